Context: an optimization exercise on an open-source flow, tuned for small area and a short achievable clock period. The choices shown serve that exercise and are no tape-out recipe.
Only simulation tests tie the RTL to the original design; equivalence was not proved.
The runs stand in the order in which they began. Some may have run side by side, so a run need not build on the results above it, and the first need not be the original design.
Not every run is shown, and edits may drop behaviour that the tests do not exercise.
Power and IR drop assume default switching activity.

### flow/config.mk
export PLATFORM = sky130hd
export DESIGN_NAME = alu_top
export DESIGN_NICKNAME = alu_top
export VERILOG_FILES = /design/flow/design.v
export SDC_FILE = /design/flow/constraint.sdc
export NUM_CORES = 4
export LEC_CHECK = 0
export CAP_MARGIN = 20
export CORE_MARGIN = 2
export CORE_UTILIZATION = 40
export SLEW_MARGIN = 20
### flow/constraint.sdc
create_clock -name core_clock -period 24.0 [get_ports {clk}]
set_input_delay 4.8000 -clock core_clock [delete_from_list [all_inputs] [get_ports {clk}]]
set_output_delay 4.8000 -clock core_clock [all_outputs]
set_load 0.01 [all_outputs]
### flow/design.v
module alu_top (
    input             clk,
    input      [7:0]  a_in,
    input      [7:0]  b_in,
    input      [3:0]  command_in,
    input             oe,
    output reg [15:0] d_out
);
    reg [7:0] a_q, b_q;
    reg [3:0] cmd_q;
    reg       oe_q;
    wire [15:0] alu_out;
    always @(posedge clk) begin
        a_q   <= a_in;
        b_q   <= b_in;
        cmd_q <= command_in;
        oe_q  <= oe;
        d_out <= alu_out;
    end
    alu u_alu (.a_in(a_q), .b_in(b_q), .command_in(cmd_q), .oe(oe_q), .d_out(alu_out));
endmodule

module alu ( input [7:0]a_in,b_in,input [3:0]command_in,input oe,output [15:0]d_out);
	parameter 	ADD = 4'b0000,
				INC = 4'b0001,
				SUB =  4'b0010,
				DEC = 4'b0011,
				MUL = 4'b0100,
				DIV = 4'b0101,
				SHL = 4'b0110,
				SHR = 4'b0111,
				AND = 4'b1000,
				OR = 4'b1001,
				INV = 4'b1010,
				NAND = 4'b1011,
				NOR = 4'b1100,
				XOR = 4'b1101,
				XNOR = 4'b1110,
				BUF = 4'b1111;
	reg [15:0] out;
	always@(command_in,a_in,b_in)
		begin
			case(command_in)
				ADD : out = a_in+b_in;
				INC : out = a_in+1'b1;
				SUB : out = a_in-b_in;
				DEC : out = a_in-1'b1;
				MUL : out = a_in*b_in;
				DIV : out = (b_in == 8'd0) ? 16'hFFFF : a_in/b_in;
				SHL : out = a_in<<1;
				SHR : out = a_in>>1;
				AND : out = a_in&&b_in;
				OR : out = a_in||b_in;
				INV : out = !(a_in);
				NAND : out = ~(a_in&b_in);
				NOR : out = ~(a_in|b_in);
				XOR : out = a_in^b_in;
				XNOR : out = a_in~^b_in;
				BUF : out = a_in;
			endcase
		end
	assign d_out = (oe) ? out : 16'h0000;
endmodule  
### flow/run.sh
#!/bin/bash
# synth_recipe.tcl (not shown) runs the flow's synth.tcl, then flattens the netlist and writes it again
# the make line also repeats each setting of config.mk as NAME=value (left out here)
make -C /OpenROAD-flow-scripts/flow DESIGN_CONFIG=/design/flow/config.mk WORK_HOME=/design/flow/orfs CLKGATE_MAP_FILE= SYNTH_SCRIPT=/design/flow/synth_recipe.tcl finish
==> results of run 1 <==
flip-flops by register name, summed over array words and instances (netlist names):
| name | cells |
|---|---|
| a_q | 8 |
| d_out | 16 |
| oe_q | 1 |
| b_q | 8 |
| cmd_q | 4 |
final timing paths:
kind | end | slack, ns | cells past startpoint
setup / recovery | d_out[0]$_SDFF_PN0_ | 0.88 | 121
hold / removal | d_out[6]$_SDFF_PN0_ | 0.67 | 1
setup reg to reg | d_out[0]$_SDFF_PN0_ | 0.88 | 121
hold reg to reg | d_out[6]$_SDFF_PN0_ | 0.67 | 1
what timing repair did:
item,4_1_cts,5_1_grt
resized for setup,19,91
gates cloned,1,0
setup endpoints to repair,1,2
pin swaps,7,72
buffers inserted,15,46
cell usage in the layout (no fill, tap or decap), types with 14 or more instances in the layout:
master	count
buf_4	93
o21ai_0	54
clkdlybuf4s50_1	37
xor2_1	24
o21a_1	39
o31ai_1	21
a21oi_2	16
nand3_1	20
a21o_1	20
dfxtp_1	34
inv_1	92
a21oi_1	61
nand2_1	118
mux2_2	18
xnor2_1	45
fa_1	38
ha_1	151
nand2b_1	15
nor2_1	133
nor3_1	57
or3_1	14
ha_4	21
nor2b_1	17
logic make-up (layout without fill, tap and decap cells):
logic type                 Yosys count  after routing  share of synthesized area, %
muxes                               45             45                         5.123
DFF                                 37             37                         7.433
xor gates and xnor gates            70             70                         6.153
AOI/OAI and AO/OA                  349            350                         24.10
adders and majority gates          212            212                         29.46
and+or+nand+nor                    455            455                         22.10
buffers and inverters              144            243                         5.600
other                                1              8                       0.03763
worst register-to-register path, delay by kind of cell, from the launching register on:
family | cells | cell delay [ns]
AOI/OAI and AO/OA | 64 | 12.15
and+or+nand+nor | 31 | 3.96
adders and majority gates | 13 | 3.70
muxes | 8 | 2.14
buffers and inverters | 5 | 0.72
DFF | 1 | 0.37
per-layer routing:
layer | vias to the layer above | global-route usage (%) | part of all wire (%)
met3 | 53 | 1.966 | 6.2
li1 | 4936 | - | -
met4 | 0 | 4.787 | 2.0
met1 | 4774 | 33.89 | 46
met5 | - | 0 | 0
met2 | 365 | 38.53 | 46
cells in the mapped netlist (5+ instances only):
master	n	area (um2)
o21bai_1	12	90.09
xor2_1	25	219.0
a21o_1	20	150.1
and3_1	6	37.54
a31oi_1	12	75.07
o31ai_1	21	157.7
nor4_1	8	50.05
nor3b_1	6	45.04
a221oi_1	7	61.31
nor3_1	59	295.3
a211oi_1	9	67.56
dfxtp_1	37	740.7
nand4_1	11	68.82
ha_1	173	2165
inv_1	96	360.4
o21ai_0	67	335.3
nor2b_1	19	118.9
a21oi_1	80	400.4
clkbuf_1	36	135.1
mux2i_1	14	140.1
or2_2	10	62.56
fa_1	38	760.7
a22oi_1	6	45.04
a21boi_0	5	37.54
o21a_1	39	292.8
nor2_1	139	521.8
nand2b_1	15	93.84
or3_1	14	87.58
mux2_2	23	259.0
nand3_1	21	105.1
and2_1	8	50.05
xnor2_1	45	394.1
nand2_1	118	442.9
o211ai_1	12	90.09
through the flow:
step / setup TNS (ns) / hold slack (ns) / utilization [%] / instances / worst slack [ns]
global route: -0.4122 / 0.6944 / 50.23 / 1744 / -0.4122
CTS: 0 / 0.6666 / 46.75 / 1698 / 0.06955
floorplan: 0 / 0.6022 / - / 1320 / 0.007525
detailed placement: -0.6625 / 0.6354 / 45.22 / 1674 / -0.6625
finish: 0 / 0.6705 / 50.23 / 1744 / 0.8824
global placement: -0.1501 / 0.6543 / 45.22 / 1674 / -0.1501
layout make-up:
class	instances	share of cell area, %
Clock inverter	3	0.1736
Clock buffer	5	1.021
Timing Repair Buffer	135	9.253
Tap cell	324	3.309
Sequential cell	37	6.097
Inverter	100	3.187
Multi-Input combinational cell	1140	76.96
power by group through the flow:
| stage | logic, mW | clock network, mW | registers (mW) |
|---|---|---|---|
| final | 1.81 | 0.0697 | 0.0717 |
| after global routing | 2.01 | 0.0732 | 0.0723 |
| after CTS | 1.57 | 0.0706 | 0.0719 |
| after detailed placement | 1.55 | 0 | 0.0732 |
| after global placement | 1.53 | 0 | 0.0734 |
| after floorplan | 1.26 | 0 | 0.0735 |
==> impl_metrics.py, run 1 <==
metrics = {
    "status": {
        "status": "complete, no violations",
    },
    "detailed_routing": {
        "antenna_left": 0,
        "via_per_inst": 5.807,
        "drcViolationCount": 0,
        "drt_iter0_markers": 886,
        "vias": 10130,
        "drtPass1Iterations": 6,
        "post_drt_wl_per_cell_um": 18.31,
        "totalWireLength_um": 31930,
    },
    "sta": {
        "final_hold_viol_count": 0,
        "finalMaxSlewViolations": 0,
        "period_minus_slack_ns": 23.12,
        "final-setup-viol-count": 0,
        "clock_skew_ns": 0.01252,
        "slew_headroom_pct": 24.32,
        "rsz0062_at_grt": "yes",
        "fmax_ghz": 0.04326,
        "min_period_over_period_pct": 96.32,
        "tightestPinTransition_ns": 1.126,
    },
    "final_layout": {
        "fillers": 2434,
        "multiInputGateArea_um2": 9428,
        "final_net_count": 1652,
        "fin_area_um2": 12250,
        "diodes": 0,
        "final-seq-area_um2": 747.0,
        "drive_above_1_share_pct": 18.17,
        "area_growth_pct": 22.94,
    },
    "critical_path": {
        "cp-startpoint": "b_q[2]$_DFF_P_",
        "cp_slowest_cell": "ha_1",
        "endpoint_kind": "register",
        "crit-reg2reg-launch": "b_q[2]$_DFF_P_",
        "cp_top_family": "compound AO/OA/AOI/OAI gates",
        "critPathKind": "reg2reg",
        "crit_fanout": 8,
        "max_stage_delay_ns": 0.41,
        "startpoint_type": "register",
        "crit_top_cell": "o21a_1",
        "critPathBufInv": 5,
        "cp.arrival_ns": 23.29,
        "required_ns": 24.18,
    },
    "pwr": {
        "p_int_mw": 0.9641,
        "power_mw": 1.952,
        "power.density_nw_per_um2": 159.4,
        "swShare_pct": 50.62,
        "power.switching_mw": 0.9883,
        "p_leak_nw": 5.419,
        "p_seq_share_pct": 3.7,
        "p_comb_share_pct": 92.8,
        "clockPowerShare_pct": 3.6,
        "peakVddDrop_uv": 299.9,
    },
    "synthesis": {
        "syn_area_um2": 9965,
        "synthArstFlopShare_pct": 0,
        "yosysSeqAreaShare_pct": 7.433,
        "synthFlopType": "dfxtp_1",
        "yosys_warnings": 2,
        "syn_area_per_cell_um2": 7.589,
        "netlist_instances": 1313,
        "yosysUniqueCellTypes": 96,
        "ys_seq_elements": 37,
        "synth_edf_count": 0,
    },
    "grt": {
        "grt_pass1_wl_um": 50080,
        "grt_util_all_layers_pct": 23.54,
        "overflow": 0,
        "grt_max_degree": 37,
        "antenna_found_initial": 1,
        "grt_pass1_vias": 9537,
    },
    "die": {
        "die_x_um": 161.8,
        "die_y_um": 161.8,
        "rows": 57,
        "ios": 38,
        "die_area_um2": 26190,
        "start_util_pct": 40.85,
        "coreArea_um2": 24390,
    },
    "clock_network": {
        "cts_root_buffer": "clkbuf_16",
        "clk_latency_ns": 0.30,
        "cts.clk_slew.worst_paths_ns": 0.07,
        "h-tree-depth": 2,
        "cts_tree": "yes",
        "numCtsBuffers": 5,
        "clkSinkCount": 37,
        "cts_hold_buffers": 0,
        "clockBufferDepth": 2,
    },
    "run": {
        "drv_cap": 0,
    },
    "placed_design": {
        "port_buffers": 37,
        "gp_congestion": 0.9438,
        "dpl-instance-area_um2": 11030,
        "dp_hpwl_um": 23460,
    },
    "worst_hold_path": {
        "holdCritPathClass": "reg2reg",
        "min_from": "oe_q$_DFF_P_",
    },
}
==> run 2: changes to the inputs <==
==> flow/design.v (replaced) <==
module alu_top (
    input             clk,
    input      [7:0]  a_in,
    input      [7:0]  b_in,
    input      [3:0]  command_in,
    input             oe,
    output reg [15:0] d_out
);
    reg [7:0] a_q, b_q;
    reg [3:0] cmd_q;
    reg       oe_q;
    wire [15:0] alu_out;
    always @(posedge clk) begin
        a_q   <= a_in;
        b_q   <= b_in;
        cmd_q <= command_in;
        oe_q  <= oe;
        d_out <= alu_out;
    end
    alu u_alu (.a_in(a_q), .b_in(b_q), .command_in(cmd_q), .oe(oe_q), .d_out(alu_out));
endmodule

module alu ( input [7:0]a_in,b_in,input [3:0]command_in,input oe,output [15:0]d_out);
	wire [7:0] a = a_in;
	wire [7:0] b = b_in;
	wire [3:0] c = command_in;
	wire [7:0] y   = c[0] ? {8{c[1]}} : (b ^ {8{c[1]}});
	wire       cin = c[1] ^ c[0];
	wire [8:0] sum = {1'b0, a} + {1'b0, y} + {8'd0, cin};
	wire [15:0] prod = a * b;
	wire [7:0] q;
	wire [7:0] rem [0:8];
	assign rem[8] = 8'd0;
	genvar i;
	generate
		for (i = 7; i >= 0; i = i - 1) begin : g_div
			localparam W = 8 - i;
			wire [W-1:0] t;
			wire [W:0]   d;
			if (W == 1) begin : g_t1
				assign t = a[i];
			end else begin : g_tn
				assign t = {rem[i+1][W-2:0], a[i]};
			end
			assign d = {1'b0, t} - {1'b0, b[W-1:0]};
			if (W == 8) begin : g_q8
				assign q[i] = ~d[W];
			end else begin : g_qn
				assign q[i] = ~d[W] & ~(|b[7:W]);
			end
			if (W == 8) begin : g_r8
				assign rem[i] = q[i] ? d[W-1:0] : t;
			end else begin : g_rn
				assign rem[i] = {{(8-W){1'b0}}, (q[i] ? d[W-1:0] : t)};
			end
		end
	endgenerate
	wire bz = (b == 8'd0);
	reg [15:0] out;
	always @(*) begin
		case (c)
			4'd0, 4'd1: out = {7'd0, sum[8], sum[7:0]};
			4'd2, 4'd3: out = {{8{~sum[8]}}, sum[7:0]};
			4'd4: out = prod;
			4'd5: out = {{8{bz}}, q};
			4'd6: out = {7'd0, a, 1'b0};
			4'd7: out = {9'd0, a[7:1]};
			4'd8: out = {15'd0, (|a) & (|b)};
			4'd9: out = {15'd0, (|a) | (|b)};
			4'd10: out = {15'd0, ~(|a)};
			4'd11: out = {8'hFF, ~(a & b)};
			4'd12: out = {8'hFF, ~(a | b)};
			4'd13: out = {8'h00, a ^ b};
			4'd14: out = {8'hFF, ~(a ^ b)};
			default: out = {8'h00, a};
		endcase
	end
	assign d_out = oe ? out : 16'h0000;
endmodule
--- a/flow/config.mk
+++ b/flow/config.mk
@@ -6,4 +6,5 @@
 export NUM_CORES = 4
 export LEC_CHECK = 0
+export ABC_AREA = 1
 export CAP_MARGIN = 20
 export CORE_MARGIN = 2
==> run 2 against run 1 <==
  * Routed wire length shrank 51%
  * First-iteration DRC count shrank 57%
  * Via count shrank 48%
  * Sequential power grew 3.2%
  * Critical endpoint unchanged
  * Sequential share of layout area grew 5.1 points
==> impl_metrics.py, run 2 <==
metrics = {
    "placed_design": {
        "port_buffers": 37,
        "gp_congestion": 0.9254,
        "dpl-instance-area_um2": 6420,
        "pre_cts_ws_ns": 14.24,
        "dp_hpwl_um": 12210,
    },
    "clock_network": {
        "post_cts_buffers": 0,
        "cts_root_buffer": "clkbuf_16",
        "h-tree-depth": 2,
        "numCtsBuffers": 5,
        "cts_hold_buffers": 0,
        "cts_tree": "yes",
        "cts_resized": 0,
        "clkSinkCount": 37,
        "clk_latency_ns": 0.30,
        "clockBufferDepth": 2,
        "cts.clk_slew.worst_paths_ns": 0.06,
    },
    "synthesis": {
        "synth_top_area_share_pct": 22.18,
        "netlist_instances": 806,
        "syn_area_um2": 5922,
        "yosys_warnings": 2,
        "yosysSeqAreaShare_pct": 12.51,
        "netlist_top_cells_count": "nand2_1 (158), inv_1 (151), ha_1 (105)",
        "synth_top_cell_by_area": "ha_1",
        "yosysUniqueCellTypes": 46,
        "synthArstFlopShare_pct": 0,
        "yosysMostFrequentCell": "nand2_1",
        "synthFlopType": "dfxtp_1",
        "synth_edf_count": 0,
        "synthTopCellsByArea": "ha_1 (22%), fa_1 (15%), dfxtp_1 (13%)",
        "syn_area_per_cell_um2": 7.347,
        "ys_seq_elements": 37,
    },
    "detailed_routing": {
        "via_per_inst": 5.132,
        "totalWireLength_um": 15780,
        "drtPass1Iterations": 5,
        "post_drt_wl_per_cell_um": 15.52,
        "antenna_left": 0,
        "drt_iter0_markers": 383,
        "drcViolationCount": 0,
        "vias": 5219,
    },
    "worst_hold_path": {
        "holdPathStages": 1,
        "min_from": "oe_q$_DFF_P_",
        "holdCritPathClass": "reg2reg",
    },
    "pwr": {
        "peakVddDrop_uv": 30.42,
        "p_leak_nw": 3.549,
        "power.density_nw_per_um2": 53.38,
    },
    "critical_path": {
        "critPathKind": "reg2reg",
        "r2r_cells": 57,
        "max_stage_delay_ns": 0.58,
        "crit_top_cell": "nand2_1",
        "crit-reg2reg-launch": "a_q[7]$_DFF_P_",
        "startpoint_type": "register",
        "cp.arrival_ns": 10.06,
        "cp-startpoint": "a_q[7]$_DFF_P_",
        "required_ns": 24.19,
        "cp_slowest_cell": "dfxtp_1",
        "endpoint_kind": "register",
        "crit_fanout": 13,
    },
    "sta": {
        "rsz0062_at_grt": "no",
        "min_period_over_period_pct": 41.11,
        "clock_skew_ns": 0.005156,
        "period_minus_slack_ns": 9.867,
        "slew_headroom_pct": 50.87,
        "holdWs_ns": 0.6300,
        "final_hold_viol_count": 0,
        "tightestPinTransition_ns": 0.7345,
        "setup_ws_ns": 14.13,
        "finalMaxSlewViolations": 0,
        "final-setup-viol-count": 0,
        "setup-tns-final_ns": 0,
        "fmax_ghz": 0.1013,
    },
    "die": {
        "die_area_um2": 15790,
        "start_util_pct": 40.90,
        "die_x_um": 125.7,
        "rows": 44,
        "die_y_um": 125.7,
        "coreArea_um2": 14480,
        "ios": 38,
    },
    "final_layout": {
        "top_register": "d_out",
        "final_common_cell": "nand2_1",
        "fin_util_pct": 45.50,
        "final_cell_mix": "nand2_1 (158), inv_1 (151), ha_1 (105)",
        "largest_register_ffs": 16,
        "area_growth_pct": 11.24,
        "largestRegisters": "d_out x16, a_q x8, b_q x8",
        "fin_area_um2": 6588,
        "final_net_count": 1003,
        "diodes": 0,
        "drive_above_1_share_pct": 5.402,
    },
    "grt": {
        "grt_util_all_layers_pct": 20.92,
        "overflow": 0,
        "grt_pass1_vias": 5081,
        "antenna_found_initial": 0,
        "grt_pass1_wl_um": 26430,
        "grt_max_degree": 21,
    },
    "status": {
        "status": "complete, no violations",
    },
    "run": {
        "drv_cap": 0,
    },
}
-- run 2: final timing paths --
check	to	slack, ns
min	d_out[11]$_SDFF_PN0_	0.63
max reg2reg	d_out[0]$_SDFF_PN0_	14.13
min reg2reg	d_out[11]$_SDFF_PN0_	0.63
max	d_out[0]$_SDFF_PN0_	14.13
-- run 2: per-stage QoR --
stage	instances	power, mW
final	1017	0.3516
after global routing	1017	0.3896
after CTS	1017	0.3551
after detailed placement	1009	0.2744
after global placement	1009	0.2739
after floorplan	806	0.2228
-- run 2: power by group --
group	switching (mW)	internal, mW	leakage (nW)
sequential	0.00739	0.0666	0.310
combinational	0.118	0.0811	3.16
clock	0.0290	0.0493	0.0810
total	0.155	0.197	3.55
-- run 2: critical path, delay by kind of cell (launching register included) --
| kind | cells | cell delay (ns) |
|---|---|---|
| and+or+nand+nor | 22 | 2.65 |
| AOI/OAI and AO/OA | 21 | 3.05 |
| DFF | 1 | 0.58 |
| buffers and inverters | 6 | 0.72 |
| adders and majority gates | 8 | 2.75 |
-- run 2: cells by family (layout without fill, tap and decap cells) --
logic type      count (synthesis)  after routing  share of synthesized area (%)
simple gates                  273            273                          20.58
xor+xnor                       16             16                          2.366
compound gates                154            154                          15.36
buf+inv                       177            204                          12.13
fa+ha+maj                     149            149                          37.06
flops                          37             37                          12.51
-- run 2: cell type report --
class,instances,area [um2]
repair buffers,40,392.9
clock inverters,2,38.79
inverters,156,593.1
multi-input cells,592,4463
clock buffers,6,128.9
flip-flops and latches,37,740.7
well taps,184,230.2
fillers,1490,7891
-- run 2: per-layer routing --
metal	up-vias	GRT usage [%]	routed length (um)
met3	26	2.846	891
met1	2363	28.91	7465
met4	0	5.948	357
met2	168	34.37	7066
met5	-	0	0
li1	2662	-	-
==> run 3: changes to the inputs <==
==> flow/design.v (replaced) <==
module alu_top (
    input             clk,
    input      [7:0]  a_in,
    input      [7:0]  b_in,
    input      [3:0]  command_in,
    input             oe,
    output reg [15:0] d_out
);
    reg [7:0] a_q, b_q;
    reg [3:0] cmd_q;
    reg       oe_q;
    wire [15:0] alu_out;
    always @(posedge clk) begin
        a_q   <= a_in;
        b_q   <= b_in;
        cmd_q <= command_in;
        oe_q  <= oe;
        d_out <= alu_out;
    end
    alu u_alu (.a_in(a_q), .b_in(b_q), .command_in(cmd_q), .oe(oe_q), .d_out(alu_out));
endmodule

module alu ( input [7:0]a_in,b_in,input [3:0]command_in,input oe,output [15:0]d_out);
	wire [15:0] prod;
	wire [7:0] q;
	mul u_mul (.a(a_in), .b(b_in), .p(prod));
	div u_div (.a(a_in), .b(b_in), .q(q));
	wire [7:0] a = a_in;
	wire [7:0] b = b_in;
	wire [3:0] c = command_in;
	wire s_ar  = oe & (c[3:2] == 2'b00);
	wire s_add = oe & (c[3:1] == 3'b000);
	wire s_sub = oe & (c[3:1] == 3'b001);
	wire s_mul = oe & (c == 4'd4);
	wire s_div = oe & (c == 4'd5);
	wire s_shl = oe & (c == 4'd6);
	wire s_shr = oe & (c == 4'd7);
	wire s_and = oe & (c == 4'd8);
	wire s_or  = oe & (c == 4'd9);
	wire s_inv = oe & (c == 4'd10);
	wire s_ff  = oe & ((c == 4'd11) | (c == 4'd12) | (c == 4'd14));
	wire t00 = oe & ((c == 4'd11) | (c == 4'd12) | (c == 4'd14));
	wire t01 = oe & ((c == 4'd11) | (c == 4'd13));
	wire t10 = oe & ((c == 4'd11) | (c == 4'd13) | (c == 4'd15));
	wire t11 = oe & ((c == 4'd14) | (c == 4'd15));
	wire [7:0] y   = c[0] ? {8{c[1]}} : (b ^ {8{c[1]}});
	wire       cin = c[1] ^ c[0];
	wire [8:0] sum = {1'b0, a} + {1'b0, y} + {8'd0, cin};
	wire bz = ~(|b);
	wire az = ~(|a);
	wire hi = s_ff | (s_sub & ~sum[8]) | (s_div & bz);
	wire [7:0] lg = ({8{t00}} & ~a & ~b) | ({8{t01}} & ~a & b) | ({8{t10}} & a & ~b) | ({8{t11}} & a & b);
	wire [7:0] lo = ({8{s_ar}} & sum[7:0]) | ({8{s_mul}} & prod[7:0]) | ({8{s_div}} & q)
	              | ({8{s_shl}} & {a[6:0], 1'b0}) | ({8{s_shr}} & {1'b0, a[7:1]}) | lg
	              | {7'd0, (s_and & ~az & ~bz) | (s_or & ~(az & bz)) | (s_inv & az)};
	assign d_out[7:0] = lo;
	assign d_out[8] = hi | (s_mul & prod[8]) | (s_add & sum[8]) | (s_shl & a[7]);
	assign d_out[15:9] = {7{hi}} | ({7{s_mul}} & prod[15:9]);
endmodule
module fa (input x, y, z, output s, c);
	assign s = x ^ y ^ z;
	assign c = (x & y) | (z & (x ^ y));
endmodule
module ha (input x, y, output s, c);
	assign s = x ^ y;
	assign c = x & y;
endmodule
module mul (input [7:0] a, b, output [15:0] p);
	wire [7:0] pp [0:7];
	genvar i, j;
	generate
		for (i = 0; i < 8; i = i + 1) begin : g_pp
			assign pp[i] = a & {8{b[i]}};
		end
	endgenerate
	wire [6:0] s [1:7];
	wire [6:0] c [1:7];
	generate
		for (j = 0; j < 7; j = j + 1) begin : g_r1
			ha h (.x(pp[0][j+1]), .y(pp[1][j]), .s(s[1][j]), .c(c[1][j]));
		end
		for (i = 2; i < 8; i = i + 1) begin : g_row
			for (j = 0; j < 7; j = j + 1) begin : g_col
				wire top = (j == 6) ? pp[i-1][7] : s[i-1][j+1];
				fa f (.x(top), .y(pp[i][j]), .z(c[i-1][j]), .s(s[i][j]), .c(c[i][j]));
			end
		end
	endgenerate
	assign p[0] = pp[0][0];
	generate
		for (i = 1; i < 8; i = i + 1) begin : g_lo
			assign p[i] = s[i][0];
		end
	endgenerate
	wire [7:0] rc;
	ha hf (.x(s[7][1]), .y(c[7][0]), .s(p[8]), .c(rc[0]));
	generate
		for (j = 1; j < 7; j = j + 1) begin : g_fin
			wire top = (j == 6) ? pp[7][7] : s[7][j+1];
			fa f (.x(top), .y(c[7][j]), .z(rc[j-1]), .s(p[8+j]), .c(rc[j]));
		end
	endgenerate
	assign p[15] = rc[6];
endmodule
module div (input [7:0] a, b, output [7:0] q);
	wire [9:0] b1 = {2'b00, b};
	wire [9:0] b2 = {1'b0, b, 1'b0};
	wire [9:0] b3 = b1 + b2;
	wire [7:0] rem [0:4];
	assign rem[4] = 8'd0;
	genvar k;
	generate
		for (k = 3; k >= 0; k = k - 1) begin : g_st
			localparam I = 2*k;
			localparam W = 8 - I;
			wire [W-1:0] t;
			if (W == 2) begin : g_t2
				assign t = a[I+1:I];
			end else begin : g_tn
				assign t = {rem[k+1][W-3:0], a[I+1:I]};
			end
			wire [10:0] d1 = {11'd0, t} - {1'b0, b1};
			wire [10:0] d2 = {11'd0, t} - {1'b0, b2};
			wire [10:0] d3 = {11'd0, t} - {1'b0, b3};
			wire ge1 = ~d1[10], ge2 = ~d2[10], ge3 = ~d3[10];
			assign q[I+1] = ge2;
			assign q[I] = ge3 | (ge1 & ~ge2);
			wire [W-1:0] r = ge3 ? d3[W-1:0] : ge2 ? d2[W-1:0] : ge1 ? d1[W-1:0] : t;
			if (W == 8) begin : g_r8
				assign rem[k] = r;
			end else begin : g_rn
				assign rem[k] = {{(8-W){1'b0}}, r};
			end
		end
	endgenerate
endmodule
==> run 3 against run 2 <==
  * Power is 2.2% lower
  * Worst hold slack lost 0.020 ns
  * Non-clock buffer count increased by 1
  * Final cell count rose by 1.2%
  * Die area hardly changed
  * Sequential power barely moved
  * Sequential share of layout area decreased by 0.12 points
  * Global-route usage fell by 0.18 points
  * Routed wire length decreased by 0.54%
  * Synthesized area barely moved
==> impl_metrics.py, run 3 <==
metrics = {
    "synthesis": {
        "synthTopCellsByArea": "fa_1 (20%), ha_1 (19%), dfxtp_1 (13%)",
        "yosys_warnings": 3,
        "syn_area_per_cell_um2": 7.286,
        "ys_seq_elements": 37,
        "synthArstFlopShare_pct": 0,
        "synth_edf_count": 0,
        "yosysMostFrequentCell": "nand2_1",
        "synth_top_cell_by_area": "fa_1",
        "syn_area_um2": 5923,
        "yosysUniqueCellTypes": 46,
        "yosysSeqAreaShare_pct": 12.51,
        "netlist_top_cells_count": "nand2_1 (186), inv_1 (159), ha_1 (88)",
        "synthFlopType": "dfxtp_1",
        "synth_top_area_share_pct": 19.94,
        "netlist_instances": 813,
    },
    "detailed_routing": {
        "post_drt_wl_per_cell_um": 15.25,
        "highest_layer": "met4",
        "drcViolationCount": 0,
        "totalWireLength_um": 15690,
        "drtPass1Iterations": 7,
        "wl_met2_um": 6910,
        "wl_met1_um": 7621,
        "vias": 5191,
        "route.met3.wl_um": 949,
        "drt_iter0_markers": 397,
        "antenna_left": 0,
        "via_per_inst": 5.045,
    },
    "final_layout": {
        "final_net_count": 1013,
        "diodes": 0,
        "area_growth_pct": 12.42,
        "largestRegisters": "d_out x16, a_q x8, b_q x8",
        "final_cell_mix": "nand2_1 (186), inv_1 (159), ha_1 (88)",
        "fin_cells": 1029,
        "largest_register_ffs": 16,
        "final_common_cell": "nand2_1",
        "drive_above_1_share_pct": 5.444,
        "top_register": "d_out",
    },
    "placed_design": {
        "gp_congestion": 0.9262,
        "dp_cells": 1021,
        "dp_hpwl_um": 12470,
        "port_buffers": 37,
    },
    "clock_network": {
        "cts_hold_buffers": 0,
        "clk_latency_ns": 0.30,
        "clkSinkCount": 37,
        "cts.clk_slew.worst_paths_ns": 0.06,
        "cts_root_buffer": "clkbuf_16",
        "h-tree-depth": 2,
        "post_cts_buffers": 0,
        "clockBufferDepth": 2,
        "cts_resized": 0,
        "numCtsBuffers": 5,
        "cts_tree": "yes",
    },
    "critical_path": {
        "cp-startpoint": "a_q[7]$_DFF_P_",
        "startpoint_type": "register",
        "reg2reg_to": "d_out[14]$_DFF_P_",
        "max_stage_delay_ns": 0.78,
        "cp_slowest_cell": "dfxtp_1",
        "cp_top_family": "adder cells",
        "crit-reg2reg-launch": "a_q[7]$_DFF_P_",
        "crit_top_cell": "fa_1",
        "reg2reg_slack_ns": 16.53,
        "critPathKind": "reg2reg",
        "r2r_cells": 22,
        "crit_fanout": 13,
        "required_ns": 24.23,
        "crit_chain": "ha_1 -> ha_1 -> inv_1 -> fa_1 -> inv_1 -> fa_1 -> fa_1 -> fa_1 -> inv_1 -> fa_1 -> fa_1 -> inv_1 -> ha_1 -> fa_1 -> fa_1 -> fa_1 -> fa_1 -> fa_1 -> inv_1 -> fa_1 -> or2_2 -> nand2_1",
        "cp.depth": 22,
        "cp.arrival_ns": 7.70,
        "critPathBufInv": 5,
        "critPathCapture": "d_out[14]$_DFF_P_",
        "endpoint_kind": "register",
    },
    "die": {
        "die_x_um": 125.7,
        "rows": 44,
        "ios": 38,
        "die_area_um2": 15800,
        "start_util_pct": 40.91,
        "die_y_um": 125.7,
        "coreArea_um2": 14480,
    },
    "pwr": {
        "swShare_pct": 41.93,
        "power.switching_mw": 0.1442,
        "p_seq_share_pct": 21.5,
        "p_comb_share_pct": 55.4,
        "clockPowerShare_pct": 23.1,
        "p_leak_nw": 3.499,
        "p_int_mw": 0.1997,
        "peakVddDrop_uv": 27.39,
        "power.density_nw_per_um2": 51.64,
    },
    "sta": {
        "clock_skew_ns": 0.01248,
        "fmax_ghz": 0.1339,
        "period_minus_slack_ns": 7.470,
        "setup-tns-final_ns": 0,
        "final_hold_viol_count": 0,
        "min_period_over_period_pct": 31.12,
        "rsz0062_at_grt": "no",
        "slew_headroom_pct": 37.95,
        "tightestPinTransition_ns": 0.9273,
        "finalMaxSlewViolations": 0,
        "holdWs_ns": 0.6101,
        "final-setup-viol-count": 0,
    },
    "grt": {
        "overflow": 0,
        "antenna_found_initial": 0,
        "grt_util_all_layers_pct": 20.75,
        "grt_pass1_wl_um": 26270,
        "grt_pass1_vias": 5113,
        "grt_max_degree": 21,
    },
    "status": {
        "status": "complete, no violations",
    },
    "run": {
        "drv_cap": 0,
    },
    "worst_hold_path": {
        "holdCritPathClass": "reg2reg",
    },
}
-- run 3: worst reg2reg max path: cells and delay by family (launching register included) --
kind,cells,cell delay [ns]
fa+ha+maj,15,6.00
buf+inv,5,0.29
flops,1,0.78
simple gates,2,0.35
-- run 3: worst min-delay path by stage --
stage,startpoint,to,slack (ns),depth (start not counted)
finish,oe_q$_DFF_P_,d_out[0]$_DFF_P_,0.61,2
global route,oe_q$_DFF_P_,d_out[0]$_DFF_P_,0.68,2
CTS,oe_q$_DFF_P_,d_out[0]$_DFF_P_,0.61,2
detailed placement,oe_q$_DFF_P_,d_out[0]$_DFF_P_,0.59,2
global placement,oe_q$_DFF_P_,d_out[0]$_DFF_P_,0.60,2
floorplan,oe_q$_DFF_P_,d_out[0]$_DFF_P_,0.55,2
-- run 3: routing by layer --
layer | vias to the layer above | global-route usage (%)
li1 | 2634 | -
met1 | 2365 | 29.63
met2 | 171 | 33.20
met3 | 21 | 3.483
met4 | 0 | 4.379
met5 | - | 0
-- run 3: layout make-up --
class | instances | area (um2)
inverters | 165 | 619.3
multi-input cells | 594 | 4496
flip-flops and latches | 37 | 740.7
fillers | 1485 | 7820
clock inverters | 1 | 30.03
repair buffers | 41 | 400.4
well taps | 184 | 230.2
clock buffers | 7 | 142.6
-- run 3: metrics by stage --
step / power [mW] / util, % / instance area, um2 / setup WS, ns
floorplan: 0.2148 / - / 5923 / 16.81
global placement: 0.2649 / 44.80 / 6486 / 16.53
detailed placement: 0.2660 / 44.80 / 6486 / 16.51
CTS: 0.3475 / 45.99 / 6659 / 16.51
global route: 0.3831 / 45.99 / 6659 / 15.93
finish: 0.3439 / 45.99 / 6659 / 16.53
-- run 3: power groups by stage --
stage	combinational (mW)	clock [mW]	sequential, mW
floorplan	0.141	0	0.0735
global placement	0.189	0	0.0754
detailed placement	0.191	0	0.0754
CTS	0.191	0.0818	0.0741
global route	0.223	0.0848	0.0752
finish	0.190	0.0794	0.0741
-- run 3: cell families (layout without fill, tap and decap cells) --
family | Yosys count | in the layout | synth area share (%)
fa+ha+maj | 147 | 147 | 38.53
simple gates | 306 | 306 | 22.60
flops | 37 | 37 | 12.51
compound gates | 130 | 130 | 13.14
buf+inv | 182 | 214 | 11.60
xor+xnor | 11 | 11 | 1.626
==> run 4: changes to the inputs <==
--- a/flow/design.v
+++ b/flow/design.v
@@ -29,31 +29,39 @@
 	wire [7:0] b = b_in;
 	wire [3:0] c = command_in;
-	wire s_ar  = oe & (c[3:2] == 2'b00);
-	wire s_add = oe & (c[3:1] == 3'b000);
-	wire s_sub = oe & (c[3:1] == 3'b001);
-	wire s_mul = oe & (c == 4'd4);
-	wire s_div = oe & (c == 4'd5);
-	wire s_shl = oe & (c == 4'd6);
-	wire s_shr = oe & (c == 4'd7);
-	wire s_and = oe & (c == 4'd8);
-	wire s_or  = oe & (c == 4'd9);
-	wire s_inv = oe & (c == 4'd10);
-	wire s_ff  = oe & ((c == 4'd11) | (c == 4'd12) | (c == 4'd14));
-	wire t00 = oe & ((c == 4'd11) | (c == 4'd12) | (c == 4'd14));
-	wire t01 = oe & ((c == 4'd11) | (c == 4'd13));
-	wire t10 = oe & ((c == 4'd11) | (c == 4'd13) | (c == 4'd15));
-	wire t11 = oe & ((c == 4'd14) | (c == 4'd15));
-	wire [7:0] y   = c[0] ? {8{c[1]}} : (b ^ {8{c[1]}});
-	wire       cin = c[1] ^ c[0];
-	wire [8:0] sum = {1'b0, a} + {1'b0, y} + {8'd0, cin};
+	wire [15:0] dc = 16'd1 << c;
+	wire t00 = dc[2] | dc[3] | dc[11] | dc[12] | dc[14];
+	wire t01 = dc[0] | dc[3] | dc[11] | dc[13];
+	wire t10 = dc[2] | dc[3] | dc[6] | dc[12] | dc[14];
+	wire t11 = dc[0] | dc[3] | dc[6] | dc[11] | dc[12] | dc[13];
+	wire cen = dc[0] | dc[1] | dc[2] | dc[3] | dc[6];
+	wire cin = dc[1] | dc[2];
+	wire [7:0] y;
+	wire [8:0] cy;
+	wire [7:0] sum;
+	assign cy[0] = cin;
+	genvar k;
+	generate
+		for (k = 0; k < 8; k = k + 1) begin : g_add
+			assign y[k] = a[k] ? (b[k] ? t11 : t10) : (b[k] ? t01 : t00);
+			wire ck = (k == 0) ? cy[0] : (cy[k] & cen);
+			assign sum[k] = a[k] ^ y[k] ^ ck;
+			assign cy[k+1] = (a[k] & y[k]) | (ck & (a[k] ^ y[k]));
+		end
+	endgenerate
 	wire bz = ~(|b);
 	wire az = ~(|a);
-	wire hi = s_ff | (s_sub & ~sum[8]) | (s_div & bz);
-	wire [7:0] lg = ({8{t00}} & ~a & ~b) | ({8{t01}} & ~a & b) | ({8{t10}} & a & ~b) | ({8{t11}} & a & b);
-	wire [7:0] lo = ({8{s_ar}} & sum[7:0]) | ({8{s_mul}} & prod[7:0]) | ({8{s_div}} & q)
-	              | ({8{s_shl}} & {a[6:0], 1'b0}) | ({8{s_shr}} & {1'b0, a[7:1]}) | lg
-	              | {7'd0, (s_and & ~az & ~bz) | (s_or & ~(az & bz)) | (s_inv & az)};
+	wire s_sum = oe & (dc[0] | dc[1] | dc[2] | dc[3] | dc[6] | dc[11] | dc[12] | dc[13] | dc[14] | dc[15]);
+	wire s_co  = oe & (dc[0] | dc[1] | dc[6]);
+	wire s_sub = oe & (dc[2] | dc[3]);
+	wire s_mul = oe & dc[4];
+	wire s_div = oe & dc[5];
+	wire s_shr = oe & dc[7];
+	wire s_ff  = oe & (dc[11] | dc[12] | dc[14]);
+	wire hi = s_ff | (s_sub & ~cy[8]) | (s_div & bz);
+	wire b0 = oe & ((dc[8] & ~az & ~bz) | (dc[9] & ~(az & bz)) | (dc[10] & az));
+	wire [7:0] lo = ({8{s_sum}} & sum) | ({8{s_mul}} & prod[7:0]) | ({8{s_div}} & q)
+	              | ({8{s_shr}} & {1'b0, a[7:1]}) | {7'd0, b0};
 	assign d_out[7:0] = lo;
-	assign d_out[8] = hi | (s_mul & prod[8]) | (s_add & sum[8]) | (s_shl & a[7]);
+	assign d_out[8] = hi | (s_mul & prod[8]) | (s_co & cy[8]);
 	assign d_out[15:9] = {7{hi}} | ({7{s_mul}} & prod[15:9]);
 endmodule
==> run 4 against run 3 <==
  * Still clean
  * Synthesized area decreased by 5.2%
  * Worst hold slack better by 0.0064 ns
  * Power fell by 4.9%
  * Sequential share of layout area is 0.60 points higher
  * Critical endpoint unchanged
==> impl_metrics.py, run 4 <==
metrics = {
    "placed_design": {
        "dp_hpwl_um": 11800,
        "gp_congestion": 0.9556,
        "dpl-instance-area_um2": 6155,
        "port_buffers": 37,
        "dp_cells": 950,
    },
    "grt": {
        "overflow": 0,
        "grtUsageMet3_pct": 3.160,
        "grt_pass1_vias": 5052,
        "grt_pass1_wl_um": 24580,
        "grt_use_met1_pct": 27.15,
        "grt_max_degree": 20,
        "grt_util_all_layers_pct": 21.19,
        "busiest_layer": "met2",
        "grtUsageMet2_pct": 34.86,
        "antenna_found_initial": 0,
    },
    "critical_path": {
        "endpoint_kind": "register",
        "crit_fanout": 19,
        "startpoint_type": "register",
        "cp.arrival_ns": 7.61,
        "required_ns": 24.22,
        "critPathKind": "reg2reg",
    },
    "pwr": {
        "p_leak_nw": 3.247,
        "peakVddDrop_uv": 50.80,
        "power_mw": 0.3270,
        "power.density_nw_per_um2": 51.77,
    },
    "synthesis": {
        "synth_top_cell_by_area": "fa_1",
        "synthTopCellsByArea": "fa_1 (23%), ha_1 (17%), dfxtp_1 (13%)",
        "synth_top_area_share_pct": 23.17,
        "netlist_top_cells_count": "nand2_1 (192), inv_1 (125), ha_1 (77)",
        "yosys_warnings": 3,
        "yosysUniqueCellTypes": 44,
        "synth_edf_count": 0,
        "syn_area_um2": 5617,
        "ys_seq_elements": 37,
        "synthArstFlopShare_pct": 0,
        "syn_area_per_cell_um2": 7.499,
        "yosysMostFrequentCell": "nand2_1",
        "netlist_instances": 749,
        "synthFlopType": "dfxtp_1",
        "yosysSeqAreaShare_pct": 13.19,
    },
    "detailed_routing": {
        "drtPass1Iterations": 6,
        "post_drt_wl_per_cell_um": 15.42,
        "drcViolationCount": 0,
        "vias": 5013,
        "via_per_inst": 5.233,
        "antenna_left": 0,
        "totalWireLength_um": 14770,
        "drt_iter0_markers": 348,
    },
    "final_layout": {
        "fillers": 1390,
        "fin_cells": 958,
        "top_register": "d_out",
        "largest_register_ffs": 16,
        "fin_area_um2": 6316,
        "diodes": 0,
        "final_common_cell": "nand2_1",
        "final_cell_mix": "nand2_1 (192), inv_1 (125), ha_1 (77)",
        "fin_util_pct": 45.86,
        "final_net_count": 941,
        "largestRegisters": "d_out x16, a_q x8, b_q x8",
        "area_growth_pct": 12.45,
        "drive_above_1_share_pct": 5.656,
    },
    "run": {
        "drv_cap": 0,
    },
    "die": {
        "die_y_um": 122.5,
        "coreArea_um2": 13770,
        "die_area_um2": 15010,
        "die_x_um": 122.5,
        "ios": 38,
        "start_util_pct": 40.78,
        "rows": 43,
    },
    "sta": {
        "finalMaxSlewViolations": 0,
        "clock_skew_ns": 0.01269,
        "setup-tns-final_ns": 0,
        "final_hold_viol_count": 0,
        "final-setup-viol-count": 0,
        "period_minus_slack_ns": 7.398,
        "fmax_ghz": 0.1352,
        "tightestPinTransition_ns": 0.8730,
        "rsz0062_at_grt": "no",
        "min_period_over_period_pct": 30.82,
        "slew_headroom_pct": 41.72,
    },
    "clock_network": {
        "clkSinkCount": 37,
        "cts_resized": 0,
        "cts.clk_slew.worst_paths_ns": 0.06,
        "numCtsBuffers": 5,
        "h-tree-depth": 2,
        "cts_hold_buffers": 0,
        "clk_latency_ns": 0.30,
        "clockBufferDepth": 2,
        "post_cts_buffers": 0,
        "cts_tree": "yes",
        "cts_root_buffer": "clkbuf_16",
    },
    "worst_hold_path": {
        "holdCritPathClass": "reg2reg",
    },
    "status": {
        "status": "complete, no violations",
    },
}
run 4: path summary, 6_finish.rpt:
path                   from  cells after the start                 to  slack, ns
max          b_q[0]$_DFF_P_                     21  d_out[14]$_DFF_P_      16.60
min            oe_q$_DFF_P_                      2   d_out[8]$_DFF_P_       0.62
max reg2reg  b_q[0]$_DFF_P_                     21  d_out[14]$_DFF_P_      16.60
min reg2reg    oe_q$_DFF_P_                      2   d_out[8]$_DFF_P_       0.62
run 4: layout make-up:
cell class              instances  area [um2]  share of cell area (%)
clock buffers                   7       152.6                   2.417
repair buffers                 38       377.9                   5.983
multi-input cells             561        4308                   68.21
inverters                     134       503.0                   7.964
well taps                     180       225.2                   3.566
clock inverters                 1       8.758                  0.1387
flip-flops and latches         37       740.7                   11.73
run 4: cells by family after synthesis:
group,synth area share [%]
compound gates,11.52
buf+inv,10.11
flops,13.19
simple gates,23.15
xor+xnor,1.715
fa+ha+maj,40.32
run 4: worst max-delay path: stages, from the launching register on:
cell	delay (ns)
dfxtp_1	0.89
ha_1	0.28
ha_1	0.14
inv_1	0.05
fa_1	0.47
inv_1	0.06
fa_1	0.51
fa_1	0.52
fa_1	0.54
inv_1	0.05
fa_1	0.50
fa_1	0.54
inv_1	0.04
ha_1	0.20
fa_1	0.38
fa_1	0.38
fa_1	0.38
fa_1	0.39
fa_1	0.37
inv_1	0.07
fa_1	0.39
o21ai_0	0.15
run 4: through the flow:
step | worst slack, ns | hold slack [ns]
after floorplan | 17.09 | 0.5229
after global placement | 16.59 | 0.6163
after detailed placement | 16.57 | 0.6004
after CTS | 16.55 | 0.6150
after global routing | 15.99 | 0.6520
final | 16.60 | 0.6164
run 4: where the power goes:
group,switching [mW],internal (mW),leakage (nW)
combinational,0.101,0.0770,2.86
sequential,0.00898,0.0665,0.309
clock,0.0289,0.0446,0.0805
run 4: routing by layer:
layer | share of wire, % | wire length, um
met5 | 0 | 0
met4 | 3.9 | 577
met3 | 5.1 | 749
met2 | 47 | 6923
met1 | 44 | 6519
==> run 5: changes to the inputs <==
==> flow/design.v: back to that of run 3 <==
--- a/flow/config.mk
+++ b/flow/config.mk
@@ -10,3 +10,4 @@
 export CORE_MARGIN = 2
 export CORE_UTILIZATION = 40
+export CTS_BUF_LIST = sky130_fd_sc_hd__clkbuf_8
 export SLEW_MARGIN = 20
==> run 5 against run 4 <==
  * Critical path depth is 1 higher
  * Clock-buffer cell count is 1 lower
  * Sequential power is 2% lower
  * Routed wire length is 6.5% higher
  * Register-to-register slack worse by 0.07 ns
  * Via count is 3.7% higher
  * Power is 1.1% lower
  * Largest power group unchanged
  * Design area is 4.5% higher
  * Flip-flop and latch count stayed put
  * Maximum frequency is 0.94% lower
  * Still clean on timing, DRC and antenna
  * Synthesized cell count is 8.5% higher
  * Largest cell class unchanged
  * Critical path type unchanged
==> impl_metrics.py, run 5 <==
metrics = {
    "status": {
        "status": "complete, no violations",
    },
    "run": {
        "drv_cap": 0,
    },
    "clock_network": {
        "clkSinkCount": 37,
        "clockBufferDepth": 2,
        "cts_tree": "yes",
        "h-tree-depth": 2,
        "cts_hold_buffers": 0,
        "post_cts_buffers": 0,
        "cts.clk_slew.worst_paths_ns": 0.08,
        "numCtsBuffers": 5,
        "cts_root_buffer": "clkbuf_8",
        "cts_resized": 0,
        "clk_latency_ns": 0.31,
    },
    "critical_path": {
        "crit_top_cell": "fa_1",
        "cp_top_family": "adder cells",
        "endpoint_kind": "register",
        "crit-reg2reg-launch": "a_q[7]$_DFF_P_",
        "required_ns": 24.25,
        "startpoint_type": "register",
        "max_stage_delay_ns": 0.78,
        "cp_slowest_cell": "dfxtp_1",
        "cp.arrival_ns": 7.71,
        "critPathKind": "reg2reg",
        "cp-startpoint": "a_q[7]$_DFF_P_",
        "critPathBufInv": 5,
        "crit_chain": "ha_1 -> ha_1 -> inv_1 -> fa_1 -> inv_1 -> fa_1 -> fa_1 -> fa_1 -> inv_1 -> fa_1 -> fa_1 -> inv_1 -> ha_1 -> fa_1 -> fa_1 -> fa_1 -> fa_1 -> fa_1 -> inv_1 -> fa_1 -> or2_2 -> nand2_1",
        "crit_fanout": 13,
    },
    "grt": {
        "grt_pass1_wl_um": 26230,
        "grt_max_degree": 21,
        "antenna_found_initial": 0,
        "overflow": 0,
        "grt_pass1_vias": 5122,
        "grt_util_all_layers_pct": 20.65,
    },
    "synthesis": {
        "netlist_instances": 813,
        "syn_area_um2": 5923,
        "ys_seq_elements": 37,
        "synth_edf_count": 0,
        "yosys_warnings": 3,
        "netlist_top_cells_count": "nand2_1 (186), inv_1 (159), ha_1 (88)",
        "syn_area_per_cell_um2": 7.286,
        "synth_top_area_share_pct": 19.94,
        "yosysUniqueCellTypes": 46,
        "synth_top_cell_by_area": "fa_1",
        "synthFlopType": "dfxtp_1",
        "yosysSeqAreaShare_pct": 12.51,
        "synthArstFlopShare_pct": 0,
        "yosysMostFrequentCell": "nand2_1",
        "synthTopCellsByArea": "fa_1 (20%), ha_1 (19%), dfxtp_1 (13%)",
    },
    "sta": {
        "clock_skew_ns": 0.01709,
        "setup-tns-final_ns": 0,
        "finalMaxSlewViolations": 0,
        "tightestPinTransition_ns": 0.9620,
        "slew_headroom_pct": 35.63,
        "rsz0062_at_grt": "no",
        "fmax_ghz": 0.1339,
        "final_hold_viol_count": 0,
        "final-setup-viol-count": 0,
        "setup_ws_ns": 16.53,
        "min_period_over_period_pct": 31.12,
        "period_minus_slack_ns": 7.468,
    },
    "detailed_routing": {
        "totalWireLength_um": 15730,
        "drt_iter0_markers": 418,
        "via_per_inst": 5.052,
        "drtPass1Iterations": 5,
        "post_drt_wl_per_cell_um": 15.28,
        "antenna_left": 0,
        "drcViolationCount": 0,
        "vias": 5199,
    },
    "placed_design": {
        "pre_cts_ws_ns": 16.51,
        "port_buffers": 37,
        "dp_hpwl_um": 12470,
        "gp_congestion": 0.9262,
        "dpl-instance-area_um2": 6486,
    },
    "final_layout": {
        "diodes": 0,
        "fin_area_um2": 6603,
        "fillers": 1496,
        "final_cell_mix": "nand2_1 (186), inv_1 (160), ha_1 (88)",
        "final_net_count": 1013,
        "largestRegisters": "d_out x16, a_q x8, b_q x8",
        "top_register": "d_out",
        "area_growth_pct": 11.47,
        "final_common_cell": "nand2_1",
        "fin_util_pct": 45.60,
        "drive_above_1_share_pct": 5.444,
        "largest_register_ffs": 16,
    },
    "pwr": {
        "power_mw": 0.3234,
        "power.density_nw_per_um2": 48.97,
        "p_leak_nw": 3.477,
        "peakVddDrop_uv": 21.92,
    },
    "die": {
        "die_area_um2": 15800,
        "die_y_um": 125.7,
        "rows": 44,
        "die_x_um": 125.7,
        "coreArea_um2": 14480,
        "start_util_pct": 40.91,
        "ios": 38,
    },
    "worst_hold_path": {
        "holdCritPathClass": "reg2reg",
        "min_from": "oe_q$_DFF_P_",
    },
}
[run 5: final cells by class]
| type | count | area, um2 | area share (%) |
|---|---|---|---|
| flip-flops and latches | 37 | 740.7 | 11.22 |
| multi-input cells | 594 | 4496 | 68.09 |
| clock inverters | 2 | 33.78 | 0.5117 |
| well taps | 184 | 230.2 | 3.487 |
| repair buffers | 41 | 400.4 | 6.064 |
| clock buffers | 6 | 82.58 | 1.251 |
| inverters | 165 | 619.3 | 9.380 |
[run 5: cells by family (layout without fill, tap and decap cells)]
kind of cell	count (synthesis)	in the layout	synth area share (%)
AO/OA/AOI/OAI	130	130	13.14
XOR/XNOR	11	11	1.626
buffers and inverters	182	214	11.60
flip-flops	37	37	12.51
AND/OR/NAND/NOR	306	306	22.60
adder cells (fa/ha/maj)	147	147	38.53
[run 5: per-layer routing]
metal,share of wire [%],track usage (%),up-vias,routed length [um]
li1,-,-,2636,-
met1,48,29.74,2344,7500
met2,44,32.91,189,6903
met3,6.8,3.483,30,1063
met4,1.6,3.987,0,258
met5,0,0,-,0
[run 5: final timing paths]
check | to | slack, ns | depth (start not counted)
setup / recovery | d_out[14]$_DFF_P_ | 16.53 | 22
setup reg to reg | d_out[14]$_DFF_P_ | 16.53 | 22
hold reg to reg | d_out[0]$_DFF_P_ | 0.61 | 2
hold / removal | d_out[0]$_DFF_P_ | 0.61 | 2
[run 5: power by group]
part | internal (mW) | switching, mW | total (mW)
combinational | 0.0810 | 0.110 | 0.191
clock | 0.0335 | 0.0252 | 0.0587
sequential | 0.0667 | 0.00729 | 0.0740
[run 5: worst min-delay path, cell delays in order (launching register included)]
cell       delay (ns)
dfxtp_1          0.36
nand3_1          0.11
o2111ai_1        0.09
[run 5: through the flow]
stage,std cells,hold WS (ns)
CTS,1029,0.6103
detailed placement,1021,0.5925
global placement,1021,0.6001
floorplan,813,0.5541
global route,1029,0.6838
finish,1029,0.6123
==> run 6: changes to the inputs <==
--- a/flow/config.mk
+++ b/flow/config.mk
@@ -11,3 +11,5 @@
 export CORE_UTILIZATION = 40
 export CTS_BUF_LIST = sky130_fd_sc_hd__clkbuf_8
+export CTS_CLUSTER_DIAMETER = 500
+export CTS_CLUSTER_SIZE = 40
 export SLEW_MARGIN = 20
==> run 6 against run 5 <==
  * Setup slack unchanged
  * Sequential power about the same
  * Die area unchanged
  * Highest routed layer unchanged
==> impl_metrics.py, run 6 <==
metrics = {
    "detailed_routing": {
        "via_per_inst": 5.052,
        "drtPass1Iterations": 5,
        "drcViolationCount": 0,
        "drt_iter0_markers": 418,
        "antenna_left": 0,
        "totalWireLength_um": 15730,
        "vias": 5199,
        "post_drt_wl_per_cell_um": 15.28,
    },
    "synthesis": {
        "synthArstFlopShare_pct": 0,
        "yosysMostFrequentCell": "nand2_1",
        "yosysUniqueCellTypes": 46,
        "netlist_instances": 813,
        "synth_top_cell_by_area": "fa_1",
        "ys_seq_elements": 37,
        "yosys_warnings": 3,
        "netlist_top_cells_count": "nand2_1 (186), inv_1 (159), ha_1 (88)",
        "synth_top_area_share_pct": 19.94,
        "synthFlopType": "dfxtp_1",
        "synth_edf_count": 0,
        "syn_area_um2": 5923,
        "yosysSeqAreaShare_pct": 12.51,
        "synthTopCellsByArea": "fa_1 (20%), ha_1 (19%), dfxtp_1 (13%)",
        "syn_area_per_cell_um2": 7.286,
    },
    "sta": {
        "rsz0062_at_grt": "no",
        "final_hold_viol_count": 0,
        "finalMaxSlewViolations": 0,
        "tightestPinTransition_ns": 0.9620,
        "period_minus_slack_ns": 7.468,
        "fmax_ghz": 0.1339,
        "min_period_over_period_pct": 31.12,
        "slew_headroom_pct": 35.63,
        "final-setup-viol-count": 0,
        "setup-tns-final_ns": 0,
        "clock_skew_ns": 0.01709,
    },
    "pwr": {
        "p_int_mw": 0.1812,
        "p_seq_share_pct": 22.9,
        "power.density_nw_per_um2": 48.97,
        "swShare_pct": 43.96,
        "p_leak_nw": 3.477,
        "p_comb_share_pct": 59.0,
        "peakVddDrop_uv": 21.92,
        "clockPowerShare_pct": 18.1,
        "power_mw": 0.3234,
        "power.switching_mw": 0.1421,
    },
    "worst_hold_path": {
        "min_from": "oe_q$_DFF_P_",
        "holdPathStages": 2,
        "holdCritPathClass": "reg2reg",
        "min_to": "d_out[0]$_DFF_P_",
    },
    "placed_design": {
        "gp_congestion": 0.9262,
        "dp_hpwl_um": 12470,
        "port_buffers": 37,
    },
    "final_layout": {
        "largest_register_ffs": 16,
        "largestRegisters": "d_out x16, a_q x8, b_q x8",
        "top_register": "d_out",
        "final_common_cell": "nand2_1",
        "drive_above_1_share_pct": 5.444,
        "diodes": 0,
        "final_net_count": 1013,
        "final_cell_mix": "nand2_1 (186), inv_1 (160), ha_1 (88)",
        "area_growth_pct": 11.47,
    },
    "grt": {
        "grt_max_degree": 21,
        "grt_pass1_wl_um": 26230,
        "overflow": 0,
        "antenna_found_initial": 0,
        "grt_pass1_vias": 5122,
        "grt_util_all_layers_pct": 20.65,
    },
    "critical_path": {
        "endpoint_kind": "register",
        "critPathKind": "reg2reg",
        "startpoint_type": "register",
        "reg2reg_to": "d_out[14]$_DFF_P_",
        "crit_chain": "ha_1 -> ha_1 -> inv_1 -> fa_1 -> inv_1 -> fa_1 -> fa_1 -> fa_1 -> inv_1 -> fa_1 -> fa_1 -> inv_1 -> ha_1 -> fa_1 -> fa_1 -> fa_1 -> fa_1 -> fa_1 -> inv_1 -> fa_1 -> or2_2 -> nand2_1",
        "r2r_cells": 22,
        "reg2reg_slack_ns": 16.53,
        "cp_top_family": "adder cells",
        "critPathBufInv": 5,
        "crit_fanout": 13,
        "cp.depth": 22,
        "cp.arrival_ns": 7.71,
        "crit_top_cell": "fa_1",
        "max_stage_delay_ns": 0.78,
        "required_ns": 24.25,
        "cp_slowest_cell": "dfxtp_1",
        "crit-reg2reg-launch": "a_q[7]$_DFF_P_",
    },
    "clock_network": {
        "clk_latency_ns": 0.31,
        "cts_root_buffer": "clkbuf_8",
        "clkSinkCount": 37,
        "post_cts_buffers": 0,
        "cts.clk_slew.worst_paths_ns": 0.08,
        "h-tree-depth": 2,
        "numCtsBuffers": 5,
        "cts_hold_buffers": 0,
        "clockBufferDepth": 2,
        "cts_resized": 0,
        "cts_tree": "yes",
    },
    "die": {
        "die_area_um2": 15800,
        "start_util_pct": 40.91,
        "die_y_um": 125.7,
        "coreArea_um2": 14480,
        "rows": 44,
        "die_x_um": 125.7,
        "ios": 38,
    },
    "run": {
        "drv_cap": 0,
    },
    "status": {
        "status": "complete, no violations",
    },
}
[run 6: cell counts after synthesis]
No cell type changed its count.
[run 6: how the worst max path moves through the flow]
stage | startpoint | to
final | a_q[7]$_DFF_P_ | d_out[14]$_DFF_P_
after global routing | b_q[7]$_DFF_P_ | d_out[0]$_DFF_P_
after global placement | a_q[7]$_DFF_P_ | d_out[14]$_DFF_P_
after CTS | a_q[7]$_DFF_P_ | d_out[14]$_DFF_P_
after floorplan | b_q[1]$_DFF_P_ | d_out[14]$_DFF_P_
after detailed placement | a_q[7]$_DFF_P_ | d_out[14]$_DFF_P_
[run 6: per-stage QoR]
stage | cells | area [um2] | setup slack [ns] | util [%] | hold slack [ns]
2_1_floorplan | 813 | 5923 | 16.81 | - | 0.5541
3_3_place_gp | 1021 | 6486 | 16.53 | 44.80 | 0.6001
3_5_place_dp | 1021 | 6486 | 16.51 | 44.80 | 0.5925
4_1_cts | 1029 | 6603 | 16.50 | 45.60 | 0.6103
5_1_grt | 1029 | 6603 | 15.93 | 45.60 | 0.6838
6_report | 1029 | 6603 | 16.53 | 45.60 | 0.6123
[run 6: area by class of cell]
class / instances / area (um2)
Clock inverter: 2 / 33.78
Fill cell: 1496 / 7876
Inverter: 165 / 619.3
Multi-Input combinational cell: 594 / 4496
Clock buffer: 6 / 82.58
Sequential cell: 37 / 740.7
Tap cell: 184 / 230.2
Timing Repair Buffer: 41 / 400.4
[run 6: worst reg2reg max path, cell delays in order, from the launching register on]
cell and delay (ns):
dfxtp_1 0.78, ha_1 0.26, ha_1 0.14, inv_1 0.05, fa_1 0.47, inv_1 0.06, fa_1 0.50, fa_1 0.51
fa_1 0.54, inv_1 0.05, fa_1 0.50, fa_1 0.55, inv_1 0.04, ha_1 0.20, fa_1 0.38, fa_1 0.39
fa_1 0.39, fa_1 0.40, fa_1 0.37, inv_1 0.09, fa_1 0.40, or2_2 0.29, nand2_1 0.06
[run 6: logic make-up (layout without fill, tap and decap cells)]
| kind of cell | Yosys count | in the layout | share of synthesized area, % |
|---|---|---|---|
| AO/OA/AOI/OAI | 130 | 130 | 13.14 |
| AND/OR/NAND/NOR | 306 | 306 | 22.60 |
| adder cells (fa/ha/maj) | 147 | 147 | 38.53 |
| XOR/XNOR | 11 | 11 | 1.626 |
| buffers and inverters | 182 | 214 | 11.60 |
| flip-flops | 37 | 37 | 12.51 |
[run 6: metal layers]
metal  up-vias  GRT usage, %  part of all wire [%]
met2       189         32.91                    44
met1      2344         29.74                    48
met5         -             0                     0
li1       2636             -                     -
met3        30         3.483                   6.8
met4         0         3.987                   1.6
[run 6: power groups by stage]
stage               sequential (mW)  combinational, mW  clock (mW)
floorplan                    0.0735              0.141           0
global placement             0.0754              0.189           0
detailed placement           0.0754              0.191           0
CTS                          0.0741              0.191      0.0606
global route                 0.0751              0.223      0.0635
finish                       0.0740              0.191      0.0587
==> run 7: changes to the inputs <==
==> flow/design.v: back to that of run 4 <==
--- a/flow/config.mk
+++ b/flow/config.mk
@@ -11,5 +11,3 @@
 export CORE_UTILIZATION = 40
 export CTS_BUF_LIST = sky130_fd_sc_hd__clkbuf_8
-export CTS_CLUSTER_DIAMETER = 500
-export CTS_CLUSTER_SIZE = 40
-export SLEW_MARGIN = 20
+export SLEW_MARGIN = 60
==> run 7 against run 6 <==
  * Still clean
  * Clock power decreased by 21%
  * Sequential power increased by 3%
  * Register-to-register slack improved by 0.32 ns
  * Die area decreased by 5.0%
  * Via count decreased by 4.3%
  * Flip-flop and latch count unchanged
  * Largest power group unchanged
  * Highest routed layer unchanged
==> impl_metrics.py, run 7 <==
metrics = {
    "critical_path": {
        "r2r_cells": 25,
        "critPathKind": "reg2reg",
        "reg2reg_to": "d_out[15]$_DFF_P_",
        "cp.arrival_ns": 7.33,
        "crit_fanout": 8,
        "endpoint_kind": "register",
        "required_ns": 24.18,
        "reg2reg_slack_ns": 16.85,
        "crit-reg2reg-launch": "cmd_q[2]$_DFF_P_",
        "startpoint_type": "register",
    },
    "run": {
        "drv_cap": 0,
    },
    "synthesis": {
        "netlist_instances": 749,
        "synthArstFlopShare_pct": 0,
        "synth_top_area_share_pct": 23.17,
        "yosysUniqueCellTypes": 44,
        "synthTopCellsByArea": "fa_1 (23%), ha_1 (17%), dfxtp_1 (13%)",
        "synthFlopType": "dfxtp_1",
        "netlist_top_cells_count": "nand2_1 (192), inv_1 (125), ha_1 (77)",
        "yosysSeqAreaShare_pct": 13.19,
        "yosysMostFrequentCell": "nand2_1",
        "synth_edf_count": 0,
        "yosys_warnings": 3,
        "syn_area_per_cell_um2": 7.499,
        "synth_top_cell_by_area": "fa_1",
        "syn_area_um2": 5617,
        "ys_seq_elements": 37,
    },
    "die": {
        "rows": 43,
        "coreArea_um2": 13770,
        "die_area_um2": 15010,
        "die_y_um": 122.5,
        "ios": 38,
        "start_util_pct": 40.78,
        "die_x_um": 122.5,
    },
    "pwr": {
        "power.density_nw_per_um2": 47.92,
        "p_seq_share_pct": 25.2,
        "swShare_pct": 45.53,
        "power_mw": 0.3013,
        "peakVddDrop_uv": 31.18,
        "clockPowerShare_pct": 15.3,
        "power.switching_mw": 0.1372,
        "p_comb_share_pct": 59.5,
        "p_int_mw": 0.1641,
        "p_leak_nw": 3.223,
    },
    "final_layout": {
        "final_cell_mix": "nand2_1 (192), inv_1 (126), ha_1 (77)",
        "top_register": "d_out",
        "final_common_cell": "nand2_1",
        "final_net_count": 941,
        "diodes": 0,
        "largestRegisters": "d_out x16, a_q x8, b_q x8",
        "area_growth_pct": 11.94,
        "largest_register_ffs": 16,
        "drive_above_1_share_pct": 7.979,
        "fillers": 1408,
    },
    "clock_network": {
        "numCtsBuffers": 5,
        "cts_resized": 0,
        "h-tree-depth": 2,
        "cts_hold_buffers": 0,
        "cts_root_buffer": "clkbuf_8",
        "clkSinkCount": 37,
        "cts.clk_slew.worst_paths_ns": 0.07,
        "post_cts_buffers": 0,
        "clockBufferDepth": 2,
        "cts_tree": "yes",
        "clk_latency_ns": 0.33,
    },
    "detailed_routing": {
        "wl_met2_um": 7038,
        "via_per_inst": 5.200,
        "drtPass1Iterations": 5,
        "vias": 4976,
        "wl_met1_um": 6679,
        "highest_layer": "met4",
        "totalWireLength_um": 14950,
        "post_drt_wl_per_cell_um": 15.63,
        "route.met3.wl_um": 775,
        "antenna_left": 0,
        "drcViolationCount": 0,
        "drt_iter0_markers": 295,
    },
    "grt": {
        "overflow": 0,
        "grt_pass1_wl_um": 24630,
        "antenna_found_initial": 0,
        "grt_pass1_vias": 5019,
        "grt_max_degree": 20,
        "grt_util_all_layers_pct": 21.17,
    },
    "sta": {
        "holdWs_ns": 0.6212,
        "final-setup-viol-count": 0,
        "clock_skew_ns": 0.02028,
        "period_minus_slack_ns": 7.151,
        "final_hold_viol_count": 0,
        "tightestPinTransition_ns": 0.5839,
        "finalMaxSlewViolations": 0,
        "slew_headroom_pct": 61.02,
        "setup-tns-final_ns": 0,
        "setup_ws_ns": 16.85,
        "min_period_over_period_pct": 29.80,
        "fmax_ghz": 0.1398,
        "rsz0062_at_grt": "no",
    },
    "status": {
        "status": "complete, no violations",
    },
    "placed_design": {
        "gp_congestion": 0.9556,
        "pre_cts_ws_ns": 16.80,
        "dp_hpwl_um": 11910,
        "port_buffers": 37,
    },
    "worst_hold_path": {
        "holdCritPathClass": "reg2reg",
        "holdPathStages": 2,
        "min_to": "d_out[8]$_DFF_P_",
        "min_from": "oe_q$_DFF_P_",
    },
}
## run 7: layout make-up
cell class	instances	area (um2)	area share (%)
flip-flops and latches	37	758.2	12.06
inverters	134	503.0	8.000
multi-input cells	561	4342	69.05
well taps	180	225.2	3.582
repair buffers	38	377.9	6.010
clock inverters	2	12.51	0.1990
clock buffers	5	68.82	1.095
## run 7: through the flow
step / instances / instance area, um2 / util [%]
2_1_floorplan: 749 / 5617 / -
5_1_grt: 957 / 6287 / 45.65
3_5_place_dp: 950 / 6192 / 44.96
6_report: 957 / 6287 / 45.65
4_1_cts: 957 / 6274 / 45.55
3_3_place_gp: 950 / 6155 / 44.69
## run 7: metal layers
layer | track usage (%) | vias to the layer above
met5 | 0 | -
met2 | 35.49 | 163
met3 | 2.649 | 23
li1 | - | 2431
met1 | 27.91 | 2359
met4 | 7.902 | 0
## run 7: power groups by stage
stage                     Combinational (mW)  Clock (mW)  Sequential (mW)
after floorplan                        0.136           0           0.0729
after global placement                 0.176           0           0.0768
after detailed placement               0.180           0           0.0772
after CTS                              0.182      0.0482           0.0757
after global routing                   0.209      0.0497           0.0769
final                                  0.179      0.0461           0.0759
## run 7: kinds of logic (layout without fill, tap and decap cells)
kind of cell               Yosys count  in the layout  synth area share (%)
AOI/OAI and AO/OA                  107            107                 11.52
xor gates and xnor gates            11             11                 1.715
adders and majority gates          142            142                 40.32
buffers and inverters              151            179                 10.11
DFF                                 37             37                 13.19
and+or+nand+nor                    301            301                 23.15
## run 7: critical path, stage by stage, from the launching register on
cell and delay [ns]:
dfxtp_1 0.50, inv_2 0.15, nor3_2 0.38, nor2_1 0.07
nand2_1 0.26, a21oi_1 0.10, o21ai_0 0.09, o211ai_1 0.13
fa_1 0.39, or2_2 0.31, fa_1 0.35, or2_2 0.31
fa_1 0.36, or2_2 0.31, fa_1 0.35, or2_2 0.31
fa_1 0.34, or2_2 0.31, fa_1 0.34, or2_2 0.31
fa_1 0.36, nor2_1 0.16, fa_1 0.22, o21ai_0 0.11
a21oi_2 0.34, o21ai_0 0.15
## run 7: worst max path at each step
stage	from	endpoint	slack, ns	cells after the start
finish	cmd_q[2]$_DFF_P_	d_out[15]$_DFF_P_	16.85	25
detailed placement	cmd_q[2]$_DFF_P_	d_out[15]$_DFF_P_	16.80	25
floorplan	b_q[0]$_DFF_P_	d_out[14]$_DFF_P_	17.09	21
global route	cmd_q[2]$_DFF_P_	d_out[15]$_DFF_P_	16.41	25
CTS	cmd_q[2]$_DFF_P_	d_out[15]$_DFF_P_	16.77	25
global placement	b_q[0]$_DFF_P_	d_out[14]$_DFF_P_	16.59	21
==> run 8: changes to the inputs <==
--- a/flow/config.mk
+++ b/flow/config.mk
@@ -11,3 +11,3 @@
 export CORE_UTILIZATION = 40
 export CTS_BUF_LIST = sky130_fd_sc_hd__clkbuf_8
-export SLEW_MARGIN = 60
+export SLEW_MARGIN = 80
==> run 8 against run 7 <==
  * Still clean
  * Global-route usage rose by 0.65 points
  * Sequential power barely moved
  * Clock skew fell by 0.0017 ns
  * Final cell count rose by 1.1%
  * Maximum frequency barely moved
  * Synthesized area did not move
  * Largest power group unchanged
==> impl_metrics.py, run 8 <==
metrics = {
    "detailed_routing": {
        "drtPass1Iterations": 5,
        "vias": 5019,
        "antenna_left": 0,
        "drt_iter0_markers": 284,
        "drcViolationCount": 0,
        "via_per_inst": 5.185,
        "post_drt_wl_per_cell_um": 15.54,
        "totalWireLength_um": 15050,
    },
    "critical_path": {
        "max_stage_delay_ns": 0.54,
        "critPathKind": "reg2reg",
        "reg2reg_slack_ns": 16.85,
        "endpoint_kind": "register",
        "reg2reg_to": "d_out[8]$_DFF_P_",
        "cp.depth": 25,
        "startpoint_type": "register",
        "crit-reg2reg-launch": "cmd_q[3]$_DFF_P_",
        "cp.arrival_ns": 7.32,
        "crit_top_cell": "fa_1",
        "critPathCapture": "d_out[8]$_DFF_P_",
        "cp_top_family": "adder cells",
        "required_ns": 24.17,
        "cp_slowest_cell": "clkdlybuf4s50_1",
        "crit_fanout": 8,
        "critPathBufInv": 2,
        "r2r_cells": 25,
        "cp-startpoint": "cmd_q[3]$_DFF_P_",
    },
    "synthesis": {
        "synthFlopType": "dfxtp_1",
        "post_synth_xor_area_fraction_pct": 1.715,
        "synth_top_cell_by_area": "fa_1",
        "syn_area_um2": 5617,
        "synth_edf_count": 0,
        "synth_top_family_by_area": "adder cells",
        "netlist_top_cells_count": "nand2_1 (192), inv_1 (125), ha_1 (77)",
        "synthTopCellsByArea": "fa_1 (23%), ha_1 (17%), dfxtp_1 (13%)",
        "yosysUniqueCellTypes": 44,
        "netlist_instances": 749,
        "synth_fa_ha_area_share_pct": 40.32,
        "synth_top_area_share_pct": 23.17,
        "yosysSeqAreaShare_pct": 13.19,
        "yosysMostFrequentCell": "nand2_1",
        "muxShareOfSynthArea_pct": 0,
        "ys_seq_elements": 37,
        "synthArstFlopShare_pct": 0,
        "yosys_warnings": 3,
        "yosys.area_share.simple_pct": 23.15,
        "syn_area_per_cell_um2": 7.499,
        "synth_compound_area_share_pct": 11.52,
    },
    "worst_hold_path": {
        "holdCritPathClass": "reg2reg",
    },
    "final_layout": {
        "final_cell_mix": "nand2_1 (190), inv_1 (120), ha_1 (77)",
        "drive_above_1_share_pct": 12.31,
        "fillers": 1396,
        "top_register": "d_out",
        "largestRegisters": "d_out x16, a_q x8, b_q x8",
        "diodes": 0,
        "final_net_count": 951,
        "area_growth_pct": 16.97,
        "final_common_cell": "nand2_1",
        "largest_register_ffs": 16,
    },
    "clock_network": {
        "h-tree-depth": 2,
        "cts_resized": 0,
        "numCtsBuffers": 5,
        "cts.clk_slew.worst_paths_ns": 0.07,
        "clockBufferDepth": 2,
        "cts_hold_buffers": 0,
        "cts_root_buffer": "clkbuf_8",
        "post_cts_buffers": 0,
        "clkSinkCount": 37,
        "clk_latency_ns": 0.32,
        "cts_tree": "yes",
    },
    "die": {
        "coreArea_um2": 13770,
        "die_area_um2": 15010,
        "die_y_um": 122.5,
        "ios": 38,
        "start_util_pct": 40.78,
        "die_x_um": 122.5,
        "rows": 43,
    },
    "sta": {
        "min_period_over_period_pct": 29.79,
        "setup_ws_ns": 16.85,
        "setup-tns-final_ns": 0,
        "fmax_ghz": 0.1399,
        "final_hold_viol_count": 0,
        "final-setup-viol-count": 0,
        "slew_headroom_pct": 80.87,
        "tightestPinTransition_ns": 0.2847,
        "finalMaxSlewViolations": 0,
        "clock_skew_ns": 0.01857,
        "period_minus_slack_ns": 7.150,
        "rsz0062_at_grt": "no",
    },
    "placed_design": {
        "port_buffers": 37,
        "dp_hpwl_um": 12100,
        "pre_cts_ws_ns": 16.83,
        "gp_congestion": 0.9556,
    },
    "status": {
        "status": "complete, no violations",
    },
    "pwr": {
        "p_seq_share_pct": 24.8,
        "peakVddDrop_uv": 24.51,
        "p_comb_share_pct": 60.9,
        "power.density_nw_per_um2": 46.41,
        "power.switching_mw": 0.1385,
        "power_mw": 0.3049,
        "swShare_pct": 45.42,
        "clockPowerShare_pct": 14.3,
        "p_leak_nw": 3.299,
        "p_int_mw": 0.1664,
    },
    "run": {
        "drv_cap": 0,
    },
    "grt": {
        "antenna_found_initial": 0,
        "overflow": 0,
        "grt_pass1_wl_um": 25360,
        "grt_max_degree": 20,
        "grt_util_all_layers_pct": 21.82,
        "grt_pass1_vias": 5185,
    },
}
## run 8: power groups by stage
| stage | registers, mW | logic [mW] | clock network, mW |
|---|---|---|---|
| floorplan | 0.0729 | 0.136 | 0 |
| global placement | 0.0768 | 0.176 | 0 |
| detailed placement | 0.0769 | 0.186 | 0 |
| CTS | 0.0755 | 0.187 | 0.0452 |
| global route | 0.0767 | 0.218 | 0.0484 |
| finish | 0.0757 | 0.186 | 0.0436 |
## run 8: cells by family (layout without fill, tap and decap cells)
logic type	after synthesis	after routing
compound gates	107	107
buf+inv	151	190
xor+xnor	11	11
fa+ha+maj	142	142
simple gates	301	301
flops	37	37
## run 8: stage by stage
step	hold slack, ns	std cells	area [um2]	utilization, %
floorplan	0.5229	749	5617	-
global placement	0.6163	950	6155	44.69
detailed placement	0.5976	958	6430	46.68
CTS	0.6063	966	6511	47.27
global route	0.6317	968	6570	47.70
finish	0.6083	968	6570	47.70
## run 8: how the worst min path moves through the flow
stage,start,endpoint,cells after the start
2_1_floorplan,oe_q$_DFF_P_,d_out[8]$_DFF_P_,2
3_3_place_gp,oe_q$_DFF_P_,d_out[8]$_DFF_P_,2
3_5_place_dp,oe_q$_DFF_P_,d_out[8]$_DFF_P_,2
4_1_cts,oe_q$_DFF_P_,d_out[8]$_DFF_P_,2
5_1_grt,oe_q$_DFF_P_,d_out[8]$_DFF_P_,2
6_report,oe_q$_DFF_P_,d_out[8]$_DFF_P_,2
## run 8: cell type report
| class | instances | area [um2] | area share, % |
|---|---|---|---|
| Timing Repair Buffer | 48 | 426.7 | 6.494 |
| Tap cell | 180 | 225.2 | 3.428 |
| Multi-Input combinational cell | 561 | 4531 | 68.96 |
| Inverter | 134 | 505.5 | 7.694 |
| Clock inverter | 3 | 12.51 | 0.1904 |
| Sequential cell | 37 | 800.8 | 12.19 |
| Clock buffer | 5 | 68.82 | 1.047 |
## run 8: tightest hold or removal path, stage by stage, from the launching register on
cell	delay [ns]
dfxtp_2	0.38
nand2_1	0.07
o211ai_1	0.09
## run 8: routing by layer
| layer | vias up | share of wire (%) | track usage (%) | wire, um |
|---|---|---|---|---|
| met5 | - | 0 | 0 | 0 |
| met4 | 0 | 3.8 | 8.549 | 572 |
| met3 | 29 | 5.9 | 3.671 | 884 |
| met2 | 160 | 46 | 35.31 | 6978 |
| met1 | 2368 | 44 | 29.07 | 6610 |
| li1 | 2462 | - | - | - |
==> run 9: changes to the inputs <==
==> flow/flow/run.sh (new file) <==
#!/bin/bash
# The standard layout, with the port buffers that global placement inserts
# made of the smallest plain buffer instead of the default choice.
set -euo pipefail
export BUFFER_PORTS_ARGS="-buffer_cell sky130_fd_sc_hd__buf_1"
bash standard.sh finish > standard_flow.log 2>&1
==> flow/standard.sh (new file) <==
#!/bin/bash
# synth_recipe.tcl (not shown) runs the flow's synth.tcl, then flattens the netlist and writes it again
# the make line also repeats each setting of config.mk as NAME=value (left out here)
make -C /OpenROAD-flow-scripts/flow DESIGN_CONFIG=/design/flow/config.mk WORK_HOME=/design/flow/orfs CLKGATE_MAP_FILE= SYNTH_SCRIPT=/design/flow/synth_recipe.tcl "${@:-finish}"
--- a/flow/config.mk
+++ b/flow/config.mk
@@ -11,3 +11,3 @@
 export CORE_UTILIZATION = 40
 export CTS_BUF_LIST = sky130_fd_sc_hd__clkbuf_8
-export SLEW_MARGIN = 80
+export SLEW_MARGIN = 60
removed: flow/run.sh
==> run 9 against run 8 <==
  * Still clean
  * Largest cell class unchanged
  * Power shrank 0.14%
  * Die area is the same
  * Sequential power is essentially flat
  * Via count shrank 3.8%
  * Critical path type unchanged
  * Critical path depth is 4 lower
  * Synthesized area is the same
  * Clock skew is essentially flat
==> impl_metrics.py, run 9 <==
metrics = {
    "clock_network": {
        "h-tree-depth": 2,
        "clockBufferDepth": 2,
        "cts.clk_slew.worst_paths_ns": 0.08,
        "post_cts_buffers": 0,
        "clk_latency_ns": 0.32,
        "numCtsBuffers": 5,
        "cts_hold_buffers": 0,
        "cts_resized": 0,
        "cts_tree": "yes",
        "cts_root_buffer": "clkbuf_8",
        "clkSinkCount": 37,
    },
    "grt": {
        "antenna_found_initial": 0,
        "grt_pass1_vias": 4788,
        "grt_max_degree": 20,
        "grt_pass1_wl_um": 24200,
        "overflow": 0,
        "grt_util_all_layers_pct": 20.94,
    },
    "die": {
        "die_x_um": 122.5,
        "rows": 43,
        "die_y_um": 122.5,
        "die_area_um2": 15010,
        "start_util_pct": 40.78,
        "coreArea_um2": 13770,
        "ios": 38,
    },
    "worst_hold_path": {
        "holdCritPathClass": "reg2reg",
        "min_from": "oe_q$_DFF_P_",
        "min_to": "d_out[8]$_DFF_P_",
        "holdPathStages": 2,
    },
    "critical_path": {
        "cp_slowest_cell": "dfxtp_2",
        "max_stage_delay_ns": 0.63,
        "cp.arrival_ns": 7.39,
        "required_ns": 24.24,
        "r2r_cells": 21,
        "critPathKind": "reg2reg",
        "startpoint_type": "register",
        "reg2reg_slack_ns": 16.85,
        "crit_chain": "ha_1 -> ha_1 -> inv_1 -> fa_1 -> inv_1 -> fa_1 -> fa_1 -> fa_1 -> inv_1 -> fa_1 -> fa_1 -> inv_1 -> ha_1 -> fa_1 -> fa_1 -> fa_1 -> fa_1 -> fa_1 -> inv_1 -> fa_1 -> o21ai_0",
        "crit-reg2reg-launch": "b_q[0]$_DFF_P_",
        "crit_top_cell": "fa_1",
        "reg2reg_to": "d_out[14]$_DFF_P_",
        "crit_fanout": 19,
        "endpoint_kind": "register",
    },
    "synthesis": {
        "syn_area_per_cell_um2": 7.499,
        "yosysUniqueCellTypes": 44,
        "synth_edf_count": 0,
        "netlist_instances": 749,
        "synthTopCellsByArea": "fa_1 (23%), ha_1 (17%), dfxtp_1 (13%)",
        "ys_seq_elements": 37,
        "synth_top_cell_by_area": "fa_1",
        "synthArstFlopShare_pct": 0,
        "netlist_top_cells_count": "nand2_1 (192), inv_1 (125), ha_1 (77)",
        "yosysMostFrequentCell": "nand2_1",
        "syn_area_um2": 5617,
        "yosysSeqAreaShare_pct": 13.19,
        "yosys_warnings": 3,
        "synthFlopType": "dfxtp_1",
        "synth_top_area_share_pct": 23.17,
    },
    "final_layout": {
        "largest_register_ffs": 16,
        "final_cell_mix": "nand2_1 (192), inv_1 (125), ha_1 (77)",
        "area_growth_pct": 8.242,
        "final_common_cell": "nand2_1",
        "drive_above_1_share_pct": 8.216,
        "fin_area_um2": 6080,
        "fin_util_pct": 44.14,
        "final_net_count": 942,
        "diodes": 0,
        "largestRegisters": "d_out x16, a_q x8, b_q x8",
        "top_register": "d_out",
    },
    "sta": {
        "final-setup-viol-count": 0,
        "period_minus_slack_ns": 7.153,
        "tightestPinTransition_ns": 0.5592,
        "finalMaxSlewViolations": 0,
        "fmax_ghz": 0.1398,
        "setup-tns-final_ns": 0,
        "min_period_over_period_pct": 29.80,
        "final_hold_viol_count": 0,
        "rsz0062_at_grt": "no",
        "slew_headroom_pct": 62.45,
        "clock_skew_ns": 0.01820,
    },
    "detailed_routing": {
        "post_drt_wl_per_cell_um": 15.38,
        "vias": 4829,
        "drt_iter0_markers": 306,
        "antenna_left": 0,
        "totalWireLength_um": 14750,
        "drtPass1Iterations": 5,
        "drcViolationCount": 0,
        "via_per_inst": 5.035,
    },
    "pwr": {
        "power.density_nw_per_um2": 50.08,
        "peakVddDrop_uv": 33.26,
        "p_leak_nw": 3.137,
    },
    "status": {
        "status": "complete, no violations",
    },
    "placed_design": {
        "port_buffers": 37,
        "gp_congestion": 0.9069,
        "dpl-instance-area_um2": 5957,
        "dp_hpwl_um": 11720,
    },
    "run": {
        "drv_cap": 0,
    },
}
## run 9: cell count changes in the layout (fill, tap and decap cells not counted), moves of 6 or more
cell / delta
buf_1: +32
dfxtp_2: +12
o311ai_0: +6
clkdlybuf4s50_1: -38
dfxtp_4: -15
## run 9: logic make-up after synthesis
kind of cell	share of synthesized area, %
compound gates	11.52
buf+inv	10.11
fa+ha+maj	40.32
xor+xnor	1.715
simple gates	23.15
flops	13.19
## run 9: final cells by class
class / instances / area [um2]
clock inverter: 1 / 8.758
multi-input combinational: 561 / 4333
timing repair buffer: 39 / 153.9
tap: 180 / 225.2
clock buffer: 7 / 96.34
fill: 1468 / 7694
sequential: 37 / 759.5
inverter: 134 / 503.0
## run 9: per-layer routing
metal	wire length, um	GRT usage [%]	vias to the layer above
met5	0	0	-
met4	203	4.598	0
met2	7148	35.97	104
met3	682	2.788	14
met1	6716	28.04	2276
li1	-	-	2435
## run 9: where the power goes
group	switching, mW	leakage, nW	internal (mW)	total [mW]
Sequential	0.00916	0.309	0.0667	0.0759
Clock	0.0277	0.0549	0.0266	0.0543
Combinational	0.102	2.77	0.0721	0.174
Total	0.139	3.14	0.165	0.304
## run 9: critical path, delay by kind of cell (launching register included)
family,cells,cell delay (ns)
AO/OA/AOI/OAI,1,0.15
adder cells (fa/ha/maj),15,5.99
flip-flops,1,0.63
buffers and inverters,5,0.26
## run 9: worst max-delay path by stage
| stage | slack, ns | end | start |
|---|---|---|---|
| after floorplan | 17.09 | d_out[14]$_DFF_P_ | b_q[0]$_DFF_P_ |
| after global routing | 16.33 | d_out[14]$_DFF_P_ | cmd_q[2]$_DFF_P_ |
| after detailed placement | 16.67 | d_out[15]$_DFF_P_ | cmd_q[3]$_DFF_P_ |
| after CTS | 16.64 | d_out[8]$_DFF_P_ | cmd_q[3]$_DFF_P_ |
| final | 16.85 | d_out[14]$_DFF_P_ | b_q[0]$_DFF_P_ |
| after global placement | 16.62 | d_out[14]$_DFF_P_ | b_q[0]$_DFF_P_ |
## run 9: stage by stage
stage / power [mW] / std cells / setup WS (ns) / hold slack, ns
4_1_cts: 0.3095 / 959 / 16.64 / 0.6274
2_1_floorplan: 0.2085 / 749 / 17.09 / 0.5229
5_1_grt: 0.3395 / 959 / 16.33 / 0.6684
6_report: 0.3045 / 959 / 16.85 / 0.6444
3_3_place_gp: 0.2484 / 951 / 16.62 / 0.6200
3_5_place_dp: 0.2531 / 951 / 16.67 / 0.6147
==> run 10: changes to the inputs <==
--- a/flow/design.v
+++ b/flow/design.v
@@ -37,16 +37,13 @@
 	wire cin = dc[1] | dc[2];
 	wire [7:0] y;
-	wire [8:0] cy;
-	wire [7:0] sum;
-	assign cy[0] = cin;
 	genvar k;
 	generate
-		for (k = 0; k < 8; k = k + 1) begin : g_add
+		for (k = 0; k < 8; k = k + 1) begin : g_y
 			assign y[k] = a[k] ? (b[k] ? t11 : t10) : (b[k] ? t01 : t00);
-			wire ck = (k == 0) ? cy[0] : (cy[k] & cen);
-			assign sum[k] = a[k] ^ y[k] ^ ck;
-			assign cy[k+1] = (a[k] & y[k]) | (ck & (a[k] ^ y[k]));
 		end
 	endgenerate
+	wire [8:0] full = {1'b0, a} + {1'b0, y} + {8'd0, cin};
+	wire [7:0] sum = cen ? full[7:0] : (a ^ y);
+	wire [8:0] cy = {full[8], 8'd0};
 	wire bz = ~(|b);
 	wire az = ~(|a);
@@ -101,18 +98,9 @@
 		end
 	endgenerate
-	wire [7:0] rc;
-	ha hf (.x(s[7][1]), .y(c[7][0]), .s(p[8]), .c(rc[0]));
-	generate
-		for (j = 1; j < 7; j = j + 1) begin : g_fin
-			wire top = (j == 6) ? pp[7][7] : s[7][j+1];
-			fa f (.x(top), .y(c[7][j]), .z(rc[j-1]), .s(p[8+j]), .c(rc[j]));
-		end
-	endgenerate
-	assign p[15] = rc[6];
+	assign p[15:8] = {1'b0, pp[7][7], s[7][6:1]} + {1'b0, c[7][6:0]};
 endmodule
 module div (input [7:0] a, b, output [7:0] q);
 	wire [9:0] b1 = {2'b00, b};
 	wire [9:0] b2 = {1'b0, b, 1'b0};
-	wire [9:0] b3 = b1 + b2;
 	wire [7:0] rem [0:4];
 	assign rem[4] = 8'd0;
@@ -128,8 +116,12 @@
 				assign t = {rem[k+1][W-3:0], a[I+1:I]};
 			end
-			wire [10:0] d1 = {11'd0, t} - {1'b0, b1};
-			wire [10:0] d2 = {11'd0, t} - {1'b0, b2};
-			wire [10:0] d3 = {11'd0, t} - {1'b0, b3};
-			wire ge1 = ~d1[10], ge2 = ~d2[10], ge3 = ~d3[10];
+			wire f1 = (b <= ((1 << W) - 1));
+			wire f2 = (b <= ((1 << W) - 1) / 2);
+			wire f3 = (b <= ((1 << W) - 1) / 3);
+			wire [W:0] d1 = {1'b0, t} - {1'b0, b1[W-1:0]};
+			wire [W:0] d2 = {1'b0, t} - {1'b0, b2[W-1:0]};
+			wire [W-1:0] m3 = {b[W-2:0], 1'b0} + b[W-2:0];
+			wire [W:0] d3 = {1'b0, t} - {1'b0, m3};
+			wire ge1 = ~d1[W] & f1, ge2 = ~d2[W] & f2, ge3 = ~d3[W] & f3;
 			assign q[I+1] = ge2;
 			assign q[I] = ge3 | (ge1 & ~ge2);
==> flow/run.sh (new file) <==
#!/bin/bash
# synth_recipe.tcl (not shown) runs the flow's synth.tcl, then flattens the netlist and writes it again
# the make line also repeats each setting of config.mk as NAME=value (left out here)
make -C /OpenROAD-flow-scripts/flow DESIGN_CONFIG=/design/flow/config.mk WORK_HOME=/design/flow/orfs CLKGATE_MAP_FILE= SYNTH_SCRIPT=/design/flow/synth_recipe.tcl finish
removed: flow/flow/run.sh
removed: flow/standard.sh
==> run 10 against run 9 <==
  * Still clean on timing, DRC and antenna
  * Routed wire length grew 9.1%
  * Power grew 14%
  * Combinational power grew 18%
  * Via count grew 10%
  * Register-to-register slack gained 1.0 ns
  * Setup slack gained 1.0 ns
==> impl_metrics.py, run 10 <==
metrics = {
    "critical_path": {
        "critPathKind": "reg2reg",
        "max_stage_delay_ns": 0.42,
        "cp_top_family": "compound AO/OA/AOI/OAI gates",
        "required_ns": 24.26,
        "critPathBufInv": 5,
        "cp.arrival_ns": 6.38,
        "startpoint_type": "register",
        "endpoint_kind": "register",
        "crit_top_cell": "nand2_1",
        "cp_slowest_cell": "inv_1",
        "crit_fanout": 15,
        "r2r_cells": 38,
        "crit-reg2reg-launch": "b_q[2]$_DFF_P_",
        "reg2reg_to": "d_out[0]$_DFF_P_",
        "reg2reg_slack_ns": 17.87,
    },
    "synthesis": {
        "synth_top_cell_by_area": "ha_1",
        "synthArstFlopShare_pct": 0,
        "syn_area_um2": 5868,
        "synth_top_area_share_pct": 20.04,
        "synth_compound_area_share_pct": 13.58,
        "netlist_top_cells_count": "nand2_1 (194), inv_1 (141), ha_1 (94)",
        "yosysSeqAreaShare_pct": 12.62,
        "synth_edf_count": 0,
        "syn_area_per_cell_um2": 7.191,
        "synthFlopType": "dfxtp_1",
        "synth_fa_ha_area_share_pct": 38.46,
        "yosysUniqueCellTypes": 39,
        "post_synth_xor_area_fraction_pct": 2.836,
        "ys_seq_elements": 37,
        "yosysMostFrequentCell": "nand2_1",
        "muxShareOfSynthArea_pct": 0,
        "synth_top_family_by_area": "adder cells",
        "synthTopCellsByArea": "ha_1 (20%), fa_1 (18%), dfxtp_1 (13%)",
        "yosys.area_share.simple_pct": 22.24,
        "netlist_instances": 816,
        "yosys_warnings": 3,
    },
    "final_layout": {
        "final_net_count": 1022,
        "area_growth_pct": 13.01,
        "diodes": 0,
        "fin_util_pct": 45.98,
        "top_register": "d_out",
        "drive_above_1_share_pct": 5.862,
        "largestRegisters": "d_out x16, a_q x8, b_q x8",
        "final_common_cell": "nand2_1",
        "fin_area_um2": 6631,
        "largest_register_ffs": 16,
        "final_cell_mix": "nand2_1 (194), inv_1 (140), ha_1 (94)",
    },
    "detailed_routing": {
        "vias": 5334,
        "antenna_left": 0,
        "totalWireLength_um": 16090,
        "drcViolationCount": 0,
        "via_per_inst": 5.144,
        "drtPass1Iterations": 5,
        "drt_iter0_markers": 464,
        "post_drt_wl_per_cell_um": 15.51,
    },
    "clock_network": {
        "clkSinkCount": 37,
        "clockBufferDepth": 2,
        "cts_hold_buffers": 0,
        "clk_latency_ns": 0.32,
        "cts_root_buffer": "clkbuf_8",
        "h-tree-depth": 2,
        "post_cts_buffers": 0,
        "cts.clk_slew.worst_paths_ns": 0.09,
        "cts_resized": 0,
        "numCtsBuffers": 5,
        "cts_tree": "yes",
    },
    "die": {
        "start_util_pct": 40.68,
        "die_area_um2": 15660,
        "die_y_um": 125.1,
        "coreArea_um2": 14420,
        "ios": 38,
        "die_x_um": 125.1,
        "rows": 44,
    },
    "sta": {
        "clock_skew_ns": 0.01003,
        "rsz0062_at_grt": "no",
        "fmax_ghz": 0.1633,
        "final-setup-viol-count": 0,
        "slew_headroom_pct": 63.43,
        "final_hold_viol_count": 0,
        "min_period_over_period_pct": 25.52,
        "tightestPinTransition_ns": 0.5469,
        "setup-tns-final_ns": 0,
        "period_minus_slack_ns": 6.125,
        "finalMaxSlewViolations": 0,
    },
    "grt": {
        "grt_pass1_wl_um": 26650,
        "overflow": 0,
        "antenna_found_initial": 0,
        "grt_pass1_vias": 5247,
        "grt_util_all_layers_pct": 21.22,
        "grt_max_degree": 19,
    },
    "pwr": {
        "swShare_pct": 43.91,
        "power_mw": 0.3465,
        "p_leak_nw": 3.547,
        "peakVddDrop_uv": 34.40,
        "clockPowerShare_pct": 19.7,
        "p_seq_share_pct": 21.1,
        "power.density_nw_per_um2": 52.25,
        "power.switching_mw": 0.1522,
        "p_int_mw": 0.1943,
        "p_comb_share_pct": 59.2,
    },
    "placed_design": {
        "dp_hpwl_um": 12870,
        "dpl-instance-area_um2": 6490,
        "port_buffers": 37,
        "gp_congestion": 0.9384,
    },
    "worst_hold_path": {
        "holdCritPathClass": "reg2reg",
        "min_from": "oe_q$_DFF_P_",
        "min_to": "d_out[0]$_DFF_P_",
        "holdPathStages": 2,
    },
    "run": {
        "drv_cap": 0,
    },
    "status": {
        "status": "complete, no violations",
    },
}
-- run 10: cell types whose count changed in the layout (fill, tap and decap cells not counted), moves of 7 or more --
| cell | previous run | this run |
|---|---|---|
| inv_1 | 125 | 140 |
| clkdlybuf4s50_1 | 0 | 37 |
| nand3_1 | 28 | 38 |
| a21oi_1 | 33 | 61 |
| o21ai_0 | 31 | 39 |
| nor2_1 | 37 | 46 |
| dfxtp_2 | 15 | 8 |
| buf_1 | 37 | 0 |
| dfxtp_1 | 22 | 29 |
| fa_1 | 65 | 54 |
| ha_1 | 77 | 94 |
-- run 10: routing by layer --
metal,routed length (um),GRT usage (%)
met5,0,0
met4,469,7.255
met3,810,2.653
met2,7489,34.91
met1,7316,28.92
-- run 10: cell families (layout without fill, tap and decap cells) --
group	Yosys count	in the layout
XOR/XNOR	19	19
AND/OR/NAND/NOR	311	311
flip-flops	37	37
AO/OA/AOI/OAI	142	142
adder cells (fa/ha/maj)	148	148
buffers and inverters	159	196
-- run 10: layout make-up --
cell class | instances | area, um2
Timing Repair Buffer | 46 | 435.4
Sequential cell | 37 | 750.7
Multi-Input combinational cell | 620 | 4548
Clock buffer | 5 | 68.82
Tap cell | 184 | 230.2
Fill cell | 1491 | 7792
Inverter | 142 | 533.0
Clock inverter | 3 | 65.06
-- run 10: worst max path at each step --
stage                               from                 to  slack, ns  cells after the start
after detailed placement  b_q[3]$_DFF_P_   d_out[0]$_DFF_P_      17.83                     36
final                     b_q[2]$_DFF_P_   d_out[0]$_DFF_P_      17.87                     38
after floorplan           b_q[0]$_DFF_P_  d_out[15]$_DFF_P_      18.51                     24
after global routing      b_q[2]$_DFF_P_   d_out[0]$_DFF_P_      17.21                     38
after CTS                 b_q[3]$_DFF_P_   d_out[0]$_DFF_P_      17.78                     36
after global placement    b_q[1]$_DFF_P_   d_out[0]$_DFF_P_      17.73                     36
-- run 10: power groups by stage --
stage	Clock [mW]	Combinational (mW)	Sequential (mW)
final	0.0684	0.205	0.0730
after global routing	0.0731	0.244	0.0739
after global placement	0	0.205	0.0742
after detailed placement	0	0.206	0.0745
after CTS	0.0718	0.208	0.0731
after floorplan	0	0.155	0.0733
-- run 10: through the flow --
step | hold WS [ns] | worst slack, ns | std cells
final | 0.6127 | 17.87 | 1037
after global routing | 0.6491 | 17.21 | 1037
after CTS | 0.6302 | 17.78 | 1037
after detailed placement | 0.6199 | 17.83 | 1029
after global placement | 0.6079 | 17.73 | 1028
after floorplan | 0.5168 | 18.51 | 816
-- run 10: worst register-to-register path, delay by kind of cell, from the launching register on --
kind / cells / cell delay (ns)
compound gates: 12 / 1.81
flops: 1 / 0.32
simple gates: 17 / 1.65
fa+ha+maj: 4 / 1.31
buf+inv: 5 / 1.00
==> run 11: changes to the inputs <==
==> flow/flow/run.sh (new file) <==
#!/bin/bash
# The standard layout, with the port buffers that global placement inserts
# made of the smallest plain buffer instead of the default choice.
set -euo pipefail
export BUFFER_PORTS_ARGS="-buffer_cell sky130_fd_sc_hd__buf_1"
bash standard.sh finish > standard_flow.log 2>&1
==> flow/standard.sh (new file) <==
#!/bin/bash
# synth_recipe.tcl (not shown) runs the flow's synth.tcl, then flattens the netlist and writes it again
# the make line also repeats each setting of config.mk as NAME=value (left out here)
make -C /OpenROAD-flow-scripts/flow DESIGN_CONFIG=/design/flow/config.mk WORK_HOME=/design/flow/orfs CLKGATE_MAP_FILE= SYNTH_SCRIPT=/design/flow/synth_recipe.tcl "${@:-finish}"
removed: flow/run.sh
==> run 11 against run 10 <==
  * Clock power decreased by 13%
  * Via count decreased by 0.54%
  * Sequential power grew 2%
  * Final cell count shrank 0.29%
  * Combinational power shrank 3%
  * Maximum frequency shrank 1.8%
  * Setup slack worse by 0.11 ns
==> impl_metrics.py, run 11 <==
metrics = {
    "critical_path": {
        "max_stage_delay_ns": 0.59,
        "reg2reg_slack_ns": 17.76,
        "endpoint_kind": "register",
        "crit_top_cell": "nand2_1",
        "cp_slowest_cell": "dfxtp_2",
        "critPathKind": "reg2reg",
        "required_ns": 24.19,
        "crit-reg2reg-launch": "b_q[2]$_DFF_P_",
        "cp.arrival_ns": 6.43,
        "crit_fanout": 15,
        "critPathCapture": "d_out[0]$_DFF_P_",
        "reg2reg_to": "d_out[0]$_DFF_P_",
        "startpoint_type": "register",
        "r2r_cells": 36,
        "cp-startpoint": "b_q[2]$_DFF_P_",
    },
    "final_layout": {
        "top_register": "d_out",
        "fin_cells": 1034,
        "fin_util_pct": 44.08,
        "largest_register_ffs": 16,
        "final_net_count": 1019,
        "final_cell_mix": "nand2_1 (194), inv_1 (141), ha_1 (94)",
        "final_common_cell": "nand2_1",
        "diodes": 0,
        "largestRegisters": "d_out x16, a_q x8, b_q x8",
        "area_growth_pct": 8.337,
        "drive_above_1_share_pct": 5.529,
    },
    "clock_network": {
        "clockBufferDepth": 2,
        "clkSinkCount": 37,
        "cts.clk_slew.worst_paths_ns": 0.09,
        "clk_latency_ns": 0.32,
        "cts_tree": "yes",
        "cts_hold_buffers": 0,
        "cts_resized": 0,
        "numCtsBuffers": 5,
        "post_cts_buffers": 0,
        "h-tree-depth": 2,
        "cts_root_buffer": "clkbuf_8",
    },
    "synthesis": {
        "yosysUniqueCellTypes": 39,
        "yosysMostFrequentCell": "nand2_1",
        "ys_seq_elements": 37,
        "synthArstFlopShare_pct": 0,
        "yosysSeqAreaShare_pct": 12.62,
        "yosys_warnings": 3,
        "syn_area_um2": 5868,
        "netlist_top_cells_count": "nand2_1 (194), inv_1 (141), ha_1 (94)",
        "synthTopCellsByArea": "ha_1 (20%), fa_1 (18%), dfxtp_1 (13%)",
        "synth_edf_count": 0,
        "synth_top_area_share_pct": 20.04,
        "syn_area_per_cell_um2": 7.191,
        "netlist_instances": 816,
        "synth_top_cell_by_area": "ha_1",
        "synthFlopType": "dfxtp_1",
    },
    "sta": {
        "final_hold_viol_count": 0,
        "final-setup-viol-count": 0,
        "clock_skew_ns": 0.01195,
        "finalMaxSlewViolations": 0,
        "period_minus_slack_ns": 6.238,
        "min_period_over_period_pct": 25.99,
        "setup-tns-final_ns": 0,
        "tightestPinTransition_ns": 0.6105,
        "fmax_ghz": 0.1603,
        "slew_headroom_pct": 59.15,
        "rsz0062_at_grt": "no",
    },
    "detailed_routing": {
        "via_per_inst": 5.131,
        "totalWireLength_um": 16080,
        "drt_iter0_markers": 399,
        "drtPass1Iterations": 6,
        "post_drt_wl_per_cell_um": 15.55,
        "antenna_left": 0,
        "drcViolationCount": 0,
        "vias": 5305,
    },
    "placed_design": {
        "dp_hpwl_um": 12680,
        "dp_cells": 1026,
        "gp_congestion": 0.9201,
        "port_buffers": 37,
    },
    "grt": {
        "antenna_found_initial": 0,
        "grt_pass1_vias": 5307,
        "grt_pass1_wl_um": 26880,
        "grt_util_all_layers_pct": 21.41,
        "overflow": 0,
        "grt_max_degree": 19,
    },
    "pwr": {
        "p_leak_nw": 3.431,
        "power_mw": 0.3321,
        "peakVddDrop_uv": 33.17,
        "power.density_nw_per_um2": 52.23,
    },
    "die": {
        "die_area_um2": 15660,
        "die_x_um": 125.1,
        "ios": 38,
        "coreArea_um2": 14420,
        "start_util_pct": 40.68,
        "rows": 44,
        "die_y_um": 125.1,
    },
    "worst_hold_path": {
        "holdPathStages": 2,
        "holdCritPathClass": "reg2reg",
    },
    "status": {
        "status": "complete, no violations",
    },
    "run": {
        "drv_cap": 0,
    },
}
-- run 11: cell counts after synthesis --
No cell type changed its count.
-- run 11: stage by stage --
stage / hold WS [ns] / worst slack (ns) / cell area, um2
6_report: 0.6251 / 17.76 / 6357
5_1_grt: 0.6519 / 17.06 / 6357
4_1_cts: 0.6244 / 17.68 / 6355
3_5_place_dp: 0.6100 / 17.74 / 6238
3_3_place_gp: 0.6110 / 17.42 / 6213
2_1_floorplan: 0.5168 / 18.51 / 5868
-- run 11: worst max-delay path: cells and delay by family (launching register included) --
family                     cells  cell delay (ns)
AOI/OAI and AO/OA             10             1.68
adders and majority gates      4             1.33
buffers and inverters          4             0.76
DFF                            1             0.59
and+or+nand+nor               18             1.77
-- run 11: cells by family (layout without fill, tap and decap cells) --
group	count (synthesis)	in the layout	synth area share, %
AND/OR/NAND/NOR	311	311	22.24
buffers and inverters	159	193	10.26
adder cells (fa/ha/maj)	148	148	38.46
AO/OA/AOI/OAI	142	142	13.58
flip-flops	37	37	12.62
XOR/XNOR	19	19	2.836
-- run 11: power breakdown --
group	total [mW]	switching [mW]	leakage, nW	internal [mW]
combinational	0.198	0.118	3.06	0.0800
clock	0.0598	0.0263	0.0626	0.0335
sequential	0.0746	0.00785	0.309	0.0668
total	0.332	0.152	3.43	0.180
-- run 11: area by class of cell --
class | count | area [um2]
Inverter | 142 | 533.0
Clock buffer | 6 | 82.58
Sequential cell | 37 | 755.7
Fill cell | 1541 | 8066
Timing Repair Buffer | 43 | 183.9
Multi-Input combinational cell | 620 | 4538
Tap cell | 184 | 230.2
Clock inverter | 2 | 33.78
-- run 11: worst min path at each step --
stage / to / from / slack [ns]
2_1_floorplan: d_out[0]$_DFF_P_ / oe_q$_DFF_P_ / 0.52
3_3_place_gp: d_out[0]$_DFF_P_ / oe_q$_DFF_P_ / 0.61
3_5_place_dp: d_out[0]$_DFF_P_ / oe_q$_DFF_P_ / 0.61
4_1_cts: d_out[0]$_DFF_P_ / oe_q$_DFF_P_ / 0.62
5_1_grt: d_out[0]$_DFF_P_ / oe_q$_DFF_P_ / 0.65
6_report: d_out[0]$_DFF_P_ / oe_q$_DFF_P_ / 0.63
-- run 11: routing by layer --
layer / share of wire, % / GRT usage (%)
met1: 45 / 28.55
met2: 47 / 36.22
met3: 5.2 / 2.482
met4: 2.7 / 7.124
met5: 0 / 0
==> run 12: changes to the inputs <==
==> flow/flow/run.sh (replaced) <==
#!/bin/bash
# The standard layout with two changes: synthesis leaves arithmetic to ABC
# instead of extracting full/half adder cells (ADDER_MAP_FILE empty), and
# the port buffers that global placement inserts use the smallest buffer.
set -euo pipefail
export BUFFER_PORTS_ARGS="-buffer_cell sky130_fd_sc_hd__buf_1"
bash standard.sh ADDER_MAP_FILE= finish > standard_flow.log 2>&1
==> run 12 against run 11 <==
  * Register-to-register slack better by 1.5 ns
  * First-iteration DRC count up 42%
  * Non-clock buffer count unchanged
  * Critical path type is now reg2out
==> impl_metrics.py, run 12 <==
metrics = {
    "status": {
        "status": "complete, no violations",
    },
    "worst_hold_path": {
        "min_to": "d_out[8]$_DFF_P_",
        "holdCritPathClass": "reg2reg",
        "holdPathStages": 2,
        "min_from": "oe_q$_DFF_P_",
    },
    "synthesis": {
        "syn_area_um2": 5704,
        "synth_top_family_by_area": "simple AND/OR/NAND/NOR gates",
        "yosysUniqueCellTypes": 54,
        "ys_seq_elements": 37,
        "synthTopCellsByArea": "nand2_1 (26%), dfxtp_1 (13%), nand3_1 (12%)",
        "yosysSeqAreaShare_pct": 12.99,
        "synth_edf_count": 0,
        "synthArstFlopShare_pct": 0,
        "syn_area_per_cell_um2": 5.296,
        "yosysMostFrequentCell": "nand2_1",
        "synthFlopType": "dfxtp_1",
        "synth_compound_area_share_pct": 15.09,
        "yosys_warnings": 3,
        "synth_top_area_share_pct": 25.80,
        "netlist_instances": 1077,
        "synth_fa_ha_area_share_pct": 0.3729,
        "synth_top_cell_by_area": "nand2_1",
        "post_synth_xor_area_fraction_pct": 3.378,
        "netlist_top_cells_count": "nand2_1 (392), nand3_1 (138), inv_1 (105)",
        "muxShareOfSynthArea_pct": 0,
        "yosys.area_share.simple_pct": 56.99,
    },
    "grt": {
        "grt_pass1_vias": 5953,
        "grt_pass1_wl_um": 28750,
        "overflow": 0,
        "grt_max_degree": 26,
        "grt_util_all_layers_pct": 23.91,
        "antenna_found_initial": 0,
    },
    "detailed_routing": {
        "drcViolationCount": 0,
        "drt_iter0_markers": 566,
        "post_drt_wl_per_cell_um": 14.23,
        "antenna_left": 0,
        "totalWireLength_um": 18140,
        "drtPass1Iterations": 6,
        "via_per_inst": 5.447,
        "vias": 6945,
    },
    "final_layout": {
        "final_common_cell": "nand2_1",
        "top_register": "d_out",
        "diodes": 0,
        "area_growth_pct": 6.602,
        "largest_register_ffs": 16,
        "largestRegisters": "d_out x16, a_q x8, b_q x8",
        "final_cell_mix": "nand2_1 (392), nand3_1 (138), inv_1 (104)",
        "fillers": 1592,
        "drive_above_1_share_pct": 8.950,
        "final_net_count": 1116,
    },
    "die": {
        "rows": 43,
        "start_util_pct": 41.09,
        "die_x_um": 123.4,
        "ios": 38,
        "coreArea_um2": 13880,
        "die_y_um": 123.4,
        "die_area_um2": 15230,
    },
    "critical_path": {
        "cp_top_family": "flip-flops",
        "crit_chain": "buf_1",
        "cp.arrival_ns": 0.78,
        "critPathBufInv": 1,
        "critPathKind": "reg2out",
        "required_ns": 19.20,
        "r2r_cells": 32,
        "endpoint_kind": "primary output",
        "crit-reg2reg-launch": "b_q[2]$_DFF_P_",
        "crit_fanout": 1,
        "startpoint_type": "register",
        "reg2reg_to": "d_out[0]$_DFF_P_",
        "cp-startpoint": "d_out[14]$_DFF_P_",
        "max_stage_delay_ns": 0.33,
        "reg2reg_slack_ns": 19.26,
        "cp_slowest_cell": "dfxtp_1",
    },
    "sta": {
        "final_hold_viol_count": 0,
        "tightestPinTransition_ns": 0.6036,
        "rsz0062_at_grt": "no",
        "final-setup-viol-count": 0,
        "min_period_over_period_pct": 23.25,
        "fmax_ghz": 0.1792,
        "finalMaxSlewViolations": 0,
        "setup_ws_ns": 18.42,
        "period_minus_slack_ns": 5.581,
        "setup-tns-final_ns": 0,
        "slew_headroom_pct": 59.71,
        "clock_skew_ns": 0.007005,
    },
    "pwr": {
        "power.switching_mw": 0.1395,
        "p_seq_share_pct": 25.3,
        "p_int_mw": 0.1498,
        "clockPowerShare_pct": 19.1,
        "power.density_nw_per_um2": 47.57,
        "p_comb_share_pct": 55.5,
        "swShare_pct": 48.23,
        "p_leak_nw": 3.340,
        "peakVddDrop_uv": 28.51,
    },
    "clock_network": {
        "clk_latency_ns": 0.30,
        "cts_tree": "yes",
        "numCtsBuffers": 5,
        "clockBufferDepth": 2,
        "cts.clk_slew.worst_paths_ns": 0.08,
        "h-tree-depth": 2,
        "clkSinkCount": 37,
        "post_cts_buffers": 0,
        "cts_root_buffer": "clkbuf_8",
        "cts_hold_buffers": 0,
        "cts_resized": 0,
    },
    "placed_design": {
        "port_buffers": 37,
        "gp_congestion": 0.9369,
        "dp_hpwl_um": 13830,
        "pre_cts_ws_ns": 18.73,
    },
    "run": {
        "drv_cap": 0,
    },
}
==> run 12: cell types whose count changed in the layout (fill, tap and decap cells not counted), sizes merged, moves of 7 or more <==
cell and delta:
or2 +7, ha -94, nand4 +16, o21ai +12, fa -54, nor3 +11, a21oi -27, nand3b +16
inv -22, nand3 +110, nor2 +24, nand2 +220
==> run 12: area by class of cell <==
class / instances / area (um2) / area share, %
multi-input combinational: 883 / 4343 / 71.42
inverter: 124 / 465.4 / 7.654
sequential: 37 / 752.0 / 12.37
timing repair buffer: 43 / 183.9 / 3.025
clock inverter: 3 / 42.54 / 0.6996
clock buffer: 5 / 68.82 / 1.132
tap: 180 / 225.2 / 3.704
==> run 12: power groups by stage <==
stage	combinational (mW)	sequential [mW]	clock (mW)
final	0.161	0.0733	0.0553
after global routing	0.183	0.0740	0.0588
after CTS	0.159	0.0731	0.0566
after detailed placement	0.158	0.0746	0
after global placement	0.157	0.0742	0
after floorplan	0.129	0.0708	0
==> run 12: how the worst max path moves through the flow <==
stage                endpoint  slack [ns]  depth (start not counted)
floorplan            d_out[0]       18.87                          0
global placement     d_out[3]       18.76                          1
global route        d_out[14]       18.38                          1
CTS                 d_out[14]       18.40                          1
detailed placement  d_out[14]       18.73                          1
finish              d_out[14]       18.42                          1
==> run 12: stage by stage <==
step                hold slack (ns)  cell area (um2)  instances  utilization [%]  total power [mW]
detailed placement           0.6000             5963       1267            42.96            0.2329
global placement             0.6042             5941       1267            42.80            0.2308
floorplan                    0.4928             5704       1077                -            0.2003
finish                       0.6230             6081       1275            43.81            0.2893
CTS                          0.6189             6075       1275            43.76            0.2889
global route                 0.6451             6081       1275            43.81            0.3158
==> run 12: logic make-up after synthesis <==
logic type | after synthesis
DFF | 37
AOI/OAI and AO/OA | 143
buffers and inverters | 157
adders and majority gates | 2
xor gates and xnor gates | 22
and+or+nand+nor | 716
==> run 12: layer usage <==
metal	vias up	GRT usage, %	wire length, um	part of all wire (%)
met5	-	0	0	0
met4	0	6.676	474	2.6
met2	248	39.42	8024	44
met3	38	3.413	1301	7.2
met1	3092	32.40	8341	46
li1	3567	-	-	-
==> run 13: changes to the inputs <==
==> flow/flow/run.sh (replaced) <==
#!/bin/bash
# The standard layout with three changes:
#  - synthesis leaves arithmetic to ABC instead of extracting full/half adder
#    cells (ADDER_MAP_FILE empty);
#  - ABC maps with flow/abc_area.script, which sizes gates against a delay
#    target instead of upsizing every path as far as it goes;
#  - the port buffers that global placement inserts use the smallest buffer.
set -euo pipefail
rm -rf scripts_abc
cp -r "$FLOW_HOME/scripts" scripts_abc
cp flow/abc_area.script scripts_abc/abc_area.script
export SCRIPTS_DIR="$PWD/scripts_abc"
export BUFFER_PORTS_ARGS="-buffer_cell sky130_fd_sc_hd__buf_1"
bash standard.sh ADDER_MAP_FILE= finish > standard_flow.log 2>&1
==> flow/flow/abc_area.script (new file) <==
strash
dch
map -B 0.9
topo
stime -c
upsize -c -D 3500
dnsize -c -D 3500
==> run 13 against run 12 <==
  * Routed wire length fell by 2.1%
  * Power fell by 2.1%
  * Clock power fell by 4.2%
  * Setup slack improved by 0.018 ns
  * Worst hold slack got worse by 0.0071 ns
  * Register-to-register slack improved by 0.10 ns
  * Maximum frequency rose by 0.32%
  * Sequential power fell by 3.0%
  * Critical path type unchanged
  * Largest cell class unchanged
==> impl_metrics.py, run 13 <==
metrics = {
    "final_layout": {
        "area_growth_pct": 10.57,
        "largest_register_ffs": 16,
        "top_register": "d_out",
        "final_common_cell": "nand2_1",
        "final-seq-area_um2": 748.2,
        "fin_util_pct": 45.25,
        "multiInputGateArea_um2": 4207,
        "largestRegisters": "d_out x16, a_q x8, b_q x8",
        "final_cell_mix": "nand2_1 (406), nand3_1 (145), clkinv_1 (109)",
        "final_net_count": 1120,
        "drive_above_1_share_pct": 6.369,
        "fillers": 1523,
        "fin_area_um2": 5968,
        "fin_cells": 1275,
        "diodes": 0,
    },
    "die": {
        "start_util_pct": 40.92,
        "coreArea_um2": 13190,
        "ios": 38,
        "die_area_um2": 14440,
        "rows": 42,
        "die_x_um": 120.2,
        "die_y_um": 120.2,
    },
    "critical_path": {
        "cp-startpoint": "d_out[3]$_DFF_P_",
        "cp.depth": 1,
        "cp_top_family": "flip-flops",
        "crit_chain": "buf_1",
        "critPathKind": "reg2out",
        "crit_fanout": 1,
        "cp_slowest_cell": "dfxtp_1",
        "endpoint_kind": "primary output",
        "critPathBufInv": 1,
        "required_ns": 19.20,
        "cp.arrival_ns": 0.76,
        "critPathCapture": "d_out[3]",
        "crit-reg2reg-launch": "b_q[6]$_DFF_P_",
        "max_stage_delay_ns": 0.32,
        "reg2reg_slack_ns": 19.36,
        "startpoint_type": "register",
        "reg2reg_to": "d_out[0]$_DFF_P_",
        "r2r_cells": 33,
    },
    "detailed_routing": {
        "drt_iter0_markers": 567,
        "via_per_inst": 5.516,
        "drtPass1Iterations": 8,
        "totalWireLength_um": 17760,
        "vias": 7033,
        "post_drt_wl_per_cell_um": 13.93,
        "drcViolationCount": 0,
        "antenna_left": 0,
    },
    "clock_network": {
        "cts.clk_slew.worst_paths_ns": 0.08,
        "numCtsBuffers": 5,
        "clkSinkCount": 37,
        "post_cts_buffers": 0,
        "h-tree-depth": 2,
        "clockBufferDepth": 2,
        "cts_tree": "yes",
        "cts_root_buffer": "clkbuf_8",
        "clk_latency_ns": 0.29,
        "cts_hold_buffers": 0,
        "cts_resized": 0,
    },
    "sta": {
        "fmax_ghz": 0.1798,
        "tightestPinTransition_ns": 0.5787,
        "slew_headroom_pct": 61.28,
        "clock_skew_ns": 0.007413,
        "setup-tns-final_ns": 0,
        "final_hold_viol_count": 0,
        "rsz0062_at_grt": "no",
        "setup_ws_ns": 18.44,
        "period_minus_slack_ns": 5.563,
        "final-setup-viol-count": 0,
        "finalMaxSlewViolations": 0,
        "min_period_over_period_pct": 23.18,
    },
    "synthesis": {
        "syn_area_um2": 5398,
        "synthFlopType": "dfxtp_1",
        "syn_area_per_cell_um2": 5.170,
        "synth_edf_count": 0,
        "ys_seq_elements": 37,
        "yosysSeqAreaShare_pct": 13.72,
        "yosysUniqueCellTypes": 43,
        "synthArstFlopShare_pct": 0,
        "synth_top_area_share_pct": 28.23,
        "synthTopCellsByArea": "nand2_1 (28%), dfxtp_1 (14%), nand3_1 (13%)",
        "yosysMostFrequentCell": "nand2_1",
        "synth_top_cell_by_area": "nand2_1",
        "netlist_top_cells_count": "nand2_1 (406), nand3_1 (145), clkinv_1 (109)",
        "yosys_warnings": 3,
        "netlist_instances": 1044,
    },
    "grt": {
        "grtUsageMet3_pct": 3.802,
        "grt_use_met1_pct": 34.87,
        "grtUsageMet2_pct": 39.84,
        "busiest_layer": "met2",
        "antenna_found_initial": 0,
        "grt_pass1_wl_um": 29270,
        "grt_max_degree": 25,
        "grt_util_all_layers_pct": 24.91,
        "grt_pass1_vias": 6034,
        "overflow": 0,
    },
    "pwr": {
        "p_int_mw": 0.1485,
        "p_leak_nw": 2.923,
        "clockPowerShare_pct": 18.7,
        "power.density_nw_per_um2": 47.46,
        "p_comb_share_pct": 56.2,
        "p_seq_share_pct": 25.1,
        "peakVddDrop_uv": 42.51,
        "power.switching_mw": 0.1347,
        "swShare_pct": 47.55,
    },
    "run": {
        "drv_cap": 0,
    },
    "status": {
        "status": "complete, no violations",
    },
    "worst_hold_path": {
        "holdCritPathClass": "reg2reg",
    },
    "placed_design": {
        "dp_hpwl_um": 13650,
        "pre_cts_ws_ns": 18.76,
        "port_buffers": 37,
        "gp_congestion": 0.9317,
        "dpl-instance-area_um2": 5849,
        "dp_cells": 1267,
    },
}
[run 13: worst min path at each step]
stage / start / end / cells past startpoint
CTS: oe_q$_DFF_P_ / d_out[8]$_DFF_P_ / 2
detailed placement: oe_q$_DFF_P_ / d_out[8]$_DFF_P_ / 2
finish: oe_q$_DFF_P_ / d_out[8]$_DFF_P_ / 2
global route: oe_q$_DFF_P_ / d_out[8]$_DFF_P_ / 2
global placement: oe_q$_DFF_P_ / d_out[8]$_DFF_P_ / 2
floorplan: oe_q$_DFF_P_ / d_out[8]$_DFF_P_ / 2
[run 13: cells by family (layout without fill, tap and decap cells)]
kind of cell | count (synthesis) | after routing | share of synthesized area (%)
AO/OA/AOI/OAI | 143 | 143 | 15.81
XOR/XNOR | 22 | 22 | 3.570
adder cells (fa/ha/maj) | 2 | 2 | 0.3941
AND/OR/NAND/NOR | 716 | 716 | 57.84
flip-flops | 37 | 37 | 13.72
buffers and inverters | 124 | 179 | 8.669
[run 13: final cells by class]
cell class	count	area share [%]
clock buffer	5	1.153
clock inverter	3	0.7128
sequential	37	12.54
tap	176	3.690
inverter	124	7.841
multi-input combinational	883	70.48
timing repair buffer	47	3.585
[run 13: layer usage]
layer  vias up  routed length, um
met1      3128               8094
met5         -                  0
li1       3615                  -
met4         0                377
met3        29               1409
met2       261               7882
[run 13: power by group through the flow]
| stage | combinational [mW] | clock [mW] | sequential (mW) |
|---|---|---|---|
| 2_1_floorplan | 0.120 | 0 | 0.0748 |
| 3_3_place_gp | 0.155 | 0 | 0.0722 |
| 3_5_place_dp | 0.157 | 0 | 0.0724 |
| 4_1_cts | 0.158 | 0.0547 | 0.0710 |
| 5_1_grt | 0.183 | 0.0577 | 0.0717 |
| 6_report | 0.159 | 0.0530 | 0.0711 |
[run 13: through the flow]
| step | hold slack, ns | total power [mW] |
|---|---|---|
| after CTS | 0.5981 | 0.2835 |
| after detailed placement | 0.5821 | 0.2296 |
| after global placement | 0.5917 | 0.2276 |
| after global routing | 0.6222 | 0.3129 |
| final | 0.6160 | 0.2832 |
| after floorplan | 0.4968 | 0.1945 |
==> run 14: changes to the inputs <==
==> flow/flow/abc_area.script (replaced) <==
strash
dch
map -B 0.9
topo
stime -c
upsize -c -D 3750
dnsize -c -D 3750
==> run 14 against run 13 <==
  * Still clean
  * Sequential share of layout area rose by 0.18 points
  * Non-clock buffer count up 1
  * Clock power is 18% lower
  * Synthesized area fell by 1.4%
  * Worst hold slack gained 0.011 ns
  * Largest cell class unchanged
  * Highest routed layer unchanged
==> impl_metrics.py, run 14 <==
metrics = {
    "grt": {
        "antenna_found_initial": 0,
        "grt_max_degree": 25,
        "overflow": 0,
        "grt_pass1_wl_um": 29120,
        "grt_util_all_layers_pct": 24.78,
        "grt_pass1_vias": 6063,
    },
    "synthesis": {
        "yosysMostFrequentCell": "nand2_1",
        "yosys_warnings": 3,
        "syn_area_um2": 5323,
        "netlist_top_cells_count": "nand2_1 (418), nand3_1 (149), clkinv_1 (116)",
        "syn_area_per_cell_um2": 5.098,
        "synth_top_area_share_pct": 29.48,
        "yosysSeqAreaShare_pct": 13.92,
        "synth_top_cell_by_area": "nand2_1",
        "synthFlopType": "dfxtp_1",
        "synthArstFlopShare_pct": 0,
        "yosysUniqueCellTypes": 36,
        "synthTopCellsByArea": "nand2_1 (29%), nand3_1 (14%), dfxtp_1 (14%)",
        "netlist_instances": 1044,
        "ys_seq_elements": 37,
        "synth_edf_count": 0,
    },
    "final_layout": {
        "diodes": 0,
        "top_register": "d_out",
        "fillers": 1498,
        "final_cell_mix": "nand2_1 (418), nand3_1 (149), clkinv_1 (116)",
        "multiInputGateArea_um2": 4129,
        "area_growth_pct": 10.34,
        "drive_above_1_share_pct": 4.545,
        "final-seq-area_um2": 747.0,
        "largestRegisters": "d_out x16, a_q x8, b_q x8",
        "largest_register_ffs": 16,
        "final_common_cell": "nand2_1",
        "final_net_count": 1121,
        "fin_area_um2": 5873,
        "fin_cells": 1276,
    },
    "sta": {
        "period_minus_slack_ns": 5.558,
        "fmax_ghz": 0.1799,
        "tightestPinTransition_ns": 0.5835,
        "setup-tns-final_ns": 0,
        "finalMaxSlewViolations": 0,
        "clock_skew_ns": 0.005873,
        "final-setup-viol-count": 0,
        "holdWs_ns": 0.6266,
        "min_period_over_period_pct": 23.16,
        "rsz0062_at_grt": "no",
        "setup_ws_ns": 18.44,
        "final_hold_viol_count": 0,
        "slew_headroom_pct": 60.80,
    },
    "clock_network": {
        "cts_tree": "yes",
        "cts_resized": 0,
        "clkSinkCount": 37,
        "cts_root_buffer": "clkbuf_8",
        "numCtsBuffers": 5,
        "post_cts_buffers": 0,
        "cts_hold_buffers": 0,
        "clockBufferDepth": 2,
        "cts.clk_slew.worst_paths_ns": 0.08,
        "clk_latency_ns": 0.29,
        "h-tree-depth": 2,
    },
    "critical_path": {
        "endpoint_kind": "primary output",
        "required_ns": 19.20,
        "reg2reg_slack_ns": 19.02,
        "critPathKind": "reg2out",
        "startpoint_type": "register",
        "cp_slowest_cell": "dfxtp_1",
        "crit_chain": "buf_1",
        "cp_top_family": "flip-flops",
        "reg2reg_to": "d_out[0]$_DFF_P_",
        "crit-reg2reg-launch": "b_q[2]$_DFF_P_",
        "r2r_cells": 35,
        "critPathBufInv": 1,
        "cp.arrival_ns": 0.76,
        "max_stage_delay_ns": 0.32,
        "crit_fanout": 1,
    },
    "die": {
        "coreArea_um2": 13140,
        "die_area_um2": 14250,
        "ios": 38,
        "start_util_pct": 40.51,
        "die_y_um": 119.4,
        "rows": 42,
        "die_x_um": 119.4,
    },
    "detailed_routing": {
        "via_per_inst": 5.478,
        "route.met3.wl_um": 1351,
        "wl_met1_um": 7982,
        "totalWireLength_um": 17620,
        "post_drt_wl_per_cell_um": 13.81,
        "drt_iter0_markers": 584,
        "drcViolationCount": 0,
        "vias": 6990,
        "drtPass1Iterations": 7,
        "wl_met2_um": 7886,
        "highest_layer": "met4",
        "antenna_left": 0,
    },
    "placed_design": {
        "gp_congestion": 0.9484,
        "pre_cts_ws_ns": 18.76,
        "dp_hpwl_um": 13520,
        "dpl-instance-area_um2": 5782,
        "dp_cells": 1268,
        "port_buffers": 37,
    },
    "worst_hold_path": {
        "min_from": "oe_q$_DFF_P_",
        "holdCritPathClass": "reg2reg",
        "min_to": "d_out[8]$_DFF_P_",
        "holdPathStages": 2,
    },
    "status": {
        "status": "complete, no violations",
    },
    "pwr": {
        "peakVddDrop_uv": 32.35,
        "p_leak_nw": 2.880,
        "power.density_nw_per_um2": 46.18,
    },
    "run": {
        "drv_cap": 0,
    },
}
[run 14: worst min-delay path, stage by stage, from the launching register on]
cell and delay, ns:
dfxtp_1 0.35, nand4_1 0.14, nand3_1 0.08
[run 14: logic make-up (layout without fill, tap and decap cells)]
| kind of cell | count (synthesis) | in the layout | share of synthesized area (%) |
|---|---|---|---|
| AO/OA/AOI/OAI | 143 | 143 | 15.77 |
| adder cells (fa/ha/maj) | 2 | 2 | 0.3761 |
| flip-flops | 37 | 37 | 13.92 |
| AND/OR/NAND/NOR | 716 | 716 | 57.57 |
| XOR/XNOR | 22 | 22 | 3.620 |
| buffers and inverters | 124 | 180 | 8.745 |
[run 14: how the worst max path moves through the flow]
stage,from,to,slack [ns],cells after the start
3_3_place_gp,d_out[0]$_DFF_P_,d_out[0],18.77,1
4_1_cts,d_out[13]$_DFF_P_,d_out[13],18.43,1
2_1_floorplan,d_out[0]$_DFF_P_,d_out[0],18.87,0
3_5_place_dp,d_out[13]$_DFF_P_,d_out[13],18.76,1
6_report,d_out[13]$_DFF_P_,d_out[13],18.44,1
5_1_grt,d_out[1]$_DFF_P_,d_out[1],18.41,1
[run 14: power by group]
| part | leakage, nW | internal [mW] | switching, mW |
|---|---|---|---|
| logic | 2.53 | 0.0509 | 0.106 |
| registers | 0.309 | 0.0662 | 0.00458 |
| clock network | 0.0445 | 0.0206 | 0.0231 |
[run 14: final cells by class]
| cell class | count | area share [%] |
|---|---|---|
| multi-input combinational | 883 | 70.30 |
| sequential | 37 | 12.72 |
| inverter | 124 | 7.925 |
| timing repair buffer | 48 | 3.771 |
| tap | 176 | 3.749 |
| clock buffer | 5 | 1.172 |
| clock inverter | 3 | 0.3622 |
[run 14: through the flow]
step / power (mW) / utilization (%)
after CTS: 0.2711 / 44.70
after global routing: 0.3005 / 44.70
final: 0.2712 / 44.70
after global placement: 0.2248 / 43.88
after detailed placement: 0.2268 / 44.01
after floorplan: 0.1923 / -
[run 14: per-layer routing]
layer | up-vias | global-route usage (%)
met1 | 3062 | 34.17
li1 | 3606 | -
met3 | 30 | 3.257
met2 | 292 | 40.45
met4 | 0 | 6.985
met5 | - | 0
==> run 15: changes to the inputs <==
==> flow/flow/abc_area.script (replaced) <==
strash
dch -f
map -B 0.9
topo
stime -c
upsize -c -D 4000
dnsize -c -D 4000
==> run 15 against run 14 <==
  * Die area is 1.1% lower
  * Routed wire length grew 4.4%
  * Largest cell class unchanged
  * Critical path depth did not move
==> impl_metrics.py, run 15 <==
metrics = {
    "detailed_routing": {
        "post_drt_wl_per_cell_um": 14.60,
        "totalWireLength_um": 18410,
        "vias": 6995,
        "drtPass1Iterations": 7,
        "antenna_left": 0,
        "drt_iter0_markers": 566,
        "via_per_inst": 5.547,
        "drcViolationCount": 0,
    },
    "sta": {
        "finalMaxSlewViolations": 0,
        "slew_headroom_pct": 61.68,
        "min_period_over_period_pct": 23.16,
        "clock_skew_ns": 0.01361,
        "final-setup-viol-count": 0,
        "tightestPinTransition_ns": 0.5688,
        "rsz0062_at_grt": "no",
        "fmax_ghz": 0.1799,
        "period_minus_slack_ns": 5.559,
        "final_hold_viol_count": 0,
        "setup_ws_ns": 18.44,
        "setup-tns-final_ns": 0,
    },
    "final_layout": {
        "fin_area_um2": 5806,
        "largest_register_ffs": 16,
        "final_common_cell": "nand2_1",
        "drive_above_1_share_pct": 4.224,
        "diodes": 0,
        "largestRegisters": "d_out x16, a_q x8, b_q x8",
        "final_cell_mix": "nand2_1 (405), nand3_1 (136), clkinv_1 (106)",
        "fillers": 1508,
        "area_growth_pct": 10.29,
        "final_net_count": 1110,
        "top_register": "d_out",
    },
    "critical_path": {
        "startpoint_type": "register",
        "crit_fanout": 1,
        "critPathKind": "reg2out",
        "cp_top_family": "flip-flops",
        "cp_slowest_cell": "dfxtp_1",
        "cp.depth": 1,
        "crit-reg2reg-launch": "b_q[1]$_DFF_P_",
        "cp-startpoint": "d_out[15]$_DFF_P_",
        "crit_chain": "buf_1",
        "endpoint_kind": "primary output",
        "max_stage_delay_ns": 0.31,
        "cp.arrival_ns": 0.76,
        "critPathBufInv": 1,
        "required_ns": 19.20,
        "r2r_cells": 31,
    },
    "grt": {
        "busiest_layer": "met2",
        "grt_pass1_wl_um": 30220,
        "grt_util_all_layers_pct": 26.25,
        "grt_use_met1_pct": 34.61,
        "grtUsageMet3_pct": 5.502,
        "overflow": 0,
        "grtUsageMet2_pct": 41.56,
        "antenna_found_initial": 0,
        "grt_max_degree": 22,
        "grt_pass1_vias": 6259,
    },
    "synthesis": {
        "synth_top_cell_by_area": "nand2_1",
        "synthTopCellsByArea": "nand2_1 (29%), dfxtp_1 (14%), nand3_1 (13%)",
        "synthFlopType": "dfxtp_1",
        "ys_seq_elements": 37,
        "yosysSeqAreaShare_pct": 14.07,
        "syn_area_per_cell_um2": 5.091,
        "synth_top_area_share_pct": 28.88,
        "synth_edf_count": 0,
        "synthArstFlopShare_pct": 0,
        "yosys_warnings": 3,
        "netlist_top_cells_count": "nand2_1 (405), nand3_1 (136), clkinv_1 (106)",
        "netlist_instances": 1034,
        "syn_area_um2": 5264,
        "yosysMostFrequentCell": "nand2_1",
        "yosysUniqueCellTypes": 33,
    },
    "clock_network": {
        "h-tree-depth": 2,
        "cts.clk_slew.worst_paths_ns": 0.08,
        "cts_tree": "yes",
        "cts_resized": 0,
        "numCtsBuffers": 5,
        "clockBufferDepth": 2,
        "cts_hold_buffers": 0,
        "post_cts_buffers": 0,
        "clkSinkCount": 37,
        "cts_root_buffer": "clkbuf_8",
        "clk_latency_ns": 0.31,
    },
    "die": {
        "die_area_um2": 14090,
        "coreArea_um2": 12720,
        "rows": 41,
        "die_x_um": 118.7,
        "die_y_um": 118.7,
        "start_util_pct": 41.37,
        "ios": 38,
    },
    "pwr": {
        "clockPowerShare_pct": 16.2,
        "power.density_nw_per_um2": 46.77,
        "power.switching_mw": 0.1349,
        "p_seq_share_pct": 26.1,
        "swShare_pct": 49.67,
        "peakVddDrop_uv": 35.25,
        "p_int_mw": 0.1367,
        "power_mw": 0.2715,
        "p_leak_nw": 2.803,
        "p_comb_share_pct": 57.7,
    },
    "worst_hold_path": {
        "min_from": "oe_q$_DFF_P_",
        "holdPathStages": 4,
        "holdCritPathClass": "reg2reg",
    },
    "status": {
        "status": "complete, no violations",
    },
    "placed_design": {
        "dp_hpwl_um": 13980,
        "pre_cts_ws_ns": 18.75,
        "port_buffers": 37,
        "dpl-instance-area_um2": 5705,
        "gp_congestion": 0.9771,
    },
    "run": {
        "drv_cap": 0,
    },
}
[run 15: layout make-up]
class	count	area, um2	share of cell area, %
multi-input combinational	883	4115	70.88
sequential	37	747.0	12.87
inverter	114	427.9	7.371
tap	172	215.2	3.707
timing repair buffer	47	214.0	3.685
clock buffer	5	68.82	1.185
clock inverter	3	17.52	0.3017
[run 15: metal layers]
metal  routed length [um]  share of wire (%)
met3                 1635                8.9
met4                  602                3.3
met5                    0                  0
met1                 8161                 44
met2                 8006                 43
[run 15: per-stage QoR]
| step | cells | utilization (%) | hold slack [ns] |
|---|---|---|---|
| finish | 1261 | 45.63 | 0.6755 |
| global route | 1261 | 45.63 | 0.7378 |
| CTS | 1261 | 45.53 | 0.6690 |
| detailed placement | 1253 | 44.85 | 0.6517 |
| global placement | 1253 | 44.75 | 0.6369 |
| floorplan | 1034 | - | 0.5567 |
[run 15: logic make-up after synthesis]
family / count (synthesis) / synth area share [%]
simple gates: 693 / 55.62
compound gates: 158 / 16.83
fa+ha+maj: 1 / 0.1902
xor+xnor: 31 / 5.158
buf+inv: 114 / 8.129
flops: 37 / 14.07
[run 15: final timing paths]
kind                                         end  slack (ns)
worst max-delay path                   d_out[15]       18.44
worst min-delay path            d_out[8]$_DFF_P_        0.68
worst max register to register  d_out[1]$_DFF_P_       19.10
worst min register to register  d_out[8]$_DFF_P_        0.68
[run 15: power by group through the flow]
| stage | combinational [mW] | sequential (mW) | clock [mW] |
|---|---|---|---|
| final | 0.157 | 0.0709 | 0.0439 |
| after CTS | 0.155 | 0.0707 | 0.0450 |
| after global routing | 0.180 | 0.0716 | 0.0476 |
| after floorplan | 0.117 | 0.0745 | 0 |
| after global placement | 0.153 | 0.0720 | 0 |
| after detailed placement | 0.154 | 0.0721 | 0 |
==> run 16: changes to the inputs <==
==> flow/flow/abc_area.script (replaced) <==
strash
dc2
dch -f
map -B 0.9
topo
stime -c
upsize -c -D 4000
dnsize -c -D 4000
==> run 16 against run 15 <==
  * Clock-buffer cell count stayed put
  * Synthesized cell count shrank 7.4%
  * Clock skew fell by 0.00052 ns
  * Register-to-register slack got worse by 0.21 ns
  * Power down 2.5%
  * Sequential power rose by 2%
  * Worst hold slack worse by 0.11 ns
  * Flip-flop and latch count is the same
  * Non-clock buffer count decreased by 4
  * Final cell count fell by 6.7%
  * First-iteration DRC count decreased by 8.0%
  * Largest cell class unchanged
  * Highest routed layer unchanged
==> impl_metrics.py, run 16 <==
metrics = {
    "status": {
        "status": "complete, no violations",
    },
    "detailed_routing": {
        "via_per_inst": 5.440,
        "post_drt_wl_per_cell_um": 14.06,
        "drcViolationCount": 0,
        "antenna_left": 0,
        "drt_iter0_markers": 521,
        "drtPass1Iterations": 5,
        "totalWireLength_um": 16540,
        "vias": 6403,
    },
    "synthesis": {
        "yosys_warnings": 3,
        "synth_top_area_share_pct": 29.17,
        "synth_top_cell_by_area": "nand2_1",
        "synthTopCellsByArea": "nand2_1 (29%), dfxtp_1 (15%), nand3_1 (13%)",
        "syn_area_per_cell_um2": 5.198,
        "ys_seq_elements": 37,
        "synthFlopType": "dfxtp_1",
        "syn_area_um2": 4980,
        "synthArstFlopShare_pct": 0,
        "yosysMostFrequentCell": "nand2_1",
        "synth_edf_count": 0,
        "yosysSeqAreaShare_pct": 14.87,
        "netlist_instances": 958,
        "yosysUniqueCellTypes": 39,
        "netlist_top_cells_count": "nand2_1 (387), nand3_1 (128), clkinv_1 (112)",
    },
    "die": {
        "ios": 38,
        "die_area_um2": 13360,
        "coreArea_um2": 12060,
        "rows": 40,
        "start_util_pct": 41.29,
        "die_x_um": 115.6,
        "die_y_um": 115.6,
    },
    "grt": {
        "grt_pass1_vias": 5877,
        "grt_pass1_wl_um": 27480,
        "overflow": 0,
        "grt_max_degree": 21,
        "grt_util_all_layers_pct": 25.61,
        "antenna_found_initial": 0,
    },
    "critical_path": {
        "reg2reg_slack_ns": 18.89,
        "max_stage_delay_ns": 0.40,
        "endpoint_kind": "primary output",
        "required_ns": 19.20,
        "crit-reg2reg-launch": "b_q[3]$_DFF_P_",
        "startpoint_type": "register",
        "critPathKind": "reg2out",
        "cp.arrival_ns": 0.89,
        "cp_top_family": "flip-flops",
        "cp_slowest_cell": "dfxtp_1",
        "critPathBufInv": 1,
        "r2r_cells": 34,
        "crit_fanout": 1,
        "crit_chain": "buf_1",
        "reg2reg_to": "d_out[1]$_DFF_P_",
    },
    "placed_design": {
        "dp_hpwl_um": 12650,
        "dp_cells": 1169,
        "gp_congestion": 0.9431,
        "port_buffers": 37,
    },
    "sta": {
        "slew_headroom_pct": 63.12,
        "clock_skew_ns": 0.01309,
        "tightestPinTransition_ns": 0.5524,
        "fmax_ghz": 0.1757,
        "min_period_over_period_pct": 23.71,
        "final_hold_viol_count": 0,
        "final-setup-viol-count": 0,
        "finalMaxSlewViolations": 0,
        "period_minus_slack_ns": 5.691,
        "setup-tns-final_ns": 0,
        "rsz0062_at_grt": "no",
        "holdWs_ns": 0.5682,
    },
    "final_layout": {
        "diodes": 0,
        "fin_cells": 1177,
        "fillers": 1368,
        "largestRegisters": "d_out x16, a_q x8, b_q x8",
        "largest_register_ffs": 16,
        "area_growth_pct": 10.53,
        "final_net_count": 1030,
        "drive_above_1_share_pct": 3.568,
        "top_register": "d_out",
        "final_cell_mix": "nand2_1 (387), nand3_1 (128), clkinv_1 (112)",
        "final_common_cell": "nand2_1",
    },
    "clock_network": {
        "cts_hold_buffers": 0,
        "clkSinkCount": 37,
        "cts.clk_slew.worst_paths_ns": 0.09,
        "clk_latency_ns": 0.31,
        "cts_root_buffer": "clkbuf_8",
        "cts_tree": "yes",
        "numCtsBuffers": 5,
        "cts_resized": 0,
        "h-tree-depth": 2,
        "clockBufferDepth": 2,
        "post_cts_buffers": 0,
    },
    "worst_hold_path": {
        "min_from": "oe_q$_DFF_P_",
        "holdPathStages": 2,
        "holdCritPathClass": "reg2reg",
        "min_to": "d_out[8]$_DFF_P_",
    },
    "pwr": {
        "p_leak_nw": 2.637,
        "power.density_nw_per_um2": 48.10,
        "peakVddDrop_uv": 31.12,
    },
    "run": {
        "drv_cap": 0,
    },
}
==> run 16: metal layers <==
layer  vias to the layer above  GRT usage [%]  wire, um
li1                       3312              -         -
met4                         0          8.675       489
met3                        39          4.759      1160
met5                         -              0         0
met2                       219          42.69      7423
met1                      2833          33.26      7469
==> run 16: worst max path at each step <==
stage                                start       end  slack, ns  cells after the start
final                     d_out[0]$_DFF_P_  d_out[0]      18.31                      1
after global routing      d_out[0]$_DFF_P_  d_out[0]      18.28                      1
after CTS                 d_out[0]$_DFF_P_  d_out[0]      18.31                      1
after detailed placement  d_out[0]$_DFF_P_  d_out[0]      18.67                      1
after global placement    d_out[0]$_DFF_P_  d_out[0]      18.66                      1
after floorplan           d_out[0]$_DFF_P_  d_out[0]      18.87                      0
==> run 16: cell type report <==
class                   instances  area, um2  area share [%]
multi-input cells             804       3810           69.22
repair buffers                 43      183.9           3.342
clock buffers                   5      68.82           1.250
inverters                     117      439.2           7.979
clock inverters                 3      42.54          0.7729
flip-flops and latches         37      749.5           13.62
well taps                     168      210.2           3.819
==> run 16: logic make-up (layout without fill, tap and decap cells) <==
family | after synthesis | count (layout) | share of synthesized area, %
adder cells (fa/ha/maj) | 2 | 2 | 0.4020
AND/OR/NAND/NOR | 621 | 621 | 53.34
XOR/XNOR | 24 | 24 | 4.221
AO/OA/AOI/OAI | 157 | 157 | 18.34
buffers and inverters | 117 | 168 | 8.819
flip-flops | 37 | 37 | 14.87
==> run 16: tightest hold or removal path, delay by kind of cell, from the launching register on <==
| family | cells | cell delay, ns |
|---|---|---|
| flops | 1 | 0.36 |
| compound gates | 1 | 0.07 |
| simple gates | 1 | 0.08 |
==> run 16: power by group <==
part | total (mW) | internal (mW) | leakage, nW | switching (mW)
registers | 0.0721 | 0.0661 | 0.309 | 0.00592
clock network | 0.0555 | 0.0308 | 0.0595 | 0.0247
logic | 0.137 | 0.0457 | 2.27 | 0.0915
total | 0.265 | 0.143 | 2.64 | 0.122
==> run 16: metrics by stage <==
step	util [%]	total power [mW]	setup slack (ns)	area, um2
finish	45.63	0.2648	18.31	5504
global route	45.63	0.2921	18.28	5504
CTS	45.59	0.2651	18.31	5499
detailed placement	44.67	0.2089	18.67	5388
global placement	44.55	0.2078	18.66	5374
floorplan	-	0.1778	18.87	4980
==> run 17: changes to the inputs <==
--- a/flow/design.v
+++ b/flow/design.v
@@ -45,5 +45,4 @@
 	wire [8:0] full = {1'b0, a} + {1'b0, y} + {8'd0, cin};
 	wire [7:0] sum = cen ? full[7:0] : (a ^ y);
-	wire [8:0] cy = {full[8], 8'd0};
 	wire bz = ~(|b);
 	wire az = ~(|a);
@@ -55,10 +54,10 @@
 	wire s_shr = oe & dc[7];
 	wire s_ff  = oe & (dc[11] | dc[12] | dc[14]);
-	wire hi = s_ff | (s_sub & ~cy[8]) | (s_div & bz);
+	wire hi = s_ff | (s_sub & ~full[8]) | (s_div & bz);
 	wire b0 = oe & ((dc[8] & ~az & ~bz) | (dc[9] & ~(az & bz)) | (dc[10] & az));
 	wire [7:0] lo = ({8{s_sum}} & sum) | ({8{s_mul}} & prod[7:0]) | ({8{s_div}} & q)
 	              | ({8{s_shr}} & {1'b0, a[7:1]}) | {7'd0, b0};
 	assign d_out[7:0] = lo;
-	assign d_out[8] = hi | (s_mul & prod[8]) | (s_co & cy[8]);
+	assign d_out[8] = hi | (s_mul & prod[8]) | (s_co & full[8]);
 	assign d_out[15:9] = {7{hi}} | ({7{s_mul}} & prod[15:9]);
 endmodule
@@ -72,31 +71,141 @@
 endmodule
 module mul (input [7:0] a, b, output [15:0] p);
-	wire [7:0] pp [0:7];
-	genvar i, j;
-	generate
-		for (i = 0; i < 8; i = i + 1) begin : g_pp
-			assign pp[i] = a & {8{b[i]}};
-		end
-	endgenerate
-	wire [6:0] s [1:7];
-	wire [6:0] c [1:7];
-	generate
-		for (j = 0; j < 7; j = j + 1) begin : g_r1
-			ha h (.x(pp[0][j+1]), .y(pp[1][j]), .s(s[1][j]), .c(c[1][j]));
-		end
-		for (i = 2; i < 8; i = i + 1) begin : g_row
-			for (j = 0; j < 7; j = j + 1) begin : g_col
-				wire top = (j == 6) ? pp[i-1][7] : s[i-1][j+1];
-				fa f (.x(top), .y(pp[i][j]), .z(c[i-1][j]), .s(s[i][j]), .c(c[i][j]));
-			end
-		end
-	endgenerate
-	assign p[0] = pp[0][0];
-	generate
-		for (i = 1; i < 8; i = i + 1) begin : g_lo
-			assign p[i] = s[i][0];
-		end
-	endgenerate
-	assign p[15:8] = {1'b0, pp[7][7], s[7][6:1]} + {1'b0, c[7][6:0]};
+	wire [7:0] pp0 = a & {8{b[0]}};
+	wire [7:0] pp1 = a & {8{b[1]}};
+	wire [7:0] pp2 = a & {8{b[2]}};
+	wire [7:0] pp3 = a & {8{b[3]}};
+	wire [7:0] pp4 = a & {8{b[4]}};
+	wire [7:0] pp5 = a & {8{b[5]}};
+	wire [7:0] pp6 = a & {8{b[6]}};
+	wire [7:0] pp7 = a & {8{b[7]}};
+	wire s0h;
+	wire c0h;
+	wire s0f;
+	wire c0f;
+	wire s1h;
+	wire c1h;
+	wire s1f;
+	wire c1f;
+	wire s2h;
+	wire c2h;
+	wire s2f;
+	wire c2f;
+	wire s3h;
+	wire c3h;
+	wire s3f;
+	wire c3f;
+	wire s4h;
+	wire c4h;
+	wire s4f;
+	wire c4f;
+	wire s5f;
+	wire c5f;
+	wire s6f;
+	wire c6f;
+	wire s7f;
+	wire c7f;
+	wire s8f;
+	wire c8f;
+	wire s9f;
+	wire c9f;
+	wire s10f;
+	wire c10f;
+	wire s11f;
+	wire c11f;
+	wire s12f;
+	wire c12f;
+	wire s13f;
+	wire c13f;
+	wire s14f;
+	wire c14f;
+	wire s5h;
+	wire c5h;
+	wire s15f;
+	wire c15f;
+	wire s16f;
+	wire c16f;
+	wire s17f;
+	wire c17f;
+	wire s18f;
+	wire c18f;
+	wire s19f;
+	wire c19f;
+	wire s20f;
+	wire c20f;
+	wire s21f;
+	wire c21f;
+	wire s22f;
+	wire c22f;
+	wire s23f;
+	wire c23f;
+	wire s6h;
+	wire c6h;
+	wire s24f;
+	wire c24f;
+	wire s25f;
+	wire c25f;
+	wire s26f;
+	wire c26f;
+	wire s27f;
+	wire c27f;
+	wire s28f;
+	wire c28f;
+	wire s29f;
+	wire c29f;
+	wire s30f;
+	wire c30f;
+	wire s31f;
+	wire c31f;
+	wire s32f;
+	wire c32f;
+	wire s33f;
+	wire c33f;
+	wire s34f;
+	wire c34f;
+	ha h0 (.x(pp0[6]), .y(pp1[5]), .s(s0h), .c(c0h));
+	fa f0 (.x(pp0[7]), .y(pp1[6]), .z(pp2[5]), .s(s0f), .c(c0f));
+	ha h1 (.x(pp3[4]), .y(pp4[3]), .s(s1h), .c(c1h));
+	fa f1 (.x(pp1[7]), .y(pp2[6]), .z(pp3[5]), .s(s1f), .c(c1f));
+	ha h2 (.x(pp4[4]), .y(pp5[3]), .s(s2h), .c(c2h));
+	fa f2 (.x(pp2[7]), .y(pp3[6]), .z(pp4[5]), .s(s2f), .c(c2f));
+	ha h3 (.x(pp0[4]), .y(pp1[3]), .s(s3h), .c(c3h));
+	fa f3 (.x(pp0[5]), .y(pp1[4]), .z(pp2[3]), .s(s3f), .c(c3f));
+	ha h4 (.x(pp3[2]), .y(pp4[1]), .s(s4h), .c(c4h));
+	fa f4 (.x(s0h), .y(pp2[4]), .z(pp3[3]), .s(s4f), .c(c4f));
+	fa f5 (.x(pp4[2]), .y(pp5[1]), .z(pp6[0]), .s(s5f), .c(c5f));
+	fa f6 (.x(s0f), .y(s1h), .z(pp5[2]), .s(s6f), .c(c6f));
+	fa f7 (.x(pp6[1]), .y(pp7[0]), .z(c0h), .s(s7f), .c(c7f));
+	fa f8 (.x(s1f), .y(s2h), .z(pp6[2]), .s(s8f), .c(c8f));
+	fa f9 (.x(pp7[1]), .y(c0f), .z(c1h), .s(s9f), .c(c9f));
+	fa f10 (.x(s2f), .y(pp5[4]), .z(pp6[3]), .s(s10f), .c(c10f));
+	fa f11 (.x(pp7[2]), .y(c1f), .z(c2h), .s(s11f), .c(c11f));
+	fa f12 (.x(pp3[7]), .y(pp4[6]), .z(pp5[5]), .s(s12f), .c(c12f));
+	fa f13 (.x(pp6[4]), .y(pp7[3]), .z(c2f), .s(s13f), .c(c13f));
+	fa f14 (.x(pp4[7]), .y(pp5[6]), .z(pp6[5]), .s(s14f), .c(c14f));
+	ha h5 (.x(pp0[3]), .y(pp1[2]), .s(s5h), .c(c5h));
+	fa f15 (.x(s3h), .y(pp2[2]), .z(pp3[1]), .s(s15f), .c(c15f));
+	fa f16 (.x(s3f), .y(s4h), .z(pp5[0]), .s(s16f), .c(c16f));
+	fa f17 (.x(s4f), .y(s5f), .z(c3f), .s(s17f), .c(c17f));
+	fa f18 (.x(s6f), .y(s7f), .z(c4f), .s(s18f), .c(c18f));
+	fa f19 (.x(s8f), .y(s9f), .z(c6f), .s(s19f), .c(c19f));
+	fa f20 (.x(s10f), .y(s11f), .z(c8f), .s(s20f), .c(c20f));
+	fa f21 (.x(s12f), .y(s13f), .z(c10f), .s(s21f), .c(c21f));
+	fa f22 (.x(s14f), .y(pp7[4]), .z(c12f), .s(s22f), .c(c22f));
+	fa f23 (.x(pp5[7]), .y(pp6[6]), .z(pp7[5]), .s(s23f), .c(c23f));
+	ha h6 (.x(pp0[2]), .y(pp1[1]), .s(s6h), .c(c6h));
+	fa f24 (.x(s5h), .y(pp2[1]), .z(pp3[0]), .s(s24f), .c(c24f));
+	fa f25 (.x(s15f), .y(pp4[0]), .z(c5h), .s(s25f), .c(c25f));
+	fa f26 (.x(s16f), .y(c3h), .z(c15f), .s(s26f), .c(c26f));
+	fa f27 (.x(s17f), .y(c4h), .z(c16f), .s(s27f), .c(c27f));
+	fa f28 (.x(s18f), .y(c5f), .z(c17f), .s(s28f), .c(c28f));
+	fa f29 (.x(s19f), .y(c7f), .z(c18f), .s(s29f), .c(c29f));
+	fa f30 (.x(s20f), .y(c9f), .z(c19f), .s(s30f), .c(c30f));
+	fa f31 (.x(s21f), .y(c11f), .z(c20f), .s(s31f), .c(c31f));
+	fa f32 (.x(s22f), .y(c13f), .z(c21f), .s(s32f), .c(c32f));
+	fa f33 (.x(s23f), .y(c14f), .z(c22f), .s(s33f), .c(c33f));
+	fa f34 (.x(pp6[7]), .y(pp7[6]), .z(c23f), .s(s34f), .c(c34f));
+	wire [15:0] ra = {1'b0, pp7[7], s34f, s33f, s32f, s31f, s30f, s29f, s28f, s27f, s26f, s25f, s24f, s6h, pp0[1], pp0[0]};
+	wire [15:0] rb = {1'b0, c34f, c33f, c32f, c31f, c30f, c29f, c28f, c27f, c26f, c25f, c24f, c6h, pp2[0], pp1[0], 1'b0};
+	assign p = ra + rb;
 endmodule
 module div (input [7:0] a, b, output [7:0] q);
==> run 17 against run 16 <==
  * Clock power down about 20%
  * Combinational power about the same
  * Register-to-register slack better by 0.18 ns
  * Utilization down 1.0 points
  * Critical endpoint unchanged
  * Routed wire length down 4.8%
  * Still clean
  * Clock skew up 0.0027 ns
  * Largest cell class unchanged
  * Final cell count down 5.8%
  * Die area down 2.6%
==> impl_metrics.py, run 17 <==
metrics = {
    "critical_path": {
        "cp-startpoint": "d_out[0]$_DFF_P_",
        "reg2reg_to": "d_out[0]$_DFF_P_",
        "crit_chain": "buf_1",
        "r2r_cells": 38,
        "crit-reg2reg-launch": "b_q[3]$_DFF_P_",
        "cp_slowest_cell": "dfxtp_1",
        "reg2reg_slack_ns": 19.07,
        "critPathKind": "reg2out",
        "cp_top_family": "flip-flops",
        "endpoint_kind": "primary output",
        "required_ns": 19.20,
        "cp.arrival_ns": 0.84,
        "critPathBufInv": 1,
        "max_stage_delay_ns": 0.36,
        "crit_fanout": 1,
        "startpoint_type": "register",
    },
    "final_layout": {
        "largestRegisters": "d_out x16, a_q x8, b_q x8",
        "diodes": 0,
        "fin_cells": 1109,
        "top_register": "d_out",
        "final_net_count": 983,
        "drive_above_1_share_pct": 4.470,
        "area_growth_pct": 9.603,
        "final_cell_mix": "nand2_1 (357), clkinv_1 (102), nand3_1 (90)",
        "largest_register_ffs": 16,
        "final_common_cell": "nand2_1",
    },
    "detailed_routing": {
        "drt_iter0_markers": 576,
        "drtPass1Iterations": 5,
        "antenna_left": 0,
        "via_per_inst": 5.367,
        "totalWireLength_um": 15750,
        "post_drt_wl_per_cell_um": 14.20,
        "vias": 5952,
        "drcViolationCount": 0,
    },
    "synthesis": {
        "synth_top_area_share_pct": 27.65,
        "yosysUniqueCellTypes": 33,
        "syn_area_per_cell_um2": 5.315,
        "yosysMostFrequentCell": "nand2_1",
        "netlist_instances": 912,
        "synth_edf_count": 0,
        "yosys_warnings": 2,
        "netlist_top_cells_count": "nand2_1 (357), clkinv_1 (102), nand3_1 (90)",
        "synthArstFlopShare_pct": 0,
        "synth_top_cell_by_area": "nand2_1",
        "synthTopCellsByArea": "nand2_1 (28%), dfxtp_1 (15%), nand3_1 (9.3%)",
        "ys_seq_elements": 37,
        "yosysSeqAreaShare_pct": 15.28,
        "synthFlopType": "dfxtp_1",
        "syn_area_um2": 4847,
    },
    "die": {
        "die_x_um": 114.1,
        "ios": 38,
        "coreArea_um2": 11910,
        "start_util_pct": 40.69,
        "die_area_um2": 13010,
        "rows": 40,
        "die_y_um": 114.1,
    },
    "grt": {
        "grt_max_degree": 24,
        "overflow": 0,
        "grt_pass1_vias": 5194,
        "antenna_found_initial": 0,
        "grt_util_all_layers_pct": 24.46,
        "grt_pass1_wl_um": 25680,
    },
    "sta": {
        "finalMaxSlewViolations": 0,
        "slew_headroom_pct": 61.67,
        "clock_skew_ns": 0.01580,
        "fmax_ghz": 0.1774,
        "final_hold_viol_count": 0,
        "min_period_over_period_pct": 23.48,
        "setup-tns-final_ns": 0,
        "period_minus_slack_ns": 5.636,
        "final-setup-viol-count": 0,
        "tightestPinTransition_ns": 0.5741,
        "rsz0062_at_grt": "no",
    },
    "run": {
        "drv_cap": 0,
    },
    "status": {
        "status": "complete, no violations",
    },
    "clock_network": {
        "clockBufferDepth": 2,
        "cts_root_buffer": "clkbuf_8",
        "cts_tree": "yes",
        "h-tree-depth": 2,
        "clkSinkCount": 37,
        "clk_latency_ns": 0.30,
        "numCtsBuffers": 5,
        "cts_hold_buffers": 0,
        "cts_resized": 0,
        "cts.clk_slew.worst_paths_ns": 0.09,
        "post_cts_buffers": 0,
    },
    "placed_design": {
        "port_buffers": 37,
        "gp_congestion": 0.9914,
        "dp_hpwl_um": 12060,
        "dp_cells": 1101,
    },
    "pwr": {
        "p_leak_nw": 2.471,
        "peakVddDrop_uv": 32.66,
        "power.density_nw_per_um2": 48.21,
    },
    "worst_hold_path": {
        "min_to": "d_out[8]$_DFF_P_",
        "holdCritPathClass": "reg2reg",
        "holdPathStages": 4,
        "min_from": "oe_q$_DFF_P_",
    },
}
-- run 17: tightest hold or removal path, delay by kind of cell, from the launching register on --
kind	cells	cell delay, ns
AO/OA/AOI/OAI	1	0.04
buffers and inverters	1	0.07
flip-flops	1	0.35
AND/OR/NAND/NOR	2	0.22
-- run 17: worst max-delay path by stage --
stage	endpoint	cells after the start
6_report	d_out[0]	1
5_1_grt	d_out[0]	1
4_1_cts	d_out[0]	1
3_5_place_dp	d_out[0]	1
3_3_place_gp	d_out[0]	1
2_1_floorplan	d_out[0]	0
-- run 17: layout make-up --
cell class / instances / area, um2
Clock buffer: 5 / 68.82
Clock inverter: 3 / 18.77
Fill cell: 1339 / 6599
Inverter: 107 / 401.6
Multi-Input combinational cell: 768 / 3712
Sequential cell: 37 / 750.7
Tap cell: 147 / 183.9
Timing Repair Buffer: 42 / 176.4
-- run 17: kinds of logic after synthesis --
group           count (synthesis)  share of synthesized area, %
buf+inv                       107                         8.286
fa+ha+maj                       1                        0.2065
xor+xnor                       56                         10.12
simple gates                  547                         46.93
flops                          37                         15.28
compound gates                164                         19.18
-- run 17: per-stage QoR --
step                      setup WS, ns  cell area (um2)  util (%)  power (mW)  hold WS [ns]
final                            18.36             5313     44.60      0.2561        0.7279
after global routing             18.32             5313     44.60      0.2816        0.7663
after CTS                        18.34             5309     44.57      0.2561        0.7287
after detailed placement         18.68             5221     43.83      0.2115        0.7077
after global placement           18.68             5207     43.72      0.2111        0.7021
after floorplan                  18.87             4847         -      0.1815        0.5586
-- run 17: metal layers --
metal | vias up | wire length (um) | track usage (%)
met1 | 2585 | 7333 | 34.06
met3 | 31 | 1106 | 3.547
met5 | - | 0 | 0
li1 | 3114 | - | -
met2 | 222 | 6950 | 39.52
met4 | 0 | 358 | 6.667
-- run 17: power by group --
| part | internal, mW | total, mW | switching, mW | leakage [nW] |
|---|---|---|---|---|
| clock network | 0.0201 | 0.0443 | 0.0243 | 0.0416 |
| registers | 0.0664 | 0.0734 | 0.00698 | 0.309 |
| logic | 0.0488 | 0.138 | 0.0897 | 2.12 |
| total | 0.135 | 0.256 | 0.121 | 2.47 |
==> run 18: changes to the inputs <==
==> flow/design.v: back to that of run 10 <==
--- a/flow/config.mk
+++ b/flow/config.mk
@@ -9,5 +9,5 @@
 export CAP_MARGIN = 20
 export CORE_MARGIN = 2
-export CORE_UTILIZATION = 40
+export CORE_UTILIZATION = 60
 export CTS_BUF_LIST = sky130_fd_sc_hd__clkbuf_8
 export SLEW_MARGIN = 60
==> run 18 against run 17 <==
  * Largest power group unchanged
  * Maximum frequency up 1.2%
  * Critical endpoint is now d_out[14]
  * Flip-flop and latch count did not move
  * Synthesized cell count up 5.0%
  * Largest cell class unchanged
  * Final cell count is 0.36% higher
  * Die area down 31%
  * Critical path depth unchanged
==> impl_metrics.py, run 18 <==
metrics = {
    "grt": {
        "grt_pass1_vias": 6152,
        "grt_max_degree": 21,
        "grt_pass1_wl_um": 27460,
        "grt_util_all_layers_pct": 37.98,
        "antenna_found_initial": 0,
        "overflow": 0,
    },
    "die": {
        "start_util_pct": 61.22,
        "die_x_um": 95.10,
        "ios": 38,
        "coreArea_um2": 8134,
        "die_y_um": 95.10,
        "rows": 33,
        "die_area_um2": 9044,
    },
    "final_layout": {
        "final_cell_mix": "nand2_1 (387), nand3_1 (128), clkinv_1 (112)",
        "final_net_count": 1029,
        "drive_above_1_share_pct": 3.373,
        "final_common_cell": "nand2_1",
        "fillers": 818,
        "largest_register_ffs": 16,
        "largestRegisters": "d_out x16, a_q x8, b_q x8",
        "area_growth_pct": 8.241,
        "diodes": 0,
        "fin_area_um2": 5390,
        "top_register": "d_out",
    },
    "clock_network": {
        "clk_latency_ns": 0.29,
        "numCtsBuffers": 5,
        "cts_hold_buffers": 0,
        "clkSinkCount": 37,
        "cts_root_buffer": "clkbuf_8",
        "cts.clk_slew.worst_paths_ns": 0.08,
        "cts_tree": "yes",
        "cts_resized": 0,
        "h-tree-depth": 2,
        "clockBufferDepth": 2,
        "post_cts_buffers": 0,
    },
    "synthesis": {
        "ys_seq_elements": 37,
        "yosys_warnings": 3,
        "yosysUniqueCellTypes": 39,
        "netlist_instances": 958,
        "yosysMostFrequentCell": "nand2_1",
        "netlist_top_cells_count": "nand2_1 (387), nand3_1 (128), clkinv_1 (112)",
        "synth_edf_count": 0,
        "synth_top_area_share_pct": 29.17,
        "synth_top_cell_by_area": "nand2_1",
        "synthArstFlopShare_pct": 0,
        "synthFlopType": "dfxtp_1",
        "synthTopCellsByArea": "nand2_1 (29%), dfxtp_1 (15%), nand3_1 (13%)",
        "syn_area_per_cell_um2": 5.198,
        "syn_area_um2": 4980,
        "yosysSeqAreaShare_pct": 14.87,
    },
    "detailed_routing": {
        "drcViolationCount": 0,
        "totalWireLength_um": 17110,
        "drt_iter0_markers": 694,
        "post_drt_wl_per_cell_um": 15.37,
        "drtPass1Iterations": 7,
        "vias": 6770,
        "via_per_inst": 6.083,
        "antenna_left": 0,
    },
    "pwr": {
        "p_leak_nw": 2.616,
        "power_mw": 0.2601,
        "power.density_nw_per_um2": 48.26,
        "peakVddDrop_uv": 37.39,
    },
    "critical_path": {
        "startpoint_type": "register",
        "cp_slowest_cell": "dfxtp_1",
        "crit_fanout": 1,
        "cp.arrival_ns": 0.77,
        "max_stage_delay_ns": 0.33,
        "crit_chain": "buf_1",
        "cp_top_family": "flip-flops",
        "endpoint_kind": "primary output",
        "critPathBufInv": 1,
        "critPathKind": "reg2out",
        "required_ns": 19.20,
    },
    "status": {
        "status": "complete, no violations",
    },
    "sta": {
        "min_period_over_period_pct": 23.22,
        "period_minus_slack_ns": 5.572,
        "setup-tns-final_ns": 0,
        "final-setup-viol-count": 0,
        "final_hold_viol_count": 0,
        "clock_skew_ns": 0.006426,
        "tightestPinTransition_ns": 0.5727,
        "rsz0062_at_grt": "no",
        "slew_headroom_pct": 61.77,
        "finalMaxSlewViolations": 0,
        "fmax_ghz": 0.1795,
    },
    "run": {
        "drv_cap": 0,
    },
    "placed_design": {
        "gp_congestion": 1.033,
        "dpl-instance-area_um2": 5291,
        "dp_hpwl_um": 12860,
        "port_buffers": 37,
    },
    "worst_hold_path": {
        "holdCritPathClass": "reg2reg",
    },
}
run 18: power by group:
group | internal [mW] | switching, mW | leakage, nW
registers | 0.0662 | 0.00699 | 0.309
logic | 0.0455 | 0.0948 | 2.26
clock network | 0.0233 | 0.0234 | 0.0512
total | 0.135 | 0.125 | 2.62
run 18: kinds of logic after synthesis:
logic type	after synthesis	share of synthesized area, %
AO/OA/AOI/OAI	157	18.34
XOR/XNOR	24	4.221
adder cells (fa/ha/maj)	2	0.4020
buffers and inverters	117	8.819
flip-flops	37	14.87
AND/OR/NAND/NOR	621	53.34
run 18: cell type report:
cell class                      instances  area, um2  share of cell area [%]
Sequential cell                        37      750.7                   13.93
Timing Repair Buffer                   42      172.7                   3.203
Clock buffer                            6      82.58                   1.532
Tap cell                              105      131.4                   2.437
Clock inverter                          2      13.76                  0.2553
Multi-Input combinational cell        804       3800                   70.50
Inverter                              117      439.2                   8.148
run 18: worst paths after layout:
path | from | cells after the start | to | slack, ns
max | d_out[14]$_DFF_P_ | 1 | d_out[14] | 18.43
min | oe_q$_DFF_P_ | 2 | d_out[8]$_DFF_P_ | 0.56
max reg2reg | b_q[3]$_DFF_P_ | 36 | d_out[0]$_DFF_P_ | 18.84
min reg2reg | oe_q$_DFF_P_ | 2 | d_out[8]$_DFF_P_ | 0.56
run 18: per-layer routing:
| layer | global-route usage (%) | up-vias | wire length [um] |
|---|---|---|---|
| li1 | - | 3312 | - |
| met1 | 46.11 | 3009 | 6781 |
| met2 | 63.38 | 363 | 7785 |
| met3 | 8.696 | 86 | 1806 |
| met4 | 17.75 | 0 | 736 |
| met5 | 0 | - | 0 |
run 18: stage by stage:
stage | cells | hold slack [ns] | setup WS [ns] | utilization, %
finish | 1113 | 0.5588 | 18.43 | 66.27
global route | 1113 | 0.5905 | 18.30 | 66.27
CTS | 1113 | 0.5556 | 18.42 | 66.24
detailed placement | 1105 | 0.5435 | 18.75 | 65.05
global placement | 1104 | 0.5305 | 18.77 | 64.91
floorplan | 958 | 0.5005 | 18.87 | -
==> run 19: changes to the inputs <==
==> flow/design.v: back to that of run 17 <==
--- a/flow/config.mk
+++ b/flow/config.mk
@@ -9,5 +9,5 @@
 export CAP_MARGIN = 20
 export CORE_MARGIN = 2
-export CORE_UTILIZATION = 60
+export CORE_UTILIZATION = 40
 export CTS_BUF_LIST = sky130_fd_sc_hd__clkbuf_8
-export SLEW_MARGIN = 60
+export SLEW_MARGIN = 20
==> run 19 against run 18 <==
  * Still clean on timing, DRC and antenna
  * Register-to-register slack got worse by 0.11 ns
  * Sequential power barely moved
  * Setup slack worse by 0.067 ns
  * Critical path type unchanged
  * Largest cell class unchanged
  * Largest power group unchanged
==> impl_metrics.py, run 19 <==
metrics = {
    "final_layout": {
        "final_common_cell": "nand2_1",
        "area_growth_pct": 9.241,
        "diodes": 0,
        "largest_register_ffs": 16,
        "final_cell_mix": "nand2_1 (357), clkinv_1 (102), nand3_1 (90)",
        "fin_area_um2": 5295,
        "fillers": 1344,
        "drive_above_1_share_pct": 3.534,
        "final_net_count": 983,
        "top_register": "d_out",
        "largestRegisters": "d_out x16, a_q x8, b_q x8",
    },
    "detailed_routing": {
        "drcViolationCount": 0,
        "vias": 5961,
        "totalWireLength_um": 15670,
        "drtPass1Iterations": 6,
        "drt_iter0_markers": 538,
        "post_drt_wl_per_cell_um": 14.13,
        "via_per_inst": 5.375,
        "antenna_left": 0,
    },
    "synthesis": {
        "yosysMostFrequentCell": "nand2_1",
        "ys_seq_elements": 37,
        "yosys_warnings": 2,
        "synth_edf_count": 0,
        "synthTopCellsByArea": "nand2_1 (28%), dfxtp_1 (15%), nand3_1 (9.3%)",
        "netlist_instances": 912,
        "synthFlopType": "dfxtp_1",
        "yosysUniqueCellTypes": 33,
        "syn_area_per_cell_um2": 5.315,
        "synth_top_cell_by_area": "nand2_1",
        "netlist_top_cells_count": "nand2_1 (357), clkinv_1 (102), nand3_1 (90)",
        "synth_top_area_share_pct": 27.65,
        "syn_area_um2": 4847,
        "synthArstFlopShare_pct": 0,
        "yosysSeqAreaShare_pct": 15.28,
    },
    "worst_hold_path": {
        "min_from": "oe_q$_DFF_P_",
        "holdCritPathClass": "reg2reg",
    },
    "critical_path": {
        "cp_top_family": "flip-flops",
        "cp_slowest_cell": "dfxtp_1",
        "required_ns": 19.20,
        "crit-reg2reg-launch": "b_q[1]$_DFF_P_",
        "crit_fanout": 1,
        "cp.arrival_ns": 0.84,
        "critPathKind": "reg2out",
        "critPathBufInv": 1,
        "reg2reg_slack_ns": 18.73,
        "endpoint_kind": "primary output",
        "max_stage_delay_ns": 0.36,
        "startpoint_type": "register",
        "cp-startpoint": "d_out[0]$_DFF_P_",
        "crit_chain": "buf_1",
    },
    "grt": {
        "grt_util_all_layers_pct": 24.20,
        "grt_pass1_vias": 5106,
        "grt_pass1_wl_um": 25390,
        "overflow": 0,
        "grt_max_degree": 24,
        "antenna_found_initial": 0,
    },
    "sta": {
        "finalMaxSlewViolations": 0,
        "setup-tns-final_ns": 0,
        "min_period_over_period_pct": 23.50,
        "rsz0062_at_grt": "no",
        "final_hold_viol_count": 0,
        "setup_ws_ns": 18.36,
        "slew_headroom_pct": 43.11,
        "fmax_ghz": 0.1773,
        "period_minus_slack_ns": 5.639,
        "tightestPinTransition_ns": 0.8521,
        "clock_skew_ns": 0.01729,
        "final-setup-viol-count": 0,
    },
    "pwr": {
        "power.density_nw_per_um2": 48.22,
        "p_leak_nw": 2.466,
        "peakVddDrop_uv": 39.14,
    },
    "die": {
        "die_x_um": 114.1,
        "rows": 40,
        "start_util_pct": 40.69,
        "coreArea_um2": 11910,
        "die_y_um": 114.1,
        "die_area_um2": 13010,
        "ios": 38,
    },
    "clock_network": {
        "cts_tree": "yes",
        "cts_hold_buffers": 0,
        "post_cts_buffers": 0,
        "cts_resized": 0,
        "clk_latency_ns": 0.30,
        "cts_root_buffer": "clkbuf_8",
        "clockBufferDepth": 2,
        "cts.clk_slew.worst_paths_ns": 0.09,
        "h-tree-depth": 2,
        "numCtsBuffers": 5,
        "clkSinkCount": 37,
    },
    "placed_design": {
        "port_buffers": 37,
        "pre_cts_ws_ns": 18.69,
        "gp_congestion": 0.9914,
        "dpl-instance-area_um2": 5207,
        "dp_hpwl_um": 12000,
    },
    "status": {
        "status": "complete, no violations",
    },
    "run": {
        "drv_cap": 0,
    },
}
## run 19: cell count changes after synthesis, moves of 15 or more
cell     change
nand3_1     -38
nand2_1     -30
xnor2_1     +20
o21ai_0     +15
## run 19: worst reg2reg max path, delay by kind of cell (launching register included)
| kind | cells | cell delay (ns) |
|---|---|---|
| flops | 1 | 0.76 |
| fa+ha+maj | 1 | 0.36 |
| buf+inv | 2 | 0.70 |
| compound gates | 1 | 0.20 |
| simple gates | 32 | 3.14 |
## run 19: power breakdown
part | switching (mW) | internal (mW) | total (mW)
Clock | 0.0242 | 0.0201 | 0.0443
Combinational | 0.0891 | 0.0487 | 0.138
Sequential | 0.00702 | 0.0662 | 0.0733
## run 19: final cells by class
cell class	count	area, um2	share of cell area [%]
Timing Repair Buffer	42	176.4	3.332
Clock buffer	5	68.82	1.300
Inverter	107	401.6	7.585
Sequential cell	37	740.7	13.99
Tap cell	147	183.9	3.474
Multi-Input combinational cell	768	3705	69.97
Clock inverter	3	18.77	0.3544
## run 19: stage by stage
step | utilization [%] | hold WS [ns] | total power, mW | std cells
after detailed placement | 43.72 | 0.6885 | 0.2109 | 1101
after global placement | 43.72 | 0.7021 | 0.2111 | 1101
after CTS | 44.45 | 0.7233 | 0.2554 | 1109
after floorplan | - | 0.5586 | 0.1815 | 912
after global routing | 44.45 | 0.7749 | 0.2799 | 1109
final | 44.45 | 0.7185 | 0.2553 | 1109
## run 19: layer usage
layer / routed length, um / track usage, % / vias up
li1: - / - / 3122
met5: 0 / 0 / -
met3: 1128 / 4.447 / 38
met1: 7340 / 33.59 / 2572
met2: 6802 / 38.49 / 229
met4: 393 / 6.667 / 0
## run 19: cell families after synthesis
kind of cell / after synthesis / share of synthesized area (%)
AO/OA/AOI/OAI: 164 / 19.18
buffers and inverters: 107 / 8.286
flip-flops: 37 / 15.28
AND/OR/NAND/NOR: 547 / 46.93
XOR/XNOR: 56 / 10.12
adder cells (fa/ha/maj): 1 / 0.2065
## run 19: worst paths after layout
kind	endpoint	depth (start not counted)
worst max register to register	d_out[0]$_DFF_P_	36
worst min-delay path	d_out[8]$_DFF_P_	4
worst min register to register	d_out[8]$_DFF_P_	4
worst max-delay path	d_out[0]	1
==> run 20: changes to the inputs <==
--- a/flow/config.mk
+++ b/flow/config.mk
@@ -9,5 +9,5 @@
 export CAP_MARGIN = 20
 export CORE_MARGIN = 2
-export CORE_UTILIZATION = 40
+export CORE_UTILIZATION = 75
 export CTS_BUF_LIST = sky130_fd_sc_hd__clkbuf_8
 export SLEW_MARGIN = 20
==> run 20 against run 19 <==
  * Sequential power grew 3%
  * Utilization grew 38 points
  * First-iteration DRC count grew 100%
  * Critical path type unchanged
  * Routed wire length grew 3.5%
  * Clock-buffer cell count grew 1
  * Global-route usage grew 20 points
  * Power grew 7.2%
  * Synthesized area is the same
  * Maximum frequency grew 0.81%
  * Largest cell class unchanged
  * Critical path depth is the same
==> impl_metrics.py, run 20 <==
metrics = {
    "status": {
        "status": "complete, no violations",
    },
    "clock_network": {
        "numCtsBuffers": 5,
        "h-tree-depth": 2,
        "cts_tree": "yes",
        "clk_latency_ns": 0.30,
        "cts.clk_slew.worst_paths_ns": 0.08,
        "clkSinkCount": 37,
        "cts_root_buffer": "clkbuf_8",
        "cts_hold_buffers": 0,
        "post_cts_buffers": 0,
        "clockBufferDepth": 2,
        "cts_resized": 0,
    },
    "synthesis": {
        "synth_edf_count": 0,
        "ys_seq_elements": 37,
        "synthArstFlopShare_pct": 0,
        "syn_area_per_cell_um2": 5.315,
        "syn_area_um2": 4847,
        "yosysSeqAreaShare_pct": 15.28,
        "synthFlopType": "dfxtp_1",
        "netlist_instances": 912,
        "yosys_warnings": 2,
        "synth_top_cell_by_area": "nand2_1",
        "synthTopCellsByArea": "nand2_1 (28%), dfxtp_1 (15%), nand3_1 (9.3%)",
        "yosysMostFrequentCell": "nand2_1",
        "synth_top_area_share_pct": 27.65,
        "netlist_top_cells_count": "nand2_1 (357), clkinv_1 (102), nand3_1 (90)",
        "yosysUniqueCellTypes": 33,
    },
    "die": {
        "start_util_pct": 76.77,
        "die_y_um": 84.39,
        "die_area_um2": 7122,
        "rows": 29,
        "die_x_um": 84.39,
        "ios": 38,
        "coreArea_um2": 6314,
    },
    "sta": {
        "period_minus_slack_ns": 5.593,
        "min_period_over_period_pct": 23.31,
        "tightestPinTransition_ns": 0.9801,
        "finalMaxSlewViolations": 0,
        "setup-tns-final_ns": 0,
        "final-setup-viol-count": 0,
        "final_hold_viol_count": 0,
        "slew_headroom_pct": 34.57,
        "clock_skew_ns": 0.01199,
        "fmax_ghz": 0.1788,
        "rsz0062_at_grt": "no",
    },
    "grt": {
        "antenna_found_initial": 0,
        "grt_max_degree": 24,
        "grt_util_all_layers_pct": 44.56,
        "grt_pass1_wl_um": 26460,
        "overflow": 0,
        "grt_pass1_vias": 6129,
    },
    "placed_design": {
        "dp_hpwl_um": 11790,
        "port_buffers": 37,
        "gp_congestion": 1.031,
        "dp_cells": 1028,
    },
    "pwr": {
        "p_int_mw": 0.1484,
        "p_seq_share_pct": 27.5,
        "p_leak_nw": 2.467,
        "p_comb_share_pct": 51.6,
        "power.switching_mw": 0.1253,
        "peakVddDrop_uv": 60.80,
        "swShare_pct": 45.79,
        "power.density_nw_per_um2": 52.46,
        "clockPowerShare_pct": 20.9,
    },
    "critical_path": {
        "cp_top_family": "flip-flops",
        "crit_fanout": 1,
        "required_ns": 19.20,
        "max_stage_delay_ns": 0.32,
        "crit_chain": "buf_1",
        "cp_slowest_cell": "dfxtp_1",
        "critPathBufInv": 1,
        "endpoint_kind": "primary output",
        "startpoint_type": "register",
        "cp.arrival_ns": 0.79,
        "critPathKind": "reg2out",
    },
    "worst_hold_path": {
        "holdCritPathClass": "reg2reg",
    },
    "detailed_routing": {
        "via_per_inst": 6.413,
        "post_drt_wl_per_cell_um": 15.65,
        "totalWireLength_um": 16220,
        "antenna_left": 0,
        "drcViolationCount": 0,
        "drt_iter0_markers": 1077,
        "drtPass1Iterations": 21,
        "vias": 6644,
    },
    "final_layout": {
        "diodes": 0,
        "drive_above_1_share_pct": 3.337,
        "top_register": "d_out",
        "final_net_count": 980,
        "largest_register_ffs": 16,
        "area_growth_pct": 7.641,
        "final_cell_mix": "nand2_1 (357), clkinv_1 (102), nand3_1 (90)",
        "final_common_cell": "nand2_1",
        "fin_util_pct": 82.64,
        "fin_cells": 1036,
        "largestRegisters": "d_out x16, a_q x8, b_q x8",
    },
    "run": {
        "drv_cap": 0,
    },
}
==> run 20: cell counts after synthesis <==
No cell type changed its count.
==> run 20: worst min-delay path, cell delays in order, from the launching register on <==
cell	delay [ns]
dfxtp_1	0.36
clkinv_1	0.07
a21oi_1	0.04
nand2_1	0.10
nand3_1	0.08
==> run 20: area by class of cell <==
| cell class | count | area [um2] |
|---|---|---|
| Clock buffer | 6 | 82.58 |
| Clock inverter | 2 | 37.54 |
| Fill cell | 480 | 1096 |
| Inverter | 107 | 401.6 |
| Multi-Input combinational cell | 768 | 3705 |
| Sequential cell | 37 | 740.7 |
| Tap cell | 77 | 96.34 |
| Timing Repair Buffer | 39 | 153.9 |
==> run 20: stage by stage <==
step	total power, mW	hold WS, ns	setup slack (ns)	cell area (um2)
5_1_grt	0.2916	0.7518	18.08	5218
2_1_floorplan	0.1815	0.5586	18.87	4847
3_3_place_gp	0.2033	0.6515	18.77	5097
4_1_cts	0.2674	0.6772	18.44	5218
6_report	0.2737	0.6903	18.41	5218
3_5_place_dp	0.2116	0.6681	18.75	5097
==> run 20: path summary, 6_finish.rpt <==
check	startpoint	end	slack, ns	depth (start not counted)
max reg2reg	b_q[1]$_DFF_P_	d_out[0]$_DFF_P_	18.50	35
max	d_out[4]$_DFF_P_	d_out[4]	18.41	1
min	oe_q$_DFF_P_	d_out[8]$_DFF_P_	0.69	4
min reg2reg	oe_q$_DFF_P_	d_out[8]$_DFF_P_	0.69	4
==> run 20: power by group through the flow <==
| stage | logic, mW | registers, mW | clock network, mW |
|---|---|---|---|
| 3_3_place_gp | 0.128 | 0.0752 | 0 |
| 2_1_floorplan | 0.107 | 0.0745 | 0 |
| 6_report | 0.141 | 0.0753 | 0.0573 |
| 5_1_grt | 0.159 | 0.0751 | 0.0580 |
| 3_5_place_dp | 0.136 | 0.0756 | 0 |
| 4_1_cts | 0.137 | 0.0742 | 0.0558 |
==> run 20: logic make-up after synthesis <==
kind of cell | share of synthesized area (%)
AND/OR/NAND/NOR | 46.93
flip-flops | 15.28
adder cells (fa/ha/maj) | 0.2065
buffers and inverters | 8.286
AO/OA/AOI/OAI | 19.18
XOR/XNOR | 10.12
==> run 20: routing by layer <==
layer	wire [um]	GRT usage (%)	share of wire, %
met2	7208	75.61	44
met1	5631	51.87	35
met3	2164	9.243	13
met5	0	0	0
met4	1212	25.97	7.5
==> run 21: changes to the inputs <==
--- a/flow/config.mk
+++ b/flow/config.mk
@@ -9,5 +9,5 @@
 export CAP_MARGIN = 20
 export CORE_MARGIN = 2
-export CORE_UTILIZATION = 75
+export CORE_UTILIZATION = 65
 export CTS_BUF_LIST = sky130_fd_sc_hd__clkbuf_8
 export SLEW_MARGIN = 20
==> run 21 against run 20 <==
  * Still clean on timing, DRC and antenna
  * Via count is 2.0% lower
  * Utilization is 10 points lower
  * Clock power hardly changed
  * Flip-flop and latch count stayed put
  * Synthesized cell count stayed put
  * Combinational power hardly changed
  * Routed wire length is 1.3% lower
  * Synthesized area stayed put
  * Die area is 15% higher
  * Non-clock buffer count stayed put
  * Critical path depth stayed put
  * Highest routed layer unchanged
==> impl_metrics.py, run 21 <==
metrics = {
    "detailed_routing": {
        "totalWireLength_um": 16000,
        "wl_met1_um": 5917,
        "vias": 6511,
        "drcViolationCount": 0,
        "antenna_left": 0,
        "drtPass1Iterations": 9,
        "wl_met2_um": 7215,
        "route.met3.wl_um": 1917,
        "post_drt_wl_per_cell_um": 15.13,
        "drt_iter0_markers": 814,
        "via_per_inst": 6.154,
        "highest_layer": "met4",
    },
    "die": {
        "die_y_um": 90.36,
        "coreArea_um2": 7253,
        "die_x_um": 90.36,
        "start_util_pct": 66.83,
        "ios": 38,
        "die_area_um2": 8164,
        "rows": 31,
    },
    "final_layout": {
        "final_common_cell": "nand2_1",
        "final_cell_mix": "nand2_1 (357), clkinv_1 (102), nand3_1 (90)",
        "largestRegisters": "d_out x16, a_q x8, b_q x8",
        "final_net_count": 980,
        "largest_register_ffs": 16,
        "drive_above_1_share_pct": 3.337,
        "diodes": 0,
        "area_growth_pct": 8.209,
        "fin_area_um2": 5245,
        "top_register": "d_out",
    },
    "pwr": {
        "p_comb_share_pct": 51.1,
        "swShare_pct": 45.07,
        "peakVddDrop_uv": 47.27,
        "p_leak_nw": 2.467,
        "p_int_mw": 0.1484,
        "clockPowerShare_pct": 21.1,
        "power.density_nw_per_um2": 51.49,
        "power.switching_mw": 0.1217,
        "p_seq_share_pct": 27.7,
    },
    "synthesis": {
        "yosysSeqAreaShare_pct": 15.28,
        "synth_edf_count": 0,
        "yosysUniqueCellTypes": 33,
        "synthFlopType": "dfxtp_1",
        "ys_seq_elements": 37,
        "synthArstFlopShare_pct": 0,
        "netlist_top_cells_count": "nand2_1 (357), clkinv_1 (102), nand3_1 (90)",
        "syn_area_per_cell_um2": 5.315,
        "yosysMostFrequentCell": "nand2_1",
        "yosys_warnings": 2,
        "synth_top_cell_by_area": "nand2_1",
        "synthTopCellsByArea": "nand2_1 (28%), dfxtp_1 (15%), nand3_1 (9.3%)",
        "synth_top_area_share_pct": 27.65,
        "netlist_instances": 912,
        "syn_area_um2": 4847,
    },
    "clock_network": {
        "clockBufferDepth": 2,
        "clk_latency_ns": 0.29,
        "cts_tree": "yes",
        "cts_root_buffer": "clkbuf_8",
        "cts_hold_buffers": 0,
        "cts.clk_slew.worst_paths_ns": 0.08,
        "cts_resized": 0,
        "clkSinkCount": 37,
        "post_cts_buffers": 0,
        "h-tree-depth": 2,
        "numCtsBuffers": 5,
    },
    "critical_path": {
        "cp_slowest_cell": "dfxtp_1",
        "cp_top_family": "flip-flops",
        "endpoint_kind": "primary output",
        "cp.arrival_ns": 0.76,
        "max_stage_delay_ns": 0.32,
        "crit_fanout": 1,
        "required_ns": 19.20,
        "critPathBufInv": 1,
        "critPathKind": "reg2out",
        "startpoint_type": "register",
        "crit_chain": "buf_1",
    },
    "sta": {
        "clock_skew_ns": 0.006726,
        "rsz0062_at_grt": "no",
        "slew_headroom_pct": 41.16,
        "final_hold_viol_count": 0,
        "min_period_over_period_pct": 23.15,
        "setup-tns-final_ns": 0,
        "final-setup-viol-count": 0,
        "period_minus_slack_ns": 5.557,
        "fmax_ghz": 0.1800,
        "tightestPinTransition_ns": 0.8813,
        "finalMaxSlewViolations": 0,
    },
    "grt": {
        "antenna_found_initial": 0,
        "grt_pass1_vias": 6122,
        "grt_pass1_wl_um": 26810,
        "grt_util_all_layers_pct": 39.29,
        "overflow": 0,
        "grt_max_degree": 24,
    },
    "run": {
        "drv_cap": 0,
    },
    "placed_design": {
        "port_buffers": 37,
        "dp_hpwl_um": 11990,
        "dpl-instance-area_um2": 5125,
        "gp_congestion": 1.043,
    },
    "status": {
        "status": "complete, no violations",
    },
    "worst_hold_path": {
        "holdCritPathClass": "reg2reg",
    },
}
run 21: cell counts in the layout (fill, tap and decap cells not counted):
No cell type changed its count.
run 21: worst paths after layout:
path                                       start               end  slack [ns]  depth (start not counted)
worst max-delay path            d_out[5]$_DFF_P_          d_out[5]       18.44                          1
worst min register to register      oe_q$_DFF_P_  d_out[8]$_DFF_P_        0.70                          4
worst max register to register    b_q[1]$_DFF_P_  d_out[0]$_DFF_P_       18.58                         31
worst min-delay path                oe_q$_DFF_P_  d_out[8]$_DFF_P_        0.70                          4
run 21: worst register-to-register path, delay by kind of cell (launching register included):
family	cells	cell delay [ns]
buf+inv	3	0.83
simple gates	24	2.60
compound gates	4	1.09
flops	1	0.79
run 21: per-stage QoR:
stage	worst slack, ns	util [%]	cells	hold slack, ns	power, mW
4_1_cts	18.43	72.31	1058	0.6889	0.2665
5_1_grt	18.07	72.31	1058	0.7509	0.2922
2_1_floorplan	18.87	-	912	0.5586	0.1815
3_3_place_gp	18.77	70.66	1050	0.6671	0.2046
3_5_place_dp	18.75	70.66	1050	0.6765	0.2102
6_report	18.44	72.31	1058	0.7026	0.2701
run 21: power groups by stage:
| stage | clock network [mW] | logic (mW) | registers (mW) |
|---|---|---|---|
| floorplan | 0 | 0.107 | 0.0745 |
| global placement | 0 | 0.129 | 0.0755 |
| detailed placement | 0 | 0.135 | 0.0757 |
| CTS | 0.0568 | 0.135 | 0.0742 |
| global route | 0.0596 | 0.157 | 0.0752 |
| finish | 0.0571 | 0.138 | 0.0749 |
run 21: area by class of cell:
| class | count | area, um2 |
|---|---|---|
| well taps | 99 | 123.9 |
| inverters | 107 | 401.6 |
| clock inverters | 2 | 37.54 |
| flip-flops and latches | 37 | 740.7 |
| repair buffers | 39 | 153.9 |
| fillers | 677 | 2008 |
| multi-input cells | 768 | 3705 |
| clock buffers | 6 | 82.58 |
run 21: cells by family (layout without fill, tap and decap cells):
logic type	Yosys count	in the layout	synth area share (%)
flops	37	37	15.28
xor+xnor	56	56	10.12
compound gates	164	164	19.18
fa+ha+maj	1	1	0.2065
simple gates	547	547	46.93
buf+inv	107	154	8.286
run 21: layer usage:
layer | vias to the layer above | track usage [%]
met3 | 119 | 7.346
met5 | - | 0
li1 | 3104 | -
met4 | 0 | 21.67
met1 | 2869 | 47.10
met2 | 419 | 66.17
==> run 22: changes to the inputs <==
--- a/flow/config.mk
+++ b/flow/config.mk
@@ -11,3 +11,3 @@
 export CORE_UTILIZATION = 65
 export CTS_BUF_LIST = sky130_fd_sc_hd__clkbuf_8
-export SLEW_MARGIN = 20
+export SLEW_MARGIN = 60
==> run 22 against run 21 <==
  * Still clean
  * Flip-flop and latch count stayed put
  * Non-clock buffer count is 1 higher
  * Clock skew is 0.0058 ns higher
  * Sequential share of layout area rose by 0.21 points
  * Global-route usage fell by 0.66 points
  * Sequential power about the same
  * Register-to-register slack better by 0.31 ns
  * Worst hold slack got worse by 0.0011 ns
  * Combinational power hardly changed
  * Power is 0.10% higher
  * First-iteration DRC count down 7.5%
  * Setup slack worse by 0.014 ns
  * Largest cell class unchanged
==> impl_metrics.py, run 22 <==
metrics = {
    "status": {
        "status": "complete, no violations",
    },
    "pwr": {
        "p_leak_nw": 2.469,
        "power.switching_mw": 0.1217,
        "p_comb_share_pct": 51.1,
        "peakVddDrop_uv": 49.98,
        "p_int_mw": 0.1487,
        "swShare_pct": 45.02,
        "p_seq_share_pct": 27.8,
        "power.density_nw_per_um2": 51.37,
        "clockPowerShare_pct": 21.1,
    },
    "synthesis": {
        "synth_top_area_share_pct": 27.65,
        "yosysUniqueCellTypes": 33,
        "synthFlopType": "dfxtp_1",
        "ys_seq_elements": 37,
        "yosysSeqAreaShare_pct": 15.28,
        "synth_edf_count": 0,
        "synthTopCellsByArea": "nand2_1 (28%), dfxtp_1 (15%), nand3_1 (9.3%)",
        "netlist_instances": 912,
        "yosys_warnings": 2,
        "yosysMostFrequentCell": "nand2_1",
        "syn_area_per_cell_um2": 5.315,
        "syn_area_um2": 4847,
        "synth_top_cell_by_area": "nand2_1",
        "synthArstFlopShare_pct": 0,
        "netlist_top_cells_count": "nand2_1 (357), clkinv_1 (102), nand3_1 (90)",
    },
    "clock_network": {
        "cts.clk_slew.worst_paths_ns": 0.08,
        "numCtsBuffers": 5,
        "clockBufferDepth": 2,
        "cts_hold_buffers": 0,
        "clkSinkCount": 37,
        "cts_resized": 0,
        "cts_root_buffer": "clkbuf_8",
        "h-tree-depth": 2,
        "cts_tree": "yes",
        "post_cts_buffers": 0,
        "clk_latency_ns": 0.29,
    },
    "final_layout": {
        "fillers": 680,
        "fin_area_um2": 5263,
        "final_cell_mix": "nand2_1 (357), clkinv_1 (102), nand3_1 (90)",
        "final_net_count": 981,
        "largest_register_ffs": 16,
        "final-seq-area_um2": 754.5,
        "diodes": 0,
        "multiInputGateArea_um2": 3705,
        "top_register": "d_out",
        "largestRegisters": "d_out x16, a_q x8, b_q x8",
        "final_common_cell": "nand2_1",
        "drive_above_1_share_pct": 4.479,
        "area_growth_pct": 8.570,
    },
    "sta": {
        "finalMaxSlewViolations": 0,
        "final-setup-viol-count": 0,
        "min_period_over_period_pct": 23.21,
        "clock_skew_ns": 0.01251,
        "period_minus_slack_ns": 5.571,
        "tightestPinTransition_ns": 0.6117,
        "setup-tns-final_ns": 0,
        "rsz0062_at_grt": "no",
        "setup_ws_ns": 18.43,
        "slew_headroom_pct": 59.16,
        "final_hold_viol_count": 0,
        "fmax_ghz": 0.1795,
    },
    "placed_design": {
        "dpl-instance-area_um2": 5137,
        "dp_hpwl_um": 11970,
        "pre_cts_ws_ns": 18.74,
        "gp_congestion": 1.043,
        "port_buffers": 37,
    },
    "die": {
        "start_util_pct": 66.83,
        "die_area_um2": 8164,
        "rows": 31,
        "die_x_um": 90.36,
        "ios": 38,
        "die_y_um": 90.36,
        "coreArea_um2": 7253,
    },
    "grt": {
        "grt_pass1_vias": 6007,
        "grt_max_degree": 24,
        "antenna_found_initial": 0,
        "grt_pass1_wl_um": 26340,
        "grt_util_all_layers_pct": 38.63,
        "overflow": 0,
    },
    "detailed_routing": {
        "drcViolationCount": 0,
        "post_drt_wl_per_cell_um": 15.13,
        "antenna_left": 0,
        "drtPass1Iterations": 6,
        "via_per_inst": 6.134,
        "drt_iter0_markers": 753,
        "totalWireLength_um": 16020,
        "vias": 6496,
    },
    "critical_path": {
        "crit_chain": "buf_1",
        "cp.arrival_ns": 0.77,
        "max_stage_delay_ns": 0.33,
        "endpoint_kind": "primary output",
        "required_ns": 19.20,
        "cp_top_family": "flip-flops",
        "critPathBufInv": 1,
        "cp_slowest_cell": "dfxtp_1",
        "reg2reg_slack_ns": 18.89,
        "startpoint_type": "register",
        "critPathKind": "reg2out",
        "crit_fanout": 1,
    },
    "run": {
        "drv_cap": 0,
    },
    "worst_hold_path": {
        "holdCritPathClass": "reg2reg",
    },
}
[run 22: cell type report]
| type | instances | share of cell area [%] |
|---|---|---|
| sequential | 37 | 14.34 |
| inverter | 107 | 7.632 |
| timing repair buffer | 40 | 2.996 |
| clock inverter | 2 | 0.7133 |
| multi-input combinational | 768 | 70.40 |
| clock buffer | 6 | 1.569 |
| tap | 99 | 2.354 |
[run 22: kinds of logic after synthesis]
family,Yosys count,synth area share [%]
AOI/OAI and AO/OA,164,19.18
xor gates and xnor gates,56,10.12
adders and majority gates,1,0.2065
buffers and inverters,107,8.286
DFF,37,15.28
and+or+nand+nor,547,46.93
[run 22: path summary, 6_finish.rpt]
kind | from | end | cells past startpoint
setup / recovery | d_out[9]$_DFF_P_ | d_out[9] | 1
hold / removal | oe_q$_DFF_P_ | d_out[8]$_DFF_P_ | 4
setup reg to reg | b_q[1]$_DFF_P_ | d_out[0]$_DFF_P_ | 31
hold reg to reg | oe_q$_DFF_P_ | d_out[8]$_DFF_P_ | 4
[run 22: layer usage]
| layer | global-route usage (%) | part of all wire, % | vias to the layer above |
|---|---|---|---|
| met5 | 0 | 0 | - |
| met3 | 6.761 | 11 | 102 |
| met2 | 66.23 | 45 | 409 |
| met4 | 19.10 | 4.9 | 0 |
| met1 | 46.51 | 38 | 2859 |
| li1 | - | - | 3126 |
[run 22: per-stage QoR]
stage,cells,hold WS (ns),utilization [%],power [mW]
2_1_floorplan,912,0.5586,-,0.1815
3_3_place_gp,1050,0.6671,70.66,0.2046
3_5_place_dp,1051,0.6891,70.83,0.2103
4_1_cts,1059,0.6974,72.49,0.2663
5_1_grt,1059,0.7271,72.55,0.2915
6_report,1059,0.7015,72.55,0.2704
[run 22: power by group through the flow]
| stage | combinational, mW | clock, mW | sequential [mW] |
|---|---|---|---|
| after floorplan | 0.107 | 0 | 0.0745 |
| after global placement | 0.129 | 0 | 0.0755 |
| after detailed placement | 0.134 | 0 | 0.0759 |
| after CTS | 0.135 | 0.0566 | 0.0745 |
| after global routing | 0.157 | 0.0588 | 0.0755 |
| final | 0.138 | 0.0571 | 0.0752 |

## separate check: timing with driven ports
In the flow no input, the clock included, has a driving cell. The finished layouts below were timed again as built, in two steps.
Step 1 sets driving cells, clkbuf_16 on the clock port and buf_2 on the other inputs (assumed; they add their load-dependent delay and slew).
Step 2 times the ports against the registers' clock, not the clock port: input delays grow and output delays shrink by t, the midpoint of the rising clock arrivals with the driver on.
Three values: ideal, step 1, step 2; two values: the first two.
run	t (ns)	setup slack, ns	worst setup path after step 2	slew at the worst register clock pin (ns)	pins driven straight from the clock port
run 1	0.338	0.882 / 0.882 / 0.882	register to register	0.07 / 0.07	1
run 2	0.338	14.133 / 14.133 / 14.133	register to register	0.06 / 0.06	1
run 3	0.324	16.531 / 16.531 / 16.531	register to register	0.06 / 0.06	1
run 4	0.333	16.602 / 16.602 / 16.602	register to register	0.07 / 0.07	1
run 5	0.338	16.532 / 16.532 / 16.532	register to register	0.09 / 0.09	1
run 6	0.338	16.532 / 16.532 / 16.532	register to register	0.09 / 0.09	1
run 7	0.353	16.849 / 16.849 / 16.849	register to register	0.09 / 0.09	1
run 8	0.345	16.850 / 16.850 / 16.850	register to register	0.09 / 0.09	1
run 9	0.351	16.847 / 16.847 / 16.847	register to register	0.10 / 0.10	1
run 10	0.348	17.875 / 17.875 / 17.875	register to register	0.09 / 0.09	1
run 11	0.348	17.762 / 17.762 / 17.762	register to register	0.09 / 0.09	1
run 12	0.329	18.419 / 18.386 / 18.715	register to output	0.08 / 0.08	1
run 13	0.320	18.437 / 18.404 / 18.724	register to output	0.08 / 0.08	1
run 14	0.323	18.441 / 18.410 / 18.733	register to output	0.08 / 0.08	1
run 15	0.330	18.441 / 18.410 / 18.739	register to output	0.08 / 0.08	1
run 16	0.336	18.309 / 18.276 / 18.612	register to output	0.09 / 0.09	1
run 17	0.325	18.364 / 18.333 / 18.658	register to output	0.09 / 0.09	1
run 18	0.316	18.428 / 18.401 / 18.717	register to output	0.08 / 0.08	1
run 19	0.326	18.361 / 18.330 / 18.656	register to output	0.09 / 0.09	1
run 20	0.323	18.406 / 18.379 / 18.504	register to register	0.08 / 0.08	1
run 21	0.317	18.443 / 18.412 / 18.576	register to register	0.08 / 0.08	1
run 22	0.318	18.429 / 18.399 / 18.716	register to output	0.08 / 0.08	1
After both steps setup and hold are still met in every run listed.
